This design comes from an exercise in tuning for small area and a short achievable clock period on the open sky130 flow, not from production work.
Only simulation tests tie the RTL to the original design; equivalence was not proved.
The runs stand in the order in which they began. Some may have run side by side, so a run need not build on the results above it, and the first need not be the original design.
Some runs may be left out. An edit can pass the tests and still lose a function that they never use.

### flow/config.mk
export PLATFORM = sky130hd
export DESIGN_NAME = complex_multiplier
export DESIGN_NICKNAME = complex_multiplier
export VERILOG_FILES = /design/flow/design.v
export SDC_FILE = /design/flow/constraint.sdc
export NUM_CORES = 4
export LEC_CHECK = 0
export CAP_MARGIN = 20
export CORE_MARGIN = 2
export CORE_UTILIZATION = 30
export SLEW_MARGIN = 20
### flow/constraint.sdc
create_clock -name core_clock -period 9.0 [get_ports {clk}]
set_input_delay 1.8000 -clock core_clock [delete_from_list [all_inputs] [get_ports {clk}]]
set_output_delay 1.8000 -clock core_clock [all_outputs]
set_load 0.01 [all_outputs]
### flow/design.v
module fpu_lzc (
    input  wire [47:0] data_in,
    output reg  [5:0]  count        
);
    always @(*) begin
        casez (data_in)
            48'b1???????????????????????????????????????????????: count = 6'd0;
            48'b01??????????????????????????????????????????????: count = 6'd1;
            48'b001?????????????????????????????????????????????: count = 6'd2;
            48'b0001????????????????????????????????????????????: count = 6'd3;
            48'b00001???????????????????????????????????????????: count = 6'd4;
            48'b000001??????????????????????????????????????????: count = 6'd5;
            48'b0000001?????????????????????????????????????????: count = 6'd6;
            48'b00000001????????????????????????????????????????: count = 6'd7;
            48'b000000001???????????????????????????????????????: count = 6'd8;
            48'b0000000001??????????????????????????????????????: count = 6'd9;
            48'b00000000001?????????????????????????????????????: count = 6'd10;
            48'b000000000001????????????????????????????????????: count = 6'd11;
            48'b0000000000001???????????????????????????????????: count = 6'd12;
            48'b00000000000001??????????????????????????????????: count = 6'd13;
            48'b000000000000001?????????????????????????????????: count = 6'd14;
            48'b0000000000000001????????????????????????????????: count = 6'd15;
            48'b00000000000000001???????????????????????????????: count = 6'd16;
            48'b000000000000000001??????????????????????????????: count = 6'd17;
            48'b0000000000000000001?????????????????????????????: count = 6'd18;
            48'b00000000000000000001????????????????????????????: count = 6'd19;
            48'b000000000000000000001???????????????????????????: count = 6'd20;
            48'b0000000000000000000001??????????????????????????: count = 6'd21;
            48'b00000000000000000000001?????????????????????????: count = 6'd22;
            48'b000000000000000000000001????????????????????????: count = 6'd23;
            48'b0000000000000000000000001???????????????????????: count = 6'd24;
            48'b00000000000000000000000001??????????????????????: count = 6'd25;
            48'b000000000000000000000000001?????????????????????: count = 6'd26;
            48'b0000000000000000000000000001????????????????????: count = 6'd27;
            48'b00000000000000000000000000001???????????????????: count = 6'd28;
            48'b000000000000000000000000000001??????????????????: count = 6'd29;
            48'b0000000000000000000000000000001?????????????????: count = 6'd30;
            48'b00000000000000000000000000000001????????????????: count = 6'd31;
            48'b000000000000000000000000000000001???????????????: count = 6'd32;
            48'b0000000000000000000000000000000001??????????????: count = 6'd33;
            48'b00000000000000000000000000000000001?????????????: count = 6'd34;
            48'b000000000000000000000000000000000001????????????: count = 6'd35;
            48'b0000000000000000000000000000000000001???????????: count = 6'd36;
            48'b00000000000000000000000000000000000001??????????: count = 6'd37;
            48'b000000000000000000000000000000000000001?????????: count = 6'd38;
            48'b0000000000000000000000000000000000000001????????: count = 6'd39;
            48'b00000000000000000000000000000000000000001???????: count = 6'd40;
            48'b000000000000000000000000000000000000000001??????: count = 6'd41;
            48'b0000000000000000000000000000000000000000001?????: count = 6'd42;
            48'b00000000000000000000000000000000000000000001????: count = 6'd43;
            48'b000000000000000000000000000000000000000000001???: count = 6'd44;
            48'b0000000000000000000000000000000000000000000001??: count = 6'd45;
            48'b00000000000000000000000000000000000000000000001?: count = 6'd46;
            48'b000000000000000000000000000000000000000000000001: count = 6'd47;
            48'b000000000000000000000000000000000000000000000000: count = 6'd48;   
            default: count = 6'd0;
        endcase
    end
endmodule
module fpu_unpack (
    input  wire [31:0] ieee_in,
    output wire        sign,
    output wire [7:0]  exponent,
    output wire [23:0] significand,     
    output wire        is_zero,
    output wire        is_inf,
    output wire        is_nan,
    output wire        is_qnan,         
    output wire        is_snan,         
    output wire        is_subnormal
);
    assign sign     = ieee_in[31];
    assign exponent = ieee_in[30:23];
    wire [22:0] fraction = ieee_in[22:0];
    assign is_zero = (exponent == 8'd0) && (fraction == 23'd0);
    assign is_inf = (exponent == 8'd255) && (fraction == 23'd0);
    assign is_nan = (exponent == 8'd255) && (fraction != 23'd0);
    assign is_qnan = is_nan && fraction[22];
    assign is_snan = is_nan && ~fraction[22];
    assign is_subnormal = (exponent == 8'd0) && (fraction != 23'd0);
    assign significand = is_subnormal ? {1'b0, fraction} :
                         is_zero      ? 24'd0 :
                         is_nan       ? {1'b1, fraction} :
                         is_inf       ? 24'd0 :
                                        {1'b1, fraction};   
endmodule
module fpu_multiplier (
    input  wire [23:0] multiplicand,   
    input  wire [23:0] multiplier,     
    output wire [47:0] product         
);
    assign product = multiplicand * multiplier;
endmodule
module fpu_shift_correction (
    input  wire [47:0] shifted_sum,     
    input  wire [8:0]  norm_exp,        
    input  wire        guard_in,        
    input  wire        round_in,        
    input  wire        sticky_in,       
    output reg  [47:0] corrected_sum,   
    output reg  [8:0]  corrected_exp,   
    output reg         guard,           
    output reg         round,           
    output reg         sticky           
);
    wire needs_correction;
    assign needs_correction = (shifted_sum[47] == 1'b0) && (shifted_sum != 48'd0);
    always @(*) begin
        if (needs_correction) begin
            corrected_sum = {shifted_sum[46:0], 1'b0};
            corrected_exp = norm_exp - 9'd1;
            guard  = guard_in;
            round  = round_in;
            sticky = sticky_in;
        end
        else begin
            corrected_sum = shifted_sum;
            corrected_exp = norm_exp;
            guard  = guard_in;
            round  = round_in;
            sticky = sticky_in;
        end
    end
endmodule
module fpu_adder (
    input  wire [47:0] operand_a,       
    input  wire [47:0] operand_b,       
    input  wire        effective_sub,   
    input  wire        sticky_in,       
    output reg  [48:0] sum,             
    output reg         result_sign,     
    output wire        guard,           
    output wire        round,           
    output wire        sticky           
);
    reg [48:0] extended_a;
    reg [48:0] extended_b;
    reg [48:0] raw_sum;
    always @(*) begin
        extended_a = {1'b0, operand_a};
        extended_b = {1'b0, operand_b};
        if (effective_sub) begin
            raw_sum = extended_a - extended_b;
            if (raw_sum[48]) begin   
                raw_sum = -raw_sum;
                result_sign = 1'b1;
            end
            else begin
                result_sign = 1'b0;
            end
        end
        else begin
            raw_sum = extended_a + extended_b;
            result_sign = 1'b0;   
        end
        sum = raw_sum;
    end
    assign guard = sum[2];
    assign round = sum[1];
    assign sticky = sum[0] | sticky_in;
endmodule
module fpu_rounder (
    input  wire [47:0] mantissa,       
    input  wire [8:0]  exponent,       
    input  wire        sign,           
    input  wire        guard,          
    input  wire        round,          
    input  wire        sticky,         
    input  wire [2:0]  rm,             
    output reg  [22:0] mantissa_rounded,   
    output reg  [7:0]  exponent_rounded,   
    output wire        inexact,            
    output wire        overflow            
);
    localparam RNE = 3'b000;   
    localparam RTZ = 3'b001;   
    localparam RDN = 3'b010;   
    localparam RUP = 3'b011;   
    localparam RMM = 3'b100;   
    wire lsb = mantissa[24];   
    reg round_up;
    always @(*) begin
        case (rm)
            RNE: begin
                round_up = guard & (round | sticky | lsb);
            end
            RTZ: begin
                round_up = 1'b0;
            end
            RDN: begin
                round_up = sign & (guard | round | sticky);
            end
            RUP: begin
                round_up = ~sign & (guard | round | sticky);
            end
            RMM: begin
                round_up = guard;
            end
            default: begin
                round_up = 1'b0;
            end
        endcase
    end
    reg [24:0] mantissa_inc;   
    reg [23:0] mantissa_pre_round;
    always @(*) begin
        mantissa_pre_round = mantissa[47:24];
        mantissa_inc = 25'd0;
        if (round_up) begin
            mantissa_inc = {1'b0, mantissa_pre_round} + 25'd1;
            if (mantissa_inc[24]) begin
                mantissa_rounded = mantissa_inc[23:1];
                exponent_rounded = exponent[7:0] + 8'd1;
            end
            else begin
                mantissa_rounded = mantissa_inc[22:0];
                exponent_rounded = exponent[7:0];
            end
        end
        else begin
            mantissa_rounded = mantissa_pre_round[22:0];
            exponent_rounded = exponent[7:0];
        end
    end
    assign inexact = guard | round | sticky;
    assign overflow = (exponent_rounded == 8'd255);
endmodule
module fpu_pack (
    input  wire        sign,
    input  wire [7:0]  exponent,
    input  wire [22:0] mantissa,       
    output wire [31:0] ieee_out
);
    assign ieee_out = {sign, exponent, mantissa};
endmodule
module fp32_multiplier_pipe (
    input  wire        clk,
    input  wire        rst_n,
    input  wire [31:0] x,         
    input  wire [31:0] y,         
    input  wire [2:0]  rm,        
    output reg  [31:0] product,   
    output reg  [4:0]  flags      
);
    reg [31:0] x_s1, y_s1;
    reg [2:0]  rm_s1;
    wire       xs, ys;
    wire [7:0] xe, ye;
    wire [23:0] xm, ym;
    wire x_zero, y_zero;
    wire x_inf, y_inf;
    wire x_nan, y_nan;
    fpu_unpack unpack_x (
        .ieee_in     (x_s1),
        .sign        (xs),
        .exponent    (xe),
        .significand (xm),
        .is_zero     (x_zero),
        .is_inf      (x_inf),
        .is_nan      (x_nan),
        .is_qnan     (),
        .is_snan     (),
        .is_subnormal()
    );
    fpu_unpack unpack_y (
        .ieee_in     (y_s1),
        .sign        (ys),
        .exponent    (ye),
        .significand (ym),
        .is_zero     (y_zero),
        .is_inf      (y_inf),
        .is_nan      (y_nan),
        .is_qnan     (),
        .is_snan     (),
        .is_subnormal()
    );
    wire is_special_s1 = x_nan | y_nan | x_inf | y_inf | x_zero | y_zero;
    wire result_nan_s1 = x_nan | y_nan | (x_inf & y_zero) | (y_inf & x_zero);
    wire result_inf_s1 = (x_inf | y_inf) & !result_nan_s1;
    wire result_zero_s1 = (x_zero | y_zero) & !result_nan_s1;
    wire result_sign_s1 = xs ^ ys;
    always @(posedge clk or negedge rst_n) begin
        if (!rst_n) begin
            x_s1 <= 32'd0;
            y_s1 <= 32'd0;
            rm_s1 <= 3'd0;
        end else begin
            x_s1 <= x;
            y_s1 <= y;
            rm_s1 <= rm;
        end
    end
    reg [47:0] product_s2;
    reg [8:0]  prod_exp_s2;
    reg        prod_sign_s2;
    reg        is_special_s2, result_nan_s2, result_inf_s2, result_zero_s2;
    reg [2:0]  rm_s2;
    wire [47:0] mult_result;
    fpu_multiplier mul (
        .multiplicand (xm),
        .multiplier   (ym),
        .product      (mult_result)
    );
    wire [8:0] exp_sum = {1'b0, xe} + {1'b0, ye} - 9'd127;
    always @(posedge clk or negedge rst_n) begin
        if (!rst_n) begin
            product_s2 <= 48'd0;
            prod_exp_s2 <= 9'd0;
            prod_sign_s2 <= 1'b0;
            is_special_s2 <= 1'b0;
            result_nan_s2 <= 1'b0;
            result_inf_s2 <= 1'b0;
            result_zero_s2 <= 1'b0;
            rm_s2 <= 3'd0;
        end else begin
            product_s2 <= mult_result;
            prod_exp_s2 <= exp_sum;
            prod_sign_s2 <= result_sign_s1;
            is_special_s2 <= is_special_s1;
            result_nan_s2 <= result_nan_s1;
            result_inf_s2 <= result_inf_s1;
            result_zero_s2 <= result_zero_s1;
            rm_s2 <= rm_s1;
        end
    end
    wire [47:0] normalized_sig;   
    wire [8:0]  normalized_exp;
    wire        guard_bit, round_bit, sticky_bit;
    fpu_shift_correction shift_corr (
        .shifted_sum    (product_s2),
        .norm_exp       (prod_exp_s2),
        .guard_in       (1'b0),   
        .round_in       (1'b0),   
        .sticky_in      (1'b0),   
        .corrected_sum  (normalized_sig),
        .corrected_exp  (normalized_exp),
        .guard          (guard_bit),
        .round          (round_bit),
        .sticky         (sticky_bit)
    );
    wire [22:0] rounded_mantissa;
    wire [7:0]  rounded_exp;
    wire        inexact;
    wire        round_overflow;
    fpu_rounder rounder (
        .mantissa        (normalized_sig),
        .exponent        (normalized_exp),
        .sign            (prod_sign_s2),
        .guard           (guard_bit),
        .round           (round_bit),
        .sticky          (sticky_bit),
        .rm              (rm_s2),
        .mantissa_rounded(rounded_mantissa),
        .exponent_rounded(rounded_exp),
        .inexact         (inexact),
        .overflow        (round_overflow)
    );
    wire [8:0] final_exp = {1'b0, rounded_exp};
    wire overflow = round_overflow || (rounded_exp == 8'd255);
    wire underflow = (final_exp[8] == 1'b1) || (rounded_exp == 8'd0);
    wire [31:0] normal_result;
    fpu_pack packer (
        .sign        (prod_sign_s2),
        .exponent    (rounded_exp),
        .mantissa    (rounded_mantissa),
        .ieee_out    (normal_result)
    );
    wire [31:0] special_result = is_special_s2 ? (
                                    result_nan_s2   ? 32'h7FC00000 :   
                                    result_inf_s2   ? {prod_sign_s2, 8'hFF, 23'd0} :   
                                    result_zero_s2  ? {prod_sign_s2, 31'd0} :   
                                                      normal_result
                                  ) : (
                                    overflow        ? {prod_sign_s2, 8'hFF, 23'd0} :   
                                    underflow       ? {prod_sign_s2, 31'd0} :   
                                                      normal_result
                                  );
    always @(posedge clk or negedge rst_n) begin
        if (!rst_n) begin
            product <= 32'd0;
            flags <= 5'd0;
        end else begin
            product <= special_result;
            flags <= {result_nan_s2, 1'b0, overflow, underflow, inexact};
        end
    end
endmodule
module fp32_adder_pipe (
    input  wire        clk,
    input  wire        rst_n,
    input  wire [31:0] x,         
    input  wire [31:0] y,         
    input  wire        sub,       
    input  wire [2:0]  rm,        
    output reg  [31:0] sum,       
    output reg  [4:0]  flags      
);
    reg [31:0] x_s1, y_s1;
    reg        sub_s1;
    reg [2:0]  rm_s1;
    wire       xs, ys;
    wire [7:0] xe, ye;
    wire [23:0] xm, ym;
    wire x_zero, y_zero;
    wire x_inf, y_inf;
    wire x_nan, y_nan;
    fpu_unpack unpack_x (
        .ieee_in     (x_s1),
        .sign        (xs),
        .exponent    (xe),
        .significand (xm),
        .is_zero     (x_zero),
        .is_inf      (x_inf),
        .is_nan      (x_nan),
        .is_qnan     (),
        .is_snan     (),
        .is_subnormal()
    );
    fpu_unpack unpack_y (
        .ieee_in     (y_s1),
        .sign        (ys),
        .exponent    (ye),
        .significand (ym),
        .is_zero     (y_zero),
        .is_inf      (y_inf),
        .is_nan      (y_nan),
        .is_qnan     (),
        .is_snan     (),
        .is_subnormal()
    );
    wire eff_sub_s1 = xs ^ ys ^ sub_s1;
    wire is_special_s1 = x_nan | y_nan | x_inf | y_inf;
    wire result_nan_s1 = x_nan | y_nan | (x_inf & y_inf & eff_sub_s1);
    wire result_inf_s1 = (x_inf | y_inf) & !result_nan_s1;
    wire result_sign_inf_s1 = x_inf ? xs : (ys ^ sub_s1);
    always @(posedge clk or negedge rst_n) begin
        if (!rst_n) begin
            x_s1 <= 32'd0;
            y_s1 <= 32'd0;
            sub_s1 <= 1'b0;
            rm_s1 <= 3'd0;
        end else begin
            x_s1 <= x;
            y_s1 <= y;
            sub_s1 <= sub;
            rm_s1 <= rm;
        end
    end
    reg [47:0] xm_aligned_s2, ym_aligned_s2;
    reg [8:0]  larger_exp_s2;
    reg        xs_s2, ys_s2, eff_sub_s2;
    reg        is_special_s2, result_nan_s2, result_inf_s2;
    reg        result_sign_inf_s2;
    reg [2:0]  rm_s2;
    wire [47:0] xm_ext = {xm, 24'd0};
    wire [47:0] ym_ext = {ym, 24'd0};
    wire [7:0] exp_diff = (xe > ye) ? (xe - ye) : (ye - xe);
    wire x_larger = (xe >= ye);
    wire [47:0] xm_aligned_wire = x_larger ? xm_ext : (xm_ext >> exp_diff);
    wire [47:0] ym_aligned_wire = x_larger ? (ym_ext >> exp_diff) : ym_ext;
    wire [8:0]  larger_exp_wire = x_larger ? {1'b0, xe} : {1'b0, ye};
    always @(posedge clk or negedge rst_n) begin
        if (!rst_n) begin
            xm_aligned_s2 <= 48'd0;
            ym_aligned_s2 <= 48'd0;
            larger_exp_s2 <= 9'd0;
            xs_s2 <= 1'b0;
            ys_s2 <= 1'b0;
            eff_sub_s2 <= 1'b0;
            is_special_s2 <= 1'b0;
            result_nan_s2 <= 1'b0;
            result_inf_s2 <= 1'b0;
            result_sign_inf_s2 <= 1'b0;
            rm_s2 <= 3'd0;
        end else begin
            xm_aligned_s2 <= xm_aligned_wire;
            ym_aligned_s2 <= ym_aligned_wire;
            larger_exp_s2 <= larger_exp_wire;
            xs_s2 <= xs;
            ys_s2 <= ys ^ sub_s1;
            eff_sub_s2 <= eff_sub_s1;
            is_special_s2 <= is_special_s1;
            result_nan_s2 <= result_nan_s1;
            result_inf_s2 <= result_inf_s1;
            result_sign_inf_s2 <= result_sign_inf_s1;
            rm_s2 <= rm_s1;
        end
    end
    reg [48:0] raw_sum_s3;
    reg        result_sign_s3;
    reg [8:0]  exp_s3;
    reg        is_special_s3, result_nan_s3, result_inf_s3;
    reg        result_sign_inf_s3;
    reg [2:0]  rm_s3;
    wire [48:0] sum_result;
    wire        sum_sign;
    fpu_adder adder (
        .operand_a    (xm_aligned_s2),
        .operand_b    (ym_aligned_s2),
        .effective_sub(eff_sub_s2),
        .sticky_in    (1'b0),
        .sum          (sum_result),
        .result_sign  (sum_sign),
        .guard        (),
        .round        (),
        .sticky       ()
    );
    always @(posedge clk or negedge rst_n) begin
        if (!rst_n) begin
            raw_sum_s3 <= 49'd0;
            result_sign_s3 <= 1'b0;
            exp_s3 <= 9'd0;
            is_special_s3 <= 1'b0;
            result_nan_s3 <= 1'b0;
            result_inf_s3 <= 1'b0;
            result_sign_inf_s3 <= 1'b0;
            rm_s3 <= 3'd0;
        end else begin
            raw_sum_s3 <= sum_result;
            result_sign_s3 <= xs_s2 ^ sum_sign;
            exp_s3 <= larger_exp_s2;
            is_special_s3 <= is_special_s2;
            result_nan_s3 <= result_nan_s2;
            result_inf_s3 <= result_inf_s2;
            result_sign_inf_s3 <= result_sign_inf_s2;
            rm_s3 <= rm_s2;
        end
    end
    wire [5:0] lzc;
    fpu_lzc lzc_inst (
        .data_in (raw_sum_s3[48:1]),
        .count   (lzc)
    );
    wire [48:0] normalized = raw_sum_s3 << lzc;
    wire [8:0]  normalized_exp = exp_s3 - {3'd0, lzc};
    wire [22:0] mantissa_rounded;
    wire [7:0]  exponent_rounded;
    wire        inexact;
    wire        round_overflow;
    fpu_rounder rounder (
        .mantissa         (normalized[48:1]),
        .exponent         (normalized_exp),
        .sign             (result_sign_s3),
        .guard            (normalized[24]),
        .round            (normalized[23]),
        .sticky           (|normalized[22:0]),
        .rm               (rm_s3),
        .mantissa_rounded (mantissa_rounded),
        .exponent_rounded (exponent_rounded),
        .inexact          (inexact),
        .overflow         (round_overflow)
    );
    wire overflow_detected = (exponent_rounded == 8'd255);
    wire underflow_detected = (normalized_exp[8] == 1'b1) || (normalized_exp == 9'd0);
    wire is_zero = (raw_sum_s3 == 49'd0);
    wire [31:0] normal_result;
    fpu_pack packer (
        .sign        (result_sign_s3),
        .exponent    (exponent_rounded),
        .mantissa    (mantissa_rounded),
        .ieee_out    (normal_result)
    );
    wire [31:0] special_result = result_nan_s3      ? 32'h7FC00000 :   
                                  result_inf_s3      ? {result_sign_inf_s3, 8'hFF, 23'd0} :   
                                  is_zero            ? {result_sign_s3, 31'd0} :   
                                  overflow_detected  ? {result_sign_s3, 8'hFF, 23'd0} :   
                                  underflow_detected ? {result_sign_s3, 31'd0} :   
                                                       normal_result;
    always @(posedge clk or negedge rst_n) begin
        if (!rst_n) begin
            sum <= 32'd0;
            flags <= 5'd0;
        end else begin
            sum <= special_result;
            flags <= {result_nan_s3, 1'b0, overflow_detected, underflow_detected, inexact};
        end
    end
endmodule
module complex_multiplier (
    input  wire        clk,
    input  wire        rst_n,
    input  wire        enable,
    input  wire [31:0] a_real,
    input  wire [31:0] a_imag,
    input  wire [31:0] c_real,
    input  wire [31:0] c_imag,
    output wire [31:0] result_real,
    output wire [31:0] result_imag,
    output wire        valid
);
    wire [31:0] ac, bd, ad, bc;
    fp32_multiplier_pipe mul_ac (
        .clk     (clk),
        .rst_n   (rst_n),
        .x       (a_real),
        .y       (c_real),
        .rm      (3'b000),   
        .product (ac),
        .flags   ()   
    );
    fp32_multiplier_pipe mul_bd (
        .clk     (clk),
        .rst_n   (rst_n),
        .x       (a_imag),
        .y       (c_imag),
        .rm      (3'b000),
        .product (bd),
        .flags   ()
    );
    fp32_multiplier_pipe mul_ad (
        .clk     (clk),
        .rst_n   (rst_n),
        .x       (a_real),
        .y       (c_imag),
        .rm      (3'b000),
        .product (ad),
        .flags   ()
    );
    fp32_multiplier_pipe mul_bc (
        .clk     (clk),
        .rst_n   (rst_n),
        .x       (a_imag),
        .y       (c_real),
        .rm      (3'b000),
        .product (bc),
        .flags   ()
    );
    fp32_adder_pipe add_real (
        .clk    (clk),
        .rst_n  (rst_n),
        .x      (ac),
        .y      (bd),
        .sub    (1'b1),       
        .rm     (3'b000),
        .sum    (result_real),
        .flags  ()
    );
    fp32_adder_pipe add_imag (
        .clk    (clk),
        .rst_n  (rst_n),
        .x      (ad),
        .y      (bc),
        .sub    (1'b0),       
        .rm     (3'b000),
        .sum    (result_imag),
        .flags  ()
    );
    reg [6:0] valid_shift;
    always @(posedge clk or negedge rst_n) begin
        if (!rst_n)
            valid_shift <= 7'b0;
        else
            valid_shift <= {valid_shift[5:0], enable};
    end
    assign valid = valid_shift[6];
endmodule
### flow/run.sh
#!/bin/bash
# synth_recipe.tcl (not shown) runs the flow's synth.tcl, then flattens the netlist and writes it again
# the make line also repeats each setting of config.mk as NAME=value (left out here)
make -C /OpenROAD-flow-scripts/flow DESIGN_CONFIG=/design/flow/config.mk WORK_HOME=/design/flow/orfs CLKGATE_MAP_FILE= SYNTH_SCRIPT=/design/flow/synth_recipe.tcl finish
==> parameters.txt, run 1 <==
Parameter                              Value

Status
  Run status  no timing/DRC/antenna violations

Floorplan
  Die area    473300 µm²
  Area of the core    466700 µm²
  IO Pins    196
  Die Span Y    688.0 µm
  Effective utilization at floorplan    0.3008
  Horizontal extent of the die    688.0 µm
  Cell Rows    251

Detailed routing
  DR WL/cell    21.30 µm
  Final Routed Wirelength    470100 µm
  Total number of vias    113200
  Post-detailed-route DRC marker count    0
  Detailed-route vias per instance    5.131
  Drt first-iter violations    9908
  First-pass iteration count of the detailed router    6
  DRT antenna net count    0

Yosys
  Top flip-flop cell by instance count after synthesis    dfrtp_1
  EDFF count, synth    0
  Largest cells by area after synthesis    fa_1 28%, dfrtp_1 19%, ha_1 8.9%, inv_1 6.7%, nand2_1 5.2%
  Main combinational cell family by area after synthesis    adder cells
  Synth area leader    fa_1
  Synth Area in Compound Gates    0.1095
  Most numerous cell in the Yosys netlist    inv_1
  Syn nets    19020
  Portion of netlist area occupied by mux cells    0.03194
  Number of instances in the synthesized netlist    15950
  Synth async-reset ratio    1.000
  Top cell type's share of synthesized area    0.2770
  Portion of the post-synthesis area used by sequential elements    0.1854
  Flip-flop and latch count after synthesis    1040
  Xor-xnor portion of the synthesized cell area    0.03214
  Most frequent cells after synthesis    2522 x inv_1, 1946 x nand2_1, 1942 x fa_1, 1111 x and2_1, 1040 x dfrtp_1
  Total standard cell area after synthesis    140400 µm²
  Unique masters post-synth    114
  Adder and majority gate portion of the synthesized area    0.3656
  Ys Warns    7
  Mean instance size in the synthesized netlist    8.798 µm²
  Share of synthesized cell area in and, or, nand and nor gates    0.1820

Clock tree
  Clock net sink count    1040
  Max Root-Sink Buffers    4
  Clock tree from TritonCTS    done
  Number of buffers added to fix hold violations after cts    0
  Clock latency on the worst-skew pair    0.93 ns
  Clock root cell    clkbuf_16
  CTS clock-pin slew for the worst setup and hold paths    0.07 ns
  CTS H-tree lvls    3
  Setup Fix Bufs, Post-CTS    0
  Number of clock buffers inserted by TritonCTS    121

Placed design
  Routability congestion estimate from global placement    0.9699
  Detailed placer's ending HPWL    364600 µm
  I/O Buffers    195

Critical path
  Highest fanout seen on the critical path    25
  Delay contributed by the slowest stage of the critical path    0.54 ns
  Startpoint Class    register
  Standard cell with the maximum stage delay on the critical path    fa_1
  Worst EP arrival    9.38 ns
  Required time of the critical path    9.76 ns
  Type of the worst setup path    register to register
  Critical Path End Type    register

Global route
  Grt ovf    0
  Global-route wire length before repair    719800 µm
  GRT met2 Usage    0.2994
  Overall track demand over capacity in global routing    0.1962
  Pin count of the biggest net entering global routing    146
  Antenna violations before repair    44
  Most Crowded Layer GR    met2
  Fraction of met3 tracks used by global routing    0.03676
  Met1 global-route usage    0.2765
  Via count of the first global-routing pass    115700

STA
  Maximum clock frequency    116.0 MHz
  Final count of hold timing violations    0
  Worst slew margin relative to its limit    0.2599
  Number of failing setup endpoints in the final timing report    0
  Fin crit period    8.622 ns
  RSZ-0062 raised after global routing    false
  Total Neg Setup Slack    0 ns
  Final worst path period share    0.9580
  Final count of pins violating max slew    0
  Worst-Margin Slew    1.082 ns
  Post-Route Skew    0.1305 ns

Cells and area
  Nets    18830
  Post-synthesis to final-layout area growth    10.04%
  Layout cells sized above 1    0.05858

Job
  Maximum Capacitance Violations    0

Hold path
  Tightest Hold Check Type    register to register
==> state kept, by name, indices dropped and copies added, names as in the netlist, 48 cells and up <==
signal,cells
add_imag.raw_sum_s3,49
add_real.raw_sum_s3,49
add_imag.xm_aligned_s2,48
add_imag.ym_aligned_s2,48
add_real.xm_aligned_s2,48
add_real.ym_aligned_s2,48
mul_ac.product_s2,48
mul_ad.product_s2,48
mul_bc.product_s2,48
mul_bd.product_s2,48
==> metrics by stage <==
| step | utilization | std cells | worst slack, ns | hold slack, ns | instance area, µm² |
|---|---|---|---|---|---|
| 6_report | 0.3310 | 22070 | 0.3782 | 0.2988 | 154400 |
| 5_1_grt | 0.3309 | 22060 | 0.006662 | 0.3132 | 154400 |
| 4_1_cts | 0.3308 | 22060 | 0.2493 | 0.3051 | 154400 |
| 3_5_place_dp | 0.3217 | 21840 | 0.3657 | 0.3347 | 150100 |
| 3_3_place_gp | 0.3217 | 21840 | 0.3351 | 0.3314 | 150100 |
| 2_1_floorplan | - | 15950 | 1.001 | 0.3312 | 140400 |
==> worst max-delay path: cells and delay by family (launching register included) <==
| kind | cells | cell delay (ns) |
|---|---|---|
| adder cells (fa/ha/maj) | 8 | 3.91 |
| AO/OA/AOI/OAI | 9 | 1.71 |
| buffers and inverters | 12 | 1.70 |
| AND/OR/NAND/NOR | 5 | 0.65 |
| flip-flops | 1 | 0.53 |
==> area by class of cell <==
class	count	area (µm²)
diodes	13	32.53
clock buffers	150	3267
clock inverters	71	973.4
fillers	48650	312200
inverters	2534	9514
multi-input cells	11470	101600
flip-flops and latches	1040	26140
well taps	6198	7755
repair buffers	597	5170
==> worst paths after layout <==
| kind | startpoint | to | slack, ns | cells past startpoint |
|---|---|---|---|---|
| min reg2reg | mul_ad.product[27]$_DFF_PN0_ | add_imag.x_s1[27]$_DFF_PN0_ | 0.30 | 0 |
| min in group asynchronous | rst_n | add_real.sum[3]$_DFF_PN0_ | 0.86 | 1 |
| max in group asynchronous | rst_n | mul_bc.x_s1[19]$_DFF_PN0_ | 6.05 | 3 |
| min | mul_ad.product[27]$_DFF_PN0_ | add_imag.x_s1[27]$_DFF_PN0_ | 0.30 | 0 |
| max | mul_ad.x_s1[6]$_DFF_PN0_ | mul_ad.product_s2[44]$_DFF_PN0_ | 0.38 | 34 |
| max reg2reg | mul_ad.x_s1[6]$_DFF_PN0_ | mul_ad.product_s2[44]$_DFF_PN0_ | 0.38 | 34 |
==> metal layers <==
layer	vias up	wire, µm
li1	50920	-
met4	22	18930
met1	56880	208500
met2	4567	203500
met3	855	38980
met5	-	119
==> cell usage in the layout, fill, tap and decap left out, types with 288 or more instances in the layout <==
cell     Yosys  final
nand2_1   1946   1945
o21ai_0    443    439
buf_4        9    385
xnor2_1    362    349
nor2_1     825    825
inv_1     2522   2522
fa_1      1942   1942
mux2i_1    353    351
ha_1       994    992
and2_1    1111   1112
dfrtp_1   1040    954
nand3_1    288    288
a21oi_1    696    695
==> cells by family (layout without fill, tap and decap cells) <==
kind of cell / count (synthesis) / after routing
AND/OR/NAND/NOR: 5234 / 5234
buffers and inverters: 3446 / 3352
adder cells (fa/ha/maj): 2936 / 2936
AO/OA/AOI/OAI: 2358 / 2358
flip-flops: 1040 / 1040
XOR/XNOR: 515 / 515
multiplexers: 423 / 423
other: 1 / 14
==> what timing repair did <==
| item | CTS | global route |
|---|---|---|
| resized for setup | 0 | 11 |
| setup endpoints to repair | 0 | 12 |
| hold endpoints to repair | 0 | 0 |
Power of run 1 is left out: the tool's default activity adds up to more than one toggle a clock period on the data nets, which glitch-free logic cannot reach.
==> run 2: too many edits to list; what changed since run 1 <==
flow/design.v: 656 -> 2356 lines; modules unchanged: 0
  cm_lzc32: new, 29 lines
  cm_mul_tree: new, 1956 lines, shown in part
  cm_mul_front: new, 39 lines
  cm_mul_back: new, 30 lines
  cm_add_align: new, 40 lines
  cm_add_sum: new, 18 lines
  cm_add_norm: new, 13 lines
  cm_add_round: new, 22 lines
  complex_multiplier: edited, 78 -> 209 lines
  removed: fpu_lzc, fpu_unpack, fpu_multiplier, fpu_shift_correction, fpu_adder, fpu_rounder, fpu_pack, fp32_multiplier_pipe, fp32_adder_pipe
==> module cm_lzc32 as of run 2 <==
module cm_lzc32 (
    input  wire [31:0] v,
    output wire [4:0]  n
);
    wire [15:0] z1;  wire [15:0]    n1;
    wire [7:0]  z2;  wire [2*8-1:0] n2;
    wire [3:0]  z3;  wire [3*4-1:0] n3;
    wire [1:0]  z4;  wire [4*2-1:0] n4;
    genvar i;
    generate
        for (i = 0; i < 16; i = i + 1) begin : l1
            assign z1[i] = ~(v[2*i+1] | v[2*i]);
            assign n1[i] = ~v[2*i+1];
        end
        for (i = 0; i < 8; i = i + 1) begin : l2
            assign z2[i] = z1[2*i+1] & z1[2*i];
            assign n2[2*i+1:2*i] = z1[2*i+1] ? {1'b1, n1[2*i]} : {1'b0, n1[2*i+1]};
        end
        for (i = 0; i < 4; i = i + 1) begin : l3
            assign z3[i] = z2[2*i+1] & z2[2*i];
            assign n3[3*i+2:3*i] = z2[2*i+1] ? {1'b1, n2[4*i+1:4*i]} : {1'b0, n2[4*i+3:4*i+2]};
        end
        for (i = 0; i < 2; i = i + 1) begin : l4
            assign z4[i] = z3[2*i+1] & z3[2*i];
            assign n4[4*i+3:4*i] = z3[2*i+1] ? {1'b1, n3[6*i+2:6*i]} : {1'b0, n3[6*i+5:6*i+3]};
        end
    endgenerate
    assign n = z4[1] ? {1'b1, n4[3:0]} : {1'b0, n4[7:4]};
endmodule
==> module cm_mul_tree as of run 2, first 115 of 1956 lines <==
module cm_mul_tree (
    input  wire [23:0] x,
    input  wire [23:0] y,
    output wire [24:0] s_hi,
    output wire [24:0] c_hi,
    output wire        cl
);
    wire one1;
    wire two2;
    wire neg3;
    wire pp4;
    wire pp5;
    wire pp6;
    wire pp7;
    wire pp8;
    wire pp9;
    wire pp10;
    wire pp11;
    wire pp12;
    wire pp13;
    wire pp14;
    wire pp15;
    wire pp16;
    wire pp17;
    wire pp18;
    wire pp19;
    wire pp20;
    wire pp21;
    wire pp22;
    wire pp23;
    wire pp24;
    wire pp25;
    wire pp26;
    wire pp27;
    wire pp28;
    wire nneg29;
    wire one30;
    wire two31;
    wire neg32;
    wire pp33;
    wire pp34;
    wire pp35;
    wire pp36;
    wire pp37;
    wire pp38;
    wire pp39;
    wire pp40;
    wire pp41;
    wire pp42;
    wire pp43;
    wire pp44;
    wire pp45;
    wire pp46;
    wire pp47;
    wire pp48;
    wire pp49;
    wire pp50;
    wire pp51;
    wire pp52;
    wire pp53;
    wire pp54;
    wire pp55;
    wire pp56;
    wire pp57;
    wire nneg58;
    wire one59;
    wire two60;
    wire neg61;
    wire pp62;
    wire pp63;
    wire pp64;
    wire pp65;
    wire pp66;
    wire pp67;
    wire pp68;
    wire pp69;
    wire pp70;
    wire pp71;
    wire pp72;
    wire pp73;
    wire pp74;
    wire pp75;
    wire pp76;
    wire pp77;
    wire pp78;
    wire pp79;
    wire pp80;
    wire pp81;
    wire pp82;
    wire pp83;
    wire pp84;
    wire pp85;
    wire pp86;
    wire nneg87;
    wire one88;
    wire two89;
    wire neg90;
    wire pp91;
    wire pp92;
    wire pp93;
    wire pp94;
    wire pp95;
    wire pp96;
    wire pp97;
    wire pp98;
    wire pp99;
    wire pp100;
    wire pp101;
    wire pp102;
    wire pp103;
    wire pp104;
    wire pp105;
    wire pp106;
    wire pp107;
    wire pp108;
==> module cm_mul_front as of run 2 <==
module cm_mul_front (
    input  wire [31:0] x,
    input  wire [31:0] y,
    output wire [24:0] s_hi,      
    output wire [24:0] c_hi,
    output wire        cl,        
    output wire [7:0]  e0,        
    output wire        sign,
    output wire        sp_nan,    
    output wire        sp_inf,
    output wire        sp_zero
);
    wire [7:0]  xe = x[30:23];
    wire [7:0]  ye = y[30:23];
    wire        xez = (xe == 8'd0);
    wire        yez = (ye == 8'd0);
    wire        xef = (xe == 8'hFF);
    wire        yef = (ye == 8'hFF);
    wire        xfz = (x[22:0] == 23'd0);
    wire        yfz = (y[22:0] == 23'd0);
    wire x_zero = xez & xfz;
    wire y_zero = yez & yfz;
    wire x_inf  = xef & xfz;
    wire y_inf  = yef & yfz;
    wire x_nan  = xef & ~xfz;
    wire y_nan  = yef & ~yfz;
    assign sp_nan  = x_nan | y_nan | (x_inf & y_zero) | (y_inf & x_zero);
    assign sp_inf  = (x_inf | y_inf) & ~sp_nan;
    assign sp_zero = (x_zero | y_zero) & ~sp_nan;
    assign sign    = x[31] ^ y[31];
    assign e0      = xe + ye + 8'd129;
    cm_mul_tree tree (
        .x    ({~xez, x[22:0]}),
        .y    ({~yez, y[22:0]}),
        .s_hi (s_hi),
        .c_hi (c_hi),
        .cl   (cl)
    );
endmodule
==> module cm_mul_back as of run 2 <==
module cm_mul_back (
    input  wire [24:0] s_hi,
    input  wire [24:0] c_hi,
    input  wire        cl,
    input  wire [7:0]  e0,
    input  wire        sp_nan,
    input  wire        sp_inf,
    input  wire        sp_zero,
    output wire [7:0]  exp_o,     
    output wire [22:0] man_o,     
    output wire        nan_o,
    output wire        inf_o
);
    wire [24:0] p   = s_hi + c_hi + {24'd0, cl};    
    wire        p47 = p[24];
    wire        e0_z  = (e0 == 8'd0);
    wire        e0_1  = (e0 == 8'd1);
    wire        e0_ff = (e0 == 8'hFF);
    wire [7:0]  e0m1  = e0 - 8'd1;
    wire special = sp_nan | sp_inf | sp_zero;
    wire ovf = p47 ? e0_ff : e0_z;
    wire unf = p47 ? e0_z  : e0_1;
    wire zero = sp_zero | (~special & ~ovf & unf);
    assign nan_o = sp_nan;
    assign inf_o = sp_inf | (~special & ovf);
    wire [7:0]  e = p47 ? e0 : e0m1;
    wire [22:0] m = p47 ? p[23:1] : p[22:0];
    assign exp_o = zero ? 8'd0  : e;
    assign man_o = zero ? 23'd0 : m;
endmodule
==> module cm_add_align as of run 2 <==
module cm_add_align (
    input  wire        xs,
    input  wire [7:0]  xe,
    input  wire [22:0] xm,
    input  wire        xn,
    input  wire        xi,
    input  wire        ys,        
    input  wire [7:0]  ye,
    input  wire [22:0] ym,
    input  wire        yn,
    input  wire        yi,
    output wire [23:0] big,       
    output wire [26:0] sml,     
    output wire        sticky,    
    output wire [7:0]  ebig,
    output wire        eff_sub,
    output wire        sign,
    output wire        nan_r,
    output wire        inf_r,
    output wire        sign_inf
);
    assign eff_sub  = xs ^ ys;
    assign nan_r    = xn | yn | (xi & yi & eff_sub);
    assign inf_r    = (xi | yi) & ~nan_r;
    assign sign_inf = xi ? xs : ys;
    wire swap = {ye, ym} > {xe, xm};
    assign sign = xs ^ (eff_sub & swap);
    wire [8:0] dxy = {1'b0, xe} - {1'b0, ye};
    wire [8:0] dyx = {1'b0, ye} - {1'b0, xe};
    wire       xge = ~dxy[8];
    wire [7:0] d   = xge ? dxy[7:0] : dyx[7:0];
    assign ebig = xge ? xe : ye;
    wire [23:0] sx = {|xe, xm};
    wire [23:0] sy = {|ye, ym};
    assign big = swap ? sy : sx;
    wire [23:0] sm = swap ? sx : sy;
    wire [47:0] t = {sm, 24'd0} >> d;
    assign sml  = t[47:21];
    assign sticky = |t[20:0];
endmodule
==> module cm_add_sum as of run 2 <==
module cm_add_sum (
    input  wire [23:0] big,
    input  wire [26:0] sml,
    input  wire        sticky,
    input  wire [7:0]  ebig,
    input  wire        eff_sub,
    output wire [28:0] raw,       
    output wire [4:0]  lz,
    output wire        zero,
    output wire [8:0]  en         
);
    wire [28:0] a = {1'b0, big, 4'd0};
    wire [28:0] b = {1'b0, sml, sticky};
    assign raw  = eff_sub ? (a - b) : (a + b);
    assign zero = (raw == 29'd0);
    cm_lzc32 lzc (.v({raw[28:3], 1'b1, 5'd0}), .n(lz));
    assign en = {1'b0, ebig} - {4'd0, lz};
endmodule
==> module cm_add_norm as of run 2 <==
module cm_add_norm (
    input  wire [28:0] raw,
    input  wire [4:0]  lz,
    output wire [23:0] mant,
    output wire        rup
);
    wire [28:0] n = raw << lz;
    assign mant = n[28:5];
    wire g = n[4];
    wire r = n[3];
    wire s = |n[2:0];
    assign rup = g & (r | s | n[5]);
endmodule
==> module cm_add_round as of run 2 <==
module cm_add_round (
    input  wire [23:0] mant,
    input  wire        rup,
    input  wire [8:0]  en,
    input  wire        sign,
    input  wire        zero,
    input  wire        nan_r,
    input  wire        inf_r,
    input  wire        sign_inf,
    output wire [31:0] result
);
    wire [24:0] inc = {1'b0, mant} + {24'd0, rup};
    wire [7:0]  er  = en[7:0] + {7'd0, inc[24]};
    wire ovf = (er == 8'hFF);
    wire unf = en[8] | (en == 9'd0);
    assign result = nan_r ? 32'h7FC00000 :
                    inf_r ? {sign_inf, 8'hFF, 23'd0} :
                    zero  ? {sign, 31'd0} :
                    ovf   ? {sign, 8'hFF, 23'd0} :
                    unf   ? {sign, 31'd0} :
                            {sign, er, inc[22:0]};
endmodule
==> module complex_multiplier as of run 2 <==
module complex_multiplier (
    input  wire        clk,
    input  wire        rst_n,
    input  wire        enable,
    input  wire [31:0] a_real,
    input  wire [31:0] a_imag,
    input  wire [31:0] c_real,
    input  wire [31:0] c_imag,
    output wire [31:0] result_real,
    output wire [31:0] result_imag,
    output wire        valid
);
    reg [31:0] ar_q, ai_q, cr_q, ci_q;
    always @(posedge clk) begin
        ar_q <= a_real;
        ai_q <= a_imag;
        cr_q <= c_real;
        ci_q <= c_imag;
    end
    wire [24:0] f_s  [0:3];
    wire [24:0] f_c  [0:3];
    wire        f_cl [0:3];
    wire [7:0]  f_e  [0:3];
    wire        f_sg [0:3];
    wire        f_n  [0:3];
    wire        f_i  [0:3];
    wire        f_z  [0:3];
    cm_mul_front mf0 (.x(ar_q), .y(cr_q), .s_hi(f_s[0]), .c_hi(f_c[0]), .cl(f_cl[0]), .e0(f_e[0]),
                      .sign(f_sg[0]), .sp_nan(f_n[0]), .sp_inf(f_i[0]), .sp_zero(f_z[0]));
    cm_mul_front mf1 (.x(ai_q), .y(ci_q), .s_hi(f_s[1]), .c_hi(f_c[1]), .cl(f_cl[1]), .e0(f_e[1]),
                      .sign(f_sg[1]), .sp_nan(f_n[1]), .sp_inf(f_i[1]), .sp_zero(f_z[1]));
    cm_mul_front mf2 (.x(ar_q), .y(ci_q), .s_hi(f_s[2]), .c_hi(f_c[2]), .cl(f_cl[2]), .e0(f_e[2]),
                      .sign(f_sg[2]), .sp_nan(f_n[2]), .sp_inf(f_i[2]), .sp_zero(f_z[2]));
    cm_mul_front mf3 (.x(ai_q), .y(cr_q), .s_hi(f_s[3]), .c_hi(f_c[3]), .cl(f_cl[3]), .e0(f_e[3]),
                      .sign(f_sg[3]), .sp_nan(f_n[3]), .sp_inf(f_i[3]), .sp_zero(f_z[3]));
    reg [24:0] m_s  [0:3];
    reg [24:0] m_c  [0:3];
    reg        m_cl [0:3];
    reg [7:0]  m_e  [0:3];
    reg        m_sg [0:3];
    reg        m_n  [0:3];
    reg        m_i  [0:3];
    reg        m_z  [0:3];
    integer k;
    always @(posedge clk) begin
        for (k = 0; k < 4; k = k + 1) begin
            m_s[k]  <= f_s[k];
            m_c[k]  <= f_c[k];
            m_cl[k] <= f_cl[k];
            m_e[k]  <= f_e[k];
            m_sg[k] <= f_sg[k];
            m_n[k]  <= f_n[k];
            m_i[k]  <= f_i[k];
            m_z[k]  <= f_z[k];
        end
    end
    wire [7:0]  b_e [0:3];
    wire [22:0] b_m [0:3];
    wire        b_n [0:3];
    wire        b_i [0:3];
    genvar g;
    generate
        for (g = 0; g < 4; g = g + 1) begin : mb
            cm_mul_back back (
                .s_hi(m_s[g]), .c_hi(m_c[g]), .cl(m_cl[g]), .e0(m_e[g]),
                .sp_nan(m_n[g]), .sp_inf(m_i[g]), .sp_zero(m_z[g]),
                .exp_o(b_e[g]), .man_o(b_m[g]), .nan_o(b_n[g]), .inf_o(b_i[g])
            );
        end
    endgenerate
    reg [7:0]  p_e  [0:3];
    reg [22:0] p_m  [0:3];
    reg        p_s  [0:3];
    reg        p_n  [0:3];
    reg        p_i  [0:3];
    always @(posedge clk) begin
        for (k = 0; k < 4; k = k + 1) begin
            p_e[k] <= b_e[k];
            p_m[k] <= b_m[k];
            p_s[k] <= m_sg[k];
            p_n[k] <= b_n[k];
            p_i[k] <= b_i[k];
        end
    end
    wire [23:0] al_big  [0:1];
    wire [26:0] al_sm   [0:1];
    wire        al_st   [0:1];
    wire [7:0]  al_e    [0:1];
    wire        al_sub  [0:1];
    wire        al_sg   [0:1];
    wire        al_n    [0:1];
    wire        al_i    [0:1];
    wire        al_si   [0:1];
    generate
        for (g = 0; g < 2; g = g + 1) begin : sa
            cm_add_align align (
                .xs(p_s[2*g]),         .xe(p_e[2*g]),   .xm(p_m[2*g]),   .xn(p_n[2*g]),   .xi(p_i[2*g]),
                .ys(p_s[2*g+1] ^ (g == 0)), .ye(p_e[2*g+1]), .ym(p_m[2*g+1]), .yn(p_n[2*g+1]), .yi(p_i[2*g+1]),
                .big(al_big[g]), .sml(al_sm[g]), .sticky(al_st[g]), .ebig(al_e[g]),
                .eff_sub(al_sub[g]), .sign(al_sg[g]), .nan_r(al_n[g]), .inf_r(al_i[g]), .sign_inf(al_si[g])
            );
        end
    endgenerate
    reg [23:0] q_big [0:1];
    reg [26:0] q_sm  [0:1];
    reg        q_st  [0:1];
    reg [7:0]  q_e   [0:1];
    reg        q_sub [0:1];
    reg        q_sg  [0:1];
    reg        q_n   [0:1];
    reg        q_i   [0:1];
    reg        q_si  [0:1];
    always @(posedge clk) begin
        for (k = 0; k < 2; k = k + 1) begin
            q_big[k] <= al_big[k];
            q_sm[k]  <= al_sm[k];
            q_st[k]  <= al_st[k];
            q_e[k]   <= al_e[k];
            q_sub[k] <= al_sub[k];
            q_sg[k]  <= al_sg[k];
            q_n[k]   <= al_n[k];
            q_i[k]   <= al_i[k];
            q_si[k]  <= al_si[k];
        end
    end
    wire [28:0] su_raw [0:1];
    wire [4:0]  su_lz  [0:1];
    wire        su_z   [0:1];
    wire [8:0]  su_en  [0:1];
    generate
        for (g = 0; g < 2; g = g + 1) begin : ss
            cm_add_sum sum (
                .big(q_big[g]), .sml(q_sm[g]), .sticky(q_st[g]), .ebig(q_e[g]), .eff_sub(q_sub[g]),
                .raw(su_raw[g]), .lz(su_lz[g]), .zero(su_z[g]), .en(su_en[g])
            );
        end
    endgenerate
    reg [28:0] r_raw [0:1];
    reg [4:0]  r_lz  [0:1];
    reg        r_z   [0:1];
    reg [8:0]  r_en  [0:1];
    reg        r_sg  [0:1];
    reg        r_n   [0:1];
    reg        r_i   [0:1];
    reg        r_si  [0:1];
    always @(posedge clk) begin
        for (k = 0; k < 2; k = k + 1) begin
            r_raw[k] <= su_raw[k];
            r_lz[k]  <= su_lz[k];
            r_z[k]   <= su_z[k];
            r_en[k]  <= su_en[k];
            r_sg[k]  <= q_sg[k];
            r_n[k]   <= q_n[k];
            r_i[k]   <= q_i[k];
            r_si[k]  <= q_si[k];
        end
    end
    wire [23:0] no_m   [0:1];
    wire        no_rup [0:1];
    generate
        for (g = 0; g < 2; g = g + 1) begin : sn
            cm_add_norm norm (.raw(r_raw[g]), .lz(r_lz[g]), .mant(no_m[g]), .rup(no_rup[g]));
        end
    endgenerate
    reg [23:0] n_m   [0:1];
    reg        n_rup [0:1];
    reg [8:0]  n_en  [0:1];
    reg        n_z   [0:1];
    reg        n_sg  [0:1];
    reg        n_n   [0:1];
    reg        n_i   [0:1];
    reg        n_si  [0:1];
    always @(posedge clk) begin
        for (k = 0; k < 2; k = k + 1) begin
            n_m[k]   <= no_m[k];
            n_rup[k] <= no_rup[k];
            n_en[k]  <= r_en[k];
            n_z[k]   <= r_z[k];
            n_sg[k]  <= r_sg[k];
            n_n[k]   <= r_n[k];
            n_i[k]   <= r_i[k];
            n_si[k]  <= r_si[k];
        end
    end
    wire [31:0] res [0:1];
    generate
        for (g = 0; g < 2; g = g + 1) begin : sr
            cm_add_round rnd (
                .mant(n_m[g]), .rup(n_rup[g]), .en(n_en[g]), .sign(n_sg[g]), .zero(n_z[g]),
                .nan_r(n_n[g]), .inf_r(n_i[g]), .sign_inf(n_si[g]), .result(res[g])
            );
        end
    endgenerate
    reg [31:0] out_re, out_im;
    always @(posedge clk) begin
        out_re <= res[0];
        out_im <= res[1];
    end
    assign result_real = out_re;
    assign result_imag = out_im;
    reg [6:0] valid_shift;
    always @(posedge clk or negedge rst_n) begin
        if (!rst_n)
            valid_shift <= 7'b0;
        else
            valid_shift <= {valid_shift[5:0], enable};
    end
    assign valid = valid_shift[6];
endmodule
==> run 2 against run 1 <==
Still clean. Synthesized cell count down 33%. Area after synthesis down 31%. Clock skew down 0.047 ns.
==> parameters.txt, run 2 <==
Parameter                              Value

Clock tree
  Setup Fix Bufs, Post-CTS    0
  CTS H-tree lvls    3
  Max Root-Sink Buffers    3
  Clock net sink count    891
  Number of buffers added to fix hold violations after cts    0
  Number of clock buffers inserted by TritonCTS    100
  Clock latency on the worst-skew pair    0.80 ns
  Number of instances resized during post-cts repair    0
  CTS clock-pin slew for the worst setup and hold paths    0.07 ns
  Clock tree from TritonCTS    done
  Clock root cell    clkbuf_16

STA
  Worst slew margin relative to its limit    0.1983
  Number of failing setup endpoints in the final timing report    0
  Maximum clock frequency    157.3 MHz
  Final worst path period share    0.7065
  Worst-Margin Slew    1.172 ns
  Final count of pins violating max slew    0
  Fin crit period    6.359 ns
  Final count of hold timing violations    0
  Total Neg Setup Slack    0 ns
  Post-Route Skew    0.08360 ns
  RSZ-0062 raised after global routing    false

Detailed routing
  DRT antenna net count    0
  DR WL/cell    22.04 µm
  Post-detailed-route DRC marker count    0
  Drt first-iter violations    7709
  Final Routed Wirelength    321700 µm
  Detailed-route vias per instance    5.293
  First-pass iteration count of the detailed router    7
  Total number of vias    77260

Cells and area
  Leading registers by flop count    m_c x100, m_s x100, p_m x92
  Count of placed standard cells in the final layout, fillers left out    14600
  Post-layout util    0.3327
  Layout cells sized above 1    0.06510
  Most common cell after layout, fill and taps aside    inv_1
  Fill cell instance count of the final layout    32950
  Final instance area    106000 µm²
  Post-synthesis to final-layout area growth    10.14%
  Nets    12100
  Most frequent cells in the layout    1326 x inv_1, 1032 x a22oi_1, 1016 x fa_1, 834 x dfxtp_1, 783 x xnor2_1

Placed design
  Standard cell area after detailed placement    102400 µm²
  Detailed placer's ending HPWL    226400 µm
  I/O Buffers    195
  Routability congestion estimate from global placement    0.9368
  Number of placed instances, taps included    14390

Critical path
  Worst EP arrival    6.95 ns
  Startpoint Class    register
  Highest fanout seen on the critical path    53
  Type of the worst setup path    register to register
  FF-to-FF Start    cr_q[1]$_DFF_P_
  FF-to-FF path depth    23
  Required time of the critical path    9.59 ns
  Setup slack, reg-to-reg    2.64 ns
  End of the worst register-to-register path    m_cl[0]$_DFF_P_
  Critical Path End Type    register

Yosys
  Portion of the post-synthesis area used by sequential elements    0.1857
  Total standard cell area after synthesis    96230 µm²
  Largest cells by area after synthesis    fa_1 21%, dfxtp_1 18%, ha_1 8.3%, a22oi_1 8.1%, xnor2_1 7.2%
  Most frequent cells after synthesis    1326 x inv_1, 1032 x a22oi_1, 1016 x fa_1, 884 x dfxtp_1, 787 x xnor2_1
  Syn nets    12450
  EDFF count, synth    0
  Number of instances in the synthesized netlist    10660
  Most numerous cell in the Yosys netlist    inv_1
  Top flip-flop cell by instance count after synthesis    dfxtp_1
  Synth async-reset ratio    0.007856
  Ys Warns    77
  Flip-flop and latch count after synthesis    891
  Top cell type's share of synthesized area    0.2114
  Unique masters post-synth    97
  Mean instance size in the synthesized netlist    9.028 µm²
  Synth area leader    fa_1

Floorplan
  Area of the core    318600 µm²
  Die area    325300 µm²
  IO Pins    196
  Effective utilization at floorplan    0.3021
  Horizontal extent of the die    570.4 µm
  Cell Rows    207
  Die Span Y    570.4 µm

Global route
  Global-route wire length before repair    486400 µm
  Antenna violations before repair    9
  Pin count of the biggest net entering global routing    74
  Overall track demand over capacity in global routing    0.1934
  Via count of the first global-routing pass    77280
  Grt ovf    0

Hold path
  Terminating pin of the worst hold path    n_si[0]$_DFF_P_
  Tightest Hold Check Type    register to register
  Worst Hold Launch    r_si[0]$_DFF_P_
  Hold depth    0

Job
  Maximum Capacitance Violations    0

Status
  Run status  no timing/DRC/antenna violations
==> run 2: cell count changes in the layout (fill, tap and decap cells not counted), moves of 926 or more <==
cell	delta
inv_1	-1196
a22oi_1	+968
dfrtp_1	-947
nand2_1	-1446
fa_1	-926
and2_1	-1019
==> run 2: how the worst max path moves through the flow <==
stage                      end            start  cells after the start
6_report       m_cl[0]$_DFF_P_  cr_q[1]$_DFF_P_                     23
2_1_floorplan  m_cl[0]$_DFF_P_  cr_q[9]$_DFF_P_                     25
3_3_place_gp   m_cl[0]$_DFF_P_  cr_q[1]$_DFF_P_                     23
3_5_place_dp   m_cl[0]$_DFF_P_  cr_q[1]$_DFF_P_                     23
4_1_cts        m_cl[0]$_DFF_P_  cr_q[1]$_DFF_P_                     23
5_1_grt        m_cl[0]$_DFF_P_  cr_q[1]$_DFF_P_                     23
==> run 2: worst max-delay path, stage by stage (launching register included) <==
cell,delay (ns)
dfxtp_4,0.60
buf_4,0.68
nand2b_1,0.71
o21ai_0,0.47
fa_1,0.22
inv_1,0.06
fa_1,0.53
inv_1,0.05
fa_1,0.53
inv_1,0.05
fa_1,0.53
inv_1,0.04
ha_1,0.28
ha_1,0.32
a21oi_1,0.16
nor2b_1,0.06
o21ai_0,0.16
nand2b_1,0.07
a21oi_1,0.14
nor2b_1,0.06
o21ai_0,0.16
nand2b_1,0.07
a21oi_1,0.15
o31ai_1,0.08
==> run 2: logic make-up (layout without fill, tap and decap cells) <==
| logic type | after synthesis | in the layout | share of synthesized area |
|---|---|---|---|
| other | 0 | 18 | 0 |
| buffers and inverters | 2184 | 1924 | 0.08585 |
| adder cells (fa/ha/maj) | 1658 | 1658 | 0.2948 |
| multiplexers | 489 | 489 | 0.05777 |
| XOR/XNOR | 1419 | 1419 | 0.1294 |
| AO/OA/AOI/OAI | 2214 | 2214 | 0.1580 |
| flip-flops | 891 | 891 | 0.1857 |
| AND/OR/NAND/NOR | 1804 | 1804 | 0.08846 |
==> run 2: per-layer routing <==
layer | up-vias | GRT usage | wire length [µm]
li1 | 34900 | - | -
met1 | 37560 | 0.2625 | 137500
met2 | 3956 | 0.2915 | 136600
met3 | 836 | 0.04659 | 32410
met4 | 6 | 0.08195 | 15190
met5 | - | 0 | 39
==> run 2: cell type report <==
cell class                      count  area, µm²  area share
Antenna cell                       18      45.04   0.0004250
Clock buffer                      130       2798     0.02640
Inverter                         1340       5030     0.04746
Sequential cell                   891      17940      0.1693
Multi-Input combinational cell   7584      70680      0.6668
Clock inverter                     56      778.2    0.007343
Tap cell                         4180       5230     0.04935
Timing Repair Buffer              398       3488     0.03291
==> run 2: metrics by stage <==
step	hold slack [ns]	worst slack [ns]
after floorplan	0.3096	3.504
after global placement	0.3121	2.705
after detailed placement	0.3121	2.738
after CTS	0.3270	2.728
after global routing	0.3288	2.168
final	0.3258	2.641
Power of run 2 is not shown: the default activity estimate is doubtful for this run.
==> run 3, diff against run 2 <==
--- a/flow/config.mk
+++ b/flow/config.mk
@@ -9,3 +9,4 @@
 export CORE_MARGIN = 2
-export CORE_UTILIZATION = 30
+export CORE_UTILIZATION = 40
+export SETUP_SLACK_MARGIN = 5
 export SLEW_MARGIN = 20
==> run 3 against run 2 <==
Sequential share of layout area fell by 1.9 points. Largest cell class unchanged. Setup slack improved by 1.3 ns. Cell count fell by 2.3%.
==> parameters.txt, run 3 <==
Parameter                              Value

Status
  Run status  no timing/DRC/antenna violations

Placed design
  Post-Place Worst Slack    2.699 ns
  Detailed placer's ending HPWL    223100 µm
  Routability congestion estimate from global placement    0.9446
  I/O Buffers    195

STA
  Setup ws final    3.922 ns
  Worst-Margin Slew    1.196 ns
  Final worst path period share    0.5642
  Final count of hold timing violations    0
  Worst slew margin relative to its limit    0.1969
  Fin crit period    5.078 ns
  Total Neg Setup Slack    0 ns
  Post-Route Skew    0.06671 ns
  Maximum clock frequency    196.9 MHz
  RSZ-0062 raised after global routing    true
  Number of failing setup endpoints in the final timing report    0
  Final count of pins violating max slew    0

Cells and area
  Nets    12780
  Fill cell instance count of the final layout    21400
  Post-synthesis to final-layout area growth    26.10%
  Leading registers by flop count    m_c x100, m_s x100, p_m x92
  Area used by multi-input combinational logic    77200 µm²
  Layout cells sized above 1    0.2488
  Sequential standard cell area    18220 µm²
  Most common cell after layout, fill and taps aside    inv_1
  Most frequent cells in the layout    1099 x inv_1, 877 x a22oi_1, 746 x dfxtp_1, 711 x xnor2_1, 679 x fa_1

Critical path
  Startpoint Class    register
  Worst EP arrival    5.79 ns
  Required time of the critical path    9.71 ns
  FF-to-FF Start    cr_q[5]$_DFF_P_
  Launching instance or port of the critical path    cr_q[5]$_DFF_P_
  Setup slack, reg-to-reg    3.92 ns
  Critical Path End Type    register
  End of the worst register-to-register path    m_cl[3]$_DFF_P_
  Timing endpoint of the critical path    m_cl[3]$_DFF_P_
  FF-to-FF path depth    26
  Type of the worst setup path    register to register
  Highest fanout seen on the critical path    6

Clock tree
  CTS clock-pin slew for the worst setup and hold paths    0.08 ns
  Max Root-Sink Buffers    3
  Number of buffers added to fix hold violations after cts    0
  Clock tree from TritonCTS    done
  Clock net sink count    891
  Clock root cell    clkbuf_16
  Number of clock buffers inserted by TritonCTS    101
  Clock latency on the worst-skew pair    0.81 ns
  CTS H-tree lvls    3

Yosys
  Top cell type's share of synthesized area    0.2114
  Unique masters post-synth    97
  Most numerous cell in the Yosys netlist    inv_1
  Portion of the post-synthesis area used by sequential elements    0.1857
  Total standard cell area after synthesis    96230 µm²
  Syn nets    12450
  Mean instance size in the synthesized netlist    9.028 µm²
  Most frequent cells after synthesis    1326 x inv_1, 1032 x a22oi_1, 1016 x fa_1, 884 x dfxtp_1, 787 x xnor2_1
  Ys Warns    77
  Top flip-flop cell by instance count after synthesis    dfxtp_1
  Synth async-reset ratio    0.007856
  Largest cells by area after synthesis    fa_1 21%, dfxtp_1 18%, ha_1 8.3%, a22oi_1 8.1%, xnor2_1 7.2%
  EDFF count, synth    0
  Flip-flop and latch count after synthesis    891
  Number of instances in the synthesized netlist    10660
  Synth area leader    fa_1

Global route
  Pin count of the biggest net entering global routing    65
  Overall track demand over capacity in global routing    0.3017
  Global-route wire length before repair    561000 µm
  Antenna violations before repair    15
  Via count of the first global-routing pass    87530
  Grt ovf    0

Floorplan
  IO Pins    196
  Die Span Y    494.5 µm
  Area of the core    239900 µm²
  Die area    244500 µm²
  Effective utilization at floorplan    0.4012
  Horizontal extent of the die    494.5 µm
  Cell Rows    180

Detailed routing
  Sum of met3 wire segment lengths after detailed routing    45750 µm
  Post-detailed-route DRC marker count    0
  DR WL/cell    26.96 µm
  Post-Route M1 WL    142000 µm
  Drt first-iter violations    9187
  First-pass iteration count of the detailed router    7
  Routed length on met2    164500 µm
  Final Routed Wirelength    384500 µm
  Total number of vias    85590
  Detailed-route vias per instance    6.001
  DRT antenna net count    0
  Top sig layer    met5

Job
  Maximum Capacitance Violations    0

Hold path
  Tightest Hold Check Type    register to register
[run 3: changes by cell type in the layout (fill, tap and decap cells not counted), moves of 119 or more]
| cell | previous run | this run |
|---|---|---|
| fa_1 | 1016 | 679 |
| fa_2 | 0 | 337 |
| inv_1 | 1326 | 1099 |
| inv_2 | 9 | 222 |
| buf_4 | 202 | 404 |
| a22oi_1 | 1032 | 877 |
| a22oi_2 | 0 | 155 |
| buf_6 | 0 | 151 |
| buf_12 | 1 | 146 |
| ha_1 | 628 | 509 |
[run 3: cell type report]
cell class / count / area share
Timing Repair Buffer: 1052 / 0.1100
Clock inverter: 47 / 0.004836
Inverter: 1340 / 0.04199
Clock buffer: 138 / 0.02389
Multi-Input combinational cell: 7602 / 0.6362
Tap cell: 3185 / 0.03284
Sequential cell: 891 / 0.1501
Antenna cell: 8 / 0.0001650
[run 3: cell families after synthesis]
family                     synth area share
AOI/OAI and AO/OA                    0.1580
xor gates and xnor gates             0.1294
DFF                                  0.1857
buffers and inverters               0.08585
and+or+nand+nor                     0.08846
adders and majority gates            0.2948
muxes                               0.05777
[run 3: worst min path at each step]
stage	to	slack, ns	cells past startpoint	startpoint
detailed placement	n_en[1][7]$_DFF_P_	0.31	0	r_en[1][7]$_DFF_P_
finish	n_en[1][5]$_DFF_P_	0.32	0	r_en[1][5]$_DFF_P_
global placement	n_i[1]$_DFF_P_	0.31	0	r_i[1]$_DFF_P_
CTS	n_en[0][2]$_DFF_P_	0.32	0	r_en[0][2]$_DFF_P_
floorplan	n_en[0][0]$_DFF_P_	0.31	0	r_en[0][0]$_DFF_P_
global route	n_n[0]$_DFF_P_	0.33	0	r_n[0]$_DFF_P_
[run 3: layer usage]
metal	track usage	up-vias
li1	-	36340
met1	0.3668	41770
met2	0.4595	5659
met3	0.09414	1810
met4	0.1975	16
met5	0.002544	-
[run 3: metrics by stage]
stage	util	cell area [µm²]	hold slack (ns)	instances
floorplan	-	99200	0.3096	10660
global placement	0.4269	102400	0.3114	13380
detailed placement	0.4269	102400	0.3121	13380
CTS	0.4885	117200	0.3201	14090
global route	0.5058	121300	0.3278	14260
finish	0.5059	121300	0.3204	14260
[run 3: repair_timing]
| item | 4_1_cts | 5_1_grt |
|---|---|---|
| pin swaps | 524 | 387 |
| endpoints found under the hold margin | 0 | 0 |
| setup buffers | 451 | 151 |
| gates resized for setup | 1279 | 586 |
| endpoints found under the setup margin | 414 | 398 |
| gates cloned | 73 | 18 |
[run 3: worst max-delay path, stage by stage, from the launching register on]
cell	delay (ns)
dfxtp_4	0.42
buf_12	0.12
nand2_8	0.05
o21ai_4	0.17
buf_12	0.15
buf_12	0.13
buf_6	0.13
a22oi_1	0.07
xor2_1	0.19
fa_1	0.55
inv_1	0.06
fa_2	0.55
ha_4	0.21
ha_4	0.21
a21o_1	0.15
a21o_1	0.17
a21o_1	0.15
a21o_1	0.17
a21o_1	0.16
a21oi_2	0.11
nor2b_1	0.06
o31a_1	0.30
o21ai_1	0.15
a21oi_1	0.09
o21ai_1	0.15
a21oi_1	0.09
a211o_1	0.22
Power of run 3 is not shown: the default activity estimate is doubtful for this run.
==> run 4: too many edits to list; what changed since run 3 <==
flow/design.v: 2356 -> 2328 lines; modules unchanged: 2
  cm_booth_enc: new, 17 lines
  cm_mul_tree: edited, 1956 -> 1881 lines, shown in part
  cm_mul_pre: new, 29 lines
  cm_mul_back: edited, 30 -> 31 lines
  cm_add_align: edited, 40 -> 49 lines
  cm_add_sum: edited, 18 -> 15 lines
  cm_add_norm: edited, 13 -> 16 lines
  complex_multiplier: edited, 209 -> 239 lines
  removed: cm_mul_front
==> module cm_booth_enc as of run 4 <==
module cm_booth_enc (
    input  wire [23:0] y,
    output wire [11:0] one,
    output wire [11:0] two,
    output wire [11:0] neg
);
    wire [24:0] ye = {y, 1'b0};
    genvar i;
    generate
        for (i = 0; i < 12; i = i + 1) begin : dig
            wire b2 = ye[2*i+2], b1 = ye[2*i+1], b0 = ye[2*i];
            assign one[i] = b1 ^ b0;
            assign two[i] = (b2 & ~b1 & ~b0) | (~b2 & b1 & b0);
            assign neg[i] = b2 & ~(b1 & b0);
        end
    endgenerate
endmodule
==> module cm_mul_tree, changes in run 4, first 99 of 3339 lines <==
@@ -2,10 +2,13 @@
     input  wire [23:0] x,
-    input  wire [23:0] y,
-    output wire [24:0] s_hi,
-    output wire [24:0] c_hi,
+    input  wire [11:0] one,
+    input  wire [11:0] two,
+    input  wire [11:0] neg,
+    input  wire        yh,
+    output wire [35:0] s_hi,
+    output wire [35:0] c_hi,
     output wire        cl
 );
-    wire one1;
-    wire two2;
-    wire neg3;
+    wire pp1;
+    wire pp2;
+    wire pp3;
     wire pp4;
@@ -32,9 +35,9 @@
     wire pp25;
-    wire pp26;
+    wire nneg26;
     wire pp27;
     wire pp28;
-    wire nneg29;
-    wire one30;
-    wire two31;
-    wire neg32;
+    wire pp29;
+    wire pp30;
+    wire pp31;
+    wire pp32;
     wire pp33;
@@ -58,3 +61,3 @@
     wire pp51;
-    wire pp52;
+    wire nneg52;
     wire pp53;
@@ -64,6 +67,6 @@
     wire pp57;
-    wire nneg58;
-    wire one59;
-    wire two60;
-    wire neg61;
+    wire pp58;
+    wire pp59;
+    wire pp60;
+    wire pp61;
     wire pp62;
@@ -84,3 +87,3 @@
     wire pp77;
-    wire pp78;
+    wire nneg78;
     wire pp79;
@@ -93,6 +96,6 @@
     wire pp86;
-    wire nneg87;
-    wire one88;
-    wire two89;
-    wire neg90;
+    wire pp87;
+    wire pp88;
+    wire pp89;
+    wire pp90;
     wire pp91;
@@ -110,3 +113,3 @@
     wire pp103;
-    wire pp104;
+    wire nneg104;
     wire pp105;
@@ -122,6 +125,6 @@
     wire pp115;
-    wire nneg116;
-    wire one117;
-    wire two118;
-    wire neg119;
+    wire pp116;
+    wire pp117;
+    wire pp118;
+    wire pp119;
     wire pp120;
@@ -136,3 +139,3 @@
     wire pp129;
-    wire pp130;
+    wire nneg130;
     wire pp131;
@@ -151,6 +154,6 @@
     wire pp144;
-    wire nneg145;
-    wire one146;
-    wire two147;
-    wire neg148;
+    wire pp145;
+    wire pp146;
+    wire pp147;
+    wire pp148;
     wire pp149;
==> module cm_mul_pre as of run 4 <==
module cm_mul_pre (
    input  wire [31:0] x,
    input  wire [31:0] y,
    output wire [7:0]  e0,        
    output wire        sign,
    output wire        sp_nan,    
    output wire        sp_inf,
    output wire        sp_zero
);
    wire [7:0]  xe = x[30:23];
    wire [7:0]  ye = y[30:23];
    wire        xez = (xe == 8'd0);
    wire        yez = (ye == 8'd0);
    wire        xef = (xe == 8'hFF);
    wire        yef = (ye == 8'hFF);
    wire        xfz = (x[22:0] == 23'd0);
    wire        yfz = (y[22:0] == 23'd0);
    wire x_zero = xez & xfz;
    wire y_zero = yez & yfz;
    wire x_inf  = xef & xfz;
    wire y_inf  = yef & yfz;
    wire x_nan  = xef & ~xfz;
    wire y_nan  = yef & ~yfz;
    assign sp_nan  = x_nan | y_nan | (x_inf & y_zero) | (y_inf & x_zero);
    assign sp_inf  = (x_inf | y_inf) & ~sp_nan;
    assign sp_zero = (x_zero | y_zero) & ~sp_nan;
    assign sign    = x[31] ^ y[31];
    assign e0      = xe + ye + 8'd129;
endmodule
==> module cm_mul_back, changes in run 4 <==
@@ -1,4 +1,4 @@
 module cm_mul_back (
-    input  wire [24:0] s_hi,
-    input  wire [24:0] c_hi,
+    input  wire [35:0] s_hi,      
+    input  wire [35:0] c_hi,
     input  wire        cl,
@@ -13,3 +13,4 @@
 );
-    wire [24:0] p   = s_hi + c_hi + {24'd0, cl};    
+    wire [35:0] pw  = s_hi + c_hi + {35'd0, cl};
+    wire [24:0] p   = pw[35:11];                   
     wire        p47 = p[24];
==> module cm_add_align, changes in run 4 <==
@@ -12,3 +12,3 @@
     output wire [23:0] big,       
-    output wire [26:0] sml,     
+    output wire [26:0] sml,       
     output wire        sticky,    
@@ -25,4 +25,2 @@
     assign sign_inf = xi ? xs : ys;
-    wire swap = {ye, ym} > {xe, xm};
-    assign sign = xs ^ (eff_sub & swap);
     wire [8:0] dxy = {1'b0, xe} - {1'b0, ye};
@@ -32,2 +30,6 @@
     assign ebig = xge ? xe : ye;
+    wire mgt   = ym > xm;
+    wire deq   = (xe == ye);
+    wire swap  = ~xge | (deq & mgt);
+    assign sign = xs ^ (eff_sub & swap);
     wire [23:0] sx = {|xe, xm};
@@ -37,4 +39,11 @@
     wire [47:0] t = {sm, 24'd0} >> d;
-    assign sml  = t[47:21];
-    assign sticky = |t[20:0];
+    assign sml = t[47:21];
+    wire [23:0] win;
+    genvar j;
+    generate
+        for (j = 0; j < 24; j = j + 1) begin : w
+            assign win[j] = (d >= j + 4) && (d <= j + 24);
+        end
+    endgenerate
+    assign sticky = |(sm & win);
 endmodule
==> module cm_add_sum as of run 4 <==
module cm_add_sum (
    input  wire [23:0] big,
    input  wire [26:0] sml,
    input  wire        sticky,
    input  wire        eff_sub,
    output wire [28:0] raw,       
    output wire [4:0]  lz,
    output wire        zero
);
    wire [28:0] a = {1'b0, big, 4'd0};
    wire [28:0] b = {1'b0, sml, sticky};
    assign raw  = eff_sub ? (a - b) : (a + b);
    assign zero = (raw == 29'd0);
    cm_lzc32 lzc (.v({raw[28:3], 1'b1, 5'd0}), .n(lz));
endmodule
==> module cm_add_norm as of run 4 <==
module cm_add_norm (
    input  wire [28:0] raw,
    input  wire [4:0]  lz,
    input  wire [7:0]  ebig,
    output wire [23:0] mant,
    output wire        rup,
    output wire [8:0]  en         
);
    wire [28:0] n = raw << lz;
    assign mant = n[28:5];
    wire g = n[4];
    wire r = n[3];
    wire s = |n[2:0];
    assign rup = g & (r | s | n[5]);
    assign en  = {1'b0, ebig} - {4'd0, lz};
endmodule
==> module complex_multiplier, changes in run 4 <==
@@ -12,27 +12,58 @@
 );
-    reg [31:0] ar_q, ai_q, cr_q, ci_q;
-    always @(posedge clk) begin
-        ar_q <= a_real;
-        ai_q <= a_imag;
-        cr_q <= c_real;
-        ci_q <= c_imag;
-    end
-    wire [24:0] f_s  [0:3];
-    wire [24:0] f_c  [0:3];
+    wire [11:0] bo_one [0:1];
+    wire [11:0] bo_two [0:1];
+    wire [11:0] bo_neg [0:1];
+    cm_booth_enc enc_r (.y({|c_real[30:23], c_real[22:0]}), .one(bo_one[0]), .two(bo_two[0]), .neg(bo_neg[0]));
+    cm_booth_enc enc_i (.y({|c_imag[30:23], c_imag[22:0]}), .one(bo_one[1]), .two(bo_two[1]), .neg(bo_neg[1]));
+    wire [7:0]  pr_e  [0:3];
+    wire        pr_sg [0:3];
+    wire        pr_n  [0:3];
+    wire        pr_i  [0:3];
+    wire        pr_z  [0:3];
+    cm_mul_pre pre0 (.x(a_real), .y(c_real), .e0(pr_e[0]), .sign(pr_sg[0]), .sp_nan(pr_n[0]), .sp_inf(pr_i[0]), .sp_zero(pr_z[0]));
+    cm_mul_pre pre1 (.x(a_imag), .y(c_imag), .e0(pr_e[1]), .sign(pr_sg[1]), .sp_nan(pr_n[1]), .sp_inf(pr_i[1]), .sp_zero(pr_z[1]));
+    cm_mul_pre pre2 (.x(a_real), .y(c_imag), .e0(pr_e[2]), .sign(pr_sg[2]), .sp_nan(pr_n[2]), .sp_inf(pr_i[2]), .sp_zero(pr_z[2]));
+    cm_mul_pre pre3 (.x(a_imag), .y(c_real), .e0(pr_e[3]), .sign(pr_sg[3]), .sp_nan(pr_n[3]), .sp_inf(pr_i[3]), .sp_zero(pr_z[3]));
+    reg [23:0] ar_q, ai_q;                   
+    reg [11:0] c_one [0:1];                  
+    reg [11:0] c_two [0:1];
+    reg [11:0] c_neg [0:1];
+    reg        c_h   [0:1];                  
+    reg [7:0]  o_e   [0:3];
+    reg        o_sg  [0:3];
+    reg        o_n   [0:3];
+    reg        o_i   [0:3];
+    reg        o_z   [0:3];
+    integer k;
+    always @(posedge clk) begin
+        ar_q <= {|a_real[30:23], a_real[22:0]};
+        ai_q <= {|a_imag[30:23], a_imag[22:0]};
+        c_h[0] <= |c_real[30:23];
+        c_h[1] <= |c_imag[30:23];
+        for (k = 0; k < 2; k = k + 1) begin
+            c_one[k] <= bo_one[k];
+            c_two[k] <= bo_two[k];
+            c_neg[k] <= bo_neg[k];
+        end
+        for (k = 0; k < 4; k = k + 1) begin
+            o_e[k]  <= pr_e[k];
+            o_sg[k] <= pr_sg[k];
+            o_n[k]  <= pr_n[k];
+            o_i[k]  <= pr_i[k];
+            o_z[k]  <= pr_z[k];
+        end
+    end
+    wire [35:0] f_s  [0:3];
+    wire [35:0] f_c  [0:3];
     wire        f_cl [0:3];
-    wire [7:0]  f_e  [0:3];
-    wire        f_sg [0:3];
-    wire        f_n  [0:3];
-    wire        f_i  [0:3];
-    wire        f_z  [0:3];
-    cm_mul_front mf0 (.x(ar_q), .y(cr_q), .s_hi(f_s[0]), .c_hi(f_c[0]), .cl(f_cl[0]), .e0(f_e[0]),
-                      .sign(f_sg[0]), .sp_nan(f_n[0]), .sp_inf(f_i[0]), .sp_zero(f_z[0]));
-    cm_mul_front mf1 (.x(ai_q), .y(ci_q), .s_hi(f_s[1]), .c_hi(f_c[1]), .cl(f_cl[1]), .e0(f_e[1]),
-                      .sign(f_sg[1]), .sp_nan(f_n[1]), .sp_inf(f_i[1]), .sp_zero(f_z[1]));
-    cm_mul_front mf2 (.x(ar_q), .y(ci_q), .s_hi(f_s[2]), .c_hi(f_c[2]), .cl(f_cl[2]), .e0(f_e[2]),
-                      .sign(f_sg[2]), .sp_nan(f_n[2]), .sp_inf(f_i[2]), .sp_zero(f_z[2]));
-    cm_mul_front mf3 (.x(ai_q), .y(cr_q), .s_hi(f_s[3]), .c_hi(f_c[3]), .cl(f_cl[3]), .e0(f_e[3]),
-                      .sign(f_sg[3]), .sp_nan(f_n[3]), .sp_inf(f_i[3]), .sp_zero(f_z[3]));
-    reg [24:0] m_s  [0:3];
-    reg [24:0] m_c  [0:3];
+    cm_mul_tree mt0 (.x(ar_q), .one(c_one[0]), .two(c_two[0]), .neg(c_neg[0]), .yh(c_h[0]),
+                     .s_hi(f_s[0]), .c_hi(f_c[0]), .cl(f_cl[0]));
+    cm_mul_tree mt1 (.x(ai_q), .one(c_one[1]), .two(c_two[1]), .neg(c_neg[1]), .yh(c_h[1]),
+                     .s_hi(f_s[1]), .c_hi(f_c[1]), .cl(f_cl[1]));
+    cm_mul_tree mt2 (.x(ar_q), .one(c_one[1]), .two(c_two[1]), .neg(c_neg[1]), .yh(c_h[1]),
+                     .s_hi(f_s[2]), .c_hi(f_c[2]), .cl(f_cl[2]));
+    cm_mul_tree mt3 (.x(ai_q), .one(c_one[0]), .two(c_two[0]), .neg(c_neg[0]), .yh(c_h[0]),
+                     .s_hi(f_s[3]), .c_hi(f_c[3]), .cl(f_cl[3]));
+    reg [35:0] m_s  [0:3];
+    reg [35:0] m_c  [0:3];
     reg        m_cl [0:3];
@@ -43,3 +74,2 @@
     reg        m_z  [0:3];
-    integer k;
     always @(posedge clk) begin
@@ -49,7 +79,7 @@
             m_cl[k] <= f_cl[k];
-            m_e[k]  <= f_e[k];
-            m_sg[k] <= f_sg[k];
-            m_n[k]  <= f_n[k];
-            m_i[k]  <= f_i[k];
-            m_z[k]  <= f_z[k];
+            m_e[k]  <= o_e[k];
+            m_sg[k] <= o_sg[k];
+            m_n[k]  <= o_n[k];
+            m_i[k]  <= o_i[k];
+            m_z[k]  <= o_z[k];
         end
@@ -128,3 +158,2 @@
     wire        su_z   [0:1];
-    wire [8:0]  su_en  [0:1];
     generate
@@ -132,4 +161,4 @@
             cm_add_sum sum (
-                .big(q_big[g]), .sml(q_sm[g]), .sticky(q_st[g]), .ebig(q_e[g]), .eff_sub(q_sub[g]),
-                .raw(su_raw[g]), .lz(su_lz[g]), .zero(su_z[g]), .en(su_en[g])
+                .big(q_big[g]), .sml(q_sm[g]), .sticky(q_st[g]), .eff_sub(q_sub[g]),
+                .raw(su_raw[g]), .lz(su_lz[g]), .zero(su_z[g])
             );
@@ -140,3 +169,3 @@
     reg        r_z   [0:1];
-    reg [8:0]  r_en  [0:1];
+    reg [7:0]  r_e   [0:1];
     reg        r_sg  [0:1];
@@ -150,3 +179,3 @@
             r_z[k]   <= su_z[k];
-            r_en[k]  <= su_en[k];
+            r_e[k]   <= q_e[k];
             r_sg[k]  <= q_sg[k];
@@ -159,5 +188,6 @@
     wire        no_rup [0:1];
+    wire [8:0]  no_en  [0:1];
     generate
         for (g = 0; g < 2; g = g + 1) begin : sn
-            cm_add_norm norm (.raw(r_raw[g]), .lz(r_lz[g]), .mant(no_m[g]), .rup(no_rup[g]));
+            cm_add_norm norm (.raw(r_raw[g]), .lz(r_lz[g]), .ebig(r_e[g]), .mant(no_m[g]), .rup(no_rup[g]), .en(no_en[g]));
         end
@@ -176,3 +206,3 @@
             n_rup[k] <= no_rup[k];
-            n_en[k]  <= r_en[k];
+            n_en[k]  <= no_en[k];
             n_z[k]   <= r_z[k];
--- a/flow/config.mk
+++ b/flow/config.mk
@@ -9,4 +9,3 @@
 export CORE_MARGIN = 2
-export CORE_UTILIZATION = 40
-export SETUP_SLACK_MARGIN = 5
+export CORE_UTILIZATION = 30
 export SLEW_MARGIN = 20
==> run 4 against run 3 <==
Clock-buffer cell count grew 14. Sequential share of layout area grew 4.0 points. Synthesized cell count grew 2.3%. Design area shrank 11%. Die area grew 36%. First-iteration DRC count shrank 5.9%. Clock skew shrank 0.012 ns. Core utilization shrank 17 points. Register-to-register slack lost 0.87 ns. Worst hold slack gained 0.0034 ns. Cell count grew 4.9%. Wire length shrank 15%. Critical endpoint is now q_sm[0][3]$_SDFF_PP0_.
==> parameters.txt, run 4 <==
Parameter                              Value

Status
  Run status  no timing/DRC/antenna violations

STA
  RSZ-0062 raised after global routing    false
  Number of failing setup endpoints in the final timing report    0
  Maximum clock frequency    168.2 MHz
  Final count of hold timing violations    0
  Setup ws final    3.056 ns
  Final worst path period share    0.6604
  Post-Route Skew    0.05499 ns
  Fin crit period    5.944 ns
  Total Neg Setup Slack    0 ns
  Worst-Margin Slew    1.181 ns
  Final count of pins violating max slew    0
  Worst slew margin relative to its limit    0.2062

Critical path
  Crit-path most repeated cell    a21o_1
  Timing endpoint of the critical path    q_sm[0][3]$_SDFF_PP0_
  Cell family with most CP delay    compound AO/OA/AOI/OAI gates
  Critical path depth    15
  Delay contributed by the slowest stage of the critical path    0.81 ns
  Worst path buffer plus inverter count    2
  Type of the worst setup path    register to register
  Startpoint Class    register
  FF-to-FF Start    p_e[1][0]$_SDFF_PP0_
  Crit path cell chain    ha_1 -> inv_1 -> fa_1 -> a21o_1 -> a21o_1 -> a21oi_2 -> nor3_1 -> a21oi_4 -> buf_4 -> mux2i_1 -> and2_1 -> o41ai_1 -> nor2_1 -> o32a_1 -> a21oi_1
  Launching instance or port of the critical path    p_e[1][0]$_SDFF_PP0_
  Setup slack, reg-to-reg    3.06 ns
  Required time of the critical path    9.71 ns
  Highest fanout seen on the critical path    74
  End of the worst register-to-register path    q_sm[0][3]$_SDFF_PP0_
  FF-to-FF path depth    15
  Critical Path End Type    register
  Standard cell with the maximum stage delay on the critical path    a21oi_2
  Worst EP arrival    6.65 ns

Yosys
  Mean instance size in the synthesized netlist    9.047 µm²
  Ys Warns    95
  Main combinational cell family by area after synthesis    adder cells
  Portion of the post-synthesis area used by sequential elements    0.2072
  Share of synthesized cell area in and, or, nand and nor gates    0.09128
  Synth area leader    dfxtp_1
  Top flip-flop cell by instance count after synthesis    dfxtp_1
  Synth async-reset ratio    0.006869
  Most numerous cell in the Yosys netlist    inv_1
  Adder and majority gate portion of the synthesized area    0.2871
  Largest cells by area after synthesis    dfxtp_1 21%, fa_1 21%, a22oi_1 8.4%, ha_1 8.2%, xnor2_1 6.6%
  Flip-flop and latch count after synthesis    1019
  Xor-xnor portion of the synthesized cell area    0.1286
  Portion of netlist area occupied by mux cells    0.03082
  Synth Area in Compound Gates    0.1724
  Syn nets    12690
  EDFF count, synth    0
  Unique masters post-synth    100
  Number of instances in the synthesized netlist    10900
  Top cell type's share of synthesized area    0.2055
  Most frequent cells after synthesis    1266 x inv_1, 1107 x a22oi_1, 1012 x dfxtp_1, 1012 x fa_1, 747 x xnor2_1
  Total standard cell area after synthesis    98610 µm²

Clock tree
  Number of instances resized during post-cts repair    0
  CTS clock-pin slew for the worst setup and hold paths    0.06 ns
  Clock root cell    clkbuf_16
  Number of buffers added to fix hold violations after cts    0
  Max Root-Sink Buffers    3
  Clock net sink count    1019
  CTS H-tree lvls    3
  Setup Fix Bufs, Post-CTS    0
  Clock tree from TritonCTS    done
  Number of clock buffers inserted by TritonCTS    117
  Clock latency on the worst-skew pair    0.79 ns

Floorplan
  Horizontal extent of the die    577.3 µm
  Cell Rows    210
  IO Pins    196
  Effective utilization at floorplan    0.3014
  Die area    333300 µm²
  Die Span Y    577.3 µm
  Area of the core    327100 µm²

Global route
  Global-route wire length before repair    498300 µm
  Grt ovf    0
  Antenna violations before repair    8
  Via count of the first global-routing pass    80000
  Overall track demand over capacity in global routing    0.1914
  Pin count of the biggest net entering global routing    76

Cells and area
  Leading registers by flop count    m_c x144, m_s x144, p_m x92
  Most common cell after layout, fill and taps aside    inv_1
  Post-synthesis to final-layout area growth    9.940%
  Most frequent cells in the layout    1266 x inv_1, 1107 x a22oi_1, 1012 x fa_1, 899 x dfxtp_1, 744 x xnor2_1
  Count of placed standard cells in the final layout, fillers left out    14960
  Layout cells sized above 1    0.05957
  Nets    12300

Detailed routing
  DR WL/cell    21.77 µm
  DRT antenna net count    0
  Detailed-route vias per instance    5.342
  First-pass iteration count of the detailed router    9
  Final Routed Wirelength    325600 µm
  Drt first-iter violations    8647
  Post-detailed-route DRC marker count    0
  Total number of vias    79910

Placed design
  Number of placed instances, taps included    14740
  Detailed placer's ending HPWL    216900 µm
  Routability congestion estimate from global placement    0.9124
  I/O Buffers    195
  Post-Place Worst Slack    3.156 ns

Hold path
  Tightest Hold Check Type    register to register

Job
  Maximum Capacitance Violations    0
[run 4: cell count changes in the layout (fill, tap and decap cells not counted), sizes merged, moves of 28 or more]
cell / delta
dfxtp: +128
buf: -636
xor2: +66
mux2i: -146
nand2: +104
nand2b: +28
a22oi: +76
nor2: -70
o21ai: +59
inv: -60
bufbuf: -34
xnor2: -40
mux2: -52
[run 4: cells by family after synthesis]
group / count (synthesis)
compound gates: 2450
buf+inv: 2150
simple gates: 1909
fa+ha+maj: 1656
xor+xnor: 1445
flops: 1019
mux: 270
[run 4: worst min path at each step]
stage                                   end  slack [ns]  cells past startpoint              start
after global placement       m_i[0]$_DFF_P_        0.31                      0     o_i[0]$_DFF_P_
after floorplan           m_e[0][0]$_DFF_P_        0.31                      0  o_e[0][0]$_DFF_P_
after detailed placement  m_e[0][0]$_DFF_P_        0.31                      0  o_e[0][0]$_DFF_P_
after CTS                 r_e[0][1]$_DFF_P_        0.32                      0  q_e[0][1]$_DFF_P_
final                     r_e[0][1]$_DFF_P_        0.32                      0  q_e[0][1]$_DFF_P_
after global routing      m_e[3][1]$_DFF_P_        0.32                      0  o_e[3][1]$_DFF_P_
[run 4: layout make-up]
type	instances	area, µm²
clock buffer	152	3293
inverter	1278	4797
antenna	2	5.005
multi-input combinational	7730	70140
fill	33810	218700
sequential	1019	20640
timing repair buffer	366	3248
tap	4346	5438
clock inverter	65	842.1
[run 4: per-layer routing]
metal  vias up  share of wire  track usage
met2      4539           0.42       0.2816
met5         -        0.00057     0.004254
met3       793           0.11      0.04849
met1     38770           0.43       0.2663
li1      35800              -            -
met4         4          0.044      0.07424
[run 4: stage by stage]
stage | area [µm²] | hold slack (ns) | util
finish | 108400 | 0.3238 | 0.3314
global route | 108400 | 0.3220 | 0.3314
CTS | 108400 | 0.3203 | 0.3314
detailed placement | 104300 | 0.3121 | 0.3187
global placement | 104300 | 0.3109 | 0.3187
floorplan | 98610 | 0.3096 | -
[run 4: worst reg2reg max path, stage by stage (launching register included)]
cell and delay, ns:
dfxtp_1 0.38, ha_1 0.20, inv_1 0.06, fa_1 0.48, a21o_1 0.23, a21o_1 0.25, a21oi_2 0.81, nor3_1 0.25
a21oi_4 0.63, buf_4 0.77, mux2i_1 0.31, and2_1 0.23, o41ai_1 0.75, nor2_1 0.19, o32a_1 0.21, a21oi_1 0.13
Power of run 4 is not shown: the default activity estimate is doubtful for this run.
## Run 5: large edit since run 4, in outline
flow/design.v: 2328 -> 2430 lines; modules unchanged: 3
  cm_mul_pp: new, 1723 lines, shown in part
  cm_mul_fin: new, 171 lines
  cm_mul_back: edited, 31 -> 37 lines
  cm_add_expdiff: new, 23 lines
  cm_add_align: edited, 49 -> 51 lines
  cm_add_sum: edited, 15 -> 14 lines
  cm_add_norm: edited, 16 -> 27 lines
  cm_add_round: edited, 22 -> 26 lines
  complex_multiplier: edited, 239 -> 283 lines
  removed: cm_mul_tree
==> module cm_mul_pp as of run 5, first 113 of 1723 lines <==
module cm_mul_pp (
    input  wire [23:0] x,
    input  wire [11:0] one,
    input  wire [11:0] two,
    input  wire [11:0] neg,
    input  wire        yh,
    output wire [39:0] r0,
    output wire [39:0] r1,
    output wire [39:0] r2,
    output wire        cl
);
    wire pp1;
    wire pp2;
    wire pp3;
    wire pp4;
    wire pp5;
    wire pp6;
    wire pp7;
    wire pp8;
    wire pp9;
    wire pp10;
    wire pp11;
    wire pp12;
    wire pp13;
    wire pp14;
    wire pp15;
    wire pp16;
    wire pp17;
    wire pp18;
    wire pp19;
    wire pp20;
    wire pp21;
    wire pp22;
    wire pp23;
    wire pp24;
    wire pp25;
    wire pn26;
    wire pp27;
    wire pp28;
    wire pp29;
    wire pp30;
    wire pp31;
    wire pp32;
    wire pp33;
    wire pp34;
    wire pp35;
    wire pp36;
    wire pp37;
    wire pp38;
    wire pp39;
    wire pp40;
    wire pp41;
    wire pp42;
    wire pp43;
    wire pp44;
    wire pp45;
    wire pp46;
    wire pp47;
    wire pp48;
    wire pp49;
    wire pp50;
    wire pp51;
    wire pn52;
    wire pp53;
    wire pp54;
    wire pp55;
    wire pp56;
    wire pp57;
    wire pp58;
    wire pp59;
    wire pp60;
    wire pp61;
    wire pp62;
    wire pp63;
    wire pp64;
    wire pp65;
    wire pp66;
    wire pp67;
    wire pp68;
    wire pp69;
    wire pp70;
    wire pp71;
    wire pp72;
    wire pp73;
    wire pp74;
    wire pp75;
    wire pp76;
    wire pp77;
    wire pn78;
    wire pp79;
    wire pp80;
    wire pp81;
    wire pp82;
    wire pp83;
    wire pp84;
    wire pp85;
    wire pp86;
    wire pp87;
    wire pp88;
    wire pp89;
    wire pp90;
    wire pp91;
    wire pp92;
    wire pp93;
    wire pp94;
    wire pp95;
    wire pp96;
    wire pp97;
    wire pp98;
    wire pp99;
    wire pp100;
    wire pp101;
    wire pp102;
==> module cm_mul_fin as of run 5 <==
module cm_mul_fin (
    input  wire [39:0] r0,
    input  wire [39:0] r1,
    input  wire [39:0] r2,
    input  wire        cl,
    output wire [39:0] p
);
    wire fs1;
    wire fc2;
    wire fs3;
    wire fc4;
    wire fs5;
    wire fc6;
    wire fs7;
    wire fc8;
    wire fs9;
    wire fc10;
    wire fs11;
    wire fc12;
    wire fs13;
    wire fc14;
    wire fs15;
    wire fc16;
    wire fs17;
    wire fc18;
    wire fs19;
    wire fc20;
    wire fs21;
    wire fc22;
    wire fs23;
    wire fc24;
    wire fs25;
    wire fc26;
    wire fs27;
    wire fc28;
    wire fs29;
    wire fc30;
    wire fs31;
    wire fc32;
    wire fs33;
    wire fc34;
    wire fs35;
    wire fc36;
    wire fs37;
    wire fc38;
    wire fs39;
    wire fc40;
    wire fs41;
    wire fc42;
    wire fs43;
    wire fc44;
    wire fs45;
    wire fc46;
    wire fs47;
    wire fc48;
    wire fs49;
    wire fc50;
    wire fs51;
    wire fc52;
    wire fs53;
    wire fc54;
    wire fs55;
    wire fc56;
    wire fs57;
    wire fc58;
    wire fs59;
    wire fc60;
    wire fs61;
    wire fc62;
    wire fs63;
    wire fc64;
    wire fs65;
    wire fc66;
    wire fs67;
    wire fc68;
    wire fs69;
    wire fc70;
    wire fs71;
    wire fc72;
    wire fs73;
    wire fc74;
    wire fs75;
    wire fc76;
    wire fs77;
    wire fc78;
    wire fs79;
    wire fc80;
    assign fs1 = r0[0] ^ r1[0];
    assign fc2 = r0[0] & r1[0];
    assign fs3 = r0[1] ^ r1[1] ^ r2[1];
    assign fc4 = (r0[1] & r1[1]) | (r0[1] & r2[1]) | (r1[1] & r2[1]);
    assign fs5 = r0[2] ^ r1[2] ^ r2[2];
    assign fc6 = (r0[2] & r1[2]) | (r0[2] & r2[2]) | (r1[2] & r2[2]);
    assign fs7 = r0[3] ^ r1[3] ^ r2[3];
    assign fc8 = (r0[3] & r1[3]) | (r0[3] & r2[3]) | (r1[3] & r2[3]);
    assign fs9 = r0[4] ^ r1[4] ^ r2[4];
    assign fc10 = (r0[4] & r1[4]) | (r0[4] & r2[4]) | (r1[4] & r2[4]);
    assign fs11 = r0[5] ^ r1[5] ^ r2[5];
    assign fc12 = (r0[5] & r1[5]) | (r0[5] & r2[5]) | (r1[5] & r2[5]);
    assign fs13 = r0[6] ^ r1[6] ^ r2[6];
    assign fc14 = (r0[6] & r1[6]) | (r0[6] & r2[6]) | (r1[6] & r2[6]);
    assign fs15 = r0[7] ^ r1[7] ^ r2[7];
    assign fc16 = (r0[7] & r1[7]) | (r0[7] & r2[7]) | (r1[7] & r2[7]);
    assign fs17 = r0[8] ^ r1[8] ^ r2[8];
    assign fc18 = (r0[8] & r1[8]) | (r0[8] & r2[8]) | (r1[8] & r2[8]);
    assign fs19 = r0[9] ^ r1[9] ^ r2[9];
    assign fc20 = (r0[9] & r1[9]) | (r0[9] & r2[9]) | (r1[9] & r2[9]);
    assign fs21 = r0[10] ^ r1[10] ^ r2[10];
    assign fc22 = (r0[10] & r1[10]) | (r0[10] & r2[10]) | (r1[10] & r2[10]);
    assign fs23 = r0[11] ^ r1[11] ^ r2[11];
    assign fc24 = (r0[11] & r1[11]) | (r0[11] & r2[11]) | (r1[11] & r2[11]);
    assign fs25 = r0[12] ^ r1[12] ^ r2[12];
    assign fc26 = (r0[12] & r1[12]) | (r0[12] & r2[12]) | (r1[12] & r2[12]);
    assign fs27 = r0[13] ^ r1[13] ^ r2[13];
    assign fc28 = (r0[13] & r1[13]) | (r0[13] & r2[13]) | (r1[13] & r2[13]);
    assign fs29 = r0[14] ^ r1[14] ^ r2[14];
    assign fc30 = (r0[14] & r1[14]) | (r0[14] & r2[14]) | (r1[14] & r2[14]);
    assign fs31 = r0[15] ^ r1[15] ^ r2[15];
    assign fc32 = (r0[15] & r1[15]) | (r0[15] & r2[15]) | (r1[15] & r2[15]);
    assign fs33 = r0[16] ^ r1[16] ^ r2[16];
    assign fc34 = (r0[16] & r1[16]) | (r0[16] & r2[16]) | (r1[16] & r2[16]);
    assign fs35 = r0[17] ^ r1[17] ^ r2[17];
    assign fc36 = (r0[17] & r1[17]) | (r0[17] & r2[17]) | (r1[17] & r2[17]);
    assign fs37 = r0[18] ^ r1[18] ^ r2[18];
    assign fc38 = (r0[18] & r1[18]) | (r0[18] & r2[18]) | (r1[18] & r2[18]);
    assign fs39 = r0[19] ^ r1[19] ^ r2[19];
    assign fc40 = (r0[19] & r1[19]) | (r0[19] & r2[19]) | (r1[19] & r2[19]);
    assign fs41 = r0[20] ^ r1[20] ^ r2[20];
    assign fc42 = (r0[20] & r1[20]) | (r0[20] & r2[20]) | (r1[20] & r2[20]);
    assign fs43 = r0[21] ^ r1[21] ^ r2[21];
    assign fc44 = (r0[21] & r1[21]) | (r0[21] & r2[21]) | (r1[21] & r2[21]);
    assign fs45 = r0[22] ^ r1[22] ^ r2[22];
    assign fc46 = (r0[22] & r1[22]) | (r0[22] & r2[22]) | (r1[22] & r2[22]);
    assign fs47 = r0[23] ^ r1[23] ^ r2[23];
    assign fc48 = (r0[23] & r1[23]) | (r0[23] & r2[23]) | (r1[23] & r2[23]);
    assign fs49 = r0[24] ^ r1[24] ^ r2[24];
    assign fc50 = (r0[24] & r1[24]) | (r0[24] & r2[24]) | (r1[24] & r2[24]);
    assign fs51 = r0[25] ^ r1[25] ^ r2[25];
    assign fc52 = (r0[25] & r1[25]) | (r0[25] & r2[25]) | (r1[25] & r2[25]);
    assign fs53 = r0[26] ^ r1[26] ^ r2[26];
    assign fc54 = (r0[26] & r1[26]) | (r0[26] & r2[26]) | (r1[26] & r2[26]);
    assign fs55 = r0[27] ^ r1[27] ^ r2[27];
    assign fc56 = (r0[27] & r1[27]) | (r0[27] & r2[27]) | (r1[27] & r2[27]);
    assign fs57 = r0[28] ^ r1[28] ^ r2[28];
    assign fc58 = (r0[28] & r1[28]) | (r0[28] & r2[28]) | (r1[28] & r2[28]);
    assign fs59 = r0[29] ^ r1[29] ^ r2[29];
    assign fc60 = (r0[29] & r1[29]) | (r0[29] & r2[29]) | (r1[29] & r2[29]);
    assign fs61 = r0[30] ^ r1[30] ^ r2[30];
    assign fc62 = (r0[30] & r1[30]) | (r0[30] & r2[30]) | (r1[30] & r2[30]);
    assign fs63 = r0[31] ^ r1[31] ^ r2[31];
    assign fc64 = (r0[31] & r1[31]) | (r0[31] & r2[31]) | (r1[31] & r2[31]);
    assign fs65 = r0[32] ^ r1[32] ^ r2[32];
    assign fc66 = (r0[32] & r1[32]) | (r0[32] & r2[32]) | (r1[32] & r2[32]);
    assign fs67 = r0[33] ^ r1[33] ^ r2[33];
    assign fc68 = (r0[33] & r1[33]) | (r0[33] & r2[33]) | (r1[33] & r2[33]);
    assign fs69 = r0[34] ^ r1[34] ^ r2[34];
    assign fc70 = (r0[34] & r1[34]) | (r0[34] & r2[34]) | (r1[34] & r2[34]);
    assign fs71 = r0[35] ^ r1[35] ^ r2[35];
    assign fc72 = (r0[35] & r1[35]) | (r0[35] & r2[35]) | (r1[35] & r2[35]);
    assign fs73 = r0[36] ^ r1[36] ^ r2[36];
    assign fc74 = (r0[36] & r1[36]) | (r0[36] & r2[36]) | (r1[36] & r2[36]);
    assign fs75 = r0[37] ^ r1[37] ^ r2[37];
    assign fc76 = (r0[37] & r1[37]) | (r0[37] & r2[37]) | (r1[37] & r2[37]);
    assign fs77 = r0[38] ^ r1[38] ^ r2[38];
    assign fc78 = (r0[38] & r1[38]) | (r0[38] & r2[38]) | (r1[38] & r2[38]);
    assign fs79 = r0[39] ^ r1[39] ^ r2[39];
    assign fc80 = (r0[39] & r1[39]) | (r0[39] & r2[39]) | (r1[39] & r2[39]);
    wire [39:0] fa = {fc78, fc76, fc74, fc72, fc70, fc68, fc66, fc64, fc62, fc60, fc58, fc56, fc54, fc52, fc50, fc48, fc46, fc44, fc42, fc40, fc38, fc36, fc34, fc32, fc30, fc28, fc26, fc24, fc22, fc20, fc18, fc16, fc14, fc12, fc10, fc8, fc6, fc4, fc2, r2[0]};
    wire [39:0] fb = {fs79, fs77, fs75, fs73, fs71, fs69, fs67, fs65, fs63, fs61, fs59, fs57, fs55, fs53, fs51, fs49, fs47, fs45, fs43, fs41, fs39, fs37, fs35, fs33, fs31, fs29, fs27, fs25, fs23, fs21, fs19, fs17, fs15, fs13, fs11, fs9, fs7, fs5, fs3, fs1};
    assign p = fa + fb + {39'd0, cl};
endmodule
==> module cm_mul_back as of run 5 <==
module cm_mul_back (
    input  wire [39:0] r0,        
    input  wire [39:0] r1,
    input  wire [39:0] r2,
    input  wire        cl,        
    input  wire [7:0]  e0,
    input  wire        sp_nan,
    input  wire        sp_inf,
    input  wire        sp_zero,
    output wire [7:0]  exp_o,     
    output wire [22:0] man_o,     
    output wire        nan_o,
    output wire        inf_o,
    output wire        zero_o,
    output wire        dec_o      
);
    wire [39:0] pw;
    cm_mul_fin fin (.r0(r0), .r1(r1), .r2(r2), .cl(cl), .p(pw));
    wire [24:0] p   = pw[39:15];                   
    wire        p47 = p[24];
    wire        e0_z  = (e0 == 8'd0);
    wire        e0_1  = (e0 == 8'd1);
    wire        e0_ff = (e0 == 8'hFF);
    wire [7:0]  e0m1  = e0 - 8'd1;
    wire special = sp_nan | sp_inf | sp_zero;
    wire ovf = p47 ? e0_ff : e0_z;
    wire unf = p47 ? e0_z  : e0_1;
    wire zero = sp_zero | (~special & ~ovf & unf);
    assign zero_o = zero;
    assign nan_o  = sp_nan;
    assign inf_o  = sp_inf | (~special & ovf);
    assign dec_o  = ~p47;
    wire [7:0]  e = p47 ? e0 : e0m1;
    wire [22:0] m = p47 ? p[23:1] : p[22:0];
    assign exp_o = e;
    assign man_o = m;
endmodule
==> module cm_add_expdiff as of run 5 <==
module cm_add_expdiff (
    input  wire [7:0]  e0x,
    input  wire [7:0]  e0y,
    input  wire        dx,
    input  wire        dy,
    input  wire        zx,
    input  wire        zy,
    output wire [7:0]  d,         
    output wire        xge,       
    output wire        deq        
);
    wire [9:0] a0 = {2'b0, e0x} - {2'b0, e0y};
    wire [9:0] b0 = {2'b0, e0y} - {2'b0, e0x};
    wire [9:0] am = a0 - 10'd1, ap = a0 + 10'd1;
    wire [9:0] bm = b0 - 10'd1, bp = b0 + 10'd1;
    wire [9:0] da = (dx & ~dy) ? am : (~dx & dy) ? ap : a0;
    wire [9:0] db = (dx & ~dy) ? bp : (~dx & dy) ? bm : b0;
    wire ge_n = ~da[9];
    wire eq_n = (da == 10'd0);
    assign xge  = zx ? zy : (zy | ge_n);
    assign deq  = zx ? zy : (~zy & eq_n);
    assign d    = ge_n ? da[7:0] : db[7:0];
endmodule
==> module cm_add_align as of run 5 <==
module cm_add_align (
    input  wire        xs,
    input  wire        xz,
    input  wire [22:0] xm,
    input  wire        xn,
    input  wire        xi,
    input  wire        ys,        
    input  wire        yz,
    input  wire [22:0] ym,
    input  wire        yn,
    input  wire        yi,
    input  wire [7:0]  d,
    input  wire        xge,
    input  wire        deq,
    input  wire [7:0]  ex,        
    input  wire [7:0]  ey,
    output wire [7:0]  ebig,      
    output wire [23:0] big,       
    output wire [27:0] sml,       
    output wire        eff_sub,
    output wire        sign,
    output wire        nan_r,
    output wire        inf_r,
    output wire        sign_inf
);
    assign eff_sub  = xs ^ ys;
    assign nan_r    = xn | yn | (xi & yi & eff_sub);
    assign inf_r    = (xi | yi) & ~nan_r;
    assign sign_inf = xi ? xs : ys;
    assign ebig = xge ? (ex & {8{~xz}}) : ey;
    wire [22:0] xmz = xm & {23{~xz}};
    wire [22:0] ymz = ym & {23{~yz}};
    wire [23:0] sx = {~xz, xmz};
    wire [23:0] sy = {~yz, ymz};
    wire [23:0] a = xge ? sx : sy;
    wire [23:0] s = xge ? sy : sx;
    wire [47:0] t = {s, 24'd0} >> d;
    wire [23:0] win;
    genvar j;
    generate
        for (j = 0; j < 24; j = j + 1) begin : w
            assign win[j] = (d >= j + 4) && (d <= j + 24);
        end
    endgenerate
    wire sticky = |(s & win);
    wire swap0 = deq & (ymz > xmz);
    assign big  = swap0 ? sy : a;
    wire [27:0] b = swap0 ? {sx, 4'd0} : {t[47:21], sticky};
    assign sml  = b ^ {28{eff_sub}};
    assign sign = xs ^ (eff_sub & (~xge | swap0));
endmodule
==> module cm_add_sum as of run 5 <==
module cm_add_sum (
    input  wire [23:0] big,
    input  wire [27:0] sml,       
    input  wire        eff_sub,
    output wire [28:0] raw,       
    output wire [4:0]  lz,
    output wire        zero
);
    wire [28:0] a = {1'b0, big, 4'd0};
    wire [28:0] b = {eff_sub, sml};
    assign raw  = a + b + {28'd0, eff_sub};
    assign zero = (raw == 29'd0);
    cm_lzc32 lzc (.v({raw[28:3], 1'b1, 5'd0}), .n(lz));
endmodule
==> module cm_add_norm as of run 5 <==
module cm_add_norm (
    input  wire [28:0] raw,
    input  wire [4:0]  lz,
    input  wire [7:0]  ebig,
    output wire [23:0] mant,
    output wire        rup,
    output wire        cry,       
    output wire [7:0]  er0,       
    output wire [7:0]  er1,
    output wire        ovf0,      
    output wire        ovf1,
    output wire        unf        
);
    wire [28:0] n = raw << lz;
    assign mant = n[28:5];
    wire g = n[4];
    wire r = n[3];
    wire s = |n[2:0];
    assign rup = g & (r | s | n[5]);
    assign cry = rup & (&n[28:5]);
    wire [8:0] en = {1'b0, ebig} - {4'd0, lz};
    assign er0  = en[7:0];
    assign er1  = en[7:0] + 8'd1;
    assign ovf0 = (en[7:0] == 8'hFF);
    assign ovf1 = (en[7:0] == 8'hFE);
    assign unf  = en[8] | (en == 9'd0);
endmodule
==> module cm_add_round as of run 5 <==
module cm_add_round (
    input  wire [23:0] mant,
    input  wire        rup,
    input  wire        cry,
    input  wire [7:0]  er0,
    input  wire [7:0]  er1,
    input  wire        ovf0,
    input  wire        ovf1,
    input  wire        unf,
    input  wire        sign,
    input  wire        zero,
    input  wire        nan_r,
    input  wire        inf_r,
    input  wire        sign_inf,
    output wire [31:0] result
);
    wire [22:0] inc = mant[22:0] + {22'd0, rup};
    wire [7:0]  er  = cry ? er1 : er0;
    wire ovf = cry ? ovf1 : ovf0;
    assign result = nan_r ? 32'h7FC00000 :
                    inf_r ? {sign_inf, 8'hFF, 23'd0} :
                    zero  ? {sign, 31'd0} :
                    ovf   ? {sign, 8'hFF, 23'd0} :
                    unf   ? {sign, 31'd0} :
                            {sign, er, inc};
endmodule
==> module complex_multiplier as of run 5 <==
module complex_multiplier (
    input  wire        clk,
    input  wire        rst_n,
    input  wire        enable,
    input  wire [31:0] a_real,
    input  wire [31:0] a_imag,
    input  wire [31:0] c_real,
    input  wire [31:0] c_imag,
    output wire [31:0] result_real,
    output wire [31:0] result_imag,
    output wire        valid
);
    wire [11:0] bo_one [0:1];
    wire [11:0] bo_two [0:1];
    wire [11:0] bo_neg [0:1];
    cm_booth_enc enc_r (.y({|c_real[30:23], c_real[22:0]}), .one(bo_one[0]), .two(bo_two[0]), .neg(bo_neg[0]));
    cm_booth_enc enc_i (.y({|c_imag[30:23], c_imag[22:0]}), .one(bo_one[1]), .two(bo_two[1]), .neg(bo_neg[1]));
    wire [7:0]  pr_e  [0:3];
    wire        pr_sg [0:3];
    wire        pr_n  [0:3];
    wire        pr_i  [0:3];
    wire        pr_z  [0:3];
    cm_mul_pre pre0 (.x(a_real), .y(c_real), .e0(pr_e[0]), .sign(pr_sg[0]), .sp_nan(pr_n[0]), .sp_inf(pr_i[0]), .sp_zero(pr_z[0]));
    cm_mul_pre pre1 (.x(a_imag), .y(c_imag), .e0(pr_e[1]), .sign(pr_sg[1]), .sp_nan(pr_n[1]), .sp_inf(pr_i[1]), .sp_zero(pr_z[1]));
    cm_mul_pre pre2 (.x(a_real), .y(c_imag), .e0(pr_e[2]), .sign(pr_sg[2]), .sp_nan(pr_n[2]), .sp_inf(pr_i[2]), .sp_zero(pr_z[2]));
    cm_mul_pre pre3 (.x(a_imag), .y(c_real), .e0(pr_e[3]), .sign(pr_sg[3]), .sp_nan(pr_n[3]), .sp_inf(pr_i[3]), .sp_zero(pr_z[3]));
    reg [23:0] ar_q, ai_q;                   
    reg [11:0] c_one [0:1];                  
    reg [11:0] c_two [0:1];
    reg [11:0] c_neg [0:1];
    reg        c_h   [0:1];                  
    reg [7:0]  o_e   [0:3];
    reg        o_sg  [0:3];
    reg        o_n   [0:3];
    reg        o_i   [0:3];
    reg        o_z   [0:3];
    integer k;
    always @(posedge clk) begin
        ar_q <= {|a_real[30:23], a_real[22:0]};
        ai_q <= {|a_imag[30:23], a_imag[22:0]};
        c_h[0] <= |c_real[30:23];
        c_h[1] <= |c_imag[30:23];
        for (k = 0; k < 2; k = k + 1) begin
            c_one[k] <= bo_one[k];
            c_two[k] <= bo_two[k];
            c_neg[k] <= bo_neg[k];
        end
        for (k = 0; k < 4; k = k + 1) begin
            o_e[k]  <= pr_e[k];
            o_sg[k] <= pr_sg[k];
            o_n[k]  <= pr_n[k];
            o_i[k]  <= pr_i[k];
            o_z[k]  <= pr_z[k];
        end
    end
    wire [39:0] f_r0 [0:3];
    wire [39:0] f_r1 [0:3];
    wire [39:0] f_r2 [0:3];
    wire        f_cl [0:3];
    cm_mul_pp mt0 (.x(ar_q), .one(c_one[0]), .two(c_two[0]), .neg(c_neg[0]), .yh(c_h[0]),
                   .r0(f_r0[0]), .r1(f_r1[0]), .r2(f_r2[0]), .cl(f_cl[0]));
    cm_mul_pp mt1 (.x(ai_q), .one(c_one[1]), .two(c_two[1]), .neg(c_neg[1]), .yh(c_h[1]),
                   .r0(f_r0[1]), .r1(f_r1[1]), .r2(f_r2[1]), .cl(f_cl[1]));
    cm_mul_pp mt2 (.x(ar_q), .one(c_one[1]), .two(c_two[1]), .neg(c_neg[1]), .yh(c_h[1]),
                   .r0(f_r0[2]), .r1(f_r1[2]), .r2(f_r2[2]), .cl(f_cl[2]));
    cm_mul_pp mt3 (.x(ai_q), .one(c_one[0]), .two(c_two[0]), .neg(c_neg[0]), .yh(c_h[0]),
                   .r0(f_r0[3]), .r1(f_r1[3]), .r2(f_r2[3]), .cl(f_cl[3]));
    reg [39:0] m_r0 [0:3];
    reg [39:0] m_r1 [0:3];
    reg [39:0] m_r2 [0:3];
    reg        m_cl [0:3];
    reg [7:0]  m_e  [0:3];
    reg        m_sg [0:3];
    reg        m_n  [0:3];
    reg        m_i  [0:3];
    reg        m_z  [0:3];
    always @(posedge clk) begin
        for (k = 0; k < 4; k = k + 1) begin
            m_r0[k] <= f_r0[k];
            m_r1[k] <= f_r1[k];
            m_r2[k] <= f_r2[k];
            m_cl[k] <= f_cl[k];
            m_e[k]  <= o_e[k];
            m_sg[k] <= o_sg[k];
            m_n[k]  <= o_n[k];
            m_i[k]  <= o_i[k];
            m_z[k]  <= o_z[k];
        end
    end
    wire [7:0]  b_e [0:3];
    wire [22:0] b_m [0:3];
    wire        b_n [0:3];
    wire        b_i [0:3];
    wire        b_z [0:3];
    wire        b_d [0:3];
    genvar g;
    generate
        for (g = 0; g < 4; g = g + 1) begin : mb
            cm_mul_back back (
                .r0(m_r0[g]), .r1(m_r1[g]), .r2(m_r2[g]), .cl(m_cl[g]), .e0(m_e[g]),
                .sp_nan(m_n[g]), .sp_inf(m_i[g]), .sp_zero(m_z[g]),
                .exp_o(b_e[g]), .man_o(b_m[g]), .nan_o(b_n[g]), .inf_o(b_i[g]),
                .zero_o(b_z[g]), .dec_o(b_d[g])
            );
        end
    endgenerate
    wire [7:0]  x_d   [0:1];
    wire        x_ge  [0:1];
    wire        x_eq  [0:1];
    generate
        for (g = 0; g < 2; g = g + 1) begin : ed
            cm_add_expdiff ediff (
                .e0x(m_e[2*g]), .e0y(m_e[2*g+1]), .dx(b_d[2*g]), .dy(b_d[2*g+1]),
                .zx(b_z[2*g]), .zy(b_z[2*g+1]),
                .d(x_d[g]), .xge(x_ge[g]), .deq(x_eq[g])
            );
        end
    endgenerate
    reg [22:0] p_m  [0:3];
    reg        p_s  [0:3];
    reg        p_n  [0:3];
    reg        p_i  [0:3];
    reg        p_z  [0:3];
    reg [7:0]  p_d  [0:1];
    reg        p_ge [0:1];
    reg        p_eq [0:1];
    reg [7:0]  p_e  [0:3];
    always @(posedge clk) begin
        for (k = 0; k < 4; k = k + 1) begin
            p_m[k] <= b_m[k];
            p_s[k] <= m_sg[k];
            p_n[k] <= b_n[k];
            p_i[k] <= b_i[k];
            p_z[k] <= b_z[k];
            p_e[k] <= b_e[k];
        end
        for (k = 0; k < 2; k = k + 1) begin
            p_d[k]  <= x_d[k];
            p_ge[k] <= x_ge[k];
            p_eq[k] <= x_eq[k];
        end
    end
    wire [23:0] al_big  [0:1];
    wire [27:0] al_sm   [0:1];
    wire [7:0]  al_e    [0:1];
    wire        al_sub  [0:1];
    wire        al_sg   [0:1];
    wire        al_n    [0:1];
    wire        al_i    [0:1];
    wire        al_si   [0:1];
    generate
        for (g = 0; g < 2; g = g + 1) begin : sa
            cm_add_align align (
                .xs(p_s[2*g]),              .xz(p_z[2*g]),   .xm(p_m[2*g]),   .xn(p_n[2*g]),   .xi(p_i[2*g]),
                .ys(p_s[2*g+1] ^ (g == 0)), .yz(p_z[2*g+1]), .ym(p_m[2*g+1]), .yn(p_n[2*g+1]), .yi(p_i[2*g+1]),
                .d(p_d[g]), .xge(p_ge[g]), .deq(p_eq[g]), .ex(p_e[2*g]), .ey(p_e[2*g+1]), .ebig(al_e[g]),
                .big(al_big[g]), .sml(al_sm[g]),
                .eff_sub(al_sub[g]), .sign(al_sg[g]), .nan_r(al_n[g]), .inf_r(al_i[g]), .sign_inf(al_si[g])
            );
        end
    endgenerate
    reg [23:0] q_big [0:1];
    reg [27:0] q_sm  [0:1];
    reg [7:0]  q_e   [0:1];
    reg        q_sub [0:1];
    reg        q_sg  [0:1];
    reg        q_n   [0:1];
    reg        q_i   [0:1];
    reg        q_si  [0:1];
    always @(posedge clk) begin
        for (k = 0; k < 2; k = k + 1) begin
            q_big[k] <= al_big[k];
            q_sm[k]  <= al_sm[k];
            q_e[k]   <= al_e[k];
            q_sub[k] <= al_sub[k];
            q_sg[k]  <= al_sg[k];
            q_n[k]   <= al_n[k];
            q_i[k]   <= al_i[k];
            q_si[k]  <= al_si[k];
        end
    end
    wire [28:0] su_raw [0:1];
    wire [4:0]  su_lz  [0:1];
    wire        su_z   [0:1];
    generate
        for (g = 0; g < 2; g = g + 1) begin : ss
            cm_add_sum sum (
                .big(q_big[g]), .sml(q_sm[g]), .eff_sub(q_sub[g]),
                .raw(su_raw[g]), .lz(su_lz[g]), .zero(su_z[g])
            );
        end
    endgenerate
    reg [28:0] r_raw [0:1];
    reg [4:0]  r_lz  [0:1];
    reg        r_z   [0:1];
    reg [7:0]  r_e   [0:1];
    reg        r_sg  [0:1];
    reg        r_n   [0:1];
    reg        r_i   [0:1];
    reg        r_si  [0:1];
    always @(posedge clk) begin
        for (k = 0; k < 2; k = k + 1) begin
            r_raw[k] <= su_raw[k];
            r_lz[k]  <= su_lz[k];
            r_z[k]   <= su_z[k];
            r_e[k]   <= q_e[k];
            r_sg[k]  <= q_sg[k];
            r_n[k]   <= q_n[k];
            r_i[k]   <= q_i[k];
            r_si[k]  <= q_si[k];
        end
    end
    wire [23:0] no_m   [0:1];
    wire        no_rup [0:1];
    wire        no_cry [0:1];
    wire [7:0]  no_er0 [0:1];
    wire [7:0]  no_er1 [0:1];
    wire        no_ov0 [0:1];
    wire        no_ov1 [0:1];
    wire        no_unf [0:1];
    generate
        for (g = 0; g < 2; g = g + 1) begin : sn
            cm_add_norm norm (.raw(r_raw[g]), .lz(r_lz[g]), .ebig(r_e[g]), .mant(no_m[g]), .rup(no_rup[g]),
                              .cry(no_cry[g]), .er0(no_er0[g]), .er1(no_er1[g]), .ovf0(no_ov0[g]), .ovf1(no_ov1[g]),
                              .unf(no_unf[g]));
        end
    endgenerate
    reg [23:0] n_m   [0:1];
    reg        n_rup [0:1];
    reg        n_cry [0:1];
    reg [7:0]  n_er0 [0:1];
    reg [7:0]  n_er1 [0:1];
    reg        n_ov0 [0:1];
    reg        n_ov1 [0:1];
    reg        n_unf [0:1];
    reg        n_z   [0:1];
    reg        n_sg  [0:1];
    reg        n_n   [0:1];
    reg        n_i   [0:1];
    reg        n_si  [0:1];
    always @(posedge clk) begin
        for (k = 0; k < 2; k = k + 1) begin
            n_m[k]   <= no_m[k];
            n_rup[k] <= no_rup[k];
            n_cry[k] <= no_cry[k];
            n_er0[k] <= no_er0[k];
            n_er1[k] <= no_er1[k];
            n_ov0[k] <= no_ov0[k];
            n_ov1[k] <= no_ov1[k];
            n_unf[k] <= no_unf[k];
            n_z[k]   <= r_z[k];
            n_sg[k]  <= r_sg[k];
            n_n[k]   <= r_n[k];
            n_i[k]   <= r_i[k];
            n_si[k]  <= r_si[k];
        end
    end
    wire [31:0] res [0:1];
    generate
        for (g = 0; g < 2; g = g + 1) begin : sr
            cm_add_round rnd (
                .mant(n_m[g]), .rup(n_rup[g]), .cry(n_cry[g]), .er0(n_er0[g]), .er1(n_er1[g]),
                .ovf0(n_ov0[g]), .ovf1(n_ov1[g]), .unf(n_unf[g]), .sign(n_sg[g]), .zero(n_z[g]),
                .nan_r(n_n[g]), .inf_r(n_i[g]), .sign_inf(n_si[g]), .result(res[g])
            );
        end
    endgenerate
    reg [31:0] out_re, out_im;
    always @(posedge clk) begin
        out_re <= res[0];
        out_im <= res[1];
    end
    assign result_real = out_re;
    assign result_imag = out_im;
    reg [6:0] valid_shift;
    always @(posedge clk or negedge rst_n) begin
        if (!rst_n)
            valid_shift <= 7'b0;
        else
            valid_shift <= {valid_shift[5:0], enable};
    end
    assign valid = valid_shift[6];
endmodule
--- a/flow/config.mk
+++ b/flow/config.mk
@@ -9,3 +9,4 @@
 export CORE_MARGIN = 2
-export CORE_UTILIZATION = 30
+export CORE_UTILIZATION = 40
+export SETUP_SLACK_MARGIN = 5
 export SLEW_MARGIN = 20
==> run 5 against run 4 <==
Critical path type unchanged. Clock skew decreased by 0.014 ns. Non-clock buffer count increased by 81. Register-to-register slack improved by 1.8 ns. Core utilization increased by 12 points. Fmax increased by 45%. Global-route usage increased by 6.8 points.
==> parameters.txt, run 5 <==
Parameter                              Value

Status
  Run status  no timing/DRC/antenna violations

Cells and area
  Leading registers by flop count    m_r1 x160, m_r2 x160, m_r0 x158
  Layout cells sized above 1    0.08803
  Most common cell after layout, fill and taps aside    dfxtp_1
  Post-layout util    0.4464
  Post-synthesis to final-layout area growth    11.15%
  Most frequent cells in the layout    1127 x dfxtp_1, 1106 x a22oi_1, 1086 x inv_1, 1055 x xnor2_1, 1038 x fa_1
  Nets    12560

Floorplan
  Cell Rows    187
  Die area    264200 µm²
  Horizontal extent of the die    514.0 µm
  Area of the core    259000 µm²
  Effective utilization at floorplan    0.4016
  IO Pins    196
  Die Span Y    514.0 µm

Yosys
  Flip-flop and latch count after synthesis    1253
  Syn nets    12880
  Top cell type's share of synthesized area    0.2398
  Synth async-reset ratio    0.005587
  Top flip-flop cell by instance count after synthesis    dfxtp_1
  Most frequent cells after synthesis    1246 x dfxtp_1, 1107 x a22oi_1, 1096 x inv_1, 1056 x xnor2_1, 1038 x fa_1
  Total standard cell area after synthesis    104000 µm²
  Mean instance size in the synthesized netlist    9.335 µm²
  Most numerous cell in the Yosys netlist    dfxtp_1
  Synth area leader    dfxtp_1
  Unique masters post-synth    117
  EDFF count, synth    0
  Largest cells by area after synthesis    dfxtp_1 24%, fa_1 20%, xnor2_1 8.9%, a22oi_1 8.0%, ha_1 6.8%
  Ys Warns    113
  Portion of the post-synthesis area used by sequential elements    0.2415
  Number of instances in the synthesized netlist    11140

Global route
  Overall track demand over capacity in global routing    0.2591
  Global-route wire length before repair    531500 µm
  Antenna violations before repair    14
  Via count of the first global-routing pass    86920
  Grt ovf    0
  Pin count of the biggest net entering global routing    60

Detailed routing
  Drt first-iter violations    9102
  DRT antenna net count    0
  DR WL/cell    24.50 µm
  Post-detailed-route DRC marker count    0
  Total number of vias    83830
  Detailed-route vias per instance    5.843
  First-pass iteration count of the detailed router    9
  Final Routed Wirelength    351500 µm

Critical path
  Worst EP arrival    4.80 ns
  Type of the worst setup path    register to register
  Startpoint Class    register
  Highest fanout seen on the critical path    5
  Required time of the critical path    9.69 ns
  Launching instance or port of the critical path    m_r0[1][20]$_DFF_P_
  FF-to-FF Start    m_r0[1][20]$_DFF_P_
  Critical Path End Type    register

Clock tree
  CTS H-tree lvls    4
  Number of clock buffers inserted by TritonCTS    138
  Clock tree from TritonCTS    done
  Number of buffers added to fix hold violations after cts    0
  Clock root cell    clkbuf_16
  Clock latency on the worst-skew pair    0.82 ns
  CTS clock-pin slew for the worst setup and hold paths    0.06 ns
  Max Root-Sink Buffers    3
  Clock net sink count    1253

Placed design
  Detailed placer's ending HPWL    231200 µm
  I/O Buffers    195
  Routability congestion estimate from global placement    0.9244

Hold path
  Tightest Hold Check Type    register to register
  Worst Hold Launch    q_e[0][7]$_DFF_P_

Job
  Maximum Capacitance Violations    0

STA
  Final count of hold timing violations    0
  Number of failing setup endpoints in the final timing report    0
  Total Neg Setup Slack    0 ns
  Maximum clock frequency    243.2 MHz
  Final worst path period share    0.4568
  Worst-Margin Slew    1.100 ns
  Final count of pins violating max slew    0
  Worst slew margin relative to its limit    0.2668
  Post-Route Skew    0.04146 ns
  RSZ-0062 raised after global routing    true
  Fin crit period    4.111 ns
run 5: cell count changes in the layout (fill, tap and decap cells not counted), sizes merged, moves of 75 or more:
cell / before / now
dfxtp: 1012 / 1246
buf: 171 / 246
ha: 643 / 566
xnor2: 749 / 1057
xor2: 696 / 471
inv: 1285 / 1128
run 5: final timing paths:
| check | cells past startpoint | slack (ns) | endpoint |
|---|---|---|---|
| setup / recovery | 15 | 4.89 | p_d[0][2]$_DFF_P_ |
| hold / removal | 0 | 0.32 | r_e[0][7]$_DFF_P_ |
| setup reg to reg | 15 | 4.89 | p_d[0][2]$_DFF_P_ |
| hold reg to reg | 0 | 0.32 | r_e[0][7]$_DFF_P_ |
| max in group asynchronous | 1 | 7.53 | valid_shift[2]$_DFF_PN0_ |
| min in group asynchronous | 1 | 1.25 | valid_shift[5]$_DFF_PN0_ |
run 5: critical path, cell delays in order (launching register included):
cell,delay [ns]
dfxtp_1,0.31
fa_1,0.48
ha_1,0.35
a21o_1,0.18
a21o_1,0.17
a21oi_1,0.43
o21ai_1,0.15
a21o_1,0.22
a31oi_4,0.23
xor2_4,0.16
buf_12,0.22
nor2_4,0.18
a31oi_4,0.11
a41oi_4,0.29
or3b_1,0.37
o21a_1,0.11
run 5: kinds of logic (layout without fill, tap and decap cells):
kind of cell / after synthesis / after routing / synth area share
DFF: 1253 / 1253 / 0.2415
AOI/OAI and AO/OA: 2501 / 2501 / 0.1659
other: 0 / 6 / 0
muxes: 298 / 298 / 0.03120
adders and majority gates: 1604 / 1604 / 0.2678
and+or+nand+nor: 1945 / 1946 / 0.09177
xor gates and xnor gates: 1528 / 1528 / 0.1289
buffers and inverters: 2015 / 1810 / 0.07297
run 5: stage by stage:
stage / cell area (µm²) / std cells / setup slack [ns] / hold WS [ns]
floorplan: 104000 / 11140 / 5.191 / 0.3096
global placement: 108400 / 14010 / 3.778 / 0.3127
detailed placement: 108400 / 14010 / 3.745 / 0.3121
CTS: 114400 / 14310 / 4.847 / 0.3255
global route: 115600 / 14340 / 4.751 / 0.3309
finish: 115600 / 14350 / 4.889 / 0.3204
run 5: layer usage:
metal	global-route usage	part of all wire	routed length (µm)	vias up
met4	0.1199	0.052	18200	18
li1	-	-	-	36830
met1	0.3438	0.41	144900	41270
met5	0	0.00075	264	-
met3	0.06125	0.10	35770	1035
met2	0.3983	0.43	152400	4675
run 5: area by class of cell:
cell class                      count  area [µm²]
Antenna cell                        6       15.01
Inverter                         1112        4193
Timing Repair Buffer              447        4179
Sequential cell                  1253       25360
Fill cell                       24560      143400
Clock inverter                     73       934.6
Tap cell                         3402        4257
Multi-Input combinational cell   7877       72780
Clock buffer                      178        3909
run 5: timing repair:
action | in CTS | in global routing
gates cloned | 5 | 3
buffers inserted | 40 | 33
gates resized for setup | 144 | 183
pin swaps | 42 | 84
setup endpoints to repair | 253 | 138
endpoints found under the hold margin | 0 | 0
Power of run 5 is not shown: the default activity estimate is doubtful for this run.
==> run 6, diff against run 5 <==
--- a/flow/design.v
+++ b/flow/design.v
@@ -1983,3 +1983,3 @@
     output wire        zero_o,
-    output wire        dec_o      
+    output wire        p47_o      
 );
@@ -2000,3 +2000,3 @@
     assign inf_o  = sp_inf | (~special & ovf);
-    assign dec_o  = ~p47;
+    assign p47_o  = p47;
     wire [7:0]  e = p47 ? e0 : e0m1;
@@ -2009,6 +2009,8 @@
     input  wire [7:0]  e0y,
-    input  wire        dx,
-    input  wire        dy,
-    input  wire        zx,
-    input  wire        zy,
+    input  wire        spx,       
+    input  wire        spzx,      
+    input  wire        spy,
+    input  wire        spzy,
+    input  wire        p47x,
+    input  wire        p47y,
     output wire [7:0]  d,         
@@ -2021,9 +2023,30 @@
     wire [9:0] bm = b0 - 10'd1, bp = b0 + 10'd1;
-    wire [9:0] da = (dx & ~dy) ? am : (~dx & dy) ? ap : a0;
-    wire [9:0] db = (dx & ~dy) ? bp : (~dx & dy) ? bm : b0;
-    wire ge_n = ~da[9];
-    wire eq_n = (da == 10'd0);
-    assign xge  = zx ? zy : (zy | ge_n);
-    assign deq  = zx ? zy : (~zy & eq_n);
-    assign d    = ge_n ? da[7:0] : db[7:0];
+    wire zx1 = spzx | (~spx & (e0x == 8'd0));
+    wire zx0 = spzx | (~spx & (e0x == 8'd1));
+    wire zy1 = spzy | (~spy & (e0y == 8'd0));
+    wire zy0 = spzy | (~spy & (e0y == 8'd1));
+    wire [9:0] da [0:3];
+    wire [9:0] db [0:3];
+    wire       zxc [0:3];
+    wire       zyc [0:3];
+    assign da[3] = a0; assign db[3] = b0; assign zxc[3] = zx1; assign zyc[3] = zy1;
+    assign da[0] = a0; assign db[0] = b0; assign zxc[0] = zx0; assign zyc[0] = zy0;
+    assign da[1] = am; assign db[1] = bp; assign zxc[1] = zx0; assign zyc[1] = zy1;
+    assign da[2] = ap; assign db[2] = bm; assign zxc[2] = zx1; assign zyc[2] = zy0;
+    wire [9:0] cand [0:3];
+    genvar c;
+    generate
+        for (c = 0; c < 4; c = c + 1) begin : cd
+            wire ge_n = ~da[c][9];
+            wire eq_n = (da[c] == 10'd0);
+            wire zx = zxc[c], zy = zyc[c];
+            assign cand[c] = {zx ? zy : (zy | ge_n),
+                              zx ? zy : (~zy & eq_n),
+                              ge_n ? da[c][7:0] : db[c][7:0]};
+        end
+    endgenerate
+    wire [9:0] sel = cand[{p47x, p47y}];
+    assign xge = sel[9];
+    assign deq = sel[8];
+    assign d   = sel[7:0];
 endmodule
@@ -2048,2 +2071,3 @@
     output wire [27:0] sml,       
+    output wire        swap0,     
     output wire        eff_sub,
@@ -2059,8 +2083,6 @@
     assign ebig = xge ? (ex & {8{~xz}}) : ey;
-    wire [22:0] xmz = xm & {23{~xz}};
-    wire [22:0] ymz = ym & {23{~yz}};
-    wire [23:0] sx = {~xz, xmz};
-    wire [23:0] sy = {~yz, ymz};
-    wire [23:0] a = xge ? sx : sy;
+    wire [23:0] sx = {~xz, xm & {23{~xz}}};
+    wire [23:0] sy = {~yz, ym & {23{~yz}}};
     wire [23:0] s = xge ? sy : sx;
+    assign big = xge ? sx : sy;
     wire [47:0] t = {s, 24'd0} >> d;
@@ -2073,8 +2095,5 @@
     endgenerate
-    wire sticky = |(s & win);
-    wire swap0 = deq & (ymz > xmz);
-    assign big  = swap0 ? sy : a;
-    wire [27:0] b = swap0 ? {sx, 4'd0} : {t[47:21], sticky};
-    assign sml  = b ^ {28{eff_sub}};
-    assign sign = xs ^ (eff_sub & (~xge | swap0));
+    assign sml = {t[47:21], |(s & win)};
+    assign swap0 = deq & ~xz & (ym > xm);
+    assign sign  = xs ^ (eff_sub & (~xge | swap0));
 endmodule
@@ -2082,13 +2101,14 @@
     input  wire [23:0] big,
-    input  wire [27:0] sml,       
+    input  wire [27:0] sml,
+    input  wire        swap0,
     input  wire        eff_sub,
     output wire [28:0] raw,       
-    output wire [4:0]  lz,
     output wire        zero
 );
-    wire [28:0] a = {1'b0, big, 4'd0};
-    wire [28:0] b = {eff_sub, sml};
+    wire [23:0] hi = swap0 ? sml[27:4] : big;
+    wire [27:0] lo = swap0 ? {big, 4'd0} : sml;
+    wire [28:0] a = {1'b0, hi, 4'd0};
+    wire [28:0] b = {1'b0, lo} ^ {29{eff_sub}};
     assign raw  = a + b + {28'd0, eff_sub};
-    assign zero = (raw == 29'd0);
-    cm_lzc32 lzc (.v({raw[28:3], 1'b1, 5'd0}), .n(lz));
+    assign zero = eff_sub ? ({big, 4'd0} == sml) : ~(|big | |sml);
 endmodule
@@ -2096,3 +2116,2 @@
     input  wire [28:0] raw,
-    input  wire [4:0]  lz,
     input  wire [7:0]  ebig,
@@ -2107,2 +2126,4 @@
 );
+    wire [4:0] lz;
+    cm_lzc32 lzc (.v({raw[28:3], 1'b1, 5'd0}), .n(lz));
     wire [28:0] n = raw << lz;
@@ -2159,45 +2180,32 @@
 );
-    wire [11:0] bo_one [0:1];
-    wire [11:0] bo_two [0:1];
-    wire [11:0] bo_neg [0:1];
-    cm_booth_enc enc_r (.y({|c_real[30:23], c_real[22:0]}), .one(bo_one[0]), .two(bo_two[0]), .neg(bo_neg[0]));
-    cm_booth_enc enc_i (.y({|c_imag[30:23], c_imag[22:0]}), .one(bo_one[1]), .two(bo_two[1]), .neg(bo_neg[1]));
-    wire [7:0]  pr_e  [0:3];
-    wire        pr_sg [0:3];
-    wire        pr_n  [0:3];
-    wire        pr_i  [0:3];
-    wire        pr_z  [0:3];
-    cm_mul_pre pre0 (.x(a_real), .y(c_real), .e0(pr_e[0]), .sign(pr_sg[0]), .sp_nan(pr_n[0]), .sp_inf(pr_i[0]), .sp_zero(pr_z[0]));
-    cm_mul_pre pre1 (.x(a_imag), .y(c_imag), .e0(pr_e[1]), .sign(pr_sg[1]), .sp_nan(pr_n[1]), .sp_inf(pr_i[1]), .sp_zero(pr_z[1]));
-    cm_mul_pre pre2 (.x(a_real), .y(c_imag), .e0(pr_e[2]), .sign(pr_sg[2]), .sp_nan(pr_n[2]), .sp_inf(pr_i[2]), .sp_zero(pr_z[2]));
-    cm_mul_pre pre3 (.x(a_imag), .y(c_real), .e0(pr_e[3]), .sign(pr_sg[3]), .sp_nan(pr_n[3]), .sp_inf(pr_i[3]), .sp_zero(pr_z[3]));
-    reg [23:0] ar_q, ai_q;                   
-    reg [11:0] c_one [0:1];                  
-    reg [11:0] c_two [0:1];
-    reg [11:0] c_neg [0:1];
-    reg        c_h   [0:1];                  
-    reg [7:0]  o_e   [0:3];
-    reg        o_sg  [0:3];
-    reg        o_n   [0:3];
-    reg        o_i   [0:3];
-    reg        o_z   [0:3];
     integer k;
-    always @(posedge clk) begin
-        ar_q <= {|a_real[30:23], a_real[22:0]};
-        ai_q <= {|a_imag[30:23], a_imag[22:0]};
-        c_h[0] <= |c_real[30:23];
-        c_h[1] <= |c_imag[30:23];
-        for (k = 0; k < 2; k = k + 1) begin
-            c_one[k] <= bo_one[k];
-            c_two[k] <= bo_two[k];
-            c_neg[k] <= bo_neg[k];
+    genvar g;
+    wire [31:0] opd [0:3];
+    assign opd[0] = a_real;
+    assign opd[1] = a_imag;
+    assign opd[2] = c_real;
+    assign opd[3] = c_imag;
+    wire [11:0] bo_one [0:3];
+    wire [11:0] bo_two [0:3];
+    wire [11:0] bo_neg [0:3];
+    generate
+        for (g = 0; g < 4; g = g + 1) begin : enc
+            cm_booth_enc be (.y({|opd[g][30:23], opd[g][22:0]}),
+                             .one(bo_one[g]), .two(bo_two[g]), .neg(bo_neg[g]));
         end
+    endgenerate
+    reg [31:0] op_q  [0:3];
+    reg [11:0] op_one[0:3];
+    reg [11:0] op_two[0:3];
+    reg [11:0] op_neg[0:3];
+    always @(posedge clk) begin
         for (k = 0; k < 4; k = k + 1) begin
-            o_e[k]  <= pr_e[k];
-            o_sg[k] <= pr_sg[k];
-            o_n[k]  <= pr_n[k];
-            o_i[k]  <= pr_i[k];
-            o_z[k]  <= pr_z[k];
+            op_q[k]   <= opd[k];
+            op_one[k] <= bo_one[k];
+            op_two[k] <= bo_two[k];
+            op_neg[k] <= bo_neg[k];
         end
     end
+    localparam [7:0] PX = {2'd2, 2'd3, 2'd1, 2'd0};    
+    localparam [7:0] PY = {2'd1, 2'd0, 2'd3, 2'd2};    
     wire [39:0] f_r0 [0:3];
@@ -2206,10 +2214,22 @@
     wire        f_cl [0:3];
-    cm_mul_pp mt0 (.x(ar_q), .one(c_one[0]), .two(c_two[0]), .neg(c_neg[0]), .yh(c_h[0]),
-                   .r0(f_r0[0]), .r1(f_r1[0]), .r2(f_r2[0]), .cl(f_cl[0]));
-    cm_mul_pp mt1 (.x(ai_q), .one(c_one[1]), .two(c_two[1]), .neg(c_neg[1]), .yh(c_h[1]),
-                   .r0(f_r0[1]), .r1(f_r1[1]), .r2(f_r2[1]), .cl(f_cl[1]));
-    cm_mul_pp mt2 (.x(ar_q), .one(c_one[1]), .two(c_two[1]), .neg(c_neg[1]), .yh(c_h[1]),
-                   .r0(f_r0[2]), .r1(f_r1[2]), .r2(f_r2[2]), .cl(f_cl[2]));
-    cm_mul_pp mt3 (.x(ai_q), .one(c_one[0]), .two(c_two[0]), .neg(c_neg[0]), .yh(c_h[0]),
-                   .r0(f_r0[3]), .r1(f_r1[3]), .r2(f_r2[3]), .cl(f_cl[3]));
+    wire [7:0]  f_e  [0:3];
+    wire        f_sg [0:3];
+    wire        f_n  [0:3];
+    wire        f_i  [0:3];
+    wire        f_z  [0:3];
+    generate
+        for (g = 0; g < 4; g = g + 1) begin : mp
+            localparam integer X = PX[2*g+1:2*g];
+            localparam integer Y = PY[2*g+1:2*g];
+            cm_mul_pp pp (
+                .x({|op_q[X][30:23], op_q[X][22:0]}),
+                .one(op_one[Y]), .two(op_two[Y]), .neg(op_neg[Y]), .yh(|op_q[Y][30:23]),
+                .r0(f_r0[g]), .r1(f_r1[g]), .r2(f_r2[g]), .cl(f_cl[g])
+            );
+            cm_mul_pre pre (
+                .x(op_q[X]), .y(op_q[Y]), .e0(f_e[g]), .sign(f_sg[g]),
+                .sp_nan(f_n[g]), .sp_inf(f_i[g]), .sp_zero(f_z[g])
+            );
+        end
+    endgenerate
     reg [39:0] m_r0 [0:3];
@@ -2229,16 +2249,15 @@
             m_cl[k] <= f_cl[k];
-            m_e[k]  <= o_e[k];
-            m_sg[k] <= o_sg[k];
-            m_n[k]  <= o_n[k];
-            m_i[k]  <= o_i[k];
-            m_z[k]  <= o_z[k];
+            m_e[k]  <= f_e[k];
+            m_sg[k] <= f_sg[k];
+            m_n[k]  <= f_n[k];
+            m_i[k]  <= f_i[k];
+            m_z[k]  <= f_z[k];
         end
     end
-    wire [7:0]  b_e [0:3];
-    wire [22:0] b_m [0:3];
-    wire        b_n [0:3];
-    wire        b_i [0:3];
-    wire        b_z [0:3];
-    wire        b_d [0:3];
-    genvar g;
+    wire [7:0]  b_e   [0:3];
+    wire [22:0] b_m   [0:3];
+    wire        b_n   [0:3];
+    wire        b_i   [0:3];
+    wire        b_z   [0:3];
+    wire        b_p47 [0:3];
     generate
@@ -2249,3 +2268,3 @@
                 .exp_o(b_e[g]), .man_o(b_m[g]), .nan_o(b_n[g]), .inf_o(b_i[g]),
-                .zero_o(b_z[g]), .dec_o(b_d[g])
+                .zero_o(b_z[g]), .p47_o(b_p47[g])
             );
@@ -2253,5 +2272,5 @@
     endgenerate
-    wire [7:0]  x_d   [0:1];
-    wire        x_ge  [0:1];
-    wire        x_eq  [0:1];
+    wire [7:0]  x_d  [0:1];
+    wire        x_ge [0:1];
+    wire        x_eq [0:1];
     generate
@@ -2259,4 +2278,6 @@
             cm_add_expdiff ediff (
-                .e0x(m_e[2*g]), .e0y(m_e[2*g+1]), .dx(b_d[2*g]), .dy(b_d[2*g+1]),
-                .zx(b_z[2*g]), .zy(b_z[2*g+1]),
+                .e0x(m_e[2*g]), .e0y(m_e[2*g+1]),
+                .spx(m_n[2*g] | m_i[2*g] | m_z[2*g]), .spzx(m_z[2*g]),
+                .spy(m_n[2*g+1] | m_i[2*g+1] | m_z[2*g+1]), .spzy(m_z[2*g+1]),
+                .p47x(b_p47[2*g]), .p47y(b_p47[2*g+1]),
                 .d(x_d[g]), .xge(x_ge[g]), .deq(x_eq[g])
@@ -2266,2 +2287,3 @@
     reg [22:0] p_m  [0:3];
+    reg [7:0]  p_e  [0:3];
     reg        p_s  [0:3];
@@ -2273,3 +2295,2 @@
     reg        p_eq [0:1];
-    reg [7:0]  p_e  [0:3];
     always @(posedge clk) begin
@@ -2277,2 +2298,3 @@
             p_m[k] <= b_m[k];
+            p_e[k] <= b_e[k];
             p_s[k] <= m_sg[k];
@@ -2281,3 +2303,2 @@
             p_z[k] <= b_z[k];
-            p_e[k] <= b_e[k];
         end
@@ -2291,2 +2312,3 @@
     wire [27:0] al_sm   [0:1];
+    wire        al_sw   [0:1];
     wire [7:0]  al_e    [0:1];
@@ -2303,3 +2325,3 @@
                 .d(p_d[g]), .xge(p_ge[g]), .deq(p_eq[g]), .ex(p_e[2*g]), .ey(p_e[2*g+1]), .ebig(al_e[g]),
-                .big(al_big[g]), .sml(al_sm[g]),
+                .big(al_big[g]), .sml(al_sm[g]), .swap0(al_sw[g]),
                 .eff_sub(al_sub[g]), .sign(al_sg[g]), .nan_r(al_n[g]), .inf_r(al_i[g]), .sign_inf(al_si[g])
@@ -2310,2 +2332,3 @@
     reg [27:0] q_sm  [0:1];
+    reg        q_sw  [0:1];
     reg [7:0]  q_e   [0:1];
@@ -2320,2 +2343,3 @@
             q_sm[k]  <= al_sm[k];
+            q_sw[k]  <= al_sw[k];
             q_e[k]   <= al_e[k];
@@ -2329,3 +2353,2 @@
     wire [28:0] su_raw [0:1];
-    wire [4:0]  su_lz  [0:1];
     wire        su_z   [0:1];
@@ -2334,4 +2357,4 @@
             cm_add_sum sum (
-                .big(q_big[g]), .sml(q_sm[g]), .eff_sub(q_sub[g]),
-                .raw(su_raw[g]), .lz(su_lz[g]), .zero(su_z[g])
+                .big(q_big[g]), .sml(q_sm[g]), .swap0(q_sw[g]), .eff_sub(q_sub[g]),
+                .raw(su_raw[g]), .zero(su_z[g])
             );
@@ -2340,3 +2363,2 @@
     reg [28:0] r_raw [0:1];
-    reg [4:0]  r_lz  [0:1];
     reg        r_z   [0:1];
@@ -2350,3 +2372,2 @@
             r_raw[k] <= su_raw[k];
-            r_lz[k]  <= su_lz[k];
             r_z[k]   <= su_z[k];
@@ -2369,3 +2390,3 @@
         for (g = 0; g < 2; g = g + 1) begin : sn
-            cm_add_norm norm (.raw(r_raw[g]), .lz(r_lz[g]), .ebig(r_e[g]), .mant(no_m[g]), .rup(no_rup[g]),
+            cm_add_norm norm (.raw(r_raw[g]), .ebig(r_e[g]), .mant(no_m[g]), .rup(no_rup[g]),
                               .cry(no_cry[g]), .er0(no_er0[g]), .er1(no_er1[g]), .ovf0(no_ov0[g]), .ovf1(no_ov1[g]),
==> run 6 against run 5 <==
Critical endpoint is now p_eq[1]$_DFF_P_. Design area rose by 5.1%. First-iteration DRC count fell by 10%. Still clean on timing, DRC and antenna. Sequential share of layout area rose by 0.23 points. Register-to-register slack improved by 0.02 ns.
==> parameters.txt, run 6 <==
Parameter                              Value

Floorplan
  Horizontal extent of the die    521.7 µm
  Die Span Y    521.7 µm
  IO Pins    196
  Die area    272200 µm²
  Effective utilization at floorplan    0.4012
  Cell Rows    190
  Area of the core    267200 µm²

Critical path
  Startpoint Class    register
  Worst EP arrival    4.87 ns
  End of the worst register-to-register path    p_eq[1]$_DFF_P_
  Highest fanout seen on the critical path    3
  Critical Path End Type    register
  FF-to-FF Start    m_r2[2][2]$_DFF_P_
  FF-to-FF path depth    18
  Type of the worst setup path    register to register
  Required time of the critical path    9.78 ns
  Setup slack, reg-to-reg    4.91 ns

Cells and area
  Most frequent cells in the layout    1300 x dfxtp_1, 1167 x inv_1, 1132 x a22oi_1, 1123 x xnor2_1, 1038 x fa_1
  Post-synthesis to final-layout area growth    13.33%
  Layout cells sized above 1    0.09492
  Most common cell after layout, fill and taps aside    dfxtp_1
  Post-layout util    0.4547
  Nets    13000
  Final instance area    121500 µm²
  Leading registers by flop count    m_r0 x160, m_r1 x160, m_r2 x160

STA
  Final count of hold timing violations    0
  Maximum clock frequency    244.4 MHz
  Post-Route Skew    0.07014 ns
  Worst-Margin Slew    1.202 ns
  Final worst path period share    0.4546
  Final count of pins violating max slew    0
  RSZ-0062 raised after global routing    true
  Number of failing setup endpoints in the final timing report    0
  Worst slew margin relative to its limit    0.1975
  Fin crit period    4.092 ns
  Total Neg Setup Slack    0 ns
  Hold WS    0.3149 ns

Yosys
  Main combinational cell family by area after synthesis    adder cells
  Largest cells by area after synthesis    dfxtp_1 25%, fa_1 19%, xnor2_1 9.3%, a22oi_1 7.9%, ha_1 6.9%
  Top flip-flop cell by instance count after synthesis    dfxtp_1
  Ys Warns    104
  Synth area leader    dfxtp_1
  Mean instance size in the synthesized netlist    9.468 µm²
  Synth Area in Compound Gates    0.1582
  Adder and majority gate portion of the synthesized area    0.2627
  Synth async-reset ratio    0.005220
  Most numerous cell in the Yosys netlist    dfxtp_1
  Total standard cell area after synthesis    107200 µm²
  Portion of the post-synthesis area used by sequential elements    0.2507
  Unique masters post-synth    94
  EDFF count, synth    0
  Most frequent cells after synthesis    1334 x dfxtp_1, 1180 x inv_1, 1139 x xnor2_1, 1132 x a22oi_1, 1038 x fa_1
  Flip-flop and latch count after synthesis    1341
  Number of instances in the synthesized netlist    11320
  Portion of netlist area occupied by mux cells    0.03556
  Xor-xnor portion of the synthesized cell area    0.1320
  Syn nets    13080
  Share of synthesized cell area in and, or, nand and nor gates    0.08881
  Top cell type's share of synthesized area    0.2491

Detailed routing
  Total number of vias    85890
  Post-detailed-route DRC marker count    0
  DRT antenna net count    0
  Final Routed Wirelength    362600 µm
  First-pass iteration count of the detailed router    6
  DR WL/cell    24.30 µm
  Drt first-iter violations    8186
  Detailed-route vias per instance    5.756

Clock tree
  CTS H-tree lvls    4
  Number of buffers added to fix hold violations after cts    0
  Clock tree from TritonCTS    done
  Clock latency on the worst-skew pair    0.88 ns
  Max Root-Sink Buffers    4
  Clock root cell    clkbuf_16
  CTS clock-pin slew for the worst setup and hold paths    0.06 ns
  Number of clock buffers inserted by TritonCTS    162
  Clock net sink count    1341

Global route
  Antenna violations before repair    14
  Global-route wire length before repair    546700 µm
  Overall track demand over capacity in global routing    0.2591
  Grt ovf    0
  Pin count of the biggest net entering global routing    57
  Via count of the first global-routing pass    89010

Hold path
  Terminating pin of the worst hold path    r_i[0]$_DFF_P_
  Worst Hold Launch    q_i[0]$_DFF_P_
  Hold depth    0
  Tightest Hold Check Type    register to register

Placed design
  Standard cell area after detailed placement    112500 µm²
  Routability congestion estimate from global placement    0.9161
  Detailed placer's ending HPWL    251300 µm
  I/O Buffers    195

Job
  Maximum Capacitance Violations    0

Status
  Run status  no timing/DRC/antenna violations
-- run 6: changes by cell type after synthesis, moves of 35 or more --
cell	change
nand2_1	-93
dfxtp_1	+88
inv_1	+84
xnor2_1	+83
a22o_1	+69
buf_1	-57
a21oi_1	-46
mux2_2	+44
o21ai_0	-44
nor4_1	+36
nand2b_1	-35
-- run 6: timing repair --
| item | CTS | global route |
|---|---|---|
| setup endpoints to repair | 242 | 166 |
| pin swaps | 74 | 91 |
| endpoints found under the hold margin | 0 | 0 |
| gates resized for setup | 200 | 195 |
| buffers inserted | 53 | 57 |
| gates cloned | 16 | 8 |
-- run 6: layout make-up --
cell class | instances | area (µm²)
fill | 25280 | 145700
multi-input combinational | 7946 | 74160
sequential | 1341 | 26930
timing repair buffer | 580 | 5640
inverter | 1209 | 4557
clock buffer | 204 | 4492
tap | 3552 | 4444
clock inverter | 86 | 1252
antenna | 4 | 10.01
timing repair inverter | 1 | 5.005
-- run 6: logic make-up after synthesis --
logic type / Yosys count
simple gates: 1905
compound gates: 2438
xor+xnor: 1616
flops: 1341
buf+inv: 2040
fa+ha+maj: 1628
mux: 356
-- run 6: how the worst max path moves through the flow --
| stage | start | end | slack [ns] | depth (start not counted) |
|---|---|---|---|---|
| finish | m_r2[2][2]$_DFF_P_ | p_eq[1]$_DFF_P_ | 4.91 | 18 |
| floorplan | q_sw[1]$_DFF_P_ | r_raw[1][28]$_DFF_P_ | 5.00 | 17 |
| global placement | m_r0[1][6]$_DFF_P_ | p_eq[0]$_DFF_P_ | 3.29 | 16 |
| CTS | m_r0[0][6]$_DFF_P_ | p_m[0][6]$_DFF_P_ | 4.89 | 21 |
| detailed placement | m_r0[1][6]$_DFF_P_ | p_eq[0]$_DFF_P_ | 3.10 | 17 |
| global route | m_r2[2][2]$_DFF_P_ | p_eq[1]$_DFF_P_ | 4.83 | 18 |
-- run 6: through the flow --
stage               setup slack [ns]  cells
floorplan                      5.005  11320
finish                         4.908  14920
global route                   4.827  14920
CTS                            4.892  14850
detailed placement             3.101  14500
global placement               3.294  14490
-- run 6: critical path, cell delays in order, from the launching register on --
cell and delay, ns:
dfxtp_2 0.32, inv_2 0.04, fa_1 0.55, inv_2 0.05
ha_4 0.26, o21ai_2 0.05, o211ai_1 0.31, o2111ai_4 0.29
a21o_1 0.27, a21oi_2 0.19, o21ai_2 0.09, a211o_1 0.29
nand3_4 0.14, buf_12 0.12, xor2_4 0.22, buf_12 0.15
mux2_4 0.29, o221a_2 0.24, o21ai_1 0.11
-- run 6: per-layer routing --
| metal | wire [µm] | track usage |
|---|---|---|
| met1 | 143300 | 0.3245 |
| met2 | 161800 | 0.4089 |
| met3 | 31170 | 0.05094 |
| met4 | 26230 | 0.1645 |
| met5 | 90 | 0 |
Power of run 6 is not shown: the default activity estimate is doubtful for this run.
==> run 7, diff against run 6 <==
==> flow/design.v: back to that of run 5 <==
--- a/flow/config.mk
+++ b/flow/config.mk
@@ -7,2 +7,3 @@
 export LEC_CHECK = 0
+export ABC_AREA = 1
 export CAP_MARGIN = 20
==> run 7 against run 6 <==
Still clean. Via count is 7.1% higher. Design area is 4.4% lower. First-iteration DRC count is 26% higher. Critical path depth is 6 lower. Synthesized cell count is 14% higher. Setup slack better by 0.031 ns. Die area is 1.7% lower. Fmax is 0.76% higher. Clock-buffer cell count is 18 lower. Worst hold slack worse by 0.010 ns. Wire length is 8.2% higher. Critical path type unchanged. Largest cell class unchanged. Highest routed layer unchanged.
==> parameters.txt, run 7 <==
Parameter                              Value

Status
  Run status  no timing/DRC/antenna violations

Critical path
  Setup slack, reg-to-reg    4.94 ns
  Startpoint Class    register
  Worst EP arrival    4.70 ns
  Type of the worst setup path    register to register
  End of the worst register-to-register path    p_m[3][19]$_DFF_P_
  FF-to-FF Start    m_r1[3][20]$_DFF_P_
  Crit-path most repeated cell    nand2_1
  Crit path cell chain    fa_1 -> ha_1 -> nand2_1 -> nor2_2 -> nand2_1 -> nor4_1 -> nand2_1 -> nand3_1 -> a21o_1 -> a21oi_1 -> xor2_1 -> o21ai_0
  Standard cell with the maximum stage delay on the critical path    o21ai_0
  FF-to-FF path depth    12
  Highest fanout seen on the critical path    4
  Delay contributed by the slowest stage of the critical path    0.62 ns
  Required time of the critical path    9.64 ns
  Critical Path End Type    register

Yosys
  Synth Area in Compound Gates    0.1363
  Adder and majority gate portion of the synthesized area    0.2645
  Mean instance size in the synthesized netlist    8.149 µm²
  Most frequent cells after synthesis    2033 x nand2_1, 1752 x inv_1, 1409 x xor2_1, 1246 x dfxtp_1, 1170 x o22ai_1
  Most numerous cell in the Yosys netlist    nand2_1
  Xor-xnor portion of the synthesized cell area    0.1245
  Syn nets    14660
  Number of instances in the synthesized netlist    12930
  Unique masters post-synth    82
  Total standard cell area after synthesis    105300 µm²
  Ys Warns    113
  Main combinational cell family by area after synthesis    adder cells
  Flip-flop and latch count after synthesis    1253
  Portion of the post-synthesis area used by sequential elements    0.2385
  Synth area leader    dfxtp_1
  Portion of netlist area occupied by mux cells    0.002281
  Synth async-reset ratio    0.005587
  Share of synthesized cell area in and, or, nand and nor gates    0.1406
  Top flip-flop cell by instance count after synthesis    dfxtp_1
  Top cell type's share of synthesized area    0.2368
  EDFF count, synth    0
  Largest cells by area after synthesis    dfxtp_1 24%, fa_1 20%, xor2_1 12%, nand2_1 7.2%, o22ai_1 6.9%

Clock tree
  Number of buffers added to fix hold violations after cts    0
  Number of clock buffers inserted by TritonCTS    147
  CTS H-tree lvls    4
  CTS clock-pin slew for the worst setup and hold paths    0.07 ns
  Max Root-Sink Buffers    3
  Clock latency on the worst-skew pair    0.87 ns
  Clock net sink count    1253
  Clock root cell    clkbuf_16
  Clock tree from TritonCTS    done

Global route
  Pin count of the biggest net entering global routing    49
  Grt ovf    0
  Via count of the first global-routing pass    89600
  Overall track demand over capacity in global routing    0.2872
  Global-route wire length before repair    576600 µm
  Antenna violations before repair    5

Cells and area
  Post-layout util    0.4433
  Post-synthesis to final-layout area growth    10.29%
  Nets    14480
  Count of placed standard cells in the final layout, fillers left out    16390
  Layout cells sized above 1    0.05534
  Most frequent cells in the layout    2027 x nand2_1, 1716 x inv_1, 1408 x xor2_1, 1214 x dfxtp_1, 1170 x o22ai_1
  Leading registers by flop count    m_r1 x160, m_r2 x160, m_r0 x158
  Most common cell after layout, fill and taps aside    nand2_1

Detailed routing
  First-pass iteration count of the detailed router    9
  Detailed-route vias per instance    5.611
  Drt first-iter violations    10270
  Post-detailed-route DRC marker count    0
  Final Routed Wirelength    392400 µm
  DRT antenna net count    0
  Total number of vias    91950
  DR WL/cell    23.94 µm

Placed design
  Post-Place Worst Slack    4.390 ns
  Detailed placer's ending HPWL    277400 µm
  I/O Buffers    195
  Routability congestion estimate from global placement    0.9951
  Number of placed instances, taps included    16090

STA
  Setup ws final    4.939 ns
  Worst-Margin Slew    1.172 ns
  RSZ-0062 raised after global routing    true
  Post-Route Skew    0.04931 ns
  Final worst path period share    0.4512
  Final count of hold timing violations    0
  Worst slew margin relative to its limit    0.2172
  Fin crit period    4.061 ns
  Final count of pins violating max slew    0
  Maximum clock frequency    246.3 MHz
  Number of failing setup endpoints in the final timing report    0
  Total Neg Setup Slack    0 ns

Hold path
  Hold depth    0
  Terminating pin of the worst hold path    n_si[1]$_DFF_P_
  Tightest Hold Check Type    register to register
  Worst Hold Launch    r_si[1]$_DFF_P_

Floorplan
  IO Pins    196
  Die Span Y    517.1 µm
  Cell Rows    188
  Area of the core    262000 µm²
  Effective utilization at floorplan    0.4019
  Die area    267400 µm²
  Horizontal extent of the die    517.1 µm

Job
  Maximum Capacitance Violations    0
## run 7: metrics by stage
stage / hold slack, ns / cell area [µm²]
after detailed placement: 0.3121 / 110400
after global routing: 0.3197 / 116200
after floorplan: 0.3096 / 105300
after CTS: 0.3020 / 115800
final: 0.3048 / 116200
after global placement: 0.3100 / 110300
## run 7: layer usage
layer  part of all wire  global-route usage  vias to the layer above
met2               0.41              0.4191                     5429
met3               0.12             0.09496                     1278
met1               0.40              0.3751                    43650
li1                   -                   -                    41590
met4              0.064              0.1504                        6
met5            0.00036           0.0009012                        -
## run 7: cell families after synthesis
| logic type | Yosys count |
|---|---|
| AO/OA/AOI/OAI | 2416 |
| XOR/XNOR | 1494 |
| adder cells (fa/ha/maj) | 1604 |
| buffers and inverters | 2583 |
| flip-flops | 1253 |
| multiplexers | 24 |
| AND/OR/NAND/NOR | 3551 |
## run 7: area by class of cell
cell class / instances / area (µm²)
timing repair buffer: 406 / 3608
fill: 26210 / 145900
clock inverter: 87 / 1280
clock buffer: 186 / 4068
inverter: 1843 / 6999
timing repair inverter: 1 / 7.507
antenna: 7 / 17.52
multi-input combinational: 9091 / 70630
tap: 3515 / 4398
sequential: 1253 / 25160
## run 7: worst max-delay path by stage
stage | start | endpoint | slack (ns) | depth (start not counted)
detailed placement | c_real[10] | o_i[0]$_DFF_P_ | 4.39 | 9
global placement | c_real[11] | o_i[0]$_DFF_P_ | 3.60 | 9
finish | m_r1[3][20]$_DFF_P_ | p_m[3][19]$_DFF_P_ | 4.94 | 12
global route | m_r0[3][22]$_DFF_P_ | p_eq[1]$_DFF_P_ | 4.99 | 19
floorplan | c_neg[1][6]$_DFF_P_ | m_r2[2][16]$_DFF_P_ | 5.37 | 9
CTS | c_two[1][8]$_DFF_P_ | m_r2[1][20]$_DFF_P_ | 5.00 | 10
## run 7: repair_timing
item / in CTS / in global routing
gates resized for setup: 27 / 68
pin swaps: 0 / 6
setup endpoints to repair: 127 / 155
setup buffers: 1 / 15
gates cloned: 1 / 2
## run 7: worst max-delay path, delay by kind of cell (launching register included)
kind	cells	cell delay, ns
adder cells (fa/ha/maj)	2	0.88
AND/OR/NAND/NOR	6	1.43
flip-flops	1	0.36
AO/OA/AOI/OAI	3	1.00
XOR/XNOR	1	0.17
Power of run 7 is not shown: the default activity estimate is doubtful for this run.
==> run 8, diff against run 7 <==
--- a/flow/design.v
+++ b/flow/design.v
@@ -1978,4 +1978,3 @@
     input  wire        sp_zero,
-    output wire [7:0]  exp_o,     
-    output wire [22:0] man_o,     
+    output wire [23:0] pm_o,      
     output wire        nan_o,
@@ -1983,3 +1982,3 @@
     output wire        zero_o,
-    output wire        dec_o      
+    output wire        p47_o      
 );
@@ -1992,3 +1991,2 @@
     wire        e0_ff = (e0 == 8'hFF);
-    wire [7:0]  e0m1  = e0 - 8'd1;
     wire special = sp_nan | sp_inf | sp_zero;
@@ -2000,7 +1998,4 @@
     assign inf_o  = sp_inf | (~special & ovf);
-    assign dec_o  = ~p47;
-    wire [7:0]  e = p47 ? e0 : e0m1;
-    wire [22:0] m = p47 ? p[23:1] : p[22:0];
-    assign exp_o = e;
-    assign man_o = m;
+    assign p47_o  = p47;
+    assign pm_o = p[23:0];
 endmodule
@@ -2009,6 +2004,8 @@
     input  wire [7:0]  e0y,
-    input  wire        dx,
-    input  wire        dy,
-    input  wire        zx,
-    input  wire        zy,
+    input  wire        spx,       
+    input  wire        spzx,      
+    input  wire        spy,
+    input  wire        spzy,
+    input  wire        p47x,
+    input  wire        p47y,
     output wire [7:0]  d,         
@@ -2021,9 +2018,30 @@
     wire [9:0] bm = b0 - 10'd1, bp = b0 + 10'd1;
-    wire [9:0] da = (dx & ~dy) ? am : (~dx & dy) ? ap : a0;
-    wire [9:0] db = (dx & ~dy) ? bp : (~dx & dy) ? bm : b0;
-    wire ge_n = ~da[9];
-    wire eq_n = (da == 10'd0);
-    assign xge  = zx ? zy : (zy | ge_n);
-    assign deq  = zx ? zy : (~zy & eq_n);
-    assign d    = ge_n ? da[7:0] : db[7:0];
+    wire zx1 = spzx | (~spx & (e0x == 8'd0));
+    wire zx0 = spzx | (~spx & (e0x == 8'd1));
+    wire zy1 = spzy | (~spy & (e0y == 8'd0));
+    wire zy0 = spzy | (~spy & (e0y == 8'd1));
+    wire [9:0] da [0:3];
+    wire [9:0] db [0:3];
+    wire       zxc [0:3];
+    wire       zyc [0:3];
+    assign da[3] = a0; assign db[3] = b0; assign zxc[3] = zx1; assign zyc[3] = zy1;
+    assign da[0] = a0; assign db[0] = b0; assign zxc[0] = zx0; assign zyc[0] = zy0;
+    assign da[1] = am; assign db[1] = bp; assign zxc[1] = zx0; assign zyc[1] = zy1;
+    assign da[2] = ap; assign db[2] = bm; assign zxc[2] = zx1; assign zyc[2] = zy0;
+    wire [9:0] cand [0:3];
+    genvar c;
+    generate
+        for (c = 0; c < 4; c = c + 1) begin : cd
+            wire ge_n = ~da[c][9];
+            wire eq_n = (da[c] == 10'd0);
+            wire zx = zxc[c], zy = zyc[c];
+            assign cand[c] = {zx ? zy : (zy | ge_n),
+                              zx ? zy : (~zy & eq_n),
+                              ge_n ? da[c][7:0] : db[c][7:0]};
+        end
+    endgenerate
+    wire [9:0] sel = cand[{p47x, p47y}];
+    assign xge = sel[9];
+    assign deq = sel[8];
+    assign d   = sel[7:0];
 endmodule
@@ -2032,3 +2050,5 @@
     input  wire        xz,
-    input  wire [22:0] xm,
+    input  wire [23:0] xp,        
+    input  wire        x47,       
+    input  wire [7:0]  xe0,       
     input  wire        xn,
@@ -2037,3 +2057,5 @@
     input  wire        yz,
-    input  wire [22:0] ym,
+    input  wire [23:0] yp,
+    input  wire        y47,
+    input  wire [7:0]  ye0,
     input  wire        yn,
@@ -2043,4 +2065,2 @@
     input  wire        deq,
-    input  wire [7:0]  ex,        
-    input  wire [7:0]  ey,
     output wire [7:0]  ebig,      
@@ -2048,2 +2068,3 @@
     output wire [27:0] sml,       
+    output wire        swap0,     
     output wire        eff_sub,
@@ -2058,9 +2079,11 @@
     assign sign_inf = xi ? xs : ys;
+    wire [22:0] xm = x47 ? xp[23:1] : xp[22:0];
+    wire [22:0] ym = y47 ? yp[23:1] : yp[22:0];
+    wire [7:0]  ex = xe0 - {7'd0, ~x47};
+    wire [7:0]  ey = ye0 - {7'd0, ~y47};
     assign ebig = xge ? (ex & {8{~xz}}) : ey;
-    wire [22:0] xmz = xm & {23{~xz}};
-    wire [22:0] ymz = ym & {23{~yz}};
-    wire [23:0] sx = {~xz, xmz};
-    wire [23:0] sy = {~yz, ymz};
-    wire [23:0] a = xge ? sx : sy;
+    wire [23:0] sx = {~xz, xm & {23{~xz}}};
+    wire [23:0] sy = {~yz, ym & {23{~yz}}};
     wire [23:0] s = xge ? sy : sx;
+    assign big = xge ? sx : sy;
     wire [47:0] t = {s, 24'd0} >> d;
@@ -2073,8 +2096,5 @@
     endgenerate
-    wire sticky = |(s & win);
-    wire swap0 = deq & (ymz > xmz);
-    assign big  = swap0 ? sy : a;
-    wire [27:0] b = swap0 ? {sx, 4'd0} : {t[47:21], sticky};
-    assign sml  = b ^ {28{eff_sub}};
-    assign sign = xs ^ (eff_sub & (~xge | swap0));
+    assign sml = {t[47:21], |(s & win)};
+    assign swap0 = deq & ~xz & (ym > xm);
+    assign sign  = xs ^ (eff_sub & (~xge | swap0));
 endmodule
@@ -2082,13 +2102,14 @@
     input  wire [23:0] big,
-    input  wire [27:0] sml,       
+    input  wire [27:0] sml,
+    input  wire        swap0,
     input  wire        eff_sub,
     output wire [28:0] raw,       
-    output wire [4:0]  lz,
     output wire        zero
 );
-    wire [28:0] a = {1'b0, big, 4'd0};
-    wire [28:0] b = {eff_sub, sml};
+    wire [23:0] hi = swap0 ? sml[27:4] : big;
+    wire [27:0] lo = swap0 ? {big, 4'd0} : sml;
+    wire [28:0] a = {1'b0, hi, 4'd0};
+    wire [28:0] b = {1'b0, lo} ^ {29{eff_sub}};
     assign raw  = a + b + {28'd0, eff_sub};
-    assign zero = (raw == 29'd0);
-    cm_lzc32 lzc (.v({raw[28:3], 1'b1, 5'd0}), .n(lz));
+    assign zero = eff_sub ? ({big, 4'd0} == sml) : ~(|big | |sml);
 endmodule
@@ -2096,15 +2117,19 @@
     input  wire [28:0] raw,
-    input  wire [4:0]  lz,
     input  wire [7:0]  ebig,
-    output wire [23:0] mant,
-    output wire        rup,
-    output wire        cry,       
-    output wire [7:0]  er0,       
-    output wire [7:0]  er1,
-    output wire        ovf0,      
-    output wire        ovf1,
-    output wire        unf        
+    input  wire        sign,
+    input  wire        zero,
+    input  wire        nan_r,
+    input  wire        inf_r,
+    input  wire        sign_inf,
+    output wire [22:0] mant,      
+    output wire        rup,       
+    output wire        sign_o,    
+    output wire [7:0]  exp_o,     
+    output wire        mzero_o,   
+    output wire        nan_o      
 );
+    wire [4:0] lz;
+    cm_lzc32 lzc (.v({raw[28:3], 1'b1, 5'd0}), .n(lz));
     wire [28:0] n = raw << lz;
-    assign mant = n[28:5];
+    assign mant = n[27:5];
     wire g = n[4];
@@ -2113,35 +2138,26 @@
     assign rup = g & (r | s | n[5]);
-    assign cry = rup & (&n[28:5]);
+    wire cry = rup & (&n[28:5]);            
     wire [8:0] en = {1'b0, ebig} - {4'd0, lz};
-    assign er0  = en[7:0];
-    assign er1  = en[7:0] + 8'd1;
-    assign ovf0 = (en[7:0] == 8'hFF);
-    assign ovf1 = (en[7:0] == 8'hFE);
-    assign unf  = en[8] | (en == 9'd0);
+    wire [7:0] er = en[7:0] + {7'd0, cry};
+    wire ovf = (er == 8'hFF);
+    wire unf = en[8] | (en == 9'd0);
+    assign nan_o   = nan_r;
+    assign sign_o  = nan_r ? 1'b0 : inf_r ? sign_inf : sign;
+    assign exp_o   = (nan_r | inf_r) ? 8'hFF :
+                     zero ? 8'd0 :
+                     ovf  ? 8'hFF :
+                     unf  ? 8'd0 : er;
+    assign mzero_o = inf_r | zero | ovf | unf;
 endmodule
 module cm_add_round (
-    input  wire [23:0] mant,
+    input  wire [22:0] mant,
     input  wire        rup,
-    input  wire        cry,
-    input  wire [7:0]  er0,
-    input  wire [7:0]  er1,
-    input  wire        ovf0,
-    input  wire        ovf1,
-    input  wire        unf,
     input  wire        sign,
-    input  wire        zero,
+    input  wire [7:0]  exp_r,
+    input  wire        mzero,
     input  wire        nan_r,
-    input  wire        inf_r,
-    input  wire        sign_inf,
     output wire [31:0] result
 );
-    wire [22:0] inc = mant[22:0] + {22'd0, rup};
-    wire [7:0]  er  = cry ? er1 : er0;
-    wire ovf = cry ? ovf1 : ovf0;
-    assign result = nan_r ? 32'h7FC00000 :
-                    inf_r ? {sign_inf, 8'hFF, 23'd0} :
-                    zero  ? {sign, 31'd0} :
-                    ovf   ? {sign, 8'hFF, 23'd0} :
-                    unf   ? {sign, 31'd0} :
-                            {sign, er, inc};
+    wire [22:0] inc = mant + {22'd0, rup};
+    assign result = {sign, exp_r, nan_r ? 23'h400000 : mzero ? 23'd0 : inc};
 endmodule
@@ -2159,2 +2175,9 @@
 );
+    integer k;
+    genvar g;
+    wire [31:0] opd [0:3];
+    assign opd[0] = a_real;
+    assign opd[1] = a_imag;
+    assign opd[2] = c_real;
+    assign opd[3] = c_imag;
     wire [11:0] bo_one [0:1];
@@ -2162,42 +2185,23 @@
     wire [11:0] bo_neg [0:1];
-    cm_booth_enc enc_r (.y({|c_real[30:23], c_real[22:0]}), .one(bo_one[0]), .two(bo_two[0]), .neg(bo_neg[0]));
-    cm_booth_enc enc_i (.y({|c_imag[30:23], c_imag[22:0]}), .one(bo_one[1]), .two(bo_two[1]), .neg(bo_neg[1]));
-    wire [7:0]  pr_e  [0:3];
-    wire        pr_sg [0:3];
-    wire        pr_n  [0:3];
-    wire        pr_i  [0:3];
-    wire        pr_z  [0:3];
-    cm_mul_pre pre0 (.x(a_real), .y(c_real), .e0(pr_e[0]), .sign(pr_sg[0]), .sp_nan(pr_n[0]), .sp_inf(pr_i[0]), .sp_zero(pr_z[0]));
-    cm_mul_pre pre1 (.x(a_imag), .y(c_imag), .e0(pr_e[1]), .sign(pr_sg[1]), .sp_nan(pr_n[1]), .sp_inf(pr_i[1]), .sp_zero(pr_z[1]));
-    cm_mul_pre pre2 (.x(a_real), .y(c_imag), .e0(pr_e[2]), .sign(pr_sg[2]), .sp_nan(pr_n[2]), .sp_inf(pr_i[2]), .sp_zero(pr_z[2]));
-    cm_mul_pre pre3 (.x(a_imag), .y(c_real), .e0(pr_e[3]), .sign(pr_sg[3]), .sp_nan(pr_n[3]), .sp_inf(pr_i[3]), .sp_zero(pr_z[3]));
-    reg [23:0] ar_q, ai_q;                   
-    reg [11:0] c_one [0:1];                  
-    reg [11:0] c_two [0:1];
-    reg [11:0] c_neg [0:1];
-    reg        c_h   [0:1];                  
-    reg [7:0]  o_e   [0:3];
-    reg        o_sg  [0:3];
-    reg        o_n   [0:3];
-    reg        o_i   [0:3];
-    reg        o_z   [0:3];
-    integer k;
+    generate
+        for (g = 0; g < 2; g = g + 1) begin : enc
+            cm_booth_enc be (.y({|opd[2+g][30:23], opd[2+g][22:0]}),
+                             .one(bo_one[g]), .two(bo_two[g]), .neg(bo_neg[g]));
+        end
+    endgenerate
+    reg [31:0] op_q  [0:3];
+    reg [11:0] op_one[0:1];
+    reg [11:0] op_two[0:1];
+    reg [11:0] op_neg[0:1];
     always @(posedge clk) begin
-        ar_q <= {|a_real[30:23], a_real[22:0]};
-        ai_q <= {|a_imag[30:23], a_imag[22:0]};
-        c_h[0] <= |c_real[30:23];
-        c_h[1] <= |c_imag[30:23];
+        for (k = 0; k < 4; k = k + 1)
+            op_q[k] <= opd[k];
         for (k = 0; k < 2; k = k + 1) begin
-            c_one[k] <= bo_one[k];
-            c_two[k] <= bo_two[k];
-            c_neg[k] <= bo_neg[k];
-        end
-        for (k = 0; k < 4; k = k + 1) begin
-            o_e[k]  <= pr_e[k];
-            o_sg[k] <= pr_sg[k];
-            o_n[k]  <= pr_n[k];
-            o_i[k]  <= pr_i[k];
-            o_z[k]  <= pr_z[k];
+            op_one[k] <= bo_one[k];
+            op_two[k] <= bo_two[k];
+            op_neg[k] <= bo_neg[k];
         end
     end
+    localparam [3:0] PX = {1'd1, 1'd0, 1'd1, 1'd0};    
+    localparam [3:0] PY = {1'd0, 1'd1, 1'd1, 1'd0};    
     wire [39:0] f_r0 [0:3];
@@ -2206,10 +2210,22 @@
     wire        f_cl [0:3];
-    cm_mul_pp mt0 (.x(ar_q), .one(c_one[0]), .two(c_two[0]), .neg(c_neg[0]), .yh(c_h[0]),
-                   .r0(f_r0[0]), .r1(f_r1[0]), .r2(f_r2[0]), .cl(f_cl[0]));
-    cm_mul_pp mt1 (.x(ai_q), .one(c_one[1]), .two(c_two[1]), .neg(c_neg[1]), .yh(c_h[1]),
-                   .r0(f_r0[1]), .r1(f_r1[1]), .r2(f_r2[1]), .cl(f_cl[1]));
-    cm_mul_pp mt2 (.x(ar_q), .one(c_one[1]), .two(c_two[1]), .neg(c_neg[1]), .yh(c_h[1]),
-                   .r0(f_r0[2]), .r1(f_r1[2]), .r2(f_r2[2]), .cl(f_cl[2]));
-    cm_mul_pp mt3 (.x(ai_q), .one(c_one[0]), .two(c_two[0]), .neg(c_neg[0]), .yh(c_h[0]),
-                   .r0(f_r0[3]), .r1(f_r1[3]), .r2(f_r2[3]), .cl(f_cl[3]));
+    wire [7:0]  f_e  [0:3];
+    wire        f_sg [0:3];
+    wire        f_n  [0:3];
+    wire        f_i  [0:3];
+    wire        f_z  [0:3];
+    generate
+        for (g = 0; g < 4; g = g + 1) begin : mp
+            localparam integer X = PX[g];
+            localparam integer Y = PY[g];
+            cm_mul_pp pp (
+                .x({|op_q[X][30:23], op_q[X][22:0]}),
+                .one(op_one[Y]), .two(op_two[Y]), .neg(op_neg[Y]), .yh(|op_q[2+Y][30:23]),
+                .r0(f_r0[g]), .r1(f_r1[g]), .r2(f_r2[g]), .cl(f_cl[g])
+            );
+            cm_mul_pre pre (
+                .x(op_q[X]), .y(op_q[2+Y]), .e0(f_e[g]), .sign(f_sg[g]),
+                .sp_nan(f_n[g]), .sp_inf(f_i[g]), .sp_zero(f_z[g])
+            );
+        end
+    endgenerate
     reg [39:0] m_r0 [0:3];
@@ -2229,16 +2245,14 @@
             m_cl[k] <= f_cl[k];
-            m_e[k]  <= o_e[k];
-            m_sg[k] <= o_sg[k];
-            m_n[k]  <= o_n[k];
-            m_i[k]  <= o_i[k];
-            m_z[k]  <= o_z[k];
+            m_e[k]  <= f_e[k];
+            m_sg[k] <= f_sg[k];
+            m_n[k]  <= f_n[k];
+            m_i[k]  <= f_i[k];
+            m_z[k]  <= f_z[k];
         end
     end
-    wire [7:0]  b_e [0:3];
-    wire [22:0] b_m [0:3];
-    wire        b_n [0:3];
-    wire        b_i [0:3];
-    wire        b_z [0:3];
-    wire        b_d [0:3];
-    genvar g;
+    wire [23:0] b_pm  [0:3];
+    wire        b_n   [0:3];
+    wire        b_i   [0:3];
+    wire        b_z   [0:3];
+    wire        b_p47 [0:3];
     generate
@@ -2248,4 +2262,4 @@
                 .sp_nan(m_n[g]), .sp_inf(m_i[g]), .sp_zero(m_z[g]),
-                .exp_o(b_e[g]), .man_o(b_m[g]), .nan_o(b_n[g]), .inf_o(b_i[g]),
-                .zero_o(b_z[g]), .dec_o(b_d[g])
+                .pm_o(b_pm[g]), .nan_o(b_n[g]), .inf_o(b_i[g]),
+                .zero_o(b_z[g]), .p47_o(b_p47[g])
             );
@@ -2253,5 +2267,5 @@
     endgenerate
-    wire [7:0]  x_d   [0:1];
-    wire        x_ge  [0:1];
-    wire        x_eq  [0:1];
+    wire [7:0]  x_d  [0:1];
+    wire        x_ge [0:1];
+    wire        x_eq [0:1];
     generate
@@ -2259,4 +2273,6 @@
             cm_add_expdiff ediff (
-                .e0x(m_e[2*g]), .e0y(m_e[2*g+1]), .dx(b_d[2*g]), .dy(b_d[2*g+1]),
-                .zx(b_z[2*g]), .zy(b_z[2*g+1]),
+                .e0x(m_e[2*g]), .e0y(m_e[2*g+1]),
+                .spx(m_n[2*g] | m_i[2*g] | m_z[2*g]), .spzx(m_z[2*g]),
+                .spy(m_n[2*g+1] | m_i[2*g+1] | m_z[2*g+1]), .spzy(m_z[2*g+1]),
+                .p47x(b_p47[2*g]), .p47y(b_p47[2*g+1]),
                 .d(x_d[g]), .xge(x_ge[g]), .deq(x_eq[g])
@@ -2265,3 +2281,5 @@
     endgenerate
-    reg [22:0] p_m  [0:3];
+    reg [23:0] p_pm [0:3];
+    reg        p_47 [0:3];
+    reg [7:0]  p_e0 [0:3];
     reg        p_s  [0:3];
@@ -2273,6 +2291,7 @@
     reg        p_eq [0:1];
-    reg [7:0]  p_e  [0:3];
     always @(posedge clk) begin
         for (k = 0; k < 4; k = k + 1) begin
-            p_m[k] <= b_m[k];
+            p_pm[k] <= b_pm[k];
+            p_47[k] <= b_p47[k];
+            p_e0[k] <= m_e[k];
             p_s[k] <= m_sg[k];
@@ -2281,3 +2300,2 @@
             p_z[k] <= b_z[k];
-            p_e[k] <= b_e[k];
         end
@@ -2291,2 +2309,3 @@
     wire [27:0] al_sm   [0:1];
+    wire        al_sw   [0:1];
     wire [7:0]  al_e    [0:1];
@@ -2300,6 +2319,8 @@
             cm_add_align align (
-                .xs(p_s[2*g]),              .xz(p_z[2*g]),   .xm(p_m[2*g]),   .xn(p_n[2*g]),   .xi(p_i[2*g]),
-                .ys(p_s[2*g+1] ^ (g == 0)), .yz(p_z[2*g+1]), .ym(p_m[2*g+1]), .yn(p_n[2*g+1]), .yi(p_i[2*g+1]),
-                .d(p_d[g]), .xge(p_ge[g]), .deq(p_eq[g]), .ex(p_e[2*g]), .ey(p_e[2*g+1]), .ebig(al_e[g]),
-                .big(al_big[g]), .sml(al_sm[g]),
+                .xs(p_s[2*g]), .xz(p_z[2*g]), .xp(p_pm[2*g]), .x47(p_47[2*g]), .xe0(p_e0[2*g]),
+                .xn(p_n[2*g]), .xi(p_i[2*g]),
+                .ys(p_s[2*g+1] ^ (g == 0)), .yz(p_z[2*g+1]), .yp(p_pm[2*g+1]), .y47(p_47[2*g+1]), .ye0(p_e0[2*g+1]),
+                .yn(p_n[2*g+1]), .yi(p_i[2*g+1]),
+                .d(p_d[g]), .xge(p_ge[g]), .deq(p_eq[g]), .ebig(al_e[g]),
+                .big(al_big[g]), .sml(al_sm[g]), .swap0(al_sw[g]),
                 .eff_sub(al_sub[g]), .sign(al_sg[g]), .nan_r(al_n[g]), .inf_r(al_i[g]), .sign_inf(al_si[g])
@@ -2310,2 +2331,3 @@
     reg [27:0] q_sm  [0:1];
+    reg        q_sw  [0:1];
     reg [7:0]  q_e   [0:1];
@@ -2320,2 +2342,3 @@
             q_sm[k]  <= al_sm[k];
+            q_sw[k]  <= al_sw[k];
             q_e[k]   <= al_e[k];
@@ -2329,3 +2352,2 @@
     wire [28:0] su_raw [0:1];
-    wire [4:0]  su_lz  [0:1];
     wire        su_z   [0:1];
@@ -2334,4 +2356,4 @@
             cm_add_sum sum (
-                .big(q_big[g]), .sml(q_sm[g]), .eff_sub(q_sub[g]),
-                .raw(su_raw[g]), .lz(su_lz[g]), .zero(su_z[g])
+                .big(q_big[g]), .sml(q_sm[g]), .swap0(q_sw[g]), .eff_sub(q_sub[g]),
+                .raw(su_raw[g]), .zero(su_z[g])
             );
@@ -2340,3 +2362,2 @@
     reg [28:0] r_raw [0:1];
-    reg [4:0]  r_lz  [0:1];
     reg        r_z   [0:1];
@@ -2350,3 +2371,2 @@
             r_raw[k] <= su_raw[k];
-            r_lz[k]  <= su_lz[k];
             r_z[k]   <= su_z[k];
@@ -2359,30 +2379,24 @@
     end
-    wire [23:0] no_m   [0:1];
+    wire [22:0] no_m   [0:1];
     wire        no_rup [0:1];
-    wire        no_cry [0:1];
-    wire [7:0]  no_er0 [0:1];
-    wire [7:0]  no_er1 [0:1];
-    wire        no_ov0 [0:1];
-    wire        no_ov1 [0:1];
-    wire        no_unf [0:1];
+    wire        no_sg  [0:1];
+    wire [7:0]  no_e   [0:1];
+    wire        no_mz  [0:1];
+    wire        no_n   [0:1];
     generate
         for (g = 0; g < 2; g = g + 1) begin : sn
-            cm_add_norm norm (.raw(r_raw[g]), .lz(r_lz[g]), .ebig(r_e[g]), .mant(no_m[g]), .rup(no_rup[g]),
-                              .cry(no_cry[g]), .er0(no_er0[g]), .er1(no_er1[g]), .ovf0(no_ov0[g]), .ovf1(no_ov1[g]),
-                              .unf(no_unf[g]));
+            cm_add_norm norm (
+                .raw(r_raw[g]), .ebig(r_e[g]), .sign(r_sg[g]), .zero(r_z[g]),
+                .nan_r(r_n[g]), .inf_r(r_i[g]), .sign_inf(r_si[g]),
+                .mant(no_m[g]), .rup(no_rup[g]), .sign_o(no_sg[g]), .exp_o(no_e[g]),
+                .mzero_o(no_mz[g]), .nan_o(no_n[g])
+            );
         end
     endgenerate
-    reg [23:0] n_m   [0:1];
+    reg [22:0] n_m   [0:1];
     reg        n_rup [0:1];
-    reg        n_cry [0:1];
-    reg [7:0]  n_er0 [0:1];
-    reg [7:0]  n_er1 [0:1];
-    reg        n_ov0 [0:1];
-    reg        n_ov1 [0:1];
-    reg        n_unf [0:1];
-    reg        n_z   [0:1];
     reg        n_sg  [0:1];
+    reg [7:0]  n_e   [0:1];
+    reg        n_mz  [0:1];
     reg        n_n   [0:1];
-    reg        n_i   [0:1];
-    reg        n_si  [0:1];
     always @(posedge clk) begin
@@ -2391,13 +2405,6 @@
             n_rup[k] <= no_rup[k];
-            n_cry[k] <= no_cry[k];
-            n_er0[k] <= no_er0[k];
-            n_er1[k] <= no_er1[k];
-            n_ov0[k] <= no_ov0[k];
-            n_ov1[k] <= no_ov1[k];
-            n_unf[k] <= no_unf[k];
-            n_z[k]   <= r_z[k];
-            n_sg[k]  <= r_sg[k];
-            n_n[k]   <= r_n[k];
-            n_i[k]   <= r_i[k];
-            n_si[k]  <= r_si[k];
+            n_sg[k]  <= no_sg[k];
+            n_e[k]   <= no_e[k];
+            n_mz[k]  <= no_mz[k];
+            n_n[k]   <= no_n[k];
         end
@@ -2408,5 +2415,4 @@
             cm_add_round rnd (
-                .mant(n_m[g]), .rup(n_rup[g]), .cry(n_cry[g]), .er0(n_er0[g]), .er1(n_er1[g]),
-                .ovf0(n_ov0[g]), .ovf1(n_ov1[g]), .unf(n_unf[g]), .sign(n_sg[g]), .zero(n_z[g]),
-                .nan_r(n_n[g]), .inf_r(n_i[g]), .sign_inf(n_si[g]), .result(res[g])
+                .mant(n_m[g]), .rup(n_rup[g]), .sign(n_sg[g]), .exp_r(n_e[g]),
+                .mzero(n_mz[g]), .nan_r(n_n[g]), .result(res[g])
             );
--- a/flow/config.mk
+++ b/flow/config.mk
@@ -7,3 +7,2 @@
 export LEC_CHECK = 0
-export ABC_AREA = 1
 export CAP_MARGIN = 20
==> run 8 against run 7 <==
Critical path type unchanged. Synthesized cell count down 16%. Cell count down 14%. Register-to-register slack worse by 1.3 ns. Via count down 9.7%. Core utilization up 0.99 points. Largest cell class unchanged. Global-route usage down 2.5 points. Fmax down 24%. Clock skew down 0.013 ns. Sequential share of layout area up 0.15 points. Wire length down 9.9%. Clock-buffer cell count up 9.
==> parameters.txt, run 8 <==
Parameter                              Value

Status
  Run status  no timing/DRC/antenna violations

Job
  Maximum Capacitance Violations    0

Critical path
  Worst EP arrival    6.11 ns
  Delay contributed by the slowest stage of the critical path    0.55 ns
  Type of the worst setup path    register to register
  Crit path cell chain    or4_4 -> nor2_4 -> nand3b_1 -> a311o_2 -> nor2_4 -> buf_6 -> mux2_4 -> mux2_4 -> a211o_1 -> a211o_1 -> nor4bb_4 -> nand4bb_1 -> and4b_2 -> ha_4 -> ha_4 -> nand2_4 -> nand2_2 -> nor3_2 -> a311oi_2 -> or3_4 -> o31ai_4 -> a21o_1
  Startpoint Class    register
  Standard cell with the maximum stage delay on the critical path    or4_4
  Critical Path End Type    register
  Required time of the critical path    9.73 ns
  Highest fanout seen on the critical path    7

Placed design
  Routability congestion estimate from global placement    0.8992
  I/O Buffers    195
  Detailed placer's ending HPWL    224700 µm

Clock tree
  Clock net sink count    1251
  Clock latency on the worst-skew pair    0.81 ns
  Number of clock buffers inserted by TritonCTS    144
  Max Root-Sink Buffers    3
  CTS H-tree lvls    4
  Clock tree from TritonCTS    done
  Clock root cell    clkbuf_16
  Number of buffers added to fix hold violations after cts    0
  CTS clock-pin slew for the worst setup and hold paths    0.07 ns

Yosys
  Synth area leader    dfxtp_1
  Unique masters post-synth    97
  Ys Warns    92
  Top flip-flop cell by instance count after synthesis    dfxtp_1
  Flip-flop and latch count after synthesis    1251
  Number of instances in the synthesized netlist    10820
  Total standard cell area after synthesis    103200 µm²
  Syn nets    12540
  Top cell type's share of synthesized area    0.2413
  Portion of the post-synthesis area used by sequential elements    0.2430
  Most numerous cell in the Yosys netlist    dfxtp_1
  Most frequent cells after synthesis    1244 x dfxtp_1, 1145 x xnor2_1, 1114 x a22oi_1, 1038 x fa_1, 1017 x inv_1
  Largest cells by area after synthesis    dfxtp_1 24%, fa_1 20%, xnor2_1 9.7%, a22oi_1 8.1%, ha_1 6.8%
  Synth async-reset ratio    0.005596
  EDFF count, synth    0
  Mean instance size in the synthesized netlist    9.543 µm²

Cells and area
  Leading registers by flop count    m_r1 x160, m_r2 x160, m_r0 x158
  Most common cell after layout, fill and taps aside    xnor2_1
  Layout cells sized above 1    0.1046
  Nets    12370
  Most frequent cells in the layout    1140 x xnor2_1, 1113 x a22oi_1, 1100 x dfxtp_1, 1036 x fa_1, 1011 x inv_1
  Post-synthesis to final-layout area growth    12.73%

Global route
  Grt ovf    0
  Via count of the first global-routing pass    86420
  Overall track demand over capacity in global routing    0.2620
  Antenna violations before repair    13
  Global-route wire length before repair    533300 µm
  Pin count of the biggest net entering global routing    59

Detailed routing
  Total number of vias    83060
  DRT antenna net count    0
  DR WL/cell    24.98 µm
  First-pass iteration count of the detailed router    6
  Post-Route M1 WL    142600 µm
  Final Routed Wirelength    353500 µm
  Sum of met3 wire segment lengths after detailed routing    33750 µm
  Top sig layer    met5
  Post-detailed-route DRC marker count    0
  Drt first-iter violations    8440
  Routed length on met2    157400 µm
  Detailed-route vias per instance    5.869

STA
  Number of failing setup endpoints in the final timing report    0
  Final worst path period share    0.5970
  Total Neg Setup Slack    0 ns
  Fin crit period    5.373 ns
  Final count of hold timing violations    0
  RSZ-0062 raised after global routing    true
  Worst-Margin Slew    1.176 ns
  Maximum clock frequency    186.1 MHz
  Worst slew margin relative to its limit    0.2163
  Final count of pins violating max slew    0
  Post-Route Skew    0.03609 ns

Floorplan
  Cell Rows    186
  Effective utilization at floorplan    0.4021
  IO Pins    196
  Area of the core    256700 µm²
  Horizontal extent of the die    511.9 µm
  Die Span Y    511.9 µm
  Die area    262100 µm²

Hold path
  Tightest Hold Check Type    register to register
## run 8: changes by cell type after synthesis, moves of 91 or more
| cell | previous run | this run |
|---|---|---|
| a22oi_1 | 7 | 1114 |
| nor2_1 | 706 | 484 |
| nand3_1 | 444 | 89 |
| inv_1 | 1752 | 1017 |
| mux2i_1 | 24 | 258 |
| mux2_2 | 0 | 97 |
| clkbuf_1 | 435 | 697 |
| xnor2_1 | 83 | 1145 |
| o21ai_0 | 555 | 225 |
| buf_1 | 246 | 155 |
| xor2_1 | 1409 | 484 |
| nand2_1 | 2033 | 364 |
| o22ai_1 | 1170 | 112 |
## run 8: layout make-up
class	instances	area [µm²]
clock buffers	195	4078
fillers	24140	140400
well taps	3384	4234
repair inverters	3	22.52
multi-input cells	7667	72670
inverters	1030	3897
repair buffers	543	5096
flip-flops and latches	1251	25370
diodes	8	20.02
clock inverters	71	947.2
## run 8: final timing paths
kind | startpoint | to | slack [ns] | cells past startpoint
hold reg to reg | q_e[1][7]$_DFF_P_ | r_e[1][7]$_DFF_P_ | 0.32 | 0
min in group asynchronous | rst_n | valid_shift[2]$_DFF_PN0_ | 1.25 | 1
max in group asynchronous | rst_n | valid_shift[4]$_DFF_PN0_ | 7.52 | 1
setup / recovery | r_raw[1][11]$_DFF_P_ | n_e[1][0]$_SDFF_PP1_ | 3.63 | 22
hold / removal | q_e[1][7]$_DFF_P_ | r_e[1][7]$_DFF_P_ | 0.32 | 0
setup reg to reg | r_raw[1][11]$_DFF_P_ | n_e[1][0]$_SDFF_PP1_ | 3.63 | 22
## run 8: timing repair
action                     4_1_cts  5_1_grt
setup endpoints to repair      184      133
gates resized for setup        245      180
setup buffers                  110       59
cloned                          11        4
pin swaps                      100       79
## run 8: stage by stage
step / hold slack, ns / utilization / worst slack [ns] / area (µm²) / std cells
floorplan: 0.3096 / - / 4.074 / 103400 / 10820
global placement: 0.3119 / 0.4200 / 2.220 / 107800 / 13690
detailed placement: 0.3121 / 0.4200 / 2.378 / 107800 / 13690
CTS: 0.3141 / 0.4481 / 3.643 / 115000 / 14080
global route: 0.3213 / 0.4532 / 3.453 / 116300 / 14150
finish: 0.3150 / 0.4532 / 3.627 / 116300 / 14150
## run 8: cell families (layout without fill, tap and decap cells)
family / count (synthesis) / count (layout) / synth area share
xor+xnor: 1632 / 1632 / 0.1387
simple gates: 1697 / 1700 / 0.08160
mux: 372 / 372 / 0.03932
other cells: 0 / 8 / 0
compound gates: 2365 / 2366 / 0.1587
flops: 1251 / 1251 / 0.2430
fa+ha+maj: 1597 / 1597 / 0.2691
buf+inv: 1901 / 1842 / 0.06952
## run 8: worst max-delay path, delay by kind of cell (launching register included)
family / cells / cell delay, ns
simple gates: 11 / 2.22
compound gates: 6 / 1.60
mux: 2 / 0.62
fa+ha+maj: 2 / 0.37
flops: 1 / 0.34
buf+inv: 1 / 0.16
## run 8: layer usage
metal  GRT usage  vias up
li1            -    36300
met4      0.1286       12
met1      0.3375    41040
met2      0.4121     4551
met5           0        -
met3     0.06072     1165
Power of run 8 is not shown: the default activity estimate is doubtful for this run.
==> run 9, diff against run 8 <==
--- a/flow/design.v
+++ b/flow/design.v
@@ -2118,13 +2118,6 @@
     input  wire [7:0]  ebig,
-    input  wire        sign,
-    input  wire        zero,
-    input  wire        nan_r,
-    input  wire        inf_r,
-    input  wire        sign_inf,
-    output wire [22:0] mant,      
+    output wire [23:0] mant,      
     output wire        rup,       
-    output wire        sign_o,    
-    output wire [7:0]  exp_o,     
-    output wire        mzero_o,   
-    output wire        nan_o      
+    output wire [7:0]  er0,       
+    output wire        unf        
 );
@@ -2133,3 +2126,3 @@
     wire [28:0] n = raw << lz;
-    assign mant = n[27:5];
+    assign mant = n[28:5];
     wire g = n[4];
@@ -2138,26 +2131,28 @@
     assign rup = g & (r | s | n[5]);
-    wire cry = rup & (&n[28:5]);            
     wire [8:0] en = {1'b0, ebig} - {4'd0, lz};
-    wire [7:0] er = en[7:0] + {7'd0, cry};
-    wire ovf = (er == 8'hFF);
-    wire unf = en[8] | (en == 9'd0);
-    assign nan_o   = nan_r;
-    assign sign_o  = nan_r ? 1'b0 : inf_r ? sign_inf : sign;
-    assign exp_o   = (nan_r | inf_r) ? 8'hFF :
-                     zero ? 8'd0 :
-                     ovf  ? 8'hFF :
-                     unf  ? 8'd0 : er;
-    assign mzero_o = inf_r | zero | ovf | unf;
+    assign er0 = en[7:0];
+    assign unf = en[8] | (en == 9'd0);
 endmodule
 module cm_add_round (
-    input  wire [22:0] mant,
+    input  wire [23:0] mant,
     input  wire        rup,
+    input  wire [7:0]  er0,
+    input  wire        unf,
     input  wire        sign,
-    input  wire [7:0]  exp_r,
-    input  wire        mzero,
+    input  wire        zero,
     input  wire        nan_r,
+    input  wire        inf_r,
+    input  wire        sign_inf,
     output wire [31:0] result
 );
-    wire [22:0] inc = mant + {22'd0, rup};
-    assign result = {sign, exp_r, nan_r ? 23'h400000 : mzero ? 23'd0 : inc};
+    wire [22:0] inc = mant[22:0] + {22'd0, rup};
+    wire        cry = rup & (&mant);         
+    wire [7:0]  er  = er0 + {7'd0, cry};
+    wire ovf = cry ? (er0 == 8'hFE) : (er0 == 8'hFF);
+    assign result = nan_r ? 32'h7FC00000 :
+                    inf_r ? {sign_inf, 8'hFF, 23'd0} :
+                    zero  ? {sign, 31'd0} :
+                    ovf   ? {sign, 8'hFF, 23'd0} :
+                    unf   ? {sign, 31'd0} :
+                            {sign, er, inc};
 endmodule
@@ -2379,24 +2374,21 @@
     end
-    wire [22:0] no_m   [0:1];
+    wire [23:0] no_m   [0:1];
     wire        no_rup [0:1];
-    wire        no_sg  [0:1];
-    wire [7:0]  no_e   [0:1];
-    wire        no_mz  [0:1];
-    wire        no_n   [0:1];
+    wire [7:0]  no_er0 [0:1];
+    wire        no_unf [0:1];
     generate
         for (g = 0; g < 2; g = g + 1) begin : sn
-            cm_add_norm norm (
-                .raw(r_raw[g]), .ebig(r_e[g]), .sign(r_sg[g]), .zero(r_z[g]),
-                .nan_r(r_n[g]), .inf_r(r_i[g]), .sign_inf(r_si[g]),
-                .mant(no_m[g]), .rup(no_rup[g]), .sign_o(no_sg[g]), .exp_o(no_e[g]),
-                .mzero_o(no_mz[g]), .nan_o(no_n[g])
-            );
+            cm_add_norm norm (.raw(r_raw[g]), .ebig(r_e[g]), .mant(no_m[g]), .rup(no_rup[g]),
+                              .er0(no_er0[g]), .unf(no_unf[g]));
         end
     endgenerate
-    reg [22:0] n_m   [0:1];
+    reg [23:0] n_m   [0:1];
     reg        n_rup [0:1];
+    reg [7:0]  n_er0 [0:1];
+    reg        n_unf [0:1];
+    reg        n_z   [0:1];
     reg        n_sg  [0:1];
-    reg [7:0]  n_e   [0:1];
-    reg        n_mz  [0:1];
     reg        n_n   [0:1];
+    reg        n_i   [0:1];
+    reg        n_si  [0:1];
     always @(posedge clk) begin
@@ -2405,6 +2397,9 @@
             n_rup[k] <= no_rup[k];
-            n_sg[k]  <= no_sg[k];
-            n_e[k]   <= no_e[k];
-            n_mz[k]  <= no_mz[k];
-            n_n[k]   <= no_n[k];
+            n_er0[k] <= no_er0[k];
+            n_unf[k] <= no_unf[k];
+            n_z[k]   <= r_z[k];
+            n_sg[k]  <= r_sg[k];
+            n_n[k]   <= r_n[k];
+            n_i[k]   <= r_i[k];
+            n_si[k]  <= r_si[k];
         end
@@ -2415,4 +2410,5 @@
             cm_add_round rnd (
-                .mant(n_m[g]), .rup(n_rup[g]), .sign(n_sg[g]), .exp_r(n_e[g]),
-                .mzero(n_mz[g]), .nan_r(n_n[g]), .result(res[g])
+                .mant(n_m[g]), .rup(n_rup[g]), .er0(n_er0[g]), .unf(n_unf[g]),
+                .sign(n_sg[g]), .zero(n_z[g]), .nan_r(n_n[g]), .inf_r(n_i[g]), .sign_inf(n_si[g]),
+                .result(res[g])
             );
--- a/flow/config.mk
+++ b/flow/config.mk
@@ -7,2 +7,3 @@
 export LEC_CHECK = 0
+export ABC_AREA = 1
 export CAP_MARGIN = 20
==> run 9 against run 8 <==
Non-clock buffer count down 171. Die area increased by 3.4%. Area after synthesis increased by 3.4%. Setup slack better by 1.4 ns. Global-route usage rose by 0.67 points. Still clean. Critical path depth fell by 13. Via count is 12% higher. Fmax up 36%. Core utilization decreased by 1.3 points. Synthesized cell count grew 22%. Sequential share of layout area shrank 0.20 points. Highest routed layer unchanged.
==> parameters.txt, run 9 <==
Parameter                              Value

Critical path
  FF-to-FF path depth    9
  Startpoint Class    register
  Highest fanout seen on the critical path    34
  Setup slack, reg-to-reg    5.05 ns
  Worst EP arrival    4.64 ns
  End of the worst register-to-register path    m_r2[3][14]$_DFF_P_
  Critical Path End Type    register
  Type of the worst setup path    register to register
  Required time of the critical path    9.69 ns
  FF-to-FF Start    op_q[1][16]$_DFF_P_

Yosys
  Share of synthesized cell area in and, or, nand and nor gates    0.1384
  Mean instance size in the synthesized netlist    8.084 µm²
  Number of instances in the synthesized netlist    13200
  Xor-xnor portion of the synthesized cell area    0.1262
  EDFF count, synth    0
  Ys Warns    98
  Most numerous cell in the Yosys netlist    inv_1
  Main combinational cell family by area after synthesis    adder cells
  Adder and majority gate portion of the synthesized area    0.2607
  Portion of the post-synthesis area used by sequential elements    0.2366
  Unique masters post-synth    68
  Syn nets    14930
  Top cell type's share of synthesized area    0.2349
  Synth async-reset ratio    0.005560
  Most frequent cells after synthesis    1906 x inv_1, 1831 x nand2_1, 1457 x xor2_1, 1252 x dfxtp_1, 1202 x o22ai_1
  Total standard cell area after synthesis    106700 µm²
  Synth area leader    dfxtp_1
  Flip-flop and latch count after synthesis    1259
  Top flip-flop cell by instance count after synthesis    dfxtp_1
  Portion of netlist area occupied by mux cells    0.0001055
  Largest cells by area after synthesis    dfxtp_1 23%, fa_1 19%, xor2_1 12%, o22ai_1 7.0%, inv_1 6.7%
  Synth Area in Compound Gates    0.1389

Placed design
  I/O Buffers    195
  Standard cell area after detailed placement    111400 µm²
  Routability congestion estimate from global placement    0.9729
  Number of placed instances, taps included    16340
  Detailed placer's ending HPWL    262000 µm

Cells and area
  Final instance area    116900 µm²
  Layout cells sized above 1    0.04824
  Most common cell after layout, fill and taps aside    inv_1
  Count of placed standard cells in the final layout, fillers left out    16620
  Post-synthesis to final-layout area growth    9.570%
  Post-layout util    0.4406
  Nets    14700
  Leading registers by flop count    m_r1 x160, m_r2 x160, m_r0 x158
  Most frequent cells in the layout    1891 x inv_1, 1831 x nand2_1, 1457 x xor2_1, 1229 x dfxtp_1, 1202 x o22ai_1

STA
  Final count of pins violating max slew    0
  Maximum clock frequency    253.1 MHz
  Post-Route Skew    0.07686 ns
  RSZ-0062 raised after global routing    false
  Final count of hold timing violations    0
  Fin crit period    3.951 ns
  Total Neg Setup Slack    0 ns
  Final worst path period share    0.4390
  Number of failing setup endpoints in the final timing report    0
  Worst slew margin relative to its limit    0.2368
  Worst-Margin Slew    1.145 ns

Detailed routing
  Post-detailed-route DRC marker count    0
  Detailed-route vias per instance    5.588
  DR WL/cell    22.40 µm
  DRT antenna net count    0
  Sum of met3 wire segment lengths after detailed routing    38760 µm
  Drt first-iter violations    9444
  Post-Route M1 WL    150800 µm
  Final Routed Wirelength    372100 µm
  Routed length on met2    161200 µm
  Top sig layer    met5
  First-pass iteration count of the detailed router    8
  Total number of vias    92860

Clock tree
  Number of buffers added to fix hold violations after cts    0
  CTS clock-pin slew for the worst setup and hold paths    0.06 ns
  Max Root-Sink Buffers    4
  Clock latency on the worst-skew pair    0.86 ns
  Clock net sink count    1259
  Clock root cell    clkbuf_16
  Clock tree from TritonCTS    done
  Setup Fix Bufs, Post-CTS    0
  Number of clock buffers inserted by TritonCTS    158
  CTS H-tree lvls    4

Global route
  Global-route wire length before repair    563300 µm
  Overall track demand over capacity in global routing    0.2687
  Pin count of the biggest net entering global routing    86
  Antenna violations before repair    16
  Via count of the first global-routing pass    91670
  Grt ovf    0

Status
  Run status  no timing/DRC/antenna violations

Floorplan
  Area of the core    265300 µm²
  Horizontal extent of the die    520.5 µm
  Cell Rows    189
  Effective utilization at floorplan    0.4021
  IO Pins    196
  Die area    270900 µm²
  Die Span Y    520.5 µm

Hold path
  Worst Hold Launch    q_e[0][1]$_DFF_P_
  Tightest Hold Check Type    register to register
  Terminating pin of the worst hold path    r_e[0][1]$_DFF_P_
  Hold depth    0

Job
  Maximum Capacitance Violations    0
[run 9: cell types whose count changed after synthesis, moves of 203 or more]
cell,delta
xor2_1,+973
o21ai_0,+291
mux2i_1,-258
clkbuf_1,-203
nand3_1,+452
o22ai_1,+1090
a22oi_1,-1107
nand2_1,+1467
inv_1,+889
xnor2_1,-1069
nor2_1,+305
[run 9: layout make-up]
type | instances | area (µm²)
Fill cell | 26520 | 148400
Multi-Input combinational cell | 9159 | 70940
Sequential cell | 1259 | 25270
Inverter | 2017 | 7621
Tap cell | 3533 | 4420
Clock buffer | 194 | 4312
Timing Repair Buffer | 372 | 3359
Clock inverter | 80 | 969.7
Antenna cell | 3 | 7.507
[run 9: how the worst max path moves through the flow]
stage	from	to	slack, ns	depth (start not counted)
2_1_floorplan	op_neg[0][0]$_DFF_P_	m_r2[0][15]$_DFF_P_	5.29	10
3_3_place_gp	op_neg[1][3]$_DFF_P_	m_r2[1][16]$_DFF_P_	4.48	9
3_5_place_dp	op_neg[1][3]$_DFF_P_	m_r2[1][15]$_DFF_P_	4.46	9
4_1_cts	op_q[0][12]$_DFF_P_	m_r2[0][15]$_DFF_P_	5.00	10
5_1_grt	op_q[1][5]$_DFF_P_	m_r2[1][20]$_DFF_P_	5.00	10
6_report	op_q[1][16]$_DFF_P_	m_r2[3][14]$_DFF_P_	5.05	9
[run 9: through the flow]
| stage | worst slack (ns) | hold WS [ns] |
|---|---|---|
| after floorplan | 5.295 | 0.3096 |
| after global placement | 4.485 | 0.3102 |
| after detailed placement | 4.460 | 0.3121 |
| after CTS | 5.003 | 0.3248 |
| after global routing | 5.002 | 0.3286 |
| final | 5.049 | 0.3241 |
[run 9: metal layers]
layer | vias up | GRT usage
met2 | 5076 | 0.4136
li1 | 42350 | -
met3 | 1169 | 0.06352
met1 | 44260 | 0.3531
met5 | - | 0
met4 | 12 | 0.1315
[run 9: timing repair]
item	CTS	global route
endpoints found under the setup margin	133	80
resized for setup	10	45
cloned	0	0
[run 9: cells by family (layout without fill, tap and decap cells)]
kind of cell               after synthesis  count (layout)
muxes                                    1               1
buffers and inverters                 2779            2663
DFF                                   1259            1259
other                                    0               3
adders and majority gates             1600            1600
AOI/OAI and AO/OA                     2502            2502
xor gates and xnor gates              1535            1535
and+or+nand+nor                       3521            3521
[run 9: worst max-delay path, stage by stage, from the launching register on]
cell and delay [ns]:
dfxtp_1 0.31, inv_2 0.39, buf_4 0.62, o22ai_1 0.16
xor2_1 0.20, fa_1 0.50, fa_1 0.59, inv_1 0.07
fa_1 0.38, fa_1 0.46
Power of run 9 is not shown: the default activity estimate is doubtful for this run.
==> run 10, diff against run 9 <==
--- a/flow/config.mk
+++ b/flow/config.mk
@@ -11,2 +11,3 @@
 export CORE_UTILIZATION = 40
+export CTS_BUF_LIST = sky130_fd_sc_hd__clkbuf_8
 export SETUP_SLACK_MARGIN = 5
==> run 10 against run 9 <==
Critical path depth grew 1. Area after synthesis unchanged. Cell count grew 0.77%. Highest routed layer unchanged.
==> parameters.txt, run 10 <==
Parameter                              Value

Status
  Run status  no timing/DRC/antenna violations

Placed design
  Detailed placer's ending HPWL    262000 µm
  I/O Buffers    195
  Routability congestion estimate from global placement    0.9729

Cells and area
  Leading registers by flop count    m_r1 x160, m_r2 x160, m_r0 x158
  Fill cell instance count of the final layout    26660
  Most common cell after layout, fill and taps aside    inv_1
  Most frequent cells in the layout    1937 x inv_1, 1831 x nand2_1, 1457 x xor2_1, 1229 x dfxtp_1, 1202 x o22ai_1
  Layout cells sized above 1    0.05512
  Nets    14770
  Post-synthesis to final-layout area growth    9.262%

Floorplan
  IO Pins    196
  Die area    270900 µm²
  Cell Rows    189
  Horizontal extent of the die    520.5 µm
  Die Span Y    520.5 µm
  Effective utilization at floorplan    0.4021
  Area of the core    265300 µm²

Clock tree
  Setup Fix Bufs, Post-CTS    0
  Clock net sink count    1259
  Clock tree from TritonCTS    done
  Max Root-Sink Buffers    4
  CTS clock-pin slew for the worst setup and hold paths    0.06 ns
  CTS H-tree lvls    4
  Clock latency on the worst-skew pair    1.04 ns
  Number of buffers added to fix hold violations after cts    0
  Number of clock buffers inserted by TritonCTS    226
  Clock root cell    clkbuf_8

Yosys
  Synth area leader    dfxtp_1
  Most numerous cell in the Yosys netlist    inv_1
  Top flip-flop cell by instance count after synthesis    dfxtp_1
  Unique masters post-synth    68
  Synth async-reset ratio    0.005560
  Largest cells by area after synthesis    dfxtp_1 23%, fa_1 19%, xor2_1 12%, o22ai_1 7.0%, inv_1 6.7%
  Flip-flop and latch count after synthesis    1259
  Most frequent cells after synthesis    1906 x inv_1, 1831 x nand2_1, 1457 x xor2_1, 1252 x dfxtp_1, 1202 x o22ai_1
  Portion of the post-synthesis area used by sequential elements    0.2366
  Total standard cell area after synthesis    106700 µm²
  EDFF count, synth    0
  Mean instance size in the synthesized netlist    8.084 µm²
  Ys Warns    98
  Syn nets    14930
  Number of instances in the synthesized netlist    13200
  Top cell type's share of synthesized area    0.2349

STA
  Worst-Margin Slew    1.221 ns
  Post-Route Skew    0.1115 ns
  RSZ-0062 raised after global routing    false
  Final count of pins violating max slew    0
  Final worst path period share    0.4388
  Final count of hold timing violations    0
  Fin crit period    3.949 ns
  Number of failing setup endpoints in the final timing report    0
  Total Neg Setup Slack    0 ns
  Maximum clock frequency    253.2 MHz
  Worst slew margin relative to its limit    0.1776

Detailed routing
  DR WL/cell    22.22 µm
  Post-detailed-route DRC marker count    0
  Detailed-route vias per instance    5.542
  Total number of vias    92800
  Final Routed Wirelength    372100 µm
  First-pass iteration count of the detailed router    10
  DRT antenna net count    0
  Drt first-iter violations    9180

Global route
  Global-route wire length before repair    563800 µm
  Via count of the first global-routing pass    92060
  Pin count of the biggest net entering global routing    86
  Grt ovf    0
  Overall track demand over capacity in global routing    0.2687
  Antenna violations before repair    15

Critical path
  End of the worst register-to-register path    m_r2[3][16]$_DFF_P_
  Critical Path End Type    register
  Highest fanout seen on the critical path    48
  FF-to-FF Start    op_q[1][10]$_DFF_P_
  Setup slack, reg-to-reg    5.05 ns
  Required time of the critical path    9.84 ns
  FF-to-FF path depth    10
  Type of the worst setup path    register to register
  Worst EP arrival    4.79 ns
  Startpoint Class    register

Hold path
  Hold depth    0
  Worst Hold Launch    q_e[0][4]$_DFF_P_
  Tightest Hold Check Type    register to register
  Terminating pin of the worst hold path    r_e[0][4]$_DFF_P_

Job
  Maximum Capacitance Violations    0
## run 10: cell type report
class / instances / area [µm²] / area share
Multi-Input combinational cell: 9159 / 70940 / 0.6086
Tap cell: 3533 / 4420 / 0.03792
Inverter: 2017 / 7621 / 0.06538
Sequential cell: 1259 / 25270 / 0.2168
Clock buffer: 282 / 3881 / 0.03329
Timing Repair Buffer: 372 / 3371 / 0.02892
Clock inverter: 119 / 1059 / 0.009080
Antenna cell: 4 / 10.01 / 0.00008587
## run 10: metal layers
layer / GRT usage / vias up / part of all wire
met1: 0.3550 / 44090 / 0.41
met2: 0.4116 / 5025 / 0.43
met5: 0 / - / 0.00019
met3: 0.06115 / 1151 / 0.10
li1: - / 42520 / -
met4: 0.1351 / 10 / 0.057
## run 10: logic make-up after synthesis
| logic type | after synthesis | synth area share |
|---|---|---|
| and+or+nand+nor | 3521 | 0.1384 |
| buffers and inverters | 2779 | 0.09924 |
| AOI/OAI and AO/OA | 2502 | 0.1389 |
| adders and majority gates | 1600 | 0.2607 |
| xor gates and xnor gates | 1535 | 0.1262 |
| DFF | 1259 | 0.2366 |
| muxes | 1 | 0.0001055 |
## run 10: worst max path at each step
stage | start | endpoint | slack [ns]
2_1_floorplan | op_neg[0][0]$_DFF_P_ | m_r2[0][15]$_DFF_P_ | 5.29
3_3_place_gp | op_neg[1][3]$_DFF_P_ | m_r2[1][16]$_DFF_P_ | 4.48
3_5_place_dp | op_neg[1][3]$_DFF_P_ | m_r2[1][15]$_DFF_P_ | 4.46
4_1_cts | op_neg[0][3]$_DFF_P_ | m_r2[0][17]$_DFF_P_ | 4.93
5_1_grt | m_r0[2][17]$_DFF_P_ | p_pm[2][21]$_DFF_P_ | 4.97
6_report | op_q[1][10]$_DFF_P_ | m_r2[3][16]$_DFF_P_ | 5.05
## run 10: stage by stage
step	cell area, µm²	hold WS (ns)	cells	worst slack (ns)	util
6_report	116600	0.3206	16750	5.051	0.4394
5_1_grt	116600	0.3285	16740	4.972	0.4393
4_1_cts	116400	0.3214	16740	4.934	0.4387
3_5_place_dp	111400	0.3121	16340	4.460	0.4200
3_3_place_gp	111400	0.3102	16340	4.485	0.4200
2_1_floorplan	106700	0.3096	13200	5.295	-
## run 10: critical path, stage by stage (launching register included)
cell and delay, ns:
dfxtp_1 0.47, clkinv_1 0.09, buf_4 0.72, o22ai_1 0.19, xor2_1 0.21, fa_1 0.58, inv_1 0.08, fa_1 0.50
inv_1 0.05, fa_1 0.39, fa_1 0.46
## run 10: what timing repair did
item	4_1_cts	5_1_grt
setup endpoints to repair	137	98
hold endpoints to repair	0	0
resized for setup	10	52
gates cloned	0	0
Power of run 10 is not shown: the default activity estimate is doubtful for this run.
==> run 11, diff against run 10 <==
--- a/flow/config.mk
+++ b/flow/config.mk
@@ -11,3 +11,3 @@
 export CORE_UTILIZATION = 40
-export CTS_BUF_LIST = sky130_fd_sc_hd__clkbuf_8
+export CTS_BUF_LIST = sky130_fd_sc_hd__clkbuf_4
 export SETUP_SLACK_MARGIN = 5
==> run 11 against run 10 <==
Still clean. Sequential share of layout area grew 0.097 points. Flip-flop and latch count unchanged. Non-clock buffer count increased by 5. Critical path depth decreased by 1. Synthesized cell count stayed put. Critical path type unchanged. Highest routed layer unchanged.
==> parameters.txt, run 11 <==
Parameter                              Value

Status
  Run status  no timing/DRC/antenna violations

Yosys
  Number of instances in the synthesized netlist    13200
  Unique masters post-synth    68
  Total standard cell area after synthesis    106700 µm²
  Most frequent cells after synthesis    1906 x inv_1, 1831 x nand2_1, 1457 x xor2_1, 1252 x dfxtp_1, 1202 x o22ai_1
  Most numerous cell in the Yosys netlist    inv_1
  Largest cells by area after synthesis    dfxtp_1 23%, fa_1 19%, xor2_1 12%, o22ai_1 7.0%, inv_1 6.7%
  Portion of the post-synthesis area used by sequential elements    0.2366
  Synth async-reset ratio    0.005560
  Top flip-flop cell by instance count after synthesis    dfxtp_1
  Top cell type's share of synthesized area    0.2349
  Mean instance size in the synthesized netlist    8.084 µm²
  EDFF count, synth    0
  Flip-flop and latch count after synthesis    1259
  Ys Warns    98
  Syn nets    14930
  Synth area leader    dfxtp_1

Placed design
  Routability congestion estimate from global placement    0.9729
  I/O Buffers    195
  Detailed placer's ending HPWL    262000 µm

STA
  Total Neg Setup Slack    0 ns
  Final count of pins violating max slew    0
  Number of failing setup endpoints in the final timing report    0
  Worst-Margin Slew    1.243 ns
  Maximum clock frequency    251.4 MHz
  Fin crit period    3.977 ns
  RSZ-0062 raised after global routing    false
  Final count of hold timing violations    0
  Worst slew margin relative to its limit    0.1625
  Post-Route Skew    0.1552 ns
  Final worst path period share    0.4419

Floorplan
  Area of the core    265300 µm²
  Die area    270900 µm²
  Horizontal extent of the die    520.5 µm
  IO Pins    196
  Die Span Y    520.5 µm
  Cell Rows    189
  Effective utilization at floorplan    0.4021

Cells and area
  Layout cells sized above 1    0.06741
  Fill cell instance count of the final layout    26910
  Most frequent cells in the layout    1891 x inv_1, 1831 x nand2_1, 1457 x xor2_1, 1229 x dfxtp_1, 1202 x o22ai_1
  Leading registers by flop count    m_r1 x160, m_r2 x160, m_r0 x158
  Most common cell after layout, fill and taps aside    inv_1
  Nets    14890
  Post-synthesis to final-layout area growth    8.773%

Critical path
  Crit-path most repeated cell    fa_1
  End of the worst register-to-register path    m_r2[3][19]$_DFF_P_
  FF-to-FF path depth    9
  Setup slack, reg-to-reg    5.02 ns
  Delay contributed by the slowest stage of the critical path    0.68 ns
  Critical Path End Type    register
  Startpoint Class    register
  Worst EP arrival    5.21 ns
  Type of the worst setup path    register to register
  Highest fanout seen on the critical path    26
  Required time of the critical path    10.24 ns
  FF-to-FF Start    op_q[1][7]$_DFF_P_
  Standard cell with the maximum stage delay on the critical path    fa_1
  Crit path cell chain    inv_2 -> buf_4 -> o22ai_1 -> xor2_1 -> fa_1 -> fa_1 -> fa_1 -> inv_1 -> fa_1

Global route
  Pin count of the biggest net entering global routing    86
  Antenna violations before repair    19
  Via count of the first global-routing pass    93190
  Grt ovf    0
  Overall track demand over capacity in global routing    0.2697
  Global-route wire length before repair    566300 µm

Detailed routing
  Drt first-iter violations    9271
  DRT antenna net count    0
  Final Routed Wirelength    372800 µm
  Total number of vias    93610
  Detailed-route vias per instance    5.518
  Post-detailed-route DRC marker count    0
  DR WL/cell    21.98 µm
  First-pass iteration count of the detailed router    7

Clock tree
  Clock root cell    clkbuf_4
  Number of clock buffers inserted by TritonCTS    348
  Clock net sink count    1259
  CTS clock-pin slew for the worst setup and hold paths    0.06 ns
  Number of buffers added to fix hold violations after cts    0
  Max Root-Sink Buffers    4
  CTS H-tree lvls    5
  Clock latency on the worst-skew pair    1.44 ns
  Clock tree from TritonCTS    done

Hold path
  Worst Hold Launch    r_z[1]$_DFF_P_
  Hold depth    0
  Tightest Hold Check Type    register to register
  Terminating pin of the worst hold path    n_z[1]$_DFF_P_

Job
  Maximum Capacitance Violations    0
-- run 11: cell types whose count changed in the layout (fill, tap and decap cells not counted), moves of 7 or more --
cell and change:
inv_1 -46, clkbuf_8 -283, clkinv_1 +86, bufinv_16 -7, clkbuf_4 +459, clkdlybuf4s50_1 -65
dlygate4sd2_1 +64
-- run 11: worst max-delay path, delay by kind of cell (launching register included) --
family	cells	cell delay [ns]
buffers and inverters	3	1.21
DFF	1	0.31
AOI/OAI and AO/OA	1	0.18
xor gates and xnor gates	1	0.20
adders and majority gates	4	1.92
-- run 11: kinds of logic (layout without fill, tap and decap cells) --
group,Yosys count,count (layout),share of synthesized area
AO/OA/AOI/OAI,2502,2502,0.1389
XOR/XNOR,1535,1535,0.1262
adder cells (fa/ha/maj),1600,1600,0.2607
buffers and inverters,2779,3007,0.09924
flip-flops,1259,1259,0.2366
multiplexers,1,1,0.0001055
other,0,5,0
AND/OR/NAND/NOR,3521,3521,0.1384
-- run 11: area by class of cell --
| cell class | instances | area (µm²) | area share |
|---|---|---|---|
| Timing Repair Buffer | 377 | 3326 | 0.02866 |
| Tap cell | 3533 | 4420 | 0.03809 |
| Clock inverter | 154 | 1012 | 0.008722 |
| Sequential cell | 1259 | 25270 | 0.2177 |
| Clock buffer | 459 | 3446 | 0.02969 |
| Inverter | 2017 | 7619 | 0.06565 |
| Antenna cell | 5 | 12.51 | 0.0001078 |
| Multi-Input combinational cell | 9159 | 70950 | 0.6114 |
-- run 11: repair_timing --
action	4_1_cts	5_1_grt
cloned	0	0
hold endpoints to repair	0	0
setup buffers	0	5
resized for setup	78	47
setup endpoints to repair	189	80
-- run 11: worst max-delay path by stage --
stage | depth (start not counted) | start | end
floorplan | 10 | op_neg[0][0]$_DFF_P_ | m_r2[0][15]$_DFF_P_
global placement | 9 | op_neg[1][3]$_DFF_P_ | m_r2[1][16]$_DFF_P_
detailed placement | 9 | op_neg[1][3]$_DFF_P_ | m_r2[1][15]$_DFF_P_
CTS | 8 | op_neg[1][4]$_DFF_P_ | m_r2[1][15]$_DFF_P_
global route | 18 | m_r0[2][13]$_DFF_P_ | p_d[1][6]$_DFF_P_
finish | 9 | op_q[1][7]$_DFF_P_ | m_r2[3][19]$_DFF_P_
-- run 11: routing by layer --
layer,global-route usage,vias to the layer above,share of wire,wire length [µm]
met5,0,-,0.00030,111
met2,0.4137,5101,0.43,161400
met1,0.3534,44310,0.40,150400
li1,-,42970,-,-
met4,0.1382,18,0.058,21650
met3,0.06350,1211,0.11,39230
-- run 11: per-stage QoR --
| step | util | hold WS [ns] | setup slack [ns] | instances | area, µm² |
|---|---|---|---|---|---|
| after floorplan | - | 0.3096 | 5.295 | 13200 | 106700 |
| after global placement | 0.4200 | 0.3102 | 4.485 | 16340 | 111400 |
| after detailed placement | 0.4200 | 0.3121 | 4.460 | 16340 | 111400 |
| after CTS | 0.4366 | 0.3129 | 4.987 | 16950 | 115800 |
| after global routing | 0.4374 | 0.3236 | 5.006 | 16960 | 116000 |
| final | 0.4374 | 0.3247 | 5.023 | 16960 | 116100 |
Power of run 11 is not shown: the default activity estimate is doubtful for this run.
==> run 12, diff against run 11 <==
--- a/flow/config.mk
+++ b/flow/config.mk
@@ -11,4 +11,5 @@
 export CORE_UTILIZATION = 40
-export CTS_BUF_LIST = sky130_fd_sc_hd__clkbuf_4
+export CTS_BUF_LIST = sky130_fd_sc_hd__clkbuf_8
 export SETUP_SLACK_MARGIN = 5
 export SLEW_MARGIN = 20
+export TNS_END_PERCENT = 30
==> run 12 against run 11 <==
Global-route usage decreased by 0.097 points. Design area increased by 0.41%. Setup slack got worse by 0.043 ns. Via count decreased by 0.90%. Area after synthesis unchanged. First-iteration DRC count increased by 1.2%.
==> parameters.txt, run 12 <==
Parameter                              Value

Detailed routing
  Total number of vias    92770
  Detailed-route vias per instance    5.540
  Final Routed Wirelength    372000 µm
  First-pass iteration count of the detailed router    6
  DRT antenna net count    0
  DR WL/cell    22.22 µm
  Post-detailed-route DRC marker count    0
  Drt first-iter violations    9379

STA
  Final count of hold timing violations    0
  Fin crit period    4.020 ns
  Setup ws final    4.980 ns
  Worst-Margin Slew    1.180 ns
  Maximum clock frequency    248.7 MHz
  Post-Route Skew    0.1093 ns
  Total Neg Setup Slack    0 ns
  Final count of pins violating max slew    0
  Final worst path period share    0.4467
  RSZ-0062 raised after global routing    true
  Worst slew margin relative to its limit    0.2049
  Number of failing setup endpoints in the final timing report    0

Placed design
  Post-Place Worst Slack    4.460 ns
  Detailed placer's ending HPWL    262000 µm
  Routability congestion estimate from global placement    0.9729
  I/O Buffers    195

Critical path
  Startpoint Class    register
  End of the worst register-to-register path    m_r2[2][25]$_DFF_P_
  Critical Path End Type    register
  Type of the worst setup path    register to register
  Highest fanout seen on the critical path    31
  Timing endpoint of the critical path    m_r2[2][25]$_DFF_P_
  Worst EP arrival    4.88 ns
  Launching instance or port of the critical path    op_neg[1][6]$_DFF_P_
  Setup slack, reg-to-reg    4.98 ns
  Required time of the critical path    9.86 ns
  FF-to-FF path depth    8
  FF-to-FF Start    op_neg[1][6]$_DFF_P_

Clock tree
  Number of buffers added to fix hold violations after cts    0
  CTS H-tree lvls    4
  Number of clock buffers inserted by TritonCTS    226
  Max Root-Sink Buffers    4
  Clock net sink count    1259
  Clock latency on the worst-skew pair    1.04 ns
  CTS clock-pin slew for the worst setup and hold paths    0.06 ns
  Clock tree from TritonCTS    done
  Setup Fix Bufs, Post-CTS    0
  Clock root cell    clkbuf_8

Cells and area
  Leading registers by flop count    m_r1 x160, m_r2 x160, m_r0 x158
  Most common cell after layout, fill and taps aside    inv_1
  Most frequent cells in the layout    1937 x inv_1, 1831 x nand2_1, 1457 x xor2_1, 1229 x dfxtp_1, 1202 x o22ai_1
  Post-synthesis to final-layout area growth    9.221%
  Nets    14770
  Layout cells sized above 1    0.05504
  Fill cell instance count of the final layout    26670

Yosys
  Flip-flop and latch count after synthesis    1259
  Most numerous cell in the Yosys netlist    inv_1
  Mean instance size in the synthesized netlist    8.084 µm²
  Number of instances in the synthesized netlist    13200
  Most frequent cells after synthesis    1906 x inv_1, 1831 x nand2_1, 1457 x xor2_1, 1252 x dfxtp_1, 1202 x o22ai_1
  Top cell type's share of synthesized area    0.2349
  EDFF count, synth    0
  Synth async-reset ratio    0.005560
  Portion of the post-synthesis area used by sequential elements    0.2366
  Largest cells by area after synthesis    dfxtp_1 23%, fa_1 19%, xor2_1 12%, o22ai_1 7.0%, inv_1 6.7%
  Unique masters post-synth    68
  Ys Warns    98
  Total standard cell area after synthesis    106700 µm²
  Synth area leader    dfxtp_1
  Top flip-flop cell by instance count after synthesis    dfxtp_1
  Syn nets    14930

Floorplan
  Die area    270900 µm²
  Horizontal extent of the die    520.5 µm
  IO Pins    196
  Die Span Y    520.5 µm
  Area of the core    265300 µm²
  Cell Rows    189
  Effective utilization at floorplan    0.4021

Global route
  Global-route wire length before repair    563800 µm
  Via count of the first global-routing pass    92060
  Grt ovf    0
  Overall track demand over capacity in global routing    0.2687
  Antenna violations before repair    15
  Pin count of the biggest net entering global routing    86

Status
  Run status  no timing/DRC/antenna violations

Job
  Maximum Capacitance Violations    0

Hold path
  Tightest Hold Check Type    register to register
==> run 12: metrics by stage <==
stage                     cell area [µm²]  hold slack, ns  utilization  cells
after floorplan                    106700          0.3096            -  13200
after CTS                          116400          0.3214       0.4387  16740
final                              116500          0.3206       0.4392  16740
after global routing               116500          0.3285       0.4392  16740
after detailed placement           111400          0.3121       0.4200  16340
after global placement             111400          0.3102       0.4200  16340
==> run 12: final cells by class <==
cell class,instances,area [µm²],share of cell area
well taps,3533,4420,0.03793
repair buffers,372,3363,0.02886
diodes,3,7.507,0.00006442
clock buffers,282,3881,0.03331
flip-flops and latches,1259,25270,0.2168
inverters,2017,7611,0.06531
clock inverters,119,1059,0.009084
multi-input cells,9159,70920,0.6086
==> run 12: cell families after synthesis <==
| kind of cell | after synthesis | synth area share |
|---|---|---|
| xor gates and xnor gates | 1535 | 0.1262 |
| muxes | 1 | 0.0001055 |
| DFF | 1259 | 0.2366 |
| and+or+nand+nor | 3521 | 0.1384 |
| AOI/OAI and AO/OA | 2502 | 0.1389 |
| adders and majority gates | 1600 | 0.2607 |
| buffers and inverters | 2779 | 0.09924 |
==> run 12: worst min-delay path by stage <==
| stage | from | end | slack [ns] | cells after the start |
|---|---|---|---|---|
| after floorplan | r_i[0]$_DFF_P_ | n_i[0]$_DFF_P_ | 0.31 | 0 |
| after global placement | q_e[1][4]$_DFF_P_ | r_e[1][4]$_DFF_P_ | 0.31 | 0 |
| after detailed placement | q_e[0][0]$_DFF_P_ | r_e[0][0]$_DFF_P_ | 0.31 | 0 |
| after CTS | q_e[0][4]$_DFF_P_ | r_e[0][4]$_DFF_P_ | 0.32 | 0 |
| after global routing | r_z[1]$_DFF_P_ | n_z[1]$_DFF_P_ | 0.33 | 0 |
| final | q_e[0][4]$_DFF_P_ | r_e[0][4]$_DFF_P_ | 0.32 | 0 |
==> run 12: what timing repair did <==
item | 4_1_cts | 5_1_grt
setup endpoints to repair | 137 | 102
gates cloned | 0 | 0
resized for setup | 9 | 37
==> run 12: critical path, cell delays in order (launching register included) <==
cell,delay (ns)
dfxtp_2,0.31
buf_4,0.62
inv_2,0.61
xor2_1,0.33
fa_1,0.51
fa_1,0.55
inv_1,0.05
fa_1,0.39
fa_1,0.48
==> run 12: routing by layer <==
| metal | GRT usage | share of wire | vias to the layer above |
|---|---|---|---|
| li1 | - | - | 42520 |
| met1 | 0.3551 | 0.41 | 44070 |
| met2 | 0.4116 | 0.43 | 4999 |
| met3 | 0.06108 | 0.10 | 1167 |
| met4 | 0.1351 | 0.058 | 10 |
| met5 | 0 | 0.00019 | - |
Power of run 12 is not shown: the default activity estimate is doubtful for this run.
==> run 13, diff against run 12 <==
--- a/flow/config.mk
+++ b/flow/config.mk
@@ -11,5 +11,6 @@
 export CORE_UTILIZATION = 40
-export CTS_BUF_LIST = sky130_fd_sc_hd__clkbuf_8
+export CTS_BUF_LIST = sky130_fd_sc_hd__clkbuf_16
+export CTS_CLUSTER_DIAMETER = 100
+export CTS_CLUSTER_SIZE = 24
 export SETUP_SLACK_MARGIN = 5
 export SLEW_MARGIN = 20
-export TNS_END_PERCENT = 30
==> run 13 against run 12 <==
Core utilization down 0.82 points. Critical path type unchanged. Design area down 1.9%. Clock-buffer cell count down 201. Still clean on timing, DRC and antenna.
==> parameters.txt, run 13 <==
Parameter                              Value

STA
  Final worst path period share    0.4367
  Post-Route Skew    0.08971 ns
  Fin crit period    3.930 ns
  Hold WS    0.3198 ns
  RSZ-0062 raised after global routing    false
  Worst slew margin relative to its limit    0.2195
  Number of failing setup endpoints in the final timing report    0
  Final count of hold timing violations    0
  Setup ws final    5.070 ns
  Maximum clock frequency    254.4 MHz
  Final count of pins violating max slew    0
  Worst-Margin Slew    1.159 ns
  Total Neg Setup Slack    0 ns

Yosys
  Portion of the post-synthesis area used by sequential elements    0.2366
  Syn nets    14930
  Number of instances in the synthesized netlist    13200
  Flip-flop and latch count after synthesis    1259
  Unique masters post-synth    68
  EDFF count, synth    0
  Mean instance size in the synthesized netlist    8.084 µm²
  Synth area leader    dfxtp_1
  Largest cells by area after synthesis    dfxtp_1 23%, fa_1 19%, xor2_1 12%, o22ai_1 7.0%, inv_1 6.7%
  Synth async-reset ratio    0.005560
  Most numerous cell in the Yosys netlist    inv_1
  Most frequent cells after synthesis    1906 x inv_1, 1831 x nand2_1, 1457 x xor2_1, 1252 x dfxtp_1, 1202 x o22ai_1
  Top flip-flop cell by instance count after synthesis    dfxtp_1
  Ys Warns    98
  Total standard cell area after synthesis    106700 µm²
  Top cell type's share of synthesized area    0.2349

Cells and area
  Post-synthesis to final-layout area growth    7.191%
  Fill cell instance count of the final layout    26750
  Leading registers by flop count    m_r1 x160, m_r2 x160, m_r0 x158
  Most common cell after layout, fill and taps aside    inv_1
  Most frequent cells in the layout    1892 x inv_1, 1831 x nand2_1, 1457 x xor2_1, 1229 x dfxtp_1, 1202 x o22ai_1
  Nets    14620
  Layout cells sized above 1    0.03871

Floorplan
  Die Span Y    520.5 µm
  IO Pins    196
  Effective utilization at floorplan    0.4021
  Area of the core    265300 µm²
  Horizontal extent of the die    520.5 µm
  Cell Rows    189
  Die area    270900 µm²

Detailed routing
  Final Routed Wirelength    369600 µm
  DRT antenna net count    0
  Post-detailed-route DRC marker count    0
  Drt first-iter violations    9847
  First-pass iteration count of the detailed router    8
  Total number of vias    92060
  Detailed-route vias per instance    5.586
  DR WL/cell    22.43 µm

Clock tree
  Setup Fix Bufs, Post-CTS    0
  Clock net sink count    1259
  Clock tree from TritonCTS    done
  CTS clock-pin slew for the worst setup and hold paths    0.09 ns
  Clock root cell    clkbuf_16
  Clock latency on the worst-skew pair    0.83 ns
  Max Root-Sink Buffers    3
  Number of buffers added to fix hold violations after cts    0
  CTS H-tree lvls    3
  Number of instances resized during post-cts repair    15
  Number of clock buffers inserted by TritonCTS    80

Critical path
  Delay contributed by the slowest stage of the critical path    0.55 ns
  Crit-path most repeated cell    fa_1
  FF-to-FF path depth    9
  Critical Path End Type    register
  FF-to-FF Start    op_neg[0][5]$_DFF_P_
  Type of the worst setup path    register to register
  Critical path depth    9
  Worst path buffer plus inverter count    4
  End of the worst register-to-register path    m_r2[0][20]$_DFF_P_
  Startpoint Class    register
  Required time of the critical path    9.63 ns
  Setup slack, reg-to-reg    5.07 ns
  Highest fanout seen on the critical path    25
  Crit path cell chain    buf_4 -> clkinv_4 -> buf_4 -> xor2_1 -> fa_1 -> fa_1 -> inv_1 -> fa_1 -> fa_1
  Worst EP arrival    4.56 ns
  Cell family with most CP delay    adder cells
  Standard cell with the maximum stage delay on the critical path    fa_1

Global route
  Overall track demand over capacity in global routing    0.2672
  Grt ovf    0
  Antenna violations before repair    16
  Global-route wire length before repair    559800 µm
  Via count of the first global-routing pass    90630
  Pin count of the biggest net entering global routing    86

Hold path
  Terminating pin of the worst hold path    n_z[0]$_DFF_P_
  Hold depth    0
  Tightest Hold Check Type    register to register
  Worst Hold Launch    r_z[0]$_DFF_P_

Job
  Maximum Capacitance Violations    0

Placed design
  Routability congestion estimate from global placement    0.9729
  I/O Buffers    195
  Detailed placer's ending HPWL    262000 µm
  Post-Place Worst Slack    4.460 ns

Status
  Run status  no timing/DRC/antenna violations
==> run 13: changes by cell type in the layout (fill, tap and decap cells not counted), sizes merged <==
cell      before   now
inv         2042  2019
clkbuf       283    82
bufinv        18     1
clkinvlp      16     3
clkinv        60    49
==> run 13: how the worst max path moves through the flow <==
stage                              start                   to  slack (ns)
CTS                 op_neg[1][4]$_DFF_P_  m_r2[1][15]$_DFF_P_        4.99
global route        op_neg[0][5]$_DFF_P_  m_r2[0][20]$_DFF_P_        5.01
finish              op_neg[0][5]$_DFF_P_  m_r2[0][20]$_DFF_P_        5.07
floorplan           op_neg[0][0]$_DFF_P_  m_r2[0][15]$_DFF_P_        5.29
global placement    op_neg[1][3]$_DFF_P_  m_r2[1][16]$_DFF_P_        4.48
detailed placement  op_neg[1][3]$_DFF_P_  m_r2[1][15]$_DFF_P_        4.46
==> run 13: per-layer routing <==
layer  wire length (µm)  part of all wire  vias up  global-route usage
li1                   -                 -    42120                   -
met1             150100              0.41    43850              0.3553
met2             160200              0.43     4964              0.4112
met3              38210              0.10     1119             0.05912
met4              21060             0.057       10              0.1267
met5                 64           0.00017        -                   0
==> run 13: metrics by stage <==
stage | utilization | std cells | cell area, µm²
final | 0.4310 | 16480 | 114400
after global routing | 0.4310 | 16480 | 114400
after CTS | 0.4304 | 16480 | 114200
after detailed placement | 0.4200 | 16340 | 111400
after global placement | 0.4200 | 16340 | 111400
after floorplan | - | 13200 | 106700
==> run 13: cells by family (layout without fill, tap and decap cells) <==
group / after synthesis / in the layout / share of synthesized area
buf+inv: 2779 / 2525 / 0.09924
mux: 1 / 1 / 0.0001055
simple gates: 3521 / 3521 / 0.1384
flops: 1259 / 1259 / 0.2366
fa+ha+maj: 1600 / 1600 / 0.2607
compound gates: 2502 / 2502 / 0.1389
other cells: 0 / 3 / 0
xor+xnor: 1535 / 1535 / 0.1262
==> run 13: cell type report <==
class                   instances  area, µm²  share of cell area
well taps                    3533       4420             0.03865
flip-flops and latches       1259      25270              0.2209
repair buffers                372       3371             0.02947
clock inverters                55      700.7            0.006127
diodes                          3      7.507          0.00006564
inverters                    2017       7626             0.06668
multi-input cells            9159      70940              0.6203
clock buffers                  81       2027             0.01772
Power of run 13 is not shown: the default activity estimate is doubtful for this run.
==> run 14, diff against run 13 <==
--- a/flow/config.mk
+++ b/flow/config.mk
@@ -10,6 +10,4 @@
 export CORE_MARGIN = 2
-export CORE_UTILIZATION = 40
-export CTS_BUF_LIST = sky130_fd_sc_hd__clkbuf_16
-export CTS_CLUSTER_DIAMETER = 100
-export CTS_CLUSTER_SIZE = 24
+export CORE_UTILIZATION = 50
+export CTS_BUF_LIST = sky130_fd_sc_hd__clkbuf_8
 export SETUP_SLACK_MARGIN = 5
==> run 14 against run 13 <==
Critical path type unchanged. Area after synthesis stayed put. Critical path depth is 1 higher. Still clean on timing, DRC and antenna. Clock skew is 0.020 ns lower.
==> parameters.txt, run 14 <==
Parameter                              Value

Yosys
  Synth area leader    dfxtp_1
  Mean instance size in the synthesized netlist    8.084 µm²
  Top cell type's share of synthesized area    0.2349
  Total standard cell area after synthesis    106700 µm²
  Most numerous cell in the Yosys netlist    inv_1
  Ys Warns    98
  Number of instances in the synthesized netlist    13200
  Portion of the post-synthesis area used by sequential elements    0.2366
  Unique masters post-synth    68
  Top flip-flop cell by instance count after synthesis    dfxtp_1
  Flip-flop and latch count after synthesis    1259
  EDFF count, synth    0
  Largest cells by area after synthesis    dfxtp_1 23%, fa_1 19%, xor2_1 12%, o22ai_1 7.0%, inv_1 6.7%
  Syn nets    14930
  Synth async-reset ratio    0.005560
  Most frequent cells after synthesis    1906 x inv_1, 1831 x nand2_1, 1457 x xor2_1, 1252 x dfxtp_1, 1202 x o22ai_1

STA
  Fin crit period    3.990 ns
  Post-Route Skew    0.06925 ns
  Final worst path period share    0.4433
  Worst slew margin relative to its limit    0.1935
  Total Neg Setup Slack    0 ns
  Maximum clock frequency    250.6 MHz
  Final count of pins violating max slew    0
  Worst-Margin Slew    1.208 ns
  Number of failing setup endpoints in the final timing report    0
  RSZ-0062 raised after global routing    false
  Final count of hold timing violations    0

Floorplan
  Cell Rows    169
  Area of the core    212100 µm²
  IO Pins    196
  Effective utilization at floorplan    0.5031
  Die area    217100 µm²
  Horizontal extent of the die    465.9 µm
  Die Span Y    465.9 µm

Clock tree
  CTS H-tree lvls    4
  Number of clock buffers inserted by TritonCTS    222
  Clock latency on the worst-skew pair    1.08 ns
  Clock tree from TritonCTS    done
  Clock root cell    clkbuf_8
  Clock net sink count    1259
  CTS clock-pin slew for the worst setup and hold paths    0.07 ns
  Max Root-Sink Buffers    3

Hold path
  Tightest Hold Check Type    register to register
  Terminating pin of the worst hold path    n_sg[1]$_DFF_P_
  Hold depth    0
  Worst Hold Launch    r_sg[1]$_DFF_P_

Cells and area
  Count of placed standard cells in the final layout, fillers left out    16080
  Leading registers by flop count    m_r1 x160, m_r2 x160, m_r0 x158
  Nets    14780
  Fill cell instance count of the final layout    20130
  Layout cells sized above 1    0.05634
  Most frequent cells in the layout    1940 x inv_1, 1831 x nand2_1, 1457 x xor2_1, 1232 x dfxtp_1, 1202 x o22ai_1
  Most common cell after layout, fill and taps aside    inv_1
  Post-synthesis to final-layout area growth    8.824%

Critical path
  Crit-path most repeated cell    fa_1
  End of the worst register-to-register path    m_r2[3][15]$_DFF_P_
  Setup slack, reg-to-reg    5.01 ns
  Crit path cell chain    clkinv_2 -> buf_4 -> o22ai_1 -> xor2_1 -> fa_1 -> inv_1 -> fa_1 -> inv_1 -> fa_1 -> fa_1
  Worst path buffer plus inverter count    4
  Cell family with most CP delay    adder cells
  FF-to-FF path depth    10
  Type of the worst setup path    register to register
  Delay contributed by the slowest stage of the critical path    0.67 ns
  FF-to-FF Start    op_q[1][9]$_DFF_P_
  Required time of the critical path    9.89 ns
  Standard cell with the maximum stage delay on the critical path    buf_4
  Startpoint Class    register
  Worst EP arrival    4.88 ns
  Critical Path End Type    register
  Highest fanout seen on the critical path    34

Global route
  Via count of the first global-routing pass    96700
  Grt ovf    0
  Global-route wire length before repair    598200 µm
  Pin count of the biggest net entering global routing    86
  Overall track demand over capacity in global routing    0.3620
  Antenna violations before repair    13

Placed design
  Number of placed instances, taps included    15640
  Routability congestion estimate from global placement    0.9871
  I/O Buffers    195
  Detailed placer's ending HPWL    282400 µm

Detailed routing
  Total number of vias    95520
  Sum of met3 wire segment lengths after detailed routing    40890 µm
  Post-Route M1 WL    156400 µm
  DRT antenna net count    0
  First-pass iteration count of the detailed router    6
  Drt first-iter violations    9859
  Detailed-route vias per instance    5.942
  Post-detailed-route DRC marker count    0
  DR WL/cell    24.95 µm
  Top sig layer    met5
  Final Routed Wirelength    401000 µm
  Routed length on met2    176800 µm

Job
  Maximum Capacitance Violations    0

Status
  Run status  no timing/DRC/antenna violations
run 14: per-stage QoR:
stage | instance area (µm²) | hold WS (ns) | utilization | setup WS, ns
global placement | 110600 | 0.3110 | 0.5217 | 4.500
floorplan | 106700 | 0.3096 | - | 5.295
CTS | 115900 | 0.3112 | 0.5464 | 4.986
global route | 116100 | 0.3294 | 0.5474 | 5.002
detailed placement | 110600 | 0.3121 | 0.5217 | 4.397
finish | 116100 | 0.3183 | 0.5474 | 5.010
run 14: worst max-delay path by stage:
stage                               startpoint                   end  slack, ns  cells after the start
final                       op_q[1][9]$_DFF_P_   m_r2[3][15]$_DFF_P_       5.01                     10
after global routing           q_sw[1]$_DFF_P_  r_raw[1][24]$_DFF_P_       5.00                     17
after detailed placement  op_neg[1][3]$_DFF_P_   m_r2[2][17]$_DFF_P_       4.40                      9
after floorplan           op_neg[0][0]$_DFF_P_   m_r2[0][15]$_DFF_P_       5.29                     10
after global placement    op_neg[1][3]$_DFF_P_   m_r2[2][16]$_DFF_P_       4.50                      9
after CTS                  op_q[0][13]$_DFF_P_   m_r2[2][18]$_DFF_P_       4.99                     10
run 14: per-layer routing:
layer,global-route usage,up-vias
met2,0.5655,5509
met4,0.2093,6
met5,0,-
li1,-,42610
met3,0.09266,1488
met1,0.4531,45910
run 14: what timing repair did:
item,4_1_cts,5_1_grt
endpoints found under the setup margin,142,89
buffers inserted,4,1
hold buffers,0,0
cloned,0,2
gates resized for setup,24,44
pin swaps,1,1
endpoints found under the hold margin,0,0
run 14: area by class of cell:
| type | instances | area, µm² | share of cell area |
|---|---|---|---|
| multi-input combinational | 9159 | 70950 | 0.6111 |
| tap | 2821 | 3530 | 0.03040 |
| clock buffer | 282 | 3881 | 0.03343 |
| clock inverter | 133 | 1240 | 0.01068 |
| timing repair buffer | 389 | 3566 | 0.03071 |
| inverter | 2017 | 7631 | 0.06573 |
| antenna | 14 | 35.03 | 0.0003017 |
| sequential | 1259 | 25260 | 0.2176 |
| timing repair inverter | 1 | 5.005 | 0.00004311 |
run 14: cell families after synthesis:
kind of cell	share of synthesized area
adders and majority gates	0.2607
DFF	0.2366
and+or+nand+nor	0.1384
muxes	0.0001055
xor gates and xnor gates	0.1262
AOI/OAI and AO/OA	0.1389
buffers and inverters	0.09924
Power of run 14 is not shown: the default activity estimate is doubtful for this run.
==> run 15, diff against run 14 <==
--- a/flow/config.mk
+++ b/flow/config.mk
@@ -10,4 +10,6 @@
 export CORE_MARGIN = 2
-export CORE_UTILIZATION = 50
-export CTS_BUF_LIST = sky130_fd_sc_hd__clkbuf_8
+export CORE_UTILIZATION = 40
+export CTS_BUF_LIST = sky130_fd_sc_hd__clkbuf_16
+export CTS_CLUSTER_DIAMETER = 120
+export CTS_CLUSTER_SIZE = 30
 export SETUP_SLACK_MARGIN = 5
==> run 15 against run 14 <==
Still clean. First-iteration DRC count shrank 4.4%. Via count shrank 4.0%. Die area grew 25%. Cell count grew 2.3%. Global-route usage shrank 9.6 points. Non-clock buffer count shrank 17. Setup slack gained 0.056 ns. Flip-flop and latch count is the same. Synthesized cell count is the same. Critical path type unchanged.
==> parameters.txt, run 15 <==
Parameter                              Value

Critical path
  Required time of the critical path    9.71 ns
  FF-to-FF path depth    9
  Type of the worst setup path    register to register
  Crit-path most repeated cell    fa_1
  Crit path cell chain    buf_4 -> clkinv_4 -> buf_4 -> xor2_1 -> fa_1 -> fa_1 -> inv_1 -> fa_1 -> fa_1
  Cell family with most CP delay    adder cells
  Launching instance or port of the critical path    op_neg[1][3]$_DFF_P_
  Highest fanout seen on the critical path    25
  Startpoint Class    register
  Critical Path End Type    register
  FF-to-FF Start    op_neg[1][3]$_DFF_P_
  Worst EP arrival    4.65 ns
  Worst path buffer plus inverter count    4
  Standard cell with the maximum stage delay on the critical path    fa_1
  Critical path depth    9
  Delay contributed by the slowest stage of the critical path    0.55 ns

Floorplan
  Area of the core    265300 µm²
  Die Span Y    520.5 µm
  Effective utilization at floorplan    0.4021
  Die area    270900 µm²
  IO Pins    196
  Cell Rows    189
  Horizontal extent of the die    520.5 µm

Cells and area
  Post-layout util    0.4283
  Most common cell after layout, fill and taps aside    inv_1
  Fill cell instance count of the final layout    26860
  Leading registers by flop count    m_r1 x160, m_r2 x160, m_r0 x158
  Final instance area    113600 µm²
  Layout cells sized above 1    0.03581
  Most frequent cells in the layout    1897 x inv_1, 1831 x nand2_1, 1457 x xor2_1, 1229 x dfxtp_1, 1202 x o22ai_1
  Nets    14600
  Post-synthesis to final-layout area growth    6.522%

Clock tree
  Max Root-Sink Buffers    3
  Clock net sink count    1259
  CTS clock-pin slew for the worst setup and hold paths    0.12 ns
  Clock latency on the worst-skew pair    0.83 ns
  Clock tree from TritonCTS    done
  Clock root cell    clkbuf_16
  CTS H-tree lvls    2
  Number of clock buffers inserted by TritonCTS    58
  Number of buffers added to fix hold violations after cts    0

Yosys
  Unique masters post-synth    68
  Most frequent cells after synthesis    1906 x inv_1, 1831 x nand2_1, 1457 x xor2_1, 1252 x dfxtp_1, 1202 x o22ai_1
  Top flip-flop cell by instance count after synthesis    dfxtp_1
  Number of instances in the synthesized netlist    13200
  Ys Warns    98
  Synth area leader    dfxtp_1
  Mean instance size in the synthesized netlist    8.084 µm²
  Portion of the post-synthesis area used by sequential elements    0.2366
  EDFF count, synth    0
  Total standard cell area after synthesis    106700 µm²
  Top cell type's share of synthesized area    0.2349
  Syn nets    14930
  Largest cells by area after synthesis    dfxtp_1 23%, fa_1 19%, xor2_1 12%, o22ai_1 7.0%, inv_1 6.7%
  Most numerous cell in the Yosys netlist    inv_1
  Flip-flop and latch count after synthesis    1259
  Synth async-reset ratio    0.005560

STA
  Final worst path period share    0.4371
  Final count of pins violating max slew    0
  Final count of hold timing violations    0
  RSZ-0062 raised after global routing    false
  Setup ws final    5.066 ns
  Worst-Margin Slew    1.151 ns
  Number of failing setup endpoints in the final timing report    0
  Worst slew margin relative to its limit    0.2247
  Total Neg Setup Slack    0 ns
  Fin crit period    3.934 ns
  Post-Route Skew    0.07938 ns
  Maximum clock frequency    254.2 MHz

Detailed routing
  Post-Route M1 WL    150700 µm
  Top sig layer    met5
  First-pass iteration count of the detailed router    7
  Post-detailed-route DRC marker count    0
  DR WL/cell    22.40 µm
  Total number of vias    91730
  Drt first-iter violations    9430
  Final Routed Wirelength    368200 µm
  DRT antenna net count    0
  Sum of met3 wire segment lengths after detailed routing    36980 µm
  Routed length on met2    160200 µm
  Detailed-route vias per instance    5.580

Hold path
  Hold depth    0
  Worst Hold Launch    r_sg[0]$_DFF_P_
  Tightest Hold Check Type    register to register

Global route
  Antenna violations before repair    18
  Grt ovf    0
  Overall track demand over capacity in global routing    0.2658
  Pin count of the biggest net entering global routing    86
  Via count of the first global-routing pass    90320
  Global-route wire length before repair    557800 µm

Job
  Maximum Capacitance Violations    0

Status
  Run status  no timing/DRC/antenna violations

Placed design
  Routability congestion estimate from global placement    0.9729
  Standard cell area after detailed placement    111400 µm²
  I/O Buffers    195
  Detailed placer's ending HPWL    262000 µm
  Post-Place Worst Slack    4.460 ns
==> run 15: metal layers <==
metal,track usage,up-vias
li1,-,42070
met5,0,-
met3,0.05592,1008
met4,0.1231,16
met1,0.3541,43770
met2,0.4118,4865
==> run 15: logic make-up (layout without fill, tap and decap cells) <==
kind of cell,count (synthesis),count (layout),synth area share
buffers and inverters,2779,2485,0.09924
other,0,2,0
AOI/OAI and AO/OA,2502,2502,0.1389
xor gates and xnor gates,1535,1535,0.1262
muxes,1,1,0.0001055
and+or+nand+nor,3521,3521,0.1384
adders and majority gates,1600,1600,0.2607
DFF,1259,1259,0.2366
==> run 15: layout make-up <==
type                            instances  area (µm²)  share of cell area
Clock buffer                           58        1451             0.01277
Sequential cell                      1259       25270              0.2223
Antenna cell                            2       5.005          0.00004404
Clock inverter                         38       575.6            0.005064
Tap cell                             3533        4420             0.03890
Inverter                             2017        7621             0.06706
Multi-Input combinational cell       9159       70950              0.6243
Timing Repair Buffer                  372        3362             0.02958
==> run 15: timing repair <==
item                                    4_1_cts  5_1_grt
resized for setup                            11       47
endpoints found under the hold margin         0        0
buffers inserted                              0        0
endpoints found under the setup margin      123       86
==> run 15: metrics by stage <==
| step | instances | hold slack, ns |
|---|---|---|
| finish | 16440 | 0.3139 |
| floorplan | 13200 | 0.3096 |
| CTS | 16440 | 0.3127 |
| detailed placement | 16340 | 0.3121 |
| global placement | 16340 | 0.3102 |
| global route | 16440 | 0.3094 |
==> run 15: worst register-to-register path: stages (launching register included) <==
cell and delay, ns:
dfxtp_2 0.33, buf_4 0.52, clkinv_4 0.43, buf_4 0.36
xor2_1 0.27, fa_1 0.47, fa_1 0.55, inv_1 0.05
fa_1 0.39, fa_1 0.45
==> run 15: worst paths after layout <==
kind | slack, ns | endpoint
setup / recovery | 5.07 | m_r2[1][15]$_DFF_P_
hold / removal | 0.31 | n_sg[0]$_DFF_P_
setup reg to reg | 5.07 | m_r2[1][15]$_DFF_P_
hold reg to reg | 0.31 | n_sg[0]$_DFF_P_
max in group asynchronous | 7.54 | valid_shift[0]$_DFF_PN0_
min in group asynchronous | 1.23 | valid_shift[3]$_DFF_PN0_
Power of run 15 is not shown: the default activity estimate is doubtful for this run.
==> run 16, diff against run 15 <==
--- a/flow/config.mk
+++ b/flow/config.mk
@@ -10,6 +10,6 @@
 export CORE_MARGIN = 2
-export CORE_UTILIZATION = 40
+export CORE_UTILIZATION = 35
 export CTS_BUF_LIST = sky130_fd_sc_hd__clkbuf_16
-export CTS_CLUSTER_DIAMETER = 120
-export CTS_CLUSTER_SIZE = 30
+export CTS_CLUSTER_DIAMETER = 100
+export CTS_CLUSTER_SIZE = 24
 export SETUP_SLACK_MARGIN = 5
==> run 16 against run 15 <==
Still clean. Global-route usage shrank 3.0 points. Setup slack lost 0.0036 ns. Register-to-register slack barely moved. Via count barely moved.
==> parameters.txt, run 16 <==
Parameter                              Value

Global route
  Pin count of the biggest net entering global routing    86
  Via count of the first global-routing pass    89770
  Grt ovf    0
  Global-route wire length before repair    561300 µm
  Antenna violations before repair    12
  Overall track demand over capacity in global routing    0.2358

STA
  Fin crit period    3.937 ns
  Worst slew margin relative to its limit    0.1989
  Maximum clock frequency    254.0 MHz
  Number of failing setup endpoints in the final timing report    0
  Final count of hold timing violations    0
  Post-Route Skew    0.05294 ns
  Final count of pins violating max slew    0
  RSZ-0062 raised after global routing    true
  Total Neg Setup Slack    0 ns
  Worst-Margin Slew    1.189 ns
  Final worst path period share    0.4375

Critical path
  Startpoint Class    register
  Highest fanout seen on the critical path    49
  Cell family with most CP delay    adder cells
  Delay contributed by the slowest stage of the critical path    0.72 ns
  Required time of the critical path    9.65 ns
  Critical Path End Type    register
  Standard cell with the maximum stage delay on the critical path    buf_4
  Worst path buffer plus inverter count    4
  Crit path cell chain    clkinv_1 -> buf_4 -> o22ai_1 -> xor2_1 -> fa_1 -> inv_1 -> fa_1 -> inv_1 -> fa_1 -> fa_1
  Crit-path most repeated cell    fa_1
  Worst EP arrival    4.59 ns
  Type of the worst setup path    register to register

Detailed routing
  DRT antenna net count    0
  Post-detailed-route DRC marker count    0
  Final Routed Wirelength    373600 µm
  Drt first-iter violations    9805
  Detailed-route vias per instance    5.419
  DR WL/cell    22.08 µm
  Total number of vias    91690
  First-pass iteration count of the detailed router    6

Yosys
  Largest cells by area after synthesis    dfxtp_1 23%, fa_1 19%, xor2_1 12%, o22ai_1 7.0%, inv_1 6.7%
  Unique masters post-synth    68
  Ys Warns    98
  Synth async-reset ratio    0.005560
  Flip-flop and latch count after synthesis    1259
  Top flip-flop cell by instance count after synthesis    dfxtp_1
  Mean instance size in the synthesized netlist    8.084 µm²
  Top cell type's share of synthesized area    0.2349
  Syn nets    14930
  Number of instances in the synthesized netlist    13200
  Most numerous cell in the Yosys netlist    inv_1
  Total standard cell area after synthesis    106700 µm²
  Most frequent cells after synthesis    1906 x inv_1, 1831 x nand2_1, 1457 x xor2_1, 1252 x dfxtp_1, 1202 x o22ai_1
  Portion of the post-synthesis area used by sequential elements    0.2366
  EDFF count, synth    0
  Synth area leader    dfxtp_1

Clock tree
  Max Root-Sink Buffers    3
  CTS clock-pin slew for the worst setup and hold paths    0.08 ns
  Number of clock buffers inserted by TritonCTS    76
  Clock tree from TritonCTS    done
  Clock latency on the worst-skew pair    0.78 ns
  CTS H-tree lvls    3
  Clock root cell    clkbuf_16
  Clock net sink count    1259
  Number of buffers added to fix hold violations after cts    0

Cells and area
  Leading registers by flop count    m_r1 x160, m_r2 x160, m_r0 x158
  Post-synthesis to final-layout area growth    7.585%
  Most common cell after layout, fill and taps aside    inv_1
  Most frequent cells in the layout    1893 x inv_1, 1831 x nand2_1, 1457 x xor2_1, 1233 x dfxtp_1, 1202 x o22ai_1
  Nets    14620
  Layout cells sized above 1    0.03765

Floorplan
  Die area    309300 µm²
  Cell Rows    202
  Die Span Y    556.1 µm
  Area of the core    303000 µm²
  Effective utilization at floorplan    0.3521
  Horizontal extent of the die    556.1 µm
  IO Pins    196

Placed design
  Routability congestion estimate from global placement    0.9757
  Detailed placer's ending HPWL    266200 µm
  I/O Buffers    195

Status
  Run status  no timing/DRC/antenna violations

Job
  Maximum Capacitance Violations    0

Hold path
  Tightest Hold Check Type    register to register
run 16: cell count changes in the layout (fill, tap and decap cells not counted), moves of 4 or more:
cell	delta
clkbuf_16	+18
inv_12	+5
diode_2	+4
clkinv_8	+5
clkinvlp_4	+4
clkinv_1	+6
inv_1	-4
dfxtp_2	-5
dfxtp_1	+4
buf_4	+4
run 16: worst paths after layout:
check,from,end,slack (ns),depth (start not counted)
min in group asynchronous,rst_n,valid_shift[2]$_DFF_PN0_,1.28,1
min reg2reg,q_e[0][0]$_DFF_P_,r_e[0][0]$_DFF_P_,0.33,0
max,op_q[0][13]$_DFF_P_,m_r2[2][20]$_DFF_P_,5.06,10
max in group asynchronous,rst_n,valid_shift[4]$_DFF_PN0_,7.48,1
min,q_e[0][0]$_DFF_P_,r_e[0][0]$_DFF_P_,0.33,0
max reg2reg,op_q[0][13]$_DFF_P_,m_r2[2][20]$_DFF_P_,5.06,10
run 16: layout make-up:
type	instances	area, µm²
multi-input combinational	9159	70930
inverter	2017	7619
timing repair buffer	378	3441
clock inverter	47	634.4
tap	3978	4977
fill	31370	188300
sequential	1259	25270
antenna	6	15.01
clock buffer	76	1902
run 16: stage by stage:
stage	hold WS (ns)	util	setup slack, ns	cell area (µm²)	cells
5_1_grt	0.3360	0.3788	4.974	114800	16920
3_3_place_gp	0.3097	0.3696	4.634	112000	16790
6_report	0.3323	0.3788	5.063	114800	16920
2_1_floorplan	0.3096	-	5.295	106700	13200
4_1_cts	0.3332	0.3782	5.011	114600	16910
3_5_place_dp	0.3121	0.3696	4.506	112000	16790
run 16: layer usage:
layer	track usage	vias up	wire length (µm)
li1	-	42140	-
met1	0.3152	43440	155900
met2	0.3594	5063	160700
met3	0.05851	1042	38590
met4	0.1017	8	18420
met5	0	-	48
run 16: repair_timing:
item,4_1_cts,5_1_grt
setup endpoints to repair,107,95
gates resized for setup,12,44
pin swaps,1,2
setup buffers,3,2
run 16: cells by family after synthesis:
kind of cell | after synthesis | synth area share
AO/OA/AOI/OAI | 2502 | 0.1389
XOR/XNOR | 1535 | 0.1262
adder cells (fa/ha/maj) | 1600 | 0.2607
buffers and inverters | 2779 | 0.09924
flip-flops | 1259 | 0.2366
multiplexers | 1 | 0.0001055
AND/OR/NAND/NOR | 3521 | 0.1384
Power of run 16 is not shown: the default activity estimate is doubtful for this run.

-- afterwards: timing with drivers on the ports --
Ports are ideal in the flow. The routed layouts listed here were re-timed in OpenROAD.
Step 1 sets driving cells, clkbuf_16 on the clock port and buf_2 on the other inputs (assumed; they add their load-dependent delay and slew).
Step 2 adds t to the input delays and takes it off the output delays; t is the mean of the earliest and latest rising clock arrival at the registers after step 1. Input paths then give back, and output paths get back, about the clock's delay inside the block.
Slacks: ideal ports / drivers / drivers and shift; pairs: ideal ports / drivers.
run	t, ns	setup slack, ns	hold slack, ns	worst setup path at the end
run 1	0.979	0.378 / 0.378 / 0.378	0.299 / 0.299 / 0.299	register to register
run 2	0.854	2.641 / 2.641 / 2.641	0.326 / 0.326 / 0.326	register to register
run 3	0.869	3.922 / 3.922 / 3.922	0.320 / 0.320 / 0.320	register to register
run 4	0.859	3.056 / 3.056 / 3.056	0.324 / 0.324 / 0.324	register to register
run 5	0.897	4.889 / 4.889 / 4.258	0.320 / 0.320 / 0.320	input to register
run 6	0.958	4.908 / 4.908 / 4.544	0.315 / 0.315 / 0.315	input to register
run 7	0.936	4.939 / 4.939 / 4.435	0.305 / 0.305 / 0.305	input to register
run 8	0.891	3.627 / 3.627 / 3.627	0.315 / 0.315 / 0.315	register to register
run 9	0.926	5.049 / 5.049 / 5.049	0.324 / 0.324 / 0.324	register to register
run 10	1.088	5.051 / 5.051 / 5.051	0.321 / 0.321 / 0.321	register to register
run 11	1.453	5.023 / 5.023 / 5.023	0.325 / 0.325 / 0.325	register to register
run 12	1.088	4.980 / 4.980 / 4.980	0.321 / 0.321 / 0.321	register to register
run 13	0.884	5.070 / 5.070 / 5.070	0.320 / 0.320 / 0.320	register to register
run 14	1.135	5.010 / 5.010 / 5.010	0.318 / 0.318 / 0.318	register to register
run 15	0.885	5.066 / 5.066 / 5.066	0.314 / 0.314 / 0.314	register to register
run 16	0.852	5.063 / 5.063 / 5.063	0.332 / 0.332 / 0.332	register to register
After both steps setup and hold are still met in every run listed. For run 5, which loses most, drivers alone change the setup slack by 0.000 ns; drivers and shift together by -0.631 ns.
